What follows belongs to an exercise in optimizing a design on an open flow for a short achievable clock period and few clock cycles; a production flow would make more cautious choices.
Where RTL was checked, it was by simulation tests only, not by an equivalence proof against the original.
Runs are listed by start time; runs that overlapped did not see each other's results, and the first one shown may already differ from the original design.
Some runs may be left out. An edit can pass the tests and still lose a function that they never use.
For runs 2 to 5, 7 to 9, 11 and 14 to 17, only the layout was checked, not whether the RTL still works.

[flow/design.v]
module bird (
        input logic clk,
        input logic rst,
        input logic [15:0] data_in,
		  input logic hold,
		  output logic hold_ack,
        output logic [15:0] data_out,
        output logic [11:0] address,
        output logic memwt
        );
logic [11:0] pc, ir;  
logic [4:0] state;  
logic [15:0] regbank [7:0]; 
logic zeroflag;  
logic [15:0] result;  
localparam    FETCH=4'b0000,
        LDI=4'b0001, 
        LD=4'b0010,
        ST=4'b0011,
        JZ=4'b0100,
        JMP=4'b0101,
        ALU=4'b0111,
        PUSH=4'b1000,
        POP1=4'b1001,
        POP2=4'b1100,
        CALL=4'b1010,
        RET1=4'b1011,
        RET2=4'b1101;
logic zeroresult; 
always_ff @(posedge clk)
  if (rst)
    begin
        state<=FETCH;
        zeroflag<=0;
        hold_ack<=0;
        pc<=0;
    end
  else
    case(state) 
        FETCH: 
           begin
					if(hold==1)
						begin
						hold_ack<=1;
						state<=FETCH;
						end
					else
						begin
						hold_ack<=0;
						if ( data_in[15:12]==JZ)  
							if (zeroflag)   
                        state <= JMP;
							else
                        state <= FETCH;  
						else
							state <= data_in[15:12];  
						ir<=data_in[11:0];  
						pc<=pc+1;  
						end
            end
        LDI:
            begin
                regbank[ ir[2:0] ] <= data_in;  
                pc<=pc+1;  
                state <= FETCH;
            end
        LD:
            begin
                regbank[ir[2:0]] <= data_in;
                state <= FETCH;  
                end 
        ST:
            begin
                state <= FETCH;  
            end
        JMP:
            begin
                pc <= pc+ir;
                state <= FETCH;  
            end
        ALU:
            begin
                regbank[ir[2:0]]<=result;
                zeroflag<=zeroresult;
                state <= FETCH;
            end
        PUSH:
            begin
                 regbank[7]<=regbank[7]-1;
                 state <= FETCH;
            end
        POP1:
            begin
                regbank[7]<=regbank[7]+1;
                state <= POP2;
            end
        POP2:  
            begin
                regbank[ir[2:0]] <= data_in;
                state <= FETCH; 
            end
        CALL: 
            begin
                regbank[7]<=regbank[7]-1;
                pc<=pc+ir;
                state <= FETCH; 
            end
        RET1:
            begin
                regbank[7]<=regbank[7]+1;
                state <= RET2;
            end
        RET2:
            begin
                pc<=data_in[11:0];
                state <= FETCH; 
            end
    endcase
always_comb
    case (state)
        LD:    address=regbank[ir[5:3]][11:0];
        ST:    address=regbank[ir[5:3]][11:0];
        PUSH:    address=regbank[7];
        POP2:    address=regbank[7];
        CALL:    address=regbank[7];
        RET2:    address=regbank[7];
        default: address=pc;
    endcase
assign memwt=(state==ST)||(state==PUSH)||(state==CALL);
always_comb
    case (state)
        CALL: data_out = {4'b0,pc};
        default: data_out = regbank[ir[8:6]];
    endcase
always_comb  
    case (ir[11:9])
        3'h0: result = regbank[ir[8:6]]+regbank[ir[5:3]];  
        3'h1: result = regbank[ir[8:6]]-regbank[ir[5:3]];  
        3'h2: result = regbank[ir[8:6]]&regbank[ir[5:3]];  
        3'h3: result = regbank[ir[8:6]]|regbank[ir[5:3]];  
        3'h4: result = regbank[ir[8:6]]^regbank[ir[5:3]];  
        3'h7: case (ir[8:6])
            3'h0: result = !regbank[ir[5:3]];
            3'h1: result = regbank[ir[5:3]];
            3'h2: result = regbank[ir[5:3]]+1;
            3'h3: result = regbank[ir[5:3]]-1;
            default: result=16'h0000;
             endcase
        default: result=16'h0000;
    endcase
assign zeroresult = ~|result;
endmodule
[flow/run.sh]
#!/bin/bash
# synth_recipe.tcl (not shown) runs the flow's synth.tcl, then flattens the netlist and writes it again
# the make line also repeats each setting of config.mk as NAME=value (left out here)
make -C /OpenROAD-flow-scripts/flow DESIGN_CONFIG=/design/flow/config.mk WORK_HOME=/design/flow/orfs CLKGATE_MAP_FILE= SYNTH_SCRIPT=/design/flow/synth_recipe.tcl finish
[flow/config.mk]
export PLATFORM = sky130hd
export DESIGN_NAME = bird
export DESIGN_NICKNAME = bird
export VERILOG_FILES = /design/flow/design.v
export SDC_FILE = /design/flow/constraint.sdc
export NUM_CORES = 4
export LEC_CHECK = 0
export CAP_MARGIN = 20
export CORE_MARGIN = 2
export CORE_UTILIZATION = 40
export SLEW_MARGIN = 20
[flow/constraint.sdc]
create_clock -name core_clock -period 6.0 [get_ports {clk}]
set_input_delay 1.2000 -clock core_clock [delete_from_list [all_inputs] [get_ports {clk}]]
set_output_delay 1.2000 -clock core_clock [all_outputs]
set_load 0.01 [all_outputs]
==> results by group, run 1 <==
Clocking
  – Clk Tree Root Cell: clkbuf_16
  – H-tree levels: 4
  – Reg clk slew, reported paths: 0.07 ns
  – Cts repair resizes: 0
  – Post-CTS setup buffers: 0
  – Clock Latency Late Sink: 0.43 ns
  – CTS tree: done
  – Total CTS buffers: 17
  – Post-CTS Hold Buffers: 0
  – Clock sinks: 164
  – Maximum buffer depth of the clock tree: 2

Job
  – Max_cap viols: 0

Timing
  – Post-route clock period utilization: 90.79%
  – Slew Limit Headroom: 22.41%
  – Clock Skews: 0.01239 ns
  – Final hold violation count: 0
  – FMAX: 0.1836 GHz
  – Final setup viols: 0
  – Slew Limit Fails: 0
  – Least-Margin Pin Slew: between 1 and 1.5 ns
  – RSZ-0062 raised after global routing: no
  – Final min period: 5.447 ns
  – Fin Setup TNS: 0 ns

Worst setup path
  – Crit Path Max Fanout: 20
  – Critical Setup Path Class: reg -> reg
  – Worst Setup End Kind: register
  – Required arrival time at the worst endpoint: 6.14 ns
  – Worst Setup Start Kind: register
  – Arrival time worst endpoint: around 5.6 ns

Logic synthesis
  – Register area share after synthesis: 37.55%
  – Post-Synthesis Cells: 1206
  – FF+latch count, synth: 164
  – Synthesized area: between 10000 and 15000 um^2
  – Avg Cell Area, Syn: 10.35 um^2
  – Net count after synthesis: 1302
  – Primary FF master, synth: edfxtp_1
  – Synth async-reset ratio: 0%
  – Post-synth cell types: 84
  – Post-synth EDFFs: 140
  – YS warnings: 1

Detailed routing
  – Number of vias per cell: 6.162
  – Drt pass-1 iters: 5
  – WL/cell: around 24 um
  – Via count: 10190
  – # DRC: 0
  – Drt initial violations: between 1000 and 1500
  – Detail Route Antenna Nets: 0
  – Total Wirelength: 40.36 mm

Global route
  – Antenna violations before repair: 0
  – Total GRT Usage: 24.83%
  – First-pass GRT wire length: 61.15 mm
  – Largest net degree at the start of global routing: 33
  – Vias in the first global route: 9969
  – GRT overflow: 0

Placed design
  – Buffers on Ports: 48
  – Placed cells: 1621
  – GPL Wtd Cong: 0.9330
  – DP HPWL: 30.36 mm
  – Placement Cell Area: ~13000 um^2

Die
  – I/O pin cnt: 49
  – Initial Utilization: between 40% and 50%
  – Die height: approximately 180 um
  – Rows: between 60 and 70
  – Die width: 180.6 um
  – Die ar.: 32620 um^2
  – Core area: roughly 31000 um^2

Layout
  – Final Cell Area: 14030 um^2
  – Finished Layout Cells: 1653
  – Most frequent cells in the layout: 140 x edfxtp_1, 98 x nor2_1, 88 x nand2_1
  – Fill count: 2859
  – Nets@finish: 1340
  – Inserted Diodes: 0
  – Layout cells sized above 1: between 10% and 20%
  – Area Overhead vs Synth: 12.46%
  – Most common cell after layout, fill and taps aside: edfxtp_1

Run status
  – Status: no timing/DRC/antenna violations

Hold path
  – Hold Path Class: reg -> reg
registers in the layout (all words and copies together), names as in the netlist, named ones only:
signal,flops
ir,12
regbank,128
pc,12
hold_ack,1
zeroflag,1
state,4
kinds of logic (layout without fill, tap and decap cells):
group	after synthesis	count (layout)	share of synthesized area (%)
compound gates	304	304	15.97
xor+xnor	51	51	3.580
fa+ha+maj	77	77	7.902
buf+inv	139	190	4.733
flops	164	164	37.55
mux	122	122	16.57
simple gates	349	349	13.70
layout make-up:
cell class	count	area, um^2	area share (%)
multi-input combinational	903	7212	51.40
clock buffer	21	450.4	3.210
timing repair buffer	91	803.3	5.724
inverter	67	251.5	1.792
clock inverter	11	130.1	0.9273
sequential	164	4690	33.42
tap	396	495.5	3.531
cells in the mapped netlist (24+ instances only):
cell        n  area [um^2]
ha_1       74        925.9
edfxtp_1  140         4204
nand3_1    33        165.2
dfxtp_1    24        480.5
nor2_1     98        367.9
a21oi_1    72        360.4
nand2_1    88        330.3
mux2i_1    41        410.4
clkbuf_1   54        202.7
nor3_1     26        130.1
xnor2_1    38        332.8
inv_1      64        240.2
mux4_2     61         1374
o21ai_0    78        390.4
stage by stage:
step	worst slack, ns	util (%)	hold slack (ns)
6_report	0.5529	45.75	0.4844
5_1_grt	0.09502	45.75	0.5087
4_1_cts	0.6029	45.75	0.4882
3_5_place_dp	0.6566	43.86	0.4729
3_3_place_gp	0.7527	43.86	0.4667
2_1_floorplan	1.454	-	0.4328
worst max-delay path, cell delays in order, from the launching register on:
cell and delay, ns:
dfxtp_2 0.67, buf_4 0.24, nor2b_1 0.05, a211oi_1 0.39, a21oi_1 0.24, a211oi_2 0.40
nand2_1 0.11, nor3_1 0.36, a41oi_1 0.20, xnor2_1 0.18, ha_1 0.24, or3_1 0.40
o211a_1 0.24, o211a_1 0.20, a2111oi_0 0.35, a2111oi_0 0.12, nand2_1 0.17, nor2_1 0.08
o22ai_1 0.49
metal layers:
layer / part of all wire, % / track usage, % / wire length, um / vias up
met3: 7.6 / 4.184 / 3074 / 94
met4: 5.0 / 12.39 / 2015 / 0
met5: 0 / 0 / 0 / -
li1: - / - / - / 4644
met1: 41 / 32.70 / 16660 / 4934
met2: 46 / 39.63 / 18610 / 514
worst paths after layout:
kind / from / to / slack (ns) / depth (start not counted)
worst max-delay path: register / regbank[7][14] / 0.55 / 18
worst min-delay path: hold_ack / hold_ack / 0.48 / 2
worst max register to register: register / regbank[7][14] / 0.55 / 18
worst min register to register: hold_ack / hold_ack / 0.48 / 2
Testbench counts, summed over its fixed seeds: cycles 2,152,090.
Power of run 1 is not shown: the default activity estimate is doubtful for this run.
==> run 2, diff against run 1 <==
==> flow/design.v (replaced) <==
module bird (
        input  logic        clk,
        input  logic        rst,
        input  logic [15:0] data_in,
        input  logic        hold,
        output logic        hold_ack,
        output logic [15:0] data_out,
        output logic [11:0] address,
        output logic        memwt
        );
localparam int LOGN = 6;                  
localparam int NB   = 1 << (LOGN - 1);    
localparam int TW   = 12 - LOGN;          
logic [11:0] addr_q;        
logic [15:0] dout_q;
logic        memwt_q;
logic        wrp_q;         
logic        pf_q;          
logic        cx_q;          
logic        dld_q;         
logic        dpc_q;         
logic [2:0]  dd_q;
logic [11:0] npc_q;         
logic [11:0] ipc_q, ipc1_q, ipc2_q;   
logic [15:0] ci_q;
logic        zeroflag;
logic [15:0] regbank [7:0];
logic        alu_v;
logic [2:0]  alu_d;
logic [15:0] ax, ay;
logic        acin;
logic        m_add, m_and, m_or, m_xor, m_not;
wire run = ~hold_ack;
assign address  = addr_q;
assign data_out = dout_q;
assign memwt    = memwt_q;
function automatic logic [15:0] ks_add(input logic [15:0] x, input logic [15:0] y, input logic c);
    logic [15:0] g, p, gg, pp, gn, pn;
    g = x & y;
    p = x ^ y;
    gg = g; pp = p;
    gg[0] = g[0] | (p[0] & c);
    for (int s = 1; s < 16; s = s * 2) begin
        gn = gg; pn = pp;
        for (int i = s; i < 16; i++) begin
            gn[i] = gg[i] | (pp[i] & gg[i-s]);
            pn[i] = pp[i] & pp[i-s];
        end
        gg = gn; pp = pn;
    end
    ks_add = p ^ {gg[14:0], c};
endfunction
wire [15:0] sum    = ks_add(ax, ay, acin);
wire [15:0] lres   = ({16{m_and}} & (ax & ay)) | ({16{m_or}} & (ax | ay)) |
                     ({16{m_xor}} & (ax ^ ay)) | {15'b0, m_not & ~|ay};
wire [15:0] result = ({16{m_add}} & sum) | lres;
wire        z_add  = &(~((ax ^ ay) ^ {(ax[14:0] | ay[14:0]), acin}));
wire        zfast  = m_add ? z_add :
                     m_and ? ~|(ax & ay) :
                     m_or  ? ~|(ax | ay) :
                     m_xor ? (ax == ay) :
                     m_not ? |ay : 1'b1;
logic              ev [NB], ov [NB];
logic [TW-1:0]     et [NB], ot [NB];
logic [15:0]       ed [NB], od [NB];
wire        odd1 = ipc1_q[0];
wire [11:0] ea   = odd1 ? ipc2_q : ipc1_q;
wire [11:0] oa   = odd1 ? ipc1_q : ipc2_q;
wire [LOGN-2:0] ei = ea[LOGN-1:1];
wire [LOGN-2:0] oi = oa[LOGN-1:1];
wire        e_hit = ev[ei] && et[ei] == ea[11:LOGN];
wire        o_hit = ov[oi] && ot[oi] == oa[11:LOGN];
wire [15:0] w1 = odd1 ? od[oi] : ed[ei];
wire [15:0] w2 = odd1 ? ed[ei] : od[oi];
wire        h1 = odd1 ? o_hit : e_hit;
wire        h2 = odd1 ? e_hit : o_hit;
wire        ex = pf_q | cx_q;
wire [15:0] iw = pf_q ? data_in : ci_q;
wire [3:0]  op = iw[15:12];
wire [2:0]  fd = iw[2:0], fb = iw[5:3], fa = iw[8:6], ff = iw[11:9];
wire ldfw = ~pf_q & dld_q;    
function automatic logic [15:0] rv(input logic [2:0] x);
    if (ldfw && dd_q == x)       rv = data_in;
    else if (alu_v && alu_d == x) rv = result;
    else                          rv = regbank[x];
endfunction
wire [15:0] va  = rv(fa);
wire [15:0] vb  = rv(fb);
wire [15:0] vsp = rv(3'd7);
wire [11:0] sp_inc = vsp[11:0] + 12'd1;
wire [11:0] tgt = ipc1_q + iw[11:0];
wire        zero_now = alu_v ? zfast : zeroflag;
wire is_stack = (op == 4'h8) | (op == 4'h9) | (op == 4'hA) | (op == 4'hB) |
                (op == 4'hC) | (op == 4'hD);
wire hz   = alu_v & (alu_d == 3'd7) & is_stack;
wire exok = ex & ~hz;
logic        pf_n, cx_n, dld_n, dpc_n, wr_n;
logic [11:0] addr_n, npc_n, ipc_n, ipc1_n, ipc2_n;
logic [15:0] dout_n, ci_n;
logic        sp_wr;
logic [15:0] sp_n;
always_comb begin
    pf_n = 1'b1; cx_n = 1'b0; dld_n = 1'b0; dpc_n = 1'b0; wr_n = 1'b0;
    addr_n = ipc1_q; npc_n = ipc1_q; dout_n = va; ci_n = w1;
    sp_wr = 1'b0; sp_n = vsp;
    if (exok) begin
        case (op)
            4'h1: begin  
                pf_n = 1'b0; dld_n = 1'b1; addr_n = ipc1_q;
                npc_n = ipc2_q; cx_n = h2; ci_n = w2;
            end
            4'h2: begin  
                pf_n = 1'b0; dld_n = 1'b1; addr_n = vb[11:0]; cx_n = h1;
            end
            4'h3: begin  
                pf_n = 1'b0; wr_n = 1'b1; addr_n = vb[11:0]; cx_n = h1;
            end
            4'h4: addr_n = zero_now ? tgt : ipc1_q;   
            4'h5: addr_n = tgt;                       
            4'h8: begin  
                pf_n = 1'b0; wr_n = 1'b1; addr_n = vsp[11:0]; cx_n = h1;
                sp_wr = 1'b1; sp_n = vsp - 16'd1;
            end
            4'h9: begin  
                pf_n = 1'b0; dld_n = 1'b1; addr_n = sp_inc; cx_n = h1;
                sp_wr = 1'b1; sp_n = vsp + 16'd1;
            end
            4'hA: begin  
                pf_n = 1'b0; wr_n = 1'b1; addr_n = vsp[11:0]; dout_n = {4'b0, ipc1_q};
                npc_n = tgt;
                sp_wr = 1'b1; sp_n = vsp - 16'd1;
            end
            4'hB: begin  
                pf_n = 1'b0; dpc_n = 1'b1; addr_n = sp_inc;
                sp_wr = 1'b1; sp_n = vsp + 16'd1;
            end
            4'hC: begin  
                pf_n = 1'b0; dld_n = 1'b1; addr_n = vsp[11:0]; cx_n = h1;
            end
            4'hD: begin  
                pf_n = 1'b0; dpc_n = 1'b1; addr_n = vsp[11:0];
            end
            default: ;   
        endcase
    end else if (hz) begin
        addr_n = ipc_q;
    end else begin
        addr_n = dpc_q ? data_in[11:0] : npc_q;
    end
    if (cx_n) ipc_n = (op == 4'h1) ? ipc2_q : ipc1_q;
    else      ipc_n = addr_n;
end
logic [15:0] ax_n, ay_n;
logic        acin_n, madd_n, mand_n, mor_n, mxor_n, mnot_n;
always_comb begin
    ax_n = va; ay_n = vb; acin_n = 1'b0;
    madd_n = 1'b0; mand_n = 1'b0; mor_n = 1'b0; mxor_n = 1'b0; mnot_n = 1'b0;
    case (ff)
        3'h0: madd_n = 1'b1;
        3'h1: begin madd_n = 1'b1; ay_n = ~vb; acin_n = 1'b1; end
        3'h2: mand_n = 1'b1;
        3'h3: mor_n = 1'b1;
        3'h4: mxor_n = 1'b1;
        3'h7: case (fa)
            3'h0: mnot_n = 1'b1;
            3'h1: begin madd_n = 1'b1; ax_n = 16'h0000; end
            3'h2: begin madd_n = 1'b1; ax_n = 16'h0000; acin_n = 1'b1; end
            3'h3: begin madd_n = 1'b1; ax_n = 16'hFFFF; end
            default: ;
            endcase
        default: ;
    endcase
end
always_ff @(posedge clk)
    if (rst) begin
        addr_q   <= 12'd0;
        memwt_q  <= 1'b0;
        wrp_q    <= 1'b0;
        pf_q     <= 1'b1;
        cx_q     <= 1'b0;
        dld_q    <= 1'b0;
        dpc_q    <= 1'b0;
        ipc_q    <= 12'd0;
        ipc1_q   <= 12'd1;
        ipc2_q   <= 12'd2;
        zeroflag <= 1'b0;
        alu_v    <= 1'b0;
        hold_ack <= 1'b0;
    end else begin
        hold_ack <= hold;
        if (run) begin
            addr_q  <= addr_n;
            wrp_q   <= wr_n;
            memwt_q <= wr_n & ~hold;
            pf_q    <= pf_n;
            cx_q    <= cx_n;
            dld_q   <= dld_n;
            dpc_q   <= dpc_n;
            ipc_q   <= ipc_n;
            ipc1_q  <= ipc_n + 12'd1;
            ipc2_q  <= ipc_n + 12'd2;
            alu_v   <= exok & (op == 4'h7);
            if (alu_v)
                zeroflag <= zfast;
        end else
            memwt_q <= wrp_q & ~hold;
    end
always_ff @(posedge clk)
    if (!rst && run) begin
        dout_q <= dout_n;
        npc_q  <= npc_n;
        ci_q   <= ci_n;
        dd_q   <= fd;
        alu_d  <= fd;
        ax     <= ax_n;
        ay     <= ay_n;
        acin   <= acin_n;
        m_add  <= madd_n;
        m_and  <= mand_n;
        m_or   <= mor_n;
        m_xor  <= mxor_n;
        m_not  <= mnot_n;
    end
always_ff @(posedge clk)
    if (!rst && run) begin
        if (ldfw)
            regbank[dd_q] <= data_in;
        if (alu_v)
            regbank[alu_d] <= result;
        if (exok && sp_wr)
            regbank[7] <= sp_n;
    end
always_ff @(posedge clk)
    if (rst) begin
        for (int i = 0; i < NB; i++) begin
            ev[i] <= 1'b0;
            ov[i] <= 1'b0;
        end
    end else if (run) begin
        if (pf_q) begin
            if (ipc_q[0]) begin
                ov[ipc_q[LOGN-1:1]] <= 1'b1;
                ot[ipc_q[LOGN-1:1]] <= ipc_q[11:LOGN];
                od[ipc_q[LOGN-1:1]] <= data_in;
            end else begin
                ev[ipc_q[LOGN-1:1]] <= 1'b1;
                et[ipc_q[LOGN-1:1]] <= ipc_q[11:LOGN];
                ed[ipc_q[LOGN-1:1]] <= data_in;
            end
        end
        if (memwt_q) begin
            if (addr_q[0]) begin
                if (ot[addr_q[LOGN-1:1]] == addr_q[11:LOGN]) ov[addr_q[LOGN-1:1]] <= 1'b0;
            end else begin
                if (et[addr_q[LOGN-1:1]] == addr_q[11:LOGN]) ev[addr_q[LOGN-1:1]] <= 1'b0;
            end
        end
    end
endmodule
==> run 2 against run 1 <==
  * First-iteration DRC count increased to 6.3 times the previous value
  * Critical path depth rose by 3
  * Setup slack lost 0.32 ns
==> results by group, run 2 <==
Clocking
  – H-tree levels: 4 (unchanged)
  – Clk Tree Root Cell: clkbuf_16
  – Maximum buffer depth of the clock tree: 3 (+1)
  – Clock sinks: 1746 (+960%)
  – Total CTS buffers: 183 (+166)
  – Reg clk slew, reported paths: 0.06 ns (about the same)
  – Clock Latency Late Sink: 0.87 ns (+0.44 ns)
  – CTS tree: done

Worst setup path
  – Worst path top cell family by delay: compound AO/OA/AOI/OAI gates
  – Worst R2R Start: ipc1_q[0]
  – Critical Path Sink: ipc1_q[11]
  – Reg-to-reg critical path endpoint: ipc1_q[11]
  – Worst Setup End Kind: register
  – Worst Setup Start Kind: register
  – Required arrival time at the worst endpoint: 6.74 ns (+0.60 ns)
  – Crit. path cell count: 21 (+3)
  – Critical Setup Path Class: reg -> reg
  – Worst Reg-to-Reg Cells: 21 (+3)
  – R2R setup slack: 0.24 ns (-0.32 ns)
  – Arrival time worst endpoint: 6.50 ns (+0.91 ns)
  – Cell mode on critical path: buf_4
  – Crit Path Max Fanout: 15 (-25%)
  – Slowest CP cell: o41ai_4
  – Critical Path Start: ipc1_q[0]
  – Crit-path cells: mux2_8, buf_4, buf_4, mux2i_1, mux2i_1, a32o_1, o31ai_1, buf_4, o41ai_4, xnor2_1, buf_4, o41ai_4, a22oi_4, mux2_2, ha_1, inv_1, or3_1, nor2_2, or4bb_1, a21o_1, a32o_1
  – Worst Path Buf+Inv: 5 (+4)
  – Worst path max stage delay: 0.56 ns (-0.11 ns)

Timing
  – RSZ-0062 raised after global routing: no
  – Least-Margin Pin Slew: 1.241 ns (+0.07913 ns)
  – Final WS setup: 0.2356 ns (-0.3173 ns)
  – Slew Limit Fails: 0 (unchanged)
  – Final setup viols: 0 (unchanged)
  – Clock Skews: 0.07072 ns (+0.05834 ns)
  – Final hold violation count: 0 (unchanged)
  – Slew Limit Headroom: 16.88% (-5.5 points)
  – FMAX: 0.1735 GHz (-5.5%)
  – Min Hold Slack: 0.4702 ns (-0.01421 ns)
  – Final min period: 5.764 ns (+0.3173 ns)
  – Post-route clock period utilization: 96.07% (+5.3 points)

Layout
  – Area Overhead vs Synth: 14.31%
  – Layout cells sized above 1: 18.41% (+4.3 points)
  – Final Core Density: 46.03% (+0.27 points)
  – Final Cell Area: 93030 um^2 (+560%)
  – Nets@finish: 6309 (+370%)
  – Most frequent cells in the layout: 1621 x edfxtp_1, 781 x nand2_1, 370 x a21oi_1
  – Most common cell after layout, fill and taps aside: edfxtp_1

Placed design
  – GPL Wtd Cong: 0.9603 (+2.9%)
  – Buffers on Ports: 48 (unchanged)
  – DP HPWL: 177.3 mm (+480%)
  – Place WS: -0.4054 ns (-1.062 ns)
  – Placement Cell Area: 86820 um^2 (+550%)

Logic synthesis
  – Net count after synthesis: 6111 (+370%)
  – Synth async-reset ratio: 0% (unchanged)
  – Avg Cell Area, Syn: 13.50 um^2 (+30%)
  – Register area share after synthesis: 62.89% (+25 points)
  – YS warnings: 1 (unchanged)
  – Most common cell in the synthesized netlist: edfxtp_1
  – Post-Synthesis Cells: 6028 (+400%)
  – Share of the synthesized area in the top cell type: 59.81% (+26 points)
  – Most instantiated cells after synthesis: 1621 x edfxtp_1, 781 x nand2_1, 422 x nor2_1
  – Primary FF master, synth: edfxtp_1
  – Synth area leader: edfxtp_1
  – FF+latch count, synth: 1746 (+960%)
  – Post-synth EDFFs: 1621 (+1100%)
  – Synthesized area: 81380 um^2 (+550%)
  – Area contributors post-synth: edfxtp_1 60%, mux4_2 9.1%, nand2_1 3.6%, mux2i_1 3.3%, dfxtp_1 3.1%
  – Post-synth cell types: 103 (+23%)

Global route
  – GRT overflow: 0 (unchanged)
  – Largest net degree at the start of global routing: 157 (+380%)
  – Total GRT Usage: 26.22% (+1.4 points)
  – First-pass GRT wire length: 391.3 mm (+540%)
  – Antenna violations before repair: 16 (+16)
  – Vias in the first global route: 53270 (+430%)

Hold path
  – Min-delay src: wrp_q
  – Hold Path Class: reg -> reg

Detailed routing
  – Drt initial violations: 7196 (+530%)
  – Total Wirelength: 275.4 mm (+580%)
  – # DRC: 0 (unchanged)
  – WL/cell: 30.43 um (+25%)
  – Drt pass-1 iters: 8 (+3)
  – Detail Route Antenna Nets: 0 (unchanged)
  – Via count: 55760 (+450%)
  – Number of vias per cell: 6.161 (about the same)

Run status
  – Status: no timing/DRC/antenna violations

Die
  – Die width: 455.1 um (+150%)
  – Die ar.: 207100 um^2 (+530%)
  – Die height: 455.1 um (+150%)
  – Rows: 165 (+160%)
  – I/O pin cnt: 49 (unchanged)
  – Core area: 202100 um^2 (+560%)
  – Initial Utilization: 40.26% (-0.42 points)

Job
  – Max_cap viols: 0 (unchanged)
[run 2: cell count changes in the layout (fill, tap and decap cells not counted), sizes merged, moves of 268 or more]
cell	change
edfxtp	+1481
nand2	+694
buf	+354
nor2	+324
a21oi	+297
mux4	+268
[run 2: cell families (layout without fill, tap and decap cells)]
group,Yosys count,count (layout),share of synthesized area [%]
multiplexers,651,653,13.18
AO/OA/AOI/OAI,1169,1169,9.454
other,0,6,0
AND/OR/NAND/NOR,1794,1794,9.771
XOR/XNOR,101,101,1.087
flip-flops,1746,1746,62.89
adder cells (fa/ha/maj),64,64,1.021
buffers and inverters,503,846,2.598
[run 2: worst reg2reg max path, stage by stage, from the launching register on]
cell and delay, ns:
dfxtp_4 0.44, mux2_8 0.48, buf_4 0.22, buf_4 0.18, mux2i_1 0.22, mux2i_1 0.14, a32o_1 0.23, o31ai_1 0.24
buf_4 0.19, o41ai_4 0.13, xnor2_1 0.19, buf_4 0.19, o41ai_4 0.56, a22oi_4 0.19, mux2_2 0.30, ha_1 0.20
inv_1 0.05, or3_1 0.41, nor2_2 0.14, or4bb_1 0.52, a21o_1 0.18, a32o_1 0.24
[run 2: repair_timing]
action | CTS | global route
endpoints found under the setup margin | 11 | 6
pin swaps | 0 | 3
resized for setup | 3 | 18
cloned | 0 | 2
setup buffers | 0 | 6
hold buffers | 0 | 0
[run 2: final cells by class]
class                   count  area, um^2
diodes                      6       15.01
clock buffers             226        4845
clock inverters           106        1149
fillers                 17710      109100
inverters                  86       325.3
multi-input cells        3781       28580
flip-flops and latches   1746       51210
well taps                2672        3343
repair buffers            428        3555
[run 2: how the worst min path moves through the flow]
stage                     cells after the start     to  slack (ns)
final                                         2  wrp_q        0.47
after global placement                        2  wrp_q        0.45
after floorplan                               2  wrp_q        0.44
after global routing                          2  wrp_q        0.52
after CTS                                     2  wrp_q        0.48
after detailed placement                      2  wrp_q        0.47
[run 2: layer usage]
metal / GRT usage, % / vias to the layer above / part of all wire (%)
met5: 0 / - / 0.015
li1: - / 23800 / -
met4: 10.59 / 6 / 4.3
met2: 41.23 / 2942 / 46
met1: 36.02 / 28530 / 40
met3: 4.788 / 481 / 8.9
[run 2: metrics by stage]
step	TNS [ns]	cells
after floorplan	0	6028
final	0	9051
after CTS	0	9037
after detailed placement	-1.484	8705
after global routing	0	9046
after global placement	-0.6337	8703
Power of run 2 is not shown: the default activity estimate is doubtful for this run.
==> run 3, diff against run 2 <==
--- a/flow/config.mk
+++ b/flow/config.mk
@@ -5,7 +5,9 @@
 export SDC_FILE = /design/flow/constraint.sdc
 export NUM_CORES = 4
 export LEC_CHECK = 0
+export ABC_CLOCK_PERIOD_IN_PS = 2500
 export CAP_MARGIN = 20
 export CORE_MARGIN = 2
 export CORE_UTILIZATION = 40
+export SETUP_SLACK_MARGIN = 3.3
 export SLEW_MARGIN = 20
==> run 3 against run 2 <==
  * Global-route usage up 3.1 points
  * Sequential share of layout area down 6.1 points
  * Critical path depth is 2 higher
  * Via count grew 8.9%
  * Synthesized cell count unchanged
  * Routed wire length increased by 13%
  * Cell count grew 6.3%
==> results by group, run 3 <==
Run status
  – Status: no timing/DRC/antenna violations

Logic synthesis
  – Post-synth cell types: 103 (unchanged)
  – Area contributors post-synth: edfxtp_1 60%, mux4_2 9.1%, nand2_1 3.6%, mux2i_1 3.3%, dfxtp_1 3.1%
  – FF+latch count, synth: 1746 (unchanged)
  – Avg Cell Area, Syn: 13.50 um^2 (unchanged)
  – Share of the synthesized area in the top cell type: 59.81% (unchanged)
  – Most common cell in the synthesized netlist: edfxtp_1
  – YS warnings: 1 (unchanged)
  – Synthesized area: 81380 um^2 (unchanged)
  – Synth async-reset ratio: 0% (unchanged)
  – Net count after synthesis: 6111 (unchanged)
  – Register area share after synthesis: 62.89% (unchanged)
  – Most instantiated cells after synthesis: 1621 x edfxtp_1, 781 x nand2_1, 422 x nor2_1
  – Synth area leader: edfxtp_1
  – Primary FF master, synth: edfxtp_1
  – Post-synth EDFFs: 1621 (unchanged)
  – Post-Synthesis Cells: 6028 (unchanged)

Layout
  – Fill count: 16570 (-6.4%)
  – Most common cell after layout, fill and taps aside: edfxtp_1
  – Final Cell Area: 104800 um^2 (+13%)
  – Most frequent cells in the layout: 1621 x edfxtp_1, 745 x nand2_1, 576 x buf_4
  – Area of the multi-input gates: 33660 um^2 (+18%)
  – Area Overhead vs Synth: 28.83%
  – Layout cells sized above 1: 34.08% (+16 points)
  – Final Core Density: 51.87% (+5.8 points)
  – FF+latch area: 51270 um^2 (+0.11%)
  – Nets@finish: 6875 (+9.0%)

Global route
  – GRT overflow: 0 (unchanged)
  – Largest net degree at the start of global routing: 73 (-54%)
  – First-pass GRT wire length: 435.0 mm (+11%)
  – Vias in the first global route: 57810 (+8.5%)
  – Met2 usage: 45.57% (+4.3 points)
  – Met1 GRT Util: 38.90% (+2.9 points)
  – Met3 Usage GRT: 5.609% (+0.82 points)
  – Antenna violations before repair: 10 (-6)
  – GRT busiest layer: met2
  – Total GRT Usage: 29.36% (+3.1 points)

Placed design
  – GPL Wtd Cong: 0.9757 (+1.6%)
  – Buffers on Ports: 48 (unchanged)
  – DP HPWL: 177.8 mm (+0.26%)
  – Placement Cell Area: 87190 um^2 (+0.43%)

Worst setup path
  – Crit. path cell count: 23 (+9.5%)
  – Worst path max stage delay: 0.49 ns (-0.07 ns)
  – Critical Setup Path Class: reg -> reg
  – Reg-to-reg critical path endpoint: ipc1_q[10]
  – Arrival time worst endpoint: 6.03 ns (-0.47 ns)
  – Critical Path Sink: ipc1_q[10]
  – Required arrival time at the worst endpoint: 6.73 ns (about the same)
  – Worst Path Buf+Inv: 6 (+1)
  – Worst Setup End Kind: register
  – Worst Reg-to-Reg Cells: 23 (+9.5%)
  – Slowest CP cell: or4b_4
  – Worst Setup Start Kind: register
  – R2R setup slack: 0.70 ns (+0.47 ns)
  – Worst path top cell family by delay: multiplexers
  – Critical Path Start: ipc1_q[0]
  – Crit-path cells: buf_12, buf_8, buf_8, mux2_4, mux4_2, nand2_1, and3_4, or3_4, a211o_1, a22oi_2, buf_4, or4b_4, o22ai_4, a22oi_4, mux2i_4, buf_4, buf_6, ha_4, and3_2, nand2_1, mux2i_1, mux2_2, a211o_1
  – Crit Path Max Fanout: 7 (-8)
  – Worst R2R Start: ipc1_q[0]

Clocking
  – Clock Latency Late Sink: 0.87 ns (about the same)
  – CTS tree: done
  – H-tree levels: 4 (unchanged)
  – Maximum buffer depth of the clock tree: 3 (unchanged)
  – Total CTS buffers: 182 (-0.55%)
  – Reg clk slew, reported paths: 0.06 ns (about the same)
  – Clk Tree Root Cell: clkbuf_16
  – Clock sinks: 1746 (unchanged)

Timing
  – Post-route clock period utilization: 88.31% (-7.8 points)
  – Fin Setup TNS: 0 ns (unchanged)
  – Final setup viols: 0 (unchanged)
  – Final hold violation count: 0 (unchanged)
  – Slew Limit Fails: 0 (unchanged)
  – Clock Skews: 0.06278 ns (-0.007941 ns)
  – Min Hold Slack: 0.4732 ns (+0.003049 ns)
  – Slew Limit Headroom: 20.20% (+3.3 points)
  – FMAX: 0.1887 GHz (+8.8%)
  – RSZ-0062 raised after global routing: yes
  – Final min period: 5.299 ns (-0.4656 ns)
  – Least-Margin Pin Slew: 1.164 ns (-0.07699 ns)

Detailed routing
  – Detail Route Antenna Nets: 0 (unchanged)
  – Total Wirelength: 312.5 mm (+13%)
  – # DRC: 0 (unchanged)
  – Drt pass-1 iters: 6 (-2)
  – Number of vias per cell: 6.312 (+2.5%)
  – Drt initial violations: 9154 (+27%)
  – Via count: 60700 (+8.9%)
  – WL/cell: 32.49 um (+6.8%)

Die
  – Die height: 455.1 um (unchanged)
  – I/O pin cnt: 49 (unchanged)
  – Initial Utilization: 40.26% (unchanged)
  – Die ar.: 207100 um^2 (unchanged)
  – Core area: 202100 um^2 (unchanged)
  – Die width: 455.1 um (unchanged)
  – Rows: 165 (unchanged)

Hold path
  – Hold Path Class: reg -> reg

Job
  – Max_cap viols: 0 (unchanged)
run 3: cell types whose count changed in the layout (fill, tap and decap cells not counted), sizes merged, moves of 2 or more:
cell | before | now
clkdlybuf4s50 | 31 | 1
bufbuf | 0 | 18
clkbuf | 226 | 235
clkdlybuf4s15 | 0 | 21
buf | 397 | 897
clkinvlp | 6 | 8
mux2 | 46 | 51
nor2 | 422 | 463
run 3: worst min-delay path by stage:
stage | from | endpoint | slack, ns | depth (start not counted)
final | wrp_q | wrp_q | 0.47 | 2
after global routing | addr_q[0] | addr_q[0] | 0.51 | 2
after CTS | wrp_q | wrp_q | 0.46 | 2
after detailed placement | wrp_q | wrp_q | 0.45 | 2
after global placement | wrp_q | wrp_q | 0.45 | 2
after floorplan | wrp_q | wrp_q | 0.43 | 2
run 3: kinds of logic (layout without fill, tap and decap cells):
group | count (synthesis) | count (layout) | synth area share (%)
simple gates | 1794 | 1836 | 9.771
fa+ha+maj | 64 | 64 | 1.021
buf+inv | 503 | 1365 | 2.598
xor+xnor | 101 | 101 | 1.087
mux | 651 | 659 | 13.18
other cells | 0 | 5 | 0
flops | 1746 | 1746 | 62.89
compound gates | 1169 | 1169 | 9.454
run 3: layer usage:
layer,wire length [um],vias up
met5,28,-
met4,21790,4
li1,-,25050
met1,116800,30810
met2,141700,3973
met3,32230,862
run 3: worst register-to-register path, delay by kind of cell (launching register included):
| family | cells | cell delay, ns |
|---|---|---|
| AOI/OAI and AO/OA | 5 | 0.96 |
| muxes | 5 | 1.51 |
| DFF | 1 | 0.38 |
| and+or+nand+nor | 6 | 1.36 |
| adders and majority gates | 1 | 0.16 |
| buffers and inverters | 6 | 0.82 |
run 3: timing repair:
action | in CTS | in global routing
endpoints found under the setup margin | 1888 | 637
gates resized for setup | 871 | 311
hold buffers | 0 | 0
setup buffers | 393 | 200
pin swaps | 279 | 151
cloned | 78 | 6
hold endpoints to repair | 0 | 0
run 3: area by class of cell:
cell class	instances	area share, %
Clock buffer	226	4.570
Tap cell	2672	3.189
Sequential cell	1746	48.90
Timing Repair inverter	1	0.008354
Inverter	86	0.3616
Timing Repair Buffer	946	9.818
Clock inverter	106	1.038
Antenna cell	5	0.01193
Multi-Input combinational cell	3829	32.10
run 3: per-stage QoR:
step	setup slack, ns	cells
2_1_floorplan	0.8484	6028
3_3_place_gp	0.3105	8599
3_5_place_dp	0.2812	8603
4_1_cts	0.7388	9406
5_1_grt	0.6129	9613
6_report	0.7011	9617
Power of run 3 is not shown: the default activity estimate is doubtful for this run.
==> run 4, diff against run 3 <==
--- a/flow/design.v
+++ b/flow/design.v
@@ -20,7 +20,6 @@
 logic        dld_q;         
 logic        dpc_q;         
 logic [2:0]  dd_q;
-logic [11:0] npc_q;         
 logic [11:0] ipc_q, ipc1_q, ipc2_q;   
 logic [15:0] ci_q;
 logic        zeroflag;
@@ -63,13 +62,12 @@
 logic              ev [NB], ov [NB];
 logic [TW-1:0]     et [NB], ot [NB];
 logic [15:0]       ed [NB], od [NB];
-wire        odd1 = ipc1_q[0];
-wire [11:0] ea   = odd1 ? ipc2_q : ipc1_q;
-wire [11:0] oa   = odd1 ? ipc1_q : ipc2_q;
-wire [LOGN-2:0] ei = ea[LOGN-1:1];
-wire [LOGN-2:0] oi = oa[LOGN-1:1];
-wire        e_hit = ev[ei] && et[ei] == ea[11:LOGN];
-wire        o_hit = ov[oi] && ot[oi] == oa[11:LOGN];
+logic [11:0]       eaddr_q, oaddr_q;
+wire [LOGN-2:0] ei = eaddr_q[LOGN-1:1];
+wire [LOGN-2:0] oi = oaddr_q[LOGN-1:1];
+wire        e_hit = ev[ei] && et[ei] == eaddr_q[11:LOGN];
+wire        o_hit = ov[oi] && ot[oi] == oaddr_q[11:LOGN];
+wire        odd1  = ipc1_q[0];
 wire [15:0] w1 = odd1 ? od[oi] : ed[ei];
 wire [15:0] w2 = odd1 ? ed[ei] : od[oi];
 wire        h1 = odd1 ? o_hit : e_hit;
@@ -80,76 +78,96 @@
 wire [2:0]  fd = iw[2:0], fb = iw[5:3], fa = iw[8:6], ff = iw[11:9];
 wire ldfw = ~pf_q & dld_q;    
 function automatic logic [15:0] rv(input logic [2:0] x);
-    if (ldfw && dd_q == x)       rv = data_in;
-    else if (alu_v && alu_d == x) rv = result;
-    else                          rv = regbank[x];
+    if (ldfw && dd_q == x) rv = data_in;
+    else                   rv = regbank[x];
 endfunction
 wire [15:0] va  = rv(fa);
 wire [15:0] vb  = rv(fb);
 wire [15:0] vsp = rv(3'd7);
 wire [11:0] sp_inc = vsp[11:0] + 12'd1;
-wire [11:0] tgt = ipc1_q + iw[11:0];
-wire        zero_now = alu_v ? zfast : zeroflag;
-wire is_stack = (op == 4'h8) | (op == 4'h9) | (op == 4'hA) | (op == 4'hB) |
-                (op == 4'hC) | (op == 4'hD);
-wire hz   = alu_v & (alu_d == 3'd7) & is_stack;
+wire is_ldi  = op == 4'h1;
+wire is_ld   = op == 4'h2;
+wire is_st   = op == 4'h3;
+wire is_jz   = op == 4'h4;
+wire is_jmp  = op == 4'h5;
+wire is_alu  = op == 4'h7;
+wire is_push = op == 4'h8;
+wire is_pop  = op == 4'h9;
+wire is_call = op == 4'hA;
+wire is_ret  = op == 4'hB;
+wire is_peek = op == 4'hC;
+wire is_jsp  = op == 4'hD;
+wire is_stack = is_push | is_pop | is_call | is_ret | is_peek | is_jsp;
+wire uses_a  = (is_alu & (ff != 3'h7)) | is_st | is_push;
+wire uses_b  = is_alu | is_ld | is_st;
+wire hz   = alu_v & ((uses_a & (fa == alu_d)) | (uses_b & (fb == alu_d)) |
+                     (is_stack & (alu_d == 3'd7)));
 wire exok = ex & ~hz;
+wire zero_now = alu_v ? zfast : zeroflag;
+wire taken    = is_jmp | (is_jz & zero_now);
+wire [11:0] ipc3 = ipc2_q + 12'd1;
+wire [11:0] ipc4 = ipc2_q + 12'd2;
+wire [11:0] tgt0 = ipc1_q + iw[11:0];
+wire [11:0] tgt1 = ipc2_q + iw[11:0];
+wire [11:0] tgt2 = ipc3   + iw[11:0];
+wire [11:0] din1 = data_in[11:0] + 12'd1;
+wire [11:0] din2 = data_in[11:0] + 12'd2;
 logic        pf_n, cx_n, dld_n, dpc_n, wr_n;
-logic [11:0] addr_n, npc_n, ipc_n, ipc1_n, ipc2_n;
-logic [15:0] dout_n, ci_n;
+logic [11:0] daddr_n;
+logic [15:0] dout_n;
+logic [11:0] p0, p1, p2;
 logic        sp_wr;
 logic [15:0] sp_n;
 always_comb begin
     pf_n = 1'b1; cx_n = 1'b0; dld_n = 1'b0; dpc_n = 1'b0; wr_n = 1'b0;
-    addr_n = ipc1_q; npc_n = ipc1_q; dout_n = va; ci_n = w1;
+    daddr_n = vsp[11:0]; dout_n = va;
     sp_wr = 1'b0; sp_n = vsp;
+    if (exok) begin
+        if (is_ldi)       begin p0 = ipc2_q; p1 = ipc3;   p2 = ipc4;   end
+        else if (is_call | taken)
+                          begin p0 = tgt0;   p1 = tgt1;   p2 = tgt2;   end
+        else              begin p0 = ipc1_q; p1 = ipc2_q; p2 = ipc3;   end
+    end else if (~hz & dpc_q) begin
+                                p0 = data_in[11:0]; p1 = din1; p2 = din2;
+    end else              begin p0 = ipc_q;  p1 = ipc1_q; p2 = ipc2_q; end
     if (exok) begin
         case (op)
             4'h1: begin  
-                pf_n = 1'b0; dld_n = 1'b1; addr_n = ipc1_q;
-                npc_n = ipc2_q; cx_n = h2; ci_n = w2;
+                pf_n = 1'b0; dld_n = 1'b1; daddr_n = ipc1_q; cx_n = h2;
             end
             4'h2: begin  
-                pf_n = 1'b0; dld_n = 1'b1; addr_n = vb[11:0]; cx_n = h1;
+                pf_n = 1'b0; dld_n = 1'b1; daddr_n = vb[11:0]; cx_n = h1;
             end
             4'h3: begin  
-                pf_n = 1'b0; wr_n = 1'b1; addr_n = vb[11:0]; cx_n = h1;
-            end
-            4'h4: addr_n = zero_now ? tgt : ipc1_q;   
-            4'h5: addr_n = tgt;                       
+                pf_n = 1'b0; wr_n = 1'b1; daddr_n = vb[11:0]; cx_n = h1;
+            end
             4'h8: begin  
-                pf_n = 1'b0; wr_n = 1'b1; addr_n = vsp[11:0]; cx_n = h1;
+                pf_n = 1'b0; wr_n = 1'b1; cx_n = h1;
                 sp_wr = 1'b1; sp_n = vsp - 16'd1;
             end
             4'h9: begin  
-                pf_n = 1'b0; dld_n = 1'b1; addr_n = sp_inc; cx_n = h1;
+                pf_n = 1'b0; dld_n = 1'b1; daddr_n = sp_inc; cx_n = h1;
                 sp_wr = 1'b1; sp_n = vsp + 16'd1;
             end
             4'hA: begin  
-                pf_n = 1'b0; wr_n = 1'b1; addr_n = vsp[11:0]; dout_n = {4'b0, ipc1_q};
-                npc_n = tgt;
+                pf_n = 1'b0; wr_n = 1'b1; dout_n = {4'b0, ipc1_q};
                 sp_wr = 1'b1; sp_n = vsp - 16'd1;
             end
             4'hB: begin  
-                pf_n = 1'b0; dpc_n = 1'b1; addr_n = sp_inc;
+                pf_n = 1'b0; dpc_n = 1'b1; daddr_n = sp_inc;
                 sp_wr = 1'b1; sp_n = vsp + 16'd1;
             end
             4'hC: begin  
-                pf_n = 1'b0; dld_n = 1'b1; addr_n = vsp[11:0]; cx_n = h1;
+                pf_n = 1'b0; dld_n = 1'b1; cx_n = h1;
             end
             4'hD: begin  
-                pf_n = 1'b0; dpc_n = 1'b1; addr_n = vsp[11:0];
+                pf_n = 1'b0; dpc_n = 1'b1;
             end
             default: ;   
         endcase
-    end else if (hz) begin
-        addr_n = ipc_q;
-    end else begin
-        addr_n = dpc_q ? data_in[11:0] : npc_q;
-    end
-    if (cx_n) ipc_n = (op == 4'h1) ? ipc2_q : ipc1_q;
-    else      ipc_n = addr_n;
+    end
 end
+wire [11:0] addr_n = pf_n ? p0 : daddr_n;
 logic [15:0] ax_n, ay_n;
 logic        acin_n, madd_n, mand_n, mor_n, mxor_n, mnot_n;
 always_comb begin
@@ -183,6 +201,8 @@
         ipc_q    <= 12'd0;
         ipc1_q   <= 12'd1;
         ipc2_q   <= 12'd2;
+        eaddr_q  <= 12'd2;
+        oaddr_q  <= 12'd1;
         zeroflag <= 1'b0;
         alu_v    <= 1'b0;
         hold_ack <= 1'b0;
@@ -196,10 +216,12 @@
             cx_q    <= cx_n;
             dld_q   <= dld_n;
             dpc_q   <= dpc_n;
-            ipc_q   <= ipc_n;
-            ipc1_q  <= ipc_n + 12'd1;
-            ipc2_q  <= ipc_n + 12'd2;
-            alu_v   <= exok & (op == 4'h7);
+            ipc_q   <= p0;
+            ipc1_q  <= p1;
+            ipc2_q  <= p2;
+            eaddr_q <= p0[0] ? p1 : p2;
+            oaddr_q <= p0[0] ? p2 : p1;
+            alu_v   <= exok & is_alu;
             if (alu_v)
                 zeroflag <= zfast;
         end else
@@ -208,8 +230,7 @@
 always_ff @(posedge clk)
     if (!rst && run) begin
         dout_q <= dout_n;
-        npc_q  <= npc_n;
-        ci_q   <= ci_n;
+        ci_q   <= is_ldi ? w2 : w1;
         dd_q   <= fd;
         alu_d  <= fd;
         ax     <= ax_n;
@@ -238,14 +259,14 @@
         end
     end else if (run) begin
         if (pf_q) begin
-            if (ipc_q[0]) begin
-                ov[ipc_q[LOGN-1:1]] <= 1'b1;
-                ot[ipc_q[LOGN-1:1]] <= ipc_q[11:LOGN];
-                od[ipc_q[LOGN-1:1]] <= data_in;
+            if (addr_q[0]) begin
+                ov[addr_q[LOGN-1:1]] <= 1'b1;
+                ot[addr_q[LOGN-1:1]] <= addr_q[11:LOGN];
+                od[addr_q[LOGN-1:1]] <= data_in;
             end else begin
-                ev[ipc_q[LOGN-1:1]] <= 1'b1;
-                et[ipc_q[LOGN-1:1]] <= ipc_q[11:LOGN];
-                ed[ipc_q[LOGN-1:1]] <= data_in;
+                ev[addr_q[LOGN-1:1]] <= 1'b1;
+                et[addr_q[LOGN-1:1]] <= addr_q[11:LOGN];
+                ed[addr_q[LOGN-1:1]] <= data_in;
             end
         end
         if (memwt_q) begin
==> run 4 against run 3 <==
  * Register-to-register slack gained 1.6 ns
  * Cell count decreased by 11%
  * Worst hold slack got worse by 0.024 ns
  * Cell area is 1.1% lower
  * Clock-buffer cell count rose by 7
==> results by group, run 4 <==
Run status
  – Status: no timing/DRC/antenna violations

Clocking
  – CTS tree: done
  – H-tree levels: 4 (unchanged)
  – Reg clk slew, reported paths: 0.06 ns (about the same)
  – Clock sinks: 1767 (+1.2%)
  – Total CTS buffers: 183 (+0.55%)
  – Maximum buffer depth of the clock tree: 3 (unchanged)
  – Clk Tree Root Cell: clkbuf_16
  – Clock Latency Late Sink: 0.89 ns (+0.02 ns)

Layout
  – Most common cell after layout, fill and taps aside: edfxtp_1
  – Fill count: 15670 (-5.4%)
  – Nets@finish: 5819 (-15%)
  – Most frequent cells in the layout: 1673 x edfxtp_1, 534 x mux4_2, 445 x nand2_1
  – Area Overhead vs Synth: 29.18%
  – Area of the multi-input gates: 31810 um^2 (-5.5%)
  – Layout cells sized above 1: 41.25% (+7.2 points)
  – FF+latch area: 52230 um^2 (+1.9%)
  – Final Cell Area: 103700 um^2 (-1.1%)

Timing
  – Slew Limit Headroom: 25.36% (+5.2 points)
  – Final hold violation count: 0 (unchanged)
  – Least-Margin Pin Slew: 1.120 ns (-0.04401 ns)
  – Slew Limit Fails: 0 (unchanged)
  – Final min period: 3.679 ns (-1.619 ns)
  – Final setup viols: 0 (unchanged)
  – RSZ-0062 raised after global routing: yes
  – Fin Setup TNS: 0 ns (unchanged)
  – Final WS setup: 2.321 ns (+1.619 ns)
  – Post-route clock period utilization: 61.32% (-27 points)
  – FMAX: 0.2718 GHz (+44%)
  – Clock Skews: 0.05996 ns (-0.002819 ns)

Logic synthesis
  – Synth area leader: edfxtp_1
  – Synthesized area: 80250 um^2 (-1.4%)
  – Avg Cell Area, Syn: 15.99 um^2 (+18%)
  – Post-synth EDFFs: 1673 (+3.2%)
  – Net count after synthesis: 5127 (-16%)
  – Share of the synthesized area in the top cell type: 62.60% (+2.8 points)
  – Most common cell in the synthesized netlist: edfxtp_1
  – Post-synth cell types: 89 (-14%)
  – Register area share after synthesis: 64.94% (+2.1 points)
  – Primary FF master, synth: edfxtp_1
  – Post-Synthesis Cells: 5018 (-17%)
  – FF+latch count, synth: 1767 (+1.2%)
  – Synth async-reset ratio: 0% (unchanged)
  – Most instantiated cells after synthesis: 1673 x edfxtp_1, 534 x mux4_2, 491 x nand2_1
  – YS warnings: 1 (unchanged)
  – Area contributors post-synth: edfxtp_1 63%, mux4_2 15%, dfxtp_1 2.3%, nand2_1 2.3%, mux2i_1 2.0%

Global route
  – Vias in the first global route: 51680 (-11%)
  – Met3 Usage GRT: 7.690% (+2.1 points)
  – Total GRT Usage: 27.73% (-1.6 points)
  – First-pass GRT wire length: 400.0 mm (-8.0%)
  – GRT overflow: 0 (unchanged)
  – GRT busiest layer: met2
  – Largest net degree at the start of global routing: 76 (+4.1%)
  – Met1 GRT Util: 38.17% (-0.73 points)
  – Met2 usage: 41.32% (-4.2 points)
  – Antenna violations before repair: 20 (+10)

Placed design
  – Buffers on Ports: 48 (unchanged)
  – DP HPWL: 156.6 mm (-12%)
  – Placement Cell Area: 85570 um^2 (-1.9%)
  – GPL Wtd Cong: 0.9517 (-2.5%)
  – Place WS: 0.9251 ns (+0.6439 ns)

Worst setup path
  – Required arrival time at the worst endpoint: 6.55 ns (-0.18 ns)
  – Reg-to-reg critical path endpoint: ev[25]
  – Crit-path cells: buf_12, buf_12, mux4_2, mux4_2, mux2i_1, xor2_1, nand2_1, nor4_4, nand4_1, buf_6, and3_4, buf_12, nor2_2
  – Worst Setup End Kind: register
  – Worst Setup Start Kind: register
  – Critical Setup Path Class: reg -> reg
  – Arrival time worst endpoint: 4.23 ns (-1.80 ns)
  – Worst Reg-to-Reg Cells: 13 (-43%)
  – Worst path max stage delay: 0.52 ns (+0.03 ns)
  – Cell mode on critical path: buf_12
  – Crit Path Max Fanout: 8 (+1)
  – R2R setup slack: 2.32 ns (+1.62 ns)
  – Slowest CP cell: mux4_2

Hold path
  – Min-delay src: eaddr_q[5]
  – Hold Path Class: reg -> reg
  – Hold Path Depth: 2 (unchanged)

Detailed routing
  – Total Wirelength: 290.2 mm (-7.1%)
  – Drt pass-1 iters: 9 (+3)
  – # DRC: 0 (unchanged)
  – Number of vias per cell: 6.335 (+0.36%)
  – Via count: 53960 (-11%)
  – WL/cell: 34.06 um (+4.8%)
  – Detail Route Antenna Nets: 0 (unchanged)
  – Drt initial violations: 8661 (-5.4%)

Job
  – Max_cap viols: 0 (unchanged)

Die
  – Initial Utilization: 40.20% (-0.069 points)
  – Rows: 164 (-0.61%)
  – Die ar.: 204200 um^2 (-1.4%)
  – Die height: 451.9 um (-0.69%)
  – Core area: 199700 um^2 (-1.2%)
  – I/O pin cnt: 49 (unchanged)
  – Die width: 451.9 um (-0.69%)
run 4: cell types whose count changed in the layout (fill, tap and decap cells not counted), sizes merged, moves of 51 or more:
cell | before | now
a311oi | 111 | 28
nand3 | 230 | 119
xnor2 | 50 | 103
nand2 | 782 | 491
mux4 | 329 | 534
edfxtp | 1621 | 1673
buf | 897 | 770
nor2 | 463 | 356
mux2i | 279 | 160
a21oi | 370 | 124
o22ai | 80 | 12
o21ai | 191 | 140
run 4: final cells by class:
cell class                      count  area share [%]
Antenna cell                        7         0.01690
Tap cell                         2656           3.205
Sequential cell                  1767           50.38
Timing Repair Buffer              804           9.502
Inverter                           87          0.3741
Clock buffer                      233           4.668
Multi-Input combinational cell   2867           30.69
Clock inverter                     97           1.167
run 4: worst max-delay path by stage:
stage / slack [ns] / depth (start not counted) / start / endpoint
2_1_floorplan: 1.81 / 14 / data_in[14] / regbank[7][14]
3_3_place_gp: 0.93 / 12 / data_in[12] / addr_q[6]
3_5_place_dp: 0.93 / 12 / data_in[12] / addr_q[6]
4_1_cts: 2.46 / 13 / register / ev[25]
5_1_grt: 2.26 / 14 / dd_q[1] / regbank[7][14]
6_report: 2.32 / 13 / register / ev[25]
run 4: cells by family (layout without fill, tap and decap cells):
family	count (synthesis)	in the layout	synth area share, %
compound gates	651	653	5.530
xor+xnor	141	142	1.539
fa+ha+maj	90	90	1.459
buf+inv	433	1221	2.268
flops	1767	1767	64.94
mux	734	734	17.55
other cells	0	7	0
simple gates	1202	1248	6.712
run 4: timing repair:
| item | CTS | global route |
|---|---|---|
| endpoints found under the setup margin | 1909 | 1123 |
| pin swaps | 282 | 125 |
| cloned | 94 | 14 |
| buffers inserted | 437 | 92 |
| hold buffers | 0 | 0 |
| gates resized for setup | 928 | 312 |
run 4: routing by layer:
layer	up-vias	routed length [um]
li1	21500	-
met1	28010	110300
met2	3703	128100
met3	746	36120
met4	8	15510
met5	-	92
run 4: through the flow:
| stage | instances | hold WS (ns) | utilization [%] |
|---|---|---|---|
| 6_report | 8518 | 0.4494 | 51.93 |
| 5_1_grt | 8512 | 0.4674 | 51.92 |
| 4_1_cts | 8405 | 0.4437 | 50.71 |
| 3_5_place_dp | 7544 | 0.4491 | 42.86 |
| 3_3_place_gp | 7536 | 0.4424 | 42.76 |
| 2_1_floorplan | 5018 | 0.4237 | - |
run 4: worst max-delay path, delay by kind of cell (launching register included):
kind | cells | cell delay (ns)
XOR/XNOR | 1 | 0.29
buffers and inverters | 4 | 0.64
multiplexers | 3 | 1.20
flip-flops | 1 | 0.38
AND/OR/NAND/NOR | 5 | 0.87
Power of run 4 is not shown: the default activity estimate is doubtful for this run.
==> run 5, diff against run 4 <==
--- a/flow/design.v
+++ b/flow/design.v
@@ -70,8 +70,8 @@
 wire        odd1  = ipc1_q[0];
 wire [15:0] w1 = odd1 ? od[oi] : ed[ei];
 wire [15:0] w2 = odd1 ? ed[ei] : od[oi];
-wire        h1 = odd1 ? o_hit : e_hit;
-wire        h2 = odd1 ? e_hit : o_hit;
+wire        h1 = 1'b0;
+wire        h2 = 1'b0;
 wire        ex = pf_q | cx_q;
 wire [15:0] iw = pf_q ? data_in : ci_q;
 wire [3:0]  op = iw[15:12];
==> run 5 against run 4 <==
  * Synthesized cell count shrank 27%
  * Critical path depth is 1 higher
  * Fmax rose by 5.5%
  * Clock-buffer cell count down 63
  * Sequential share of layout area grew 0.86 points
  * Register-to-register slack improved by 0.21 ns
  * Cell area down 28%
==> results by group, run 5 <==
Logic synthesis
  – Synth async-reset ratio: 0% (unchanged)
  – Synth area leader: edfxtp_1
  – Post-Synthesis Cells: 3679 (-27%)
  – Post-synth EDFFs: 1225 (-27%)
  – FF+latch count, synth: 1301 (-26%)
  – Avg Cell Area, Syn: 15.79 um^2 (-1.3%)
  – Primary FF master, synth: edfxtp_1
  – Area contributors post-synth: edfxtp_1 63%, mux4_2 12%, dfxtp_1 2.6%, nand2_1 2.5%, mux2i_1 1.9%
  – Most instantiated cells after synthesis: 1225 x edfxtp_1, 380 x nand2_1, 320 x mux4_2
  – Post-synth cell types: 87 (-2.2%)
  – Net count after synthesis: 3788 (-26%)
  – Share of the synthesized area in the top cell type: 63.34% (+0.74 points)
  – Register area share after synthesis: 65.96% (+1.0 points)
  – Synthesized area: 58070 um^2 (-28%)
  – Most common cell in the synthesized netlist: edfxtp_1
  – YS warnings: 1 (unchanged)

Timing
  – Final min period: 3.489 ns (-0.1908 ns)
  – Slew Limit Fails: 0 (unchanged)
  – FMAX: 0.2866 GHz (+5.5%)
  – Post-route clock period utilization: 58.14% (-3.2 points)
  – RSZ-0062 raised after global routing: yes
  – Final hold violation count: 0 (unchanged)
  – Final setup viols: 0 (unchanged)
  – Least-Margin Pin Slew: 1.070 ns (-0.04915 ns)
  – Fin Setup TNS: 0 ns (unchanged)
  – Slew Limit Headroom: 28.54% (+3.2 points)
  – Clock Skews: 0.05342 ns (-0.006548 ns)

Global route
  – First-pass GRT wire length: 258.8 mm (-35%)
  – Vias in the first global route: 35880 (-31%)
  – Total GRT Usage: 24.32% (-3.4 points)
  – GRT overflow: 0 (unchanged)
  – Antenna violations before repair: 13 (-35%)
  – Largest net degree at the start of global routing: 70 (-7.9%)

Detailed routing
  – Detail Route Antenna Nets: 0 (unchanged)
  – Via count: 37160 (-31%)
  – Top sig layer: met5
  – WL/cell: 30.07 um (-12%)
  – # DRC: 0 (unchanged)
  – Number of vias per cell: 6.058 (-4.4%)
  – Drt pass-1 iters: 6 (-3)
  – Total Wirelength: 184.5 mm (-36%)
  – Drt initial violations: 4680 (-46%)
  – M1 WL: 72.60 mm (-34%)
  – Met2 WL: 86.64 mm (-32%)
  – Routed length on met3: 16.90 mm (-53%)

Layout
  – Area Overhead vs Synth: 28.98%
  – FF+latch area: 38380 um^2 (-27%)
  – Most common cell after layout, fill and taps aside: edfxtp_1
  – Fill count: 11330 (-28%)
  – Area of the multi-input gates: 22480 um^2 (-29%)
  – Nets@finish: 4227 (-27%)
  – Most frequent cells in the layout: 1225 x edfxtp_1, 326 x nand2_1, 320 x mux4_2
  – Layout cells sized above 1: 38.68% (-2.6 points)

Placed design
  – Buffers on Ports: 48 (unchanged)
  – DP HPWL: 103.9 mm (-34%)
  – GPL Wtd Cong: 0.9369 (-1.6%)

Worst setup path
  – Worst Reg-to-Reg Cells: 15 (+2)
  – Critical Path Start: data_in[12]
  – R2R setup slack: 2.53 ns (+0.21 ns)
  – Critical Path Sink: regbank[7][14]
  – Worst Setup Start Kind: input port
  – Required arrival time at the worst endpoint: 6.50 ns (-0.05 ns)
  – Arrival time worst endpoint: 3.99 ns (-0.24 ns)
  – Worst Setup End Kind: register
  – Crit Path Max Fanout: 10 (+2)
  – Worst R2R Start: pf_q
  – Reg-to-reg critical path endpoint: regbank[7][14]
  – Critical Setup Path Class: in -> reg

Clocking
  – Clk Tree Root Cell: clkbuf_16
  – CTS tree: done
  – Clock sinks: 1301 (-26%)
  – Total CTS buffers: 137 (-25%)
  – Clock Latency Late Sink: 0.79 ns (-0.10 ns)
  – H-tree levels: 4 (unchanged)
  – Reg clk slew, reported paths: 0.06 ns (about the same)
  – Maximum buffer depth of the clock tree: 3 (unchanged)

Hold path
  – Hold Path Class: reg -> reg
  – Min-delay src: ipc_q[6]

Die
  – Die width: 385.0 um (-15%)
  – Rows: 139 (-15%)
  – Die ar.: 148200 um^2 (-27%)
  – Initial Utilization: 40.38% (+0.18 points)
  – Die height: 385.0 um (-15%)
  – Core area: 143800 um^2 (-28%)
  – I/O pin cnt: 49 (unchanged)

Run status
  – Status: no timing/DRC/antenna violations

Job
  – Max_cap viols: 0 (unchanged)
[run 5: metrics by stage]
step | utilization (%) | hold slack, ns | setup slack, ns | cell area, um^2 | cells
final | 52.08 | 0.4594 | 2.511 | 74910 | 6134
after floorplan | - | 0.4220 | 1.864 | 59930 | 3679
after global placement | 43.19 | 0.4417 | 1.272 | 62120 | 5486
after global routing | 52.08 | 0.4833 | 2.417 | 74900 | 6133
after detailed placement | 43.19 | 0.4431 | 1.220 | 62120 | 5486
after CTS | 50.56 | 0.4571 | 2.544 | 72720 | 6035
[run 5: routing by layer]
layer  track usage, %  up-vias
li1                 -    15520
met1            33.60    19190
met2            38.42     2003
met3            4.361      442
met4            9.346        8
met5                0        -
[run 5: cells by family after synthesis]
family,Yosys count,share of synthesized area [%]
flip-flops,1301,65.96
AO/OA/AOI/OAI,522,5.949
XOR/XNOR,128,1.930
adder cells (fa/ha/maj),90,2.017
multiplexers,492,15.57
AND/OR/NAND/NOR,847,6.541
buffers and inverters,299,2.027
[run 5: critical path: stages]
cell and delay, ns:
buf_4 0.26, mux2i_2 0.22, nor2_4 0.21, inv_8 0.07, fa_2 0.37, a21o_1 0.17
a21o_1 0.18, a2111o_1 0.42, nand2_2 0.10, o2111ai_2 0.12, a31o_2 0.27, a21oi_2 0.13
xor2_1 0.16, a211oi_1 0.09
[run 5: how the worst min path moves through the flow]
stage	end	slack, ns	cells past startpoint
detailed placement	ipc_q[6]	0.44	2
finish	ipc_q[6]	0.46	2
global placement	ipc_q[6]	0.44	2
global route	ipc_q[7]	0.48	2
CTS	ipc_q[6]	0.46	2
floorplan	ipc_q[6]	0.42	2
[run 5: final cells by class]
class,count,area share (%)
flip-flops and latches,1301,51.24
multi-input cells,2083,30.01
repair buffers,522,8.987
clock buffers,170,4.827
well taps,1903,3.179
clock inverters,81,1.206
inverters,70,0.5095
repair inverters,3,0.03508
diodes,1,0.003341
[run 5: timing repair]
action | CTS | global route
pin swaps | 196 | 157
setup buffers | 275 | 84
gates cloned | 23 | 14
endpoints found under the setup margin | 1416 | 436
resized for setup | 605 | 226
hold buffers | 0 | 0
Power of run 5 is not shown: the default activity estimate is doubtful for this run.
==> run 6, diff against run 5 <==
--- a/flow/design.v
+++ b/flow/design.v
@@ -70,9 +70,12 @@
 wire        odd1  = ipc1_q[0];
 wire [15:0] w1 = odd1 ? od[oi] : ed[ei];
 wire [15:0] w2 = odd1 ? ed[ei] : od[oi];
-wire        h1 = 1'b0;
-wire        h2 = 1'b0;
-wire        ex = pf_q | cx_q;
+wire        h1 = odd1 ? o_hit : e_hit;
+wire        h2 = odd1 ? e_hit : o_hit;
+logic        jzp_q;
+logic [11:0] tq0, tq1, tq2;
+wire        squash = jzp_q & zeroflag;
+wire        ex = (pf_q & ~squash) | cx_q;
 wire [15:0] iw = pf_q ? data_in : ci_q;
 wire [3:0]  op = iw[15:12];
 wire [2:0]  fd = iw[2:0], fb = iw[5:3], fa = iw[8:6], ff = iw[11:9];
@@ -83,8 +86,10 @@
 endfunction
 wire [15:0] va  = rv(fa);
 wire [15:0] vb  = rv(fb);
-wire [15:0] vsp = rv(3'd7);
-wire [11:0] sp_inc = vsp[11:0] + 12'd1;
+wire [15:0] vsp = regbank[7];
+wire [15:0] sp_p1 = vsp + 16'd1;
+wire [15:0] sp_m1 = vsp - 16'd1;
+wire [11:0] sp_inc = sp_p1[11:0];
 wire is_ldi  = op == 4'h1;
 wire is_ld   = op == 4'h2;
 wire is_st   = op == 4'h3;
@@ -101,10 +106,10 @@
 wire uses_a  = (is_alu & (ff != 3'h7)) | is_st | is_push;
 wire uses_b  = is_alu | is_ld | is_st;
 wire hz   = alu_v & ((uses_a & (fa == alu_d)) | (uses_b & (fb == alu_d)) |
-                     (is_stack & (alu_d == 3'd7)));
+                     (is_stack & (alu_d == 3'd7))) |
+            (ldfw & (dd_q == 3'd7) & is_stack);
 wire exok = ex & ~hz;
-wire zero_now = alu_v ? zfast : zeroflag;
-wire taken    = is_jmp | (is_jz & zero_now);
+wire taken    = is_jmp | (is_jz & ~alu_v & zeroflag);
 wire [11:0] ipc3 = ipc2_q + 12'd1;
 wire [11:0] ipc4 = ipc2_q + 12'd2;
 wire [11:0] tgt0 = ipc1_q + iw[11:0];
@@ -127,6 +132,8 @@
         else if (is_call | taken)
                           begin p0 = tgt0;   p1 = tgt1;   p2 = tgt2;   end
         else              begin p0 = ipc1_q; p1 = ipc2_q; p2 = ipc3;   end
+    end else if (squash) begin
+                                p0 = tq0; p1 = tq1; p2 = tq2;
     end else if (~hz & dpc_q) begin
                                 p0 = data_in[11:0]; p1 = din1; p2 = din2;
     end else              begin p0 = ipc_q;  p1 = ipc1_q; p2 = ipc2_q; end
@@ -143,19 +150,19 @@
             end
             4'h8: begin  
                 pf_n = 1'b0; wr_n = 1'b1; cx_n = h1;
-                sp_wr = 1'b1; sp_n = vsp - 16'd1;
+                sp_wr = 1'b1; sp_n = sp_m1;
             end
             4'h9: begin  
                 pf_n = 1'b0; dld_n = 1'b1; daddr_n = sp_inc; cx_n = h1;
-                sp_wr = 1'b1; sp_n = vsp + 16'd1;
+                sp_wr = 1'b1; sp_n = sp_p1;
             end
             4'hA: begin  
                 pf_n = 1'b0; wr_n = 1'b1; dout_n = {4'b0, ipc1_q};
-                sp_wr = 1'b1; sp_n = vsp - 16'd1;
+                sp_wr = 1'b1; sp_n = sp_m1;
             end
             4'hB: begin  
                 pf_n = 1'b0; dpc_n = 1'b1; daddr_n = sp_inc;
-                sp_wr = 1'b1; sp_n = vsp + 16'd1;
+                sp_wr = 1'b1; sp_n = sp_p1;
             end
             4'hC: begin  
                 pf_n = 1'b0; dld_n = 1'b1; cx_n = h1;
@@ -205,6 +212,7 @@
         oaddr_q  <= 12'd1;
         zeroflag <= 1'b0;
         alu_v    <= 1'b0;
+        jzp_q    <= 1'b0;
         hold_ack <= 1'b0;
     end else begin
         hold_ack <= hold;
@@ -222,6 +230,7 @@
             eaddr_q <= p0[0] ? p1 : p2;
             oaddr_q <= p0[0] ? p2 : p1;
             alu_v   <= exok & is_alu;
+            jzp_q   <= exok & is_jz & alu_v;
             if (alu_v)
                 zeroflag <= zfast;
         end else
@@ -230,6 +239,9 @@
 always_ff @(posedge clk)
     if (!rst && run) begin
         dout_q <= dout_n;
+        tq0    <= tgt0;
+        tq1    <= tgt1;
+        tq2    <= tgt2;
         ci_q   <= is_ldi ? w2 : w1;
         dd_q   <= fd;
         alu_d  <= fd;
@@ -259,22 +271,15 @@
         end
     end else if (run) begin
         if (pf_q) begin
-            if (addr_q[0]) begin
-                ov[addr_q[LOGN-1:1]] <= 1'b1;
-                ot[addr_q[LOGN-1:1]] <= addr_q[11:LOGN];
-                od[addr_q[LOGN-1:1]] <= data_in;
+            if (ipc_q[0]) begin
+                ov[ipc_q[LOGN-1:1]] <= 1'b1;
+                ot[ipc_q[LOGN-1:1]] <= ipc_q[11:LOGN];
+                od[ipc_q[LOGN-1:1]] <= data_in;
             end else begin
-                ev[addr_q[LOGN-1:1]] <= 1'b1;
-                et[addr_q[LOGN-1:1]] <= addr_q[11:LOGN];
-                ed[addr_q[LOGN-1:1]] <= data_in;
+                ev[ipc_q[LOGN-1:1]] <= 1'b1;
+                et[ipc_q[LOGN-1:1]] <= ipc_q[11:LOGN];
+                ed[ipc_q[LOGN-1:1]] <= data_in;
             end
         end
-        if (memwt_q) begin
-            if (addr_q[0]) begin
-                if (ot[addr_q[LOGN-1:1]] == addr_q[11:LOGN]) ov[addr_q[LOGN-1:1]] <= 1'b0;
-            end else begin
-                if (et[addr_q[LOGN-1:1]] == addr_q[11:LOGN]) ev[addr_q[LOGN-1:1]] <= 1'b0;
-            end
-        end
     end
 endmodule
--- a/flow/config.mk
+++ b/flow/config.mk
@@ -8,6 +8,6 @@
 export ABC_CLOCK_PERIOD_IN_PS = 2500
 export CAP_MARGIN = 20
 export CORE_MARGIN = 2
-export CORE_UTILIZATION = 40
+export CORE_UTILIZATION = 60
 export SETUP_SLACK_MARGIN = 3.3
 export SLEW_MARGIN = 20
==> run 6 against run 5 <==
  * Highest routed layer unchanged
  * Sequential cell count grew 498
  * Largest cell class unchanged
  * Register-to-register slack lost 0.30 ns
  * Area after synthesis grew 33%
  * Routed wire length grew 35%
  * Cell count grew 18%
==> results by group, run 6 <==
Clocking
  – Clock Latency Late Sink: 0.82 ns (+0.03 ns)
  – Reg clk slew, reported paths: 0.06 ns (about the same)
  – H-tree levels: 4 (unchanged)
  – Maximum buffer depth of the clock tree: 3 (unchanged)
  – Post-CTS Hold Buffers: 0 (unchanged)
  – Clk Tree Root Cell: clkbuf_16
  – Clock sinks: 1799 (+38%)
  – Total CTS buffers: 179 (+31%)
  – CTS tree: done

Timing
  – Slew Limit Headroom: 25.01% (-3.5 points)
  – Post-route clock period utilization: 62.90% (+4.8 points)
  – Slew Limit Fails: 0 (unchanged)
  – Least-Margin Pin Slew: 1.125 ns (+0.05440 ns)
  – Final hold violation count: 0 (unchanged)
  – Final min period: 3.774 ns (+0.2856 ns)
  – Fin Setup TNS: 0 ns (unchanged)
  – Clock Skews: 0.04355 ns (-0.009865 ns)
  – RSZ-0062 raised after global routing: yes
  – Final setup viols: 0 (unchanged)
  – FMAX: 0.2650 GHz (-7.6%)

Global route
  – Antenna violations before repair: 7 (-6)
  – Total GRT Usage: 37.17% (+13 points)
  – Largest net degree at the start of global routing: 77 (+10%)
  – First-pass GRT wire length: 343.6 mm (+33%)
  – GRT overflow: 0 (unchanged)
  – Vias in the first global route: 46990 (+31%)

Detailed routing
  – Number of vias per cell: 6.902 (+14%)
  – Drt initial violations: 7225 (+54%)
  – Drt pass-1 iters: 8 (+2)
  – Met2 WL: 114.0 mm (+32%)
  – Routed length on met3: 30.62 mm (+81%)
  – # DRC: 0 (unchanged)
  – M1 WL: 90.71 mm (+25%)
  – WL/cell: 34.64 um (+15%)
  – Via count: 49790 (+34%)
  – Top sig layer: met5
  – Detail Route Antenna Nets: 0 (unchanged)
  – Total Wirelength: 249.9 mm (+35%)

Die
  – Rows: 131 (-5.8%)
  – Initial Utilization: 60.47% (+20 points)
  – Die height: 362.7 um (-5.8%)
  – Die ar.: 131600 um^2 (-11%)
  – I/O pin cnt: 49 (unchanged)
  – Core area: 127700 um^2 (-11%)
  – Die width: 362.7 um (-5.8%)

Logic synthesis
  – Area contributors post-synth: edfxtp_1 64%, mux4_2 12%, dfxtp_1 4.0%, nand2_1 2.5%, mux2i_1 1.4%
  – Avg Cell Area, Syn: 16.01 um^2 (+1.4%)
  – Share of the synthesized area in the top cell type: 63.97% (+0.63 points)
  – FF+latch count, synth: 1799 (+38%)
  – YS warnings: 1 (unchanged)
  – Synthesized area: 77210 um^2 (+33%)
  – Post-synth cell types: 81 (-6.9%)
  – Primary FF master, synth: edfxtp_1
  – Synth area leader: edfxtp_1
  – Post-synth EDFFs: 1645 (+34%)
  – Register area share after synthesis: 67.97% (+2.0 points)
  – Most instantiated cells after synthesis: 1645 x edfxtp_1, 513 x nand2_1, 412 x mux4_2
  – Post-Synthesis Cells: 4822 (+31%)
  – Synth async-reset ratio: 0% (unchanged)
  – Net count after synthesis: 4917 (+30%)
  – Most common cell in the synthesized netlist: edfxtp_1

Worst setup path
  – Critical Path Sink: addr_q[9]
  – Worst Setup End Kind: register
  – Critical Path Start: pf_q
  – Crit. path cell count: 12 (-2)
  – Arrival time worst endpoint: 4.49 ns (+0.50 ns)
  – Worst path max stage delay: 0.80 ns (+0.38 ns)
  – Crit-path cells: buf_12, mux2i_4, buf_8, nand2_1, and3_1, a311oi_1, a31oi_1, o21ai_0, a222oi_1, a211oi_1, nor3_1, o21ai_0
  – Critical Setup Path Class: reg -> reg
  – Worst Reg-to-Reg Cells: 12 (-3)
  – Worst Setup Start Kind: register
  – Cell mode on critical path: o21ai_0
  – R2R setup slack: 2.23 ns (-0.30 ns)
  – Slowest CP cell: a211oi_1
  – Required arrival time at the worst endpoint: 6.71 ns (+0.21 ns)
  – Reg-to-reg critical path endpoint: addr_q[9]
  – Worst R2R Start: pf_q
  – Worst path top cell family by delay: compound AO/OA/AOI/OAI gates
  – Crit Path Max Fanout: 61 (+51)
  – Worst Path Buf+Inv: 2 (unchanged)

Hold path
  – Hold Path Depth: 1 (-1)
  – Min-delay src: ev[3]
  – Hold Path Class: reg -> reg

Layout
  – Nets@finish: 5490 (+30%)
  – Most common cell after layout, fill and taps aside: edfxtp_1
  – Most frequent cells in the layout: 1645 x edfxtp_1, 462 x nand2_1, 412 x mux4_2
  – Layout cells sized above 1: 34.89% (-3.8 points)
  – Area Overhead vs Synth: 24.10%

Placed design
  – DP HPWL: 133.2 mm (+28%)
  – GPL Wtd Cong: 0.9422 (+0.57%)
  – Buffers on Ports: 48 (unchanged)

Job
  – Max_cap viols: 0 (unchanged)

Run status
  – Status: no timing/DRC/antenna violations
-- run 6: cell types whose count changed after synthesis, moves of 20 or more --
cell / previous run / this run
and3_1: 36 / 66
nand3_1: 85 / 131
a21oi_1: 88 / 108
clkbuf_1: 168 / 211
buf_2: 20 / 50
dfxtp_1: 76 / 154
nand2_1: 380 / 513
a21o_1: 28 / 87
edfxtp_1: 1225 / 1645
a22oi_1: 6 / 35
xor2_1: 41 / 62
nor2_1: 184 / 222
mux4_2: 320 / 412
-- run 6: final cells by class --
cell class | count | area (um^2)
multi-input combinational | 2676 | 27420
inverter | 87 | 424.2
timing repair inverter | 4 | 50.05
tap | 1662 | 2079
fill | 7506 | 31860
timing repair buffer | 648 | 7443
sequential | 1799 | 52550
antenna | 3 | 7.507
clock inverter | 115 | 1125
clock buffer | 220 | 4727
-- run 6: logic make-up (layout without fill, tap and decap cells) --
logic type / count (synthesis) / in the layout / synth area share (%)
AOI/OAI and AO/OA: 697 / 698 / 6.135
xor gates and xnor gates: 150 / 150 / 1.701
adders and majority gates: 76 / 76 / 1.280
buffers and inverters: 398 / 1074 / 2.055
DFF: 1799 / 1799 / 67.97
muxes: 585 / 585 / 14.39
other: 0 / 3 / 0
and+or+nand+nor: 1117 / 1167 / 6.467
-- run 6: through the flow --
step / hold slack (ns) / util [%] / setup WS, ns / cell area (um^2) / instances
2_1_floorplan: 0.4135 / - / 1.861 / 79060 / 4822
3_3_place_gp: 0.4309 / 63.39 / 1.045 / 80940 / 6383
3_5_place_dp: 0.4370 / 63.39 / 0.9190 / 80940 / 6383
4_1_cts: 0.4513 / 72.51 / 2.608 / 92580 / 7064
5_1_grt: 0.4589 / 75.05 / 2.230 / 95820 / 7212
6_report: 0.4476 / 75.05 / 2.226 / 95830 / 7214
-- run 6: layer usage --
layer | GRT usage [%] | vias to the layer above
li1 | - | 20270
met5 | 0 | -
met1 | 51.67 | 25390
met3 | 8.952 | 696
met2 | 56.48 | 3433
met4 | 16.83 | 4
-- run 6: worst min-delay path by stage --
stage	slack, ns	endpoint
finish	0.45	ev[3]
global route	0.46	ev[3]
CTS	0.45	ev[22]
detailed placement	0.44	ev[22]
global placement	0.43	ev[2]
floorplan	0.41	wrp_q
-- run 6: repair_timing --
item                       in CTS  in global routing
gates cloned                   65                 21
setup buffers                 281                126
resized for setup             495                364
pin swaps                     166                144
setup endpoints to repair    1826                690
Testbench counts for the RTL of run 6, summed over its fixed seeds: cycles 1,476,305.
Power of run 6 is not shown: the default activity estimate is doubtful for this run.
==> run 7, diff against run 6 <==
--- a/flow/design.v
+++ b/flow/design.v
@@ -76,7 +76,7 @@
 logic [11:0] tq0, tq1, tq2;
 wire        squash = jzp_q & zeroflag;
 wire        ex = (pf_q & ~squash) | cx_q;
-wire [15:0] iw = pf_q ? data_in : ci_q;
+wire [15:0] iw = cx_q ? ci_q : data_in;
 wire [3:0]  op = iw[15:12];
 wire [2:0]  fd = iw[2:0], fb = iw[5:3], fa = iw[8:6], ff = iw[11:9];
 wire ldfw = ~pf_q & dld_q;    
@@ -117,10 +117,21 @@
 wire [11:0] tgt2 = ipc3   + iw[11:0];
 wire [11:0] din1 = data_in[11:0] + 12'd1;
 wire [11:0] din2 = data_in[11:0] + 12'd2;
+localparam int RD = 8;
+logic        ras_v  [RD];
+logic [11:0] ras_wa [RD], ras_rs [RD], ras_rv [RD];
+logic        ras_vi [RD];    
+logic        callw_q;        
+always_comb
+    for (int i = 0; i < RD; i++)
+        ras_vi[i] = ras_v[i] & ~(memwt_q & (addr_q == ras_wa[i]) & ~(i == 0 && callw_q));
+wire        ras_hit = ras_vi[0] & (ras_rs[0] == vsp[11:0]);
+wire [11:0] rv1 = ras_rv[0] + 12'd1;
+wire [11:0] rv2 = ras_rv[0] + 12'd2;
 logic        pf_n, cx_n, dld_n, dpc_n, wr_n;
 logic [11:0] daddr_n;
 logic [15:0] dout_n;
-logic [11:0] p0, p1, p2;
+logic [11:0] p0, p1, p2, pe, po;   
 logic        sp_wr;
 logic [15:0] sp_n;
 always_comb begin
@@ -128,15 +139,23 @@
     daddr_n = vsp[11:0]; dout_n = va;
     sp_wr = 1'b0; sp_n = vsp;
     if (exok) begin
-        if (is_ldi)       begin p0 = ipc2_q; p1 = ipc3;   p2 = ipc4;   end
+        if (is_ldi)       begin p0 = ipc2_q; p1 = ipc3;   p2 = ipc4;
+                                pe = ipc2_q[0] ? ipc3 : ipc4;   po = ipc2_q[0] ? ipc4 : ipc3;   end
+        else if (is_ret)  begin p0 = ras_rv[0]; p1 = rv1; p2 = rv2;
+                                pe = ras_rv[0][0] ? rv1 : rv2;  po = ras_rv[0][0] ? rv2 : rv1;  end
         else if (is_call | taken)
-                          begin p0 = tgt0;   p1 = tgt1;   p2 = tgt2;   end
-        else              begin p0 = ipc1_q; p1 = ipc2_q; p2 = ipc3;   end
+                          begin p0 = tgt0;   p1 = tgt1;   p2 = tgt2;
+                                pe = tgt0[0] ? tgt1 : tgt2;     po = tgt0[0] ? tgt2 : tgt1;     end
+        else              begin p0 = ipc1_q; p1 = ipc2_q; p2 = ipc3;
+                                pe = ipc1_q[0] ? ipc2_q : ipc3; po = ipc1_q[0] ? ipc3 : ipc2_q; end
     end else if (squash) begin
                                 p0 = tq0; p1 = tq1; p2 = tq2;
+                                pe = tq0[0] ? tq1 : tq2;        po = tq0[0] ? tq2 : tq1;
     end else if (~hz & dpc_q) begin
                                 p0 = data_in[11:0]; p1 = din1; p2 = din2;
-    end else              begin p0 = ipc_q;  p1 = ipc1_q; p2 = ipc2_q; end
+                                pe = data_in[0] ? din1 : din2;  po = data_in[0] ? din2 : din1;
+    end else              begin p0 = ipc_q;  p1 = ipc1_q; p2 = ipc2_q;
+                                pe = eaddr_q;                   po = oaddr_q;                   end
     if (exok) begin
         case (op)
             4'h1: begin  
@@ -161,7 +180,7 @@
                 sp_wr = 1'b1; sp_n = sp_m1;
             end
             4'hB: begin  
-                pf_n = 1'b0; dpc_n = 1'b1; daddr_n = sp_inc;
+                pf_n = ras_hit; dpc_n = ~ras_hit; daddr_n = sp_inc;
                 sp_wr = 1'b1; sp_n = sp_p1;
             end
             4'hC: begin  
@@ -227,8 +246,8 @@
             ipc_q   <= p0;
             ipc1_q  <= p1;
             ipc2_q  <= p2;
-            eaddr_q <= p0[0] ? p1 : p2;
-            oaddr_q <= p0[0] ? p2 : p1;
+            eaddr_q <= pe;
+            oaddr_q <= po;
             alu_v   <= exok & is_alu;
             jzp_q   <= exok & is_jz & alu_v;
             if (alu_v)
@@ -265,6 +284,37 @@
     end
 always_ff @(posedge clk)
     if (rst) begin
+        for (int i = 0; i < RD; i++)
+            ras_v[i] <= 1'b0;
+        callw_q <= 1'b0;
+    end else if (run) begin
+        callw_q <= exok & is_call;
+        if (exok && is_call) begin
+            ras_v[0]  <= 1'b1;
+            ras_wa[0] <= vsp[11:0];
+            ras_rs[0] <= sp_m1[11:0];
+            ras_rv[0] <= ipc1_q;
+            for (int i = 1; i < RD; i++) begin
+                ras_v[i]  <= ras_vi[i-1];
+                ras_wa[i] <= ras_wa[i-1];
+                ras_rs[i] <= ras_rs[i-1];
+                ras_rv[i] <= ras_rv[i-1];
+            end
+        end else if (exok && is_ret) begin
+            for (int i = 0; i < RD - 1; i++) begin
+                ras_v[i]  <= ras_vi[i+1];
+                ras_wa[i] <= ras_wa[i+1];
+                ras_rs[i] <= ras_rs[i+1];
+                ras_rv[i] <= ras_rv[i+1];
+            end
+            ras_v[RD-1] <= 1'b0;
+        end else begin
+            for (int i = 0; i < RD; i++)
+                ras_v[i] <= ras_vi[i];
+        end
+    end
+always_ff @(posedge clk)
+    if (rst) begin
         for (int i = 0; i < NB; i++) begin
             ev[i] <= 1'b0;
             ov[i] <= 1'b0;
--- a/flow/config.mk
+++ b/flow/config.mk
@@ -8,6 +8,6 @@
 export ABC_CLOCK_PERIOD_IN_PS = 2500
 export CAP_MARGIN = 20
 export CORE_MARGIN = 2
-export CORE_UTILIZATION = 60
+export CORE_UTILIZATION = 40
 export SETUP_SLACK_MARGIN = 3.3
 export SLEW_MARGIN = 20
==> run 7 against run 6 <==
  * Still clean
  * Register-to-register slack better by 0.28 ns
  * Area after synthesis up 21%
  * Fmax up 7.9%
  * Clock-buffer cell count up 54
  * Setup slack better by 0.28 ns
  * First-iteration DRC count up 28%
  * Critical path depth up 2
  * Global-route usage down 9.6 points
  * Utilization down 21 points
  * Cell count up 48%
==> results by group, run 7 <==
Worst setup path
  – Critical Path Sink: ipc2_q[10]
  – Worst Reg-to-Reg Cells: 14 (+2)
  – R2R setup slack: 2.50 ns (+0.28 ns)
  – Worst Setup End Kind: register
  – Reg-to-reg critical path endpoint: ipc2_q[10]
  – Worst Setup Start Kind: register
  – Arrival time worst endpoint: 4.23 ns (-0.26 ns)
  – Crit Path Max Fanout: 4 (-93%)
  – Critical Setup Path Class: reg -> reg
  – Critical Path Start: ipc2_q[0]
  – Required arrival time at the worst endpoint: 6.73 ns (+0.02 ns)
  – Worst R2R Start: ipc2_q[0]

Timing
  – Fin Setup TNS: 0 ns (unchanged)
  – Final WS setup: 2.501 ns (+0.2756 ns)
  – Final setup viols: 0 (unchanged)
  – Slew Limit Fails: 0 (unchanged)
  – Slew Limit Headroom: 16.10% (-8.9 points)
  – FMAX: 0.2858 GHz (+7.9%)
  – Final hold violation count: 0 (unchanged)
  – Clock Skews: 0.07758 ns (+0.03403 ns)
  – Least-Margin Pin Slew: 1.259 ns (+0.1336 ns)
  – Min Hold Slack: 0.4500 ns (+0.002369 ns)
  – Final min period: 3.499 ns (-0.2756 ns)
  – RSZ-0062 raised after global routing: yes
  – Post-route clock period utilization: 58.31% (-4.6 points)

Global route
  – Vias in the first global route: 63400 (+35%)
  – First-pass GRT wire length: 470.4 mm (+37%)
  – GRT overflow: 0 (unchanged)
  – Total GRT Usage: 27.62% (-9.6 points)
  – Largest net degree at the start of global routing: 75 (-2.6%)
  – Antenna violations before repair: 17 (+10)

Detailed routing
  – Number of vias per cell: 6.238 (-9.6%)
  – Met2 WL: 155.6 mm (+36%)
  – Routed length on met3: 39.89 mm (+30%)
  – Via count: 66680 (+34%)
  – # DRC: 0 (unchanged)
  – Drt pass-1 iters: 8 (unchanged)
  – Total Wirelength: 345.6 mm (+38%)
  – WL/cell: 32.33 um (-6.7%)
  – M1 WL: 130.0 mm (+43%)
  – Detail Route Antenna Nets: 0 (unchanged)
  – Drt initial violations: 9245 (+28%)
  – Top sig layer: met5

Logic synthesis
  – Most common cell in the synthesized netlist: edfxtp_1
  – Area contributors post-synth: edfxtp_1 62%, mux4_2 10%, nand2_1 4.9%, dfxtp_1 3.5%, mux2i_1 1.9%
  – Net count after synthesis: 6590 (+34%)
  – Post-synth cell types: 90 (+11%)
  – Synth Area in XOR/XNOR: 2.781% (+1.1 points)
  – Simple-gate share of the synthesized area: 8.897% (+2.4 points)
  – Primary FF master, synth: edfxtp_1
  – Share of the synthesized area in the top cell type: 62.26% (-1.7 points)
  – Post-synth EDFFs: 1933 (+18%)
  – Post-Synth Adder-Cell Area: 1.221% (-0.059 points)
  – Register area share after synthesis: 65.76% (-2.2 points)
  – Synth Area in Compound Gates: 6.281% (+0.15 points)
  – YS warnings: 6 (+5)
  – Most instantiated cells after synthesis: 1933 x edfxtp_1, 1214 x nand2_1, 428 x mux4_2
  – Avg Cell Area, Syn: 14.38 um^2 (-10%)
  – Synthesized area: 93230 um^2 (+21%)
  – Synth async-reset ratio: 0% (unchanged)
  – Synth area leader: edfxtp_1
  – FF+latch count, synth: 2096 (+17%)
  – Post-Synthesis Cells: 6483 (+34%)
  – Multiplexer share of the synthesized area: 12.90% (-1.5 points)
  – Largest family of logic cells by synthesized area: multiplexers

Placed design
  – GPL Wtd Cong: 0.9640 (+2.3%)
  – Buffers on Ports: 48 (unchanged)
  – Place WS: 0.9481 ns (+0.02906 ns)
  – DP HPWL: 177.0 mm (+33%)

Die
  – Die width: 486.8 um (+34%)
  – Core area: 232100 um^2 (+82%)
  – Rows: 177 (+35%)
  – I/O pin cnt: 49 (unchanged)
  – Die height: 486.8 um (+34%)
  – Initial Utilization: 40.17% (-20 points)
  – Die ar.: 237000 um^2 (+80%)

Clocking
  – Clk Tree Root Cell: clkbuf_16
  – Post-CTS Hold Buffers: 0 (unchanged)
  – Clock Latency Late Sink: 0.89 ns (+0.07 ns)
  – H-tree levels: 4 (unchanged)
  – CTS tree: done
  – Reg clk slew, reported paths: 0.07 ns (about the same)
  – Clock sinks: 2096 (+17%)
  – Maximum buffer depth of the clock tree: 3 (unchanged)
  – Total CTS buffers: 211 (+18%)

Layout
  – Nets@finish: 7573 (+38%)
  – Area Overhead vs Synth: 34.93%
  – Layout cells sized above 1: 40.92% (+6.0 points)
  – Final Core Density: 54.20% (-21 points)
  – Most common cell after layout, fill and taps aside: edfxtp_1
  – Most frequent cells in the layout: 1933 x edfxtp_1, 712 x nand2_1, 465 x buf_4

Hold path
  – Hold Path Class: reg -> reg

Job
  – Max_cap viols: 0 (unchanged)

Run status
  – Status: no timing/DRC/antenna violations
==> run 7: changes by cell type after synthesis, moves of 57 or more <==
| cell | before | now |
|---|---|---|
| o21ai_0 | 149 | 206 |
| nor2_1 | 222 | 293 |
| nand2_1 | 513 | 1214 |
| clkbuf_1 | 211 | 296 |
| edfxtp_1 | 1645 | 1933 |
| mux2i_1 | 108 | 174 |
| xor2_1 | 62 | 137 |
| xnor2_1 | 88 | 159 |
==> run 7: layout make-up <==
class | instances | area, um^2
diodes | 3 | 7.507
clock buffers | 274 | 5662
flip-flops and latches | 2096 | 61440
repair inverters | 4 | 50.05
inverters | 89 | 459.2
well taps | 3043 | 3807
fillers | 17810 | 106300
repair buffers | 1141 | 16000
multi-input cells | 3923 | 37270
clock inverters | 117 | 1100
==> run 7: per-layer routing <==
layer / track usage [%] / up-vias
li1: - / 26900
met1: 37.14 / 34170
met2: 42.67 / 4478
met3: 7.050 / 1123
met4: 11.58 / 14
met5: 0 / -
==> run 7: worst min-delay path by stage <==
| stage | from | depth (start not counted) | end |
|---|---|---|---|
| global route | ev[15] | 1 | ev[15] |
| finish | ov[25] | 1 | ov[25] |
| floorplan | dld_q | 2 | dld_q |
| CTS | ov[23] | 1 | ov[23] |
| global placement | ov[30] | 1 | ov[30] |
| detailed placement | ras_rs[6][9] | 0 | ras_rs[7][9] |
==> run 7: cell families (layout without fill, tap and decap cells) <==
family	after synthesis	after routing
AOI/OAI and AO/OA	883	883
xor gates and xnor gates	296	296
adders and majority gates	88	88
buffers and inverters	506	1625
DFF	2096	2096
muxes	656	656
other	0	3
and+or+nand+nor	1958	2000
==> run 7: metrics by stage <==
step / cell area (um^2) / cells
2_1_floorplan: 93750 / 6483
3_3_place_gp: 98130 / 9356
3_5_place_dp: 98140 / 9357
4_1_cts: 120600 / 10500
5_1_grt: 125800 / 10690
6_report: 125800 / 10690
==> run 7: worst max-delay path, cell delays in order, from the launching register on <==
cell and delay, ns:
dfxtp_4 0.42, ha_4 0.16, nand3_4 0.07, buf_8 0.15, nor2_4 0.14, xnor2_2 0.16
inv_2 0.14, ha_4 0.19, or3_1 0.31, or3_4 0.41, a2111oi_4 0.36, nor3b_4 0.09
o211ai_1 0.30, o211ai_1 0.16, a311oi_1 0.35
==> run 7: what timing repair did <==
item                                    in CTS  in global routing
pin swaps                                  585                399
resized for setup                         1659                792
setup buffers                              555                157
gates cloned                               197                 30
endpoints found under the setup margin    2377               1519
Power of run 7 is not shown: the default activity estimate is doubtful for this run.
==> run 8, diff against run 7 <==
--- a/flow/design.v
+++ b/flow/design.v
@@ -8,7 +8,7 @@
         output logic [11:0] address,
         output logic        memwt
         );
-localparam int LOGN = 6;                  
+localparam int LOGN = 7;                  
 localparam int NB   = 1 << (LOGN - 1);    
 localparam int TW   = 12 - LOGN;          
 logic [11:0] addr_q;        
==> run 8 against run 7 <==
  * Still clean
  * Die area up 55%
  * Cell count increased by 38%
  * Area after synthesis increased by 55%
  * Global-route usage shrank 1.3 points
  * Synthesized cell count rose by 33%
  * Routed wire length grew 45%
  * Via count grew 36%
  * Critical path type unchanged
==> results by group, run 8 <==
Detailed routing
  – # DRC: 0 (unchanged)
  – Total Wirelength: 499.9 mm (+45%)
  – Number of vias per cell: 6.134 (-1.7%)
  – Drt initial violations: 13400 (+45%)
  – Met2 WL: 231.5 mm (+49%)
  – Top sig layer: met5
  – M1 WL: 188.8 mm (+45%)
  – Detail Route Antenna Nets: 0 (unchanged)
  – Drt pass-1 iters: 9 (+1)
  – Routed length on met3: 50.11 mm (+26%)
  – WL/cell: 33.80 um (+4.6%)
  – Via count: 90730 (+36%)

Timing
  – Slew Limit Headroom: 24.48% (+8.4 points)
  – Final min period: 3.487 ns (-0.01166 ns)
  – FMAX: 0.2868 GHz (+0.33%)
  – Final setup viols: 0 (unchanged)
  – Slew Limit Fails: 0 (unchanged)
  – Clock Skews: 0.08450 ns (+0.006912 ns)
  – Post-route clock period utilization: 58.12% (-0.19 points)
  – Fin Setup TNS: 0 ns (unchanged)
  – Final hold violation count: 0 (unchanged)
  – Least-Margin Pin Slew: 1.133 ns (-0.1257 ns)
  – RSZ-0062 raised after global routing: yes

Die
  – Core area: 359500 um^2 (+55%)
  – Rows: 220 (+24%)
  – Die width: 605.1 um (+24%)
  – Initial Utilization: 40.21% (about the same)
  – Die height: 605.1 um (+24%)
  – I/O pin cnt: 49 (unchanged)
  – Die ar.: 366200 um^2 (+55%)

Layout
  – Fill count: 28350 (+59%)
  – Nets@finish: 9813 (+30%)
  – Final Cell Area: 185100 um^2 (+47%)
  – Layout cells sized above 1: 39.95% (-0.97 points)
  – Area Overhead vs Synth: 28.06%
  – Most common cell after layout, fill and taps aside: edfxtp_1
  – Final Core Density: 51.49% (-2.7 points)
  – Most frequent cells in the layout: 3213 x edfxtp_1, 834 x mux4_2, 637 x nand2_1

Logic synthesis
  – Synth area leader: edfxtp_1
  – Largest family of logic cells by synthesized area: multiplexers
  – Multiplexer share of the synthesized area: 14.80% (+1.9 points)
  – YS warnings: 6 (unchanged)
  – Primary FF master, synth: edfxtp_1
  – Most common cell in the synthesized netlist: edfxtp_1
  – Synthesized area: 144500 um^2 (+55%)
  – Synth async-reset ratio: 0% (unchanged)
  – Post-Synthesis Cells: 8648 (+33%)
  – Post-Synth Adder-Cell Area: 0.7877% (-0.43 points)
  – Most instantiated cells after synthesis: 3213 x edfxtp_1, 1249 x nand2_1, 834 x mux4_2
  – Register area share after synthesis: 69.92% (+4.2 points)
  – Net count after synthesis: 8755 (+33%)
  – Synth Area in Compound Gates: 4.678% (-1.6 points)
  – Simple-gate share of the synthesized area: 6.009% (-2.9 points)
  – Post-synth EDFFs: 3213 (+66%)
  – Area contributors post-synth: edfxtp_1 67%, mux4_2 13%, nand2_1 3.2%, dfxtp_1 3.2%, mux2i_1 1.3%
  – Avg Cell Area, Syn: 16.71 um^2 (+16%)
  – Share of the synthesized area in the top cell type: 66.75% (+4.5 points)
  – Synth Area in XOR/XNOR: 1.854% (-0.93 points)
  – Post-synth cell types: 94 (+4.4%)
  – FF+latch count, synth: 3442 (+64%)

Clocking
  – Clock sinks: 3442 (+64%)
  – Reg clk slew, reported paths: 0.06 ns (about the same)
  – H-tree levels: 5 (+1)
  – Clock Latency Late Sink: 0.98 ns (+0.09 ns)
  – CTS tree: done
  – Total CTS buffers: 361 (+71%)
  – Maximum buffer depth of the clock tree: 4 (+1)
  – Clk Tree Root Cell: clkbuf_16

Run status
  – Status: no timing/DRC/antenna violations

Global route
  – Antenna violations before repair: 32 (+15)
  – First-pass GRT wire length: 683.0 mm (+45%)
  – GRT overflow: 0 (unchanged)
  – Vias in the first global route: 88190 (+39%)
  – Largest net degree at the start of global routing: 136 (+81%)
  – Total GRT Usage: 26.36% (-1.3 points)

Worst setup path
  – Worst Setup Start Kind: register
  – Worst Path Buf+Inv: 11 (+9)
  – Worst Setup End Kind: register
  – Slowest CP cell: dfxtp_4
  – Critical Setup Path Class: reg -> reg
  – Crit Path Max Fanout: 8 (+4)
  – Required arrival time at the worst endpoint: 6.62 ns (-0.11 ns)
  – Worst path top cell family by delay: buffers and inverters
  – Worst path max stage delay: 0.48 ns (+0.06 ns)
  – Arrival time worst endpoint: 4.11 ns (-0.12 ns)
  – Cell mode on critical path: buf_6
  – Crit-path cells: buf_6, buf_12, buf_6, mux2_4, o211ai_1, o221a_4, o211ai_4, buf_6, buf_6, buf_6, nor2_4, nand2_8, buf_4, buf_6, buf_6, buf_8, o21ai_4, buf_8

Placed design
  – GPL Wtd Cong: 0.9318 (-3.3%)
  – Buffers on Ports: 48 (unchanged)
  – DP HPWL: 271.4 mm (+53%)
  – Placement Cell Area: 152800 um^2 (+56%)

Job
  – Max_cap viols: 0 (unchanged)

Hold path
  – Hold Path Class: reg -> reg
[run 8: per-stage QoR]
stage          hold WS (ns)  std cells  setup slack (ns)
6_report             0.4496      14790             2.513
4_1_cts              0.4509      14610             2.628
3_3_place_gp         0.4305      13280             1.024
3_5_place_dp         0.4373      13280            0.9775
2_1_floorplan        0.4174       8648           -0.7365
5_1_grt              0.4638      14780             2.461
[run 8: worst paths after layout]
path / start / end / slack, ns / depth (start not counted)
hold reg to reg: ov[42] / ov[42] / 0.45 / 1
setup / recovery: cx_q / regbank[7][15] / 2.51 / 18
setup reg to reg: cx_q / regbank[7][15] / 2.51 / 18
hold / removal: ov[42] / ov[42] / 0.45 / 1
[run 8: area by class of cell]
type	count	area [um^2]	share of cell area, %
Clock buffer	465	9722	5.252
Timing Repair inverter	1	8.758	0.004732
Sequential cell	3442	101200	54.66
Inverter	105	506.7	0.2738
Antenna cell	16	40.04	0.02163
Tap cell	4773	5972	3.226
Timing Repair Buffer	1237	17610	9.516
Multi-Input combinational cell	4558	48030	25.95
Clock inverter	195	2018	1.090
[run 8: metal layers]
| metal | GRT usage [%] | vias to the layer above |
|---|---|---|
| met3 | 4.700 | 1319 |
| met1 | 35.55 | 47470 |
| met4 | 12.51 | 4 |
| li1 | - | 36220 |
| met2 | 41.59 | 5717 |
| met5 | 0 | - |
[run 8: timing repair]
action / in CTS / in global routing
setup endpoints to repair: 3666 / 2984
cloned: 181 / 22
hold buffers: 0 / 0
buffers inserted: 486 / 144
hold endpoints to repair: 0 / 0
resized for setup: 1644 / 924
pin swaps: 480 / 407
[run 8: cell families after synthesis]
logic type | after synthesis
and+or+nand+nor | 2047
buffers and inverters | 657
DFF | 3442
xor gates and xnor gates | 306
AOI/OAI and AO/OA | 1023
adders and majority gates | 88
muxes | 1085
[run 8: worst reg2reg max path: cells and delay by family (launching register included)]
family          cells  cell delay (ns)
compound gates      4             0.67
buf+inv            11             1.39
flops               1             0.48
mux                 1             0.33
simple gates        2             0.26
Power of run 8 is not shown: the default activity estimate is doubtful for this run.
==> run 9, diff against run 8 <==
--- a/flow/design.v
+++ b/flow/design.v
@@ -8,7 +8,7 @@
         output logic [11:0] address,
         output logic        memwt
         );
-localparam int LOGN = 7;                  
+localparam int LOGN = 6;                  
 localparam int NB   = 1 << (LOGN - 1);    
 localparam int TW   = 12 - LOGN;          
 logic [11:0] addr_q;        
@@ -114,7 +114,8 @@
 wire [11:0] ipc4 = ipc2_q + 12'd2;
 wire [11:0] tgt0 = ipc1_q + iw[11:0];
 wire [11:0] tgt1 = ipc2_q + iw[11:0];
-wire [11:0] tgt2 = ipc3   + iw[11:0];
+wire [12:0] tgt2w = {ipc2_q, 1'b1} + {iw[11:0], 1'b1};
+wire [11:0] tgt2 = tgt2w[12:1];
 wire [11:0] din1 = data_in[11:0] + 12'd1;
 wire [11:0] din2 = data_in[11:0] + 12'd2;
 localparam int RD = 8;
==> run 9 against run 8 <==
  * Still clean
  * Sequential cell count fell by 1346
  * Non-clock buffer count fell by 315
  * Clock-buffer cell count fell by 196
  * Cell area fell by 35%
  * Register-to-register slack barely moved
  * Worst hold slack improved by 0.0030 ns
  * Critical path depth rose by 2
  * Global-route usage rose by 0.15 points
  * Fmax fell by 0.12%
  * Routed wire length fell by 35%
  * Die area fell by 35%
  * Area after synthesis fell by 36%
  * Critical path type unchanged
==> results by group, run 9 <==
Worst setup path
  – Required arrival time at the worst endpoint: 6.77 ns (+0.15 ns)
  – Crit Path Max Fanout: 7 (-1)
  – Worst Setup Start Kind: register
  – Critical Path Start: cx_q
  – Worst Setup End Kind: register
  – Worst R2R Start: cx_q
  – Critical Setup Path Class: reg -> reg
  – Arrival time worst endpoint: 4.26 ns (+0.15 ns)

Layout
  – FF+latch area: 61390 um^2 (-39%)
  – Most common cell after layout, fill and taps aside: edfxtp_1
  – Nets@finish: 7296 (-26%)
  – Area of the multi-input gates: 35430 um^2 (-26%)
  – Fill count: 18530 (-35%)
  – Layout cells sized above 1: 37.00% (-2.9 points)
  – Most frequent cells in the layout: 1933 x edfxtp_1, 779 x nand2_1, 440 x mux4_2
  – Final Core Density: 52.10% (+0.61 points)
  – Area Overhead vs Synth: 29.81%

Logic synthesis
  – Register area share after synthesis: 65.82% (-4.1 points)
  – Synth area leader: edfxtp_1
  – Share of the synthesized area in the top cell type: 62.31% (-4.4 points)
  – Area contributors post-synth: edfxtp_1 62%, mux4_2 11%, nand2_1 4.9%, dfxtp_1 3.5%, mux2i_1 2.0%
  – Synth async-reset ratio: 0% (unchanged)
  – FF+latch count, synth: 2096 (-39%)
  – Post-Synthesis Cells: 6496 (-25%)
  – Most instantiated cells after synthesis: 1933 x edfxtp_1, 1215 x nand2_1, 440 x mux4_2
  – Most common cell in the synthesized netlist: edfxtp_1
  – YS warnings: 6 (unchanged)
  – Net count after synthesis: 6589 (-25%)
  – Avg Cell Area, Syn: 14.34 um^2 (-14%)
  – Post-synth EDFFs: 1933 (-40%)
  – Primary FF master, synth: edfxtp_1
  – Synthesized area: 93150 um^2 (-36%)
  – Post-synth cell types: 85 (-9.6%)

Timing
  – Slew Limit Fails: 0 (unchanged)
  – FMAX: 0.2864 GHz (-0.12%)
  – Final min period: 3.491 ns (+0.004140 ns)
  – Clock Skews: 0.1006 ns (+0.01615 ns)
  – Slew Limit Headroom: 22.16% (-2.3 points)
  – Least-Margin Pin Slew: 1.165 ns (+0.03193 ns)
  – Final hold violation count: 0 (unchanged)
  – Final setup viols: 0 (unchanged)
  – Post-route clock period utilization: 58.18% (+0.069 points)
  – RSZ-0062 raised after global routing: yes

Job
  – Max_cap viols: 0 (unchanged)

Detailed routing
  – Drt pass-1 iters: 6 (-3)
  – Total Wirelength: 327.2 mm (-35%)
  – Via count: 64060 (-29%)
  – # DRC: 0 (unchanged)
  – Number of vias per cell: 6.138 (about the same)
  – Detail Route Antenna Nets: 0 (unchanged)
  – WL/cell: 31.36 um (-7.2%)
  – Drt initial violations: 8876 (-34%)

Die
  – Core area: 232100 um^2 (-35%)
  – Rows: 177 (-20%)
  – Die width: 486.6 um (-20%)
  – Die ar.: 236800 um^2 (-35%)
  – Initial Utilization: 40.14% (-0.072 points)
  – I/O pin cnt: 49 (unchanged)
  – Die height: 486.6 um (-20%)

Clocking
  – Total CTS buffers: 214 (-41%)
  – Maximum buffer depth of the clock tree: 3 (-1)
  – Clock Latency Late Sink: 0.93 ns (-0.05 ns)
  – Post-CTS Hold Buffers: 0 (unchanged)
  – CTS tree: done
  – H-tree levels: 4 (-1)
  – Clk Tree Root Cell: clkbuf_16
  – Reg clk slew, reported paths: 0.06 ns (about the same)
  – Clock sinks: 2096 (-39%)

Global route
  – Antenna violations before repair: 13 (-59%)
  – Total GRT Usage: 26.51% (+0.15 points)
  – GRT overflow: 0 (unchanged)
  – First-pass GRT wire length: 452.2 mm (-34%)
  – Vias in the first global route: 61070 (-31%)
  – Largest net degree at the start of global routing: 75 (-45%)

Placed design
  – Buffers on Ports: 48 (unchanged)
  – GPL Wtd Cong: 0.9337 (+0.20%)
  – DP HPWL: 172.2 mm (-37%)

Hold path
  – Hold Path Class: reg -> reg
  – Min-delay src: callw_q

Run status
  – Status: no timing/DRC/antenna violations
[run 9: layer usage]
layer | vias up | global-route usage, % | part of all wire (%)
li1 | 26210 | - | -
met1 | 32930 | 36.15 | 38
met2 | 4021 | 41.45 | 46
met3 | 890 | 5.147 | 10
met4 | 12 | 11.44 | 5.4
met5 | - | 0 | 0.024
[run 9: timing repair]
| action | in CTS | in global routing |
|---|---|---|
| buffers inserted | 384 | 113 |
| cloned | 126 | 30 |
| pin swaps | 610 | 264 |
| gates resized for setup | 1346 | 631 |
| setup endpoints to repair | 2339 | 1320 |
[run 9: final cells by class]
class	count	area share (%)
clock inverters	135	1.256
clock buffers	269	4.710
diodes	2	0.004139
well taps	3043	3.149
flip-flops and latches	2096	50.77
repair buffers	922	10.32
inverters	141	0.4760
repair inverters	3	0.02173
multi-input cells	3825	29.30
[run 9: worst max-delay path, stage by stage (launching register included)]
cell      delay (ns)
dfxtp_4         0.43
buf_6           0.13
buf_16          0.11
mux2i_4         0.30
buf_4           0.18
buf_6           0.10
buf_6           0.10
buf_6           0.08
buf_6           0.09
buf_6           0.10
buf_6           0.10
buf_12          0.13
buf_6           0.15
buf_4           0.12
mux2i_1         0.16
mux2i_1         0.09
mux2_2          0.30
mux2i_4         0.22
o211ai_1        0.14
o21ai_1         0.14
o221ai_2        0.14
[run 9: cell families after synthesis]
logic type / count (synthesis) / share of synthesized area [%]
flops: 2096 / 65.82
mux: 666 / 13.13
compound gates: 824 / 5.867
simple gates: 1941 / 8.810
xor+xnor: 306 / 2.877
buf+inv: 589 / 2.465
fa+ha+maj: 74 / 1.034
[run 9: final timing paths]
check	end	slack, ns	cells after the start
max	addr_q[4]	2.51	20
min	callw_q	0.45	1
max reg2reg	addr_q[4]	2.51	20
min reg2reg	callw_q	0.45	1
[run 9: stage by stage]
stage               hold slack (ns)  cell area, um^2  instances  setup TNS [ns]  setup WS (ns)
global route                 0.4771           120900      10430               0          2.461
detailed placement           0.4343            98250       9377               0          1.054
CTS                          0.4526           116700      10290               0          2.579
finish                       0.4526           120900      10440               0          2.509
global placement             0.4298            98210       9375               0          1.090
floorplan                    0.4171            93630       6496         -243.71        -0.9671
Power of run 9 is not shown: the default activity estimate is doubtful for this run.
==> run 10, diff against run 9 <==
--- a/flow/design.v
+++ b/flow/design.v
@@ -8,7 +8,7 @@
         output logic [11:0] address,
         output logic        memwt
         );
-localparam int LOGN = 6;                  
+localparam int LOGN = 7;                  
 localparam int NB   = 1 << (LOGN - 1);    
 localparam int TW   = 12 - LOGN;          
 logic [11:0] addr_q;        
@@ -122,13 +122,15 @@
 logic        ras_v  [RD];
 logic [11:0] ras_wa [RD], ras_rs [RD], ras_rv [RD];
 logic        ras_vi [RD];    
+logic [2:0]  ras_p;
 logic        callw_q;        
 always_comb
     for (int i = 0; i < RD; i++)
-        ras_vi[i] = ras_v[i] & ~(memwt_q & (addr_q == ras_wa[i]) & ~(i == 0 && callw_q));
-wire        ras_hit = ras_vi[0] & (ras_rs[0] == vsp[11:0]);
-wire [11:0] rv1 = ras_rv[0] + 12'd1;
-wire [11:0] rv2 = ras_rv[0] + 12'd2;
+        ras_vi[i] = ras_v[i] & ~(memwt_q & (addr_q == ras_wa[i]) & ~(ras_p == 3'(i) && callw_q));
+wire [11:0] ras_top = ras_rv[ras_p];
+wire        ras_hit = ras_vi[ras_p] & (ras_rs[ras_p] == vsp[11:0]);
+wire [11:0] rv1 = ras_top + 12'd1;
+wire [11:0] rv2 = ras_top + 12'd2;
 logic        pf_n, cx_n, dld_n, dpc_n, wr_n;
 logic [11:0] daddr_n;
 logic [15:0] dout_n;
@@ -142,8 +144,8 @@
     if (exok) begin
         if (is_ldi)       begin p0 = ipc2_q; p1 = ipc3;   p2 = ipc4;
                                 pe = ipc2_q[0] ? ipc3 : ipc4;   po = ipc2_q[0] ? ipc4 : ipc3;   end
-        else if (is_ret)  begin p0 = ras_rv[0]; p1 = rv1; p2 = rv2;
-                                pe = ras_rv[0][0] ? rv1 : rv2;  po = ras_rv[0][0] ? rv2 : rv1;  end
+        else if (is_ret)  begin p0 = ras_top; p1 = rv1; p2 = rv2;
+                                pe = ras_top[0] ? rv1 : rv2;    po = ras_top[0] ? rv2 : rv1;    end
         else if (is_call | taken)
                           begin p0 = tgt0;   p1 = tgt1;   p2 = tgt2;
                                 pe = tgt0[0] ? tgt1 : tgt2;     po = tgt0[0] ? tgt2 : tgt1;     end
@@ -283,38 +285,32 @@
         if (exok && sp_wr)
             regbank[7] <= sp_n;
     end
+wire [2:0] ras_pn = ras_p + 3'd1;
 always_ff @(posedge clk)
     if (rst) begin
         for (int i = 0; i < RD; i++)
             ras_v[i] <= 1'b0;
+        ras_p   <= 3'd0;
         callw_q <= 1'b0;
     end else if (run) begin
         callw_q <= exok & is_call;
+        for (int i = 0; i < RD; i++)
+            ras_v[i] <= ras_vi[i];
         if (exok && is_call) begin
-            ras_v[0]  <= 1'b1;
-            ras_wa[0] <= vsp[11:0];
-            ras_rs[0] <= sp_m1[11:0];
-            ras_rv[0] <= ipc1_q;
-            for (int i = 1; i < RD; i++) begin
-                ras_v[i]  <= ras_vi[i-1];
-                ras_wa[i] <= ras_wa[i-1];
-                ras_rs[i] <= ras_rs[i-1];
-                ras_rv[i] <= ras_rv[i-1];
-            end
+            ras_p <= ras_pn;
+            ras_v[ras_pn] <= 1'b1;
         end else if (exok && is_ret) begin
-            for (int i = 0; i < RD - 1; i++) begin
-                ras_v[i]  <= ras_vi[i+1];
-                ras_wa[i] <= ras_wa[i+1];
-                ras_rs[i] <= ras_rs[i+1];
-                ras_rv[i] <= ras_rv[i+1];
-            end
-            ras_v[RD-1] <= 1'b0;
-        end else begin
-            for (int i = 0; i < RD; i++)
-                ras_v[i] <= ras_vi[i];
+            ras_p <= ras_p - 3'd1;
+            ras_v[ras_p] <= 1'b0;
         end
     end
 always_ff @(posedge clk)
+    if (!rst && run && exok && is_call) begin
+        ras_wa[ras_pn] <= vsp[11:0];
+        ras_rs[ras_pn] <= sp_m1[11:0];
+        ras_rv[ras_pn] <= ipc1_q;
+    end
+always_ff @(posedge clk)
     if (rst) begin
         for (int i = 0; i < NB; i++) begin
             ev[i] <= 1'b0;
==> run 10 against run 9 <==
  * Die area increased by 53%
  * Utilization decreased by 2.6 points
  * Routed wire length increased by 40%
  * Clock skew decreased by 0.028 ns
  * Critical path depth decreased by 11
  * Cell area increased by 46%
  * First-iteration DRC count increased by 37%
  * Largest cell class unchanged
  * Worst hold slack got worse by 0.0046 ns
  * Fmax decreased by 0.30%
  * Synthesized cell count increased by 22%
  * Via count increased by 32%
  * Still clean on timing, DRC and antenna
==> results by group, run 10 <==
Clocking
  – Maximum buffer depth of the clock tree: 4 (+1)
  – CTS tree: done
  – Clk Tree Root Cell: clkbuf_16
  – Clock Latency Late Sink: 0.97 ns (+0.04 ns)
  – Clock sinks: 3448 (+65%)
  – Total CTS buffers: 356 (+66%)
  – Reg clk slew, reported paths: 0.06 ns (about the same)
  – Post-CTS Hold Buffers: 0 (unchanged)
  – H-tree levels: 5 (+1)

Timing
  – FMAX: 0.2856 GHz (-0.30%)
  – Slew Limit Headroom: 24.31% (+2.2 points)
  – Fin Setup TNS: 0 ns (unchanged)
  – RSZ-0062 raised after global routing: yes
  – Min Hold Slack: 0.4481 ns (-0.004552 ns)
  – Least-Margin Pin Slew: 1.135 ns (-0.02945 ns)
  – Final min period: 3.502 ns (+0.01051 ns)
  – Slew Limit Fails: 0 (unchanged)
  – Post-route clock period utilization: 58.36% (+0.18 points)
  – Clock Skews: 0.07295 ns (-0.02769 ns)
  – Final hold violation count: 0 (unchanged)
  – Final setup viols: 0 (unchanged)

Logic synthesis
  – Avg Cell Area, Syn: 18.03 um^2 (+26%)
  – Synth async-reset ratio: 0% (unchanged)
  – Primary FF master, synth: edfxtp_1
  – FF+latch count, synth: 3448 (+65%)
  – Register area share after synthesis: 70.94% (+5.1 points)
  – Area contributors post-synth: edfxtp_1 68%, mux4_2 14%, dfxtp_1 3.2%, nand2_1 1.5%, xnor2_1 1.3%
  – YS warnings: 2 (-4)
  – Most common cell in the synthesized netlist: edfxtp_1
  – Post-synth cell types: 98 (+15%)
  – Synth area leader: edfxtp_1
  – Share of the synthesized area in the top cell type: 67.76% (+5.4 points)
  – Post-synth EDFFs: 3221 (+67%)
  – Post-Synthesis Cells: 7916 (+22%)
  – Synthesized area: 142700 um^2 (+53%)
  – Net count after synthesis: 8014 (+22%)
  – Most instantiated cells after synthesis: 3221 x edfxtp_1, 886 x mux4_2, 559 x nand2_1

Worst setup path
  – Crit Path Max Fanout: 6 (-1)
  – Worst path top cell family by delay: multiplexers
  – Crit-path cells: buf_12, buf_4, buf_12, buf_16, clkbuf_16, mux4_2, mux4_2, mux4_2, mux2_4
  – Worst path max stage delay: 0.67 ns (+0.24 ns)
  – Worst Reg-to-Reg Cells: 9 (-55%)
  – Worst Path Buf+Inv: 5 (-7)
  – Critical Setup Path Class: reg -> reg
  – Required arrival time at the worst endpoint: 6.70 ns (-0.07 ns)
  – Arrival time worst endpoint: 4.20 ns (-0.06 ns)
  – Cell mode on critical path: mux4_2
  – Worst Setup Start Kind: register
  – Worst Setup End Kind: register
  – Slowest CP cell: mux4_2
  – Reg-to-reg critical path endpoint: ci_q[0]
  – R2R setup slack: 2.50 ns (about the same)

Placed design
  – Buffers on Ports: 48 (unchanged)
  – DP HPWL: 265.8 mm (+54%)
  – GPL Wtd Cong: 0.9557 (+2.4%)
  – Placement Cell Area: 151500 um^2 (+54%)

Global route
  – First-pass GRT wire length: 631.6 mm (+40%)
  – Total GRT Usage: 24.56% (-2.0 points)
  – Vias in the first global route: 81600 (+34%)
  – Largest net degree at the start of global routing: 102 (+36%)
  – Antenna violations before repair: 27 (+14)
  – GRT overflow: 0 (unchanged)

Hold path
  – Hold Path Class: reg -> reg
  – Min-delay src: ev[27]
  – WHS Endpoint: ev[27]
  – Hold Path Depth: 1 (unchanged)

Job
  – Max_cap viols: 0 (unchanged)

Detailed routing
  – # DRC: 0 (unchanged)
  – Drt pass-1 iters: 19 (+13)
  – Via count: 84440 (+32%)
  – WL/cell: 33.06 um (+5.4%)
  – Number of vias per cell: 6.073 (-1.1%)
  – Detail Route Antenna Nets: 0 (unchanged)
  – Drt initial violations: 12120 (+37%)
  – Total Wirelength: 459.6 mm (+40%)

Die
  – Die height: 601.4 um (+24%)
  – Die width: 601.4 um (+24%)
  – I/O pin cnt: 49 (unchanged)
  – Die ar.: 361700 um^2 (+53%)
  – Core area: 355700 um^2 (+53%)
  – Rows: 219 (+24%)
  – Initial Utilization: 40.14% (about the same)

Layout
  – Area Overhead vs Synth: 23.27%
  – FF+latch area: 101400 um^2 (+65%)
  – Fill count: 28840 (+56%)
  – Area of the multi-input gates: 43710 um^2 (+23%)
  – Most common cell after layout, fill and taps aside: edfxtp_1
  – Nets@finish: 8944 (+23%)
  – Most frequent cells in the layout: 3221 x edfxtp_1, 886 x mux4_2, 564 x buf_4
  – Layout cells sized above 1: 35.92% (-1.1 points)
  – Final Cell Area: 176000 um^2 (+46%)

Run status
  – Status: no timing/DRC/antenna violations
==> run 10: changes by cell type in the layout (fill, tap and decap cells not counted), moves of 58 or more <==
cell       delta
buf_6        +74
nand2_2     -192
dfxtp_1      +58
o22ai_1      -71
mux4_2      +446
buf_4       +152
edfxtp_1   +1288
clkbuf_16   +148
nand2_1     -265
nand2_4     -197
nor2_2       +78
a21o_1      +123
==> run 10: worst max-delay path by stage <==
stage                     slack (ns)      endpoint        start  cells past startpoint
after floorplan                 1.58  ras_rs[2][0]   data_in[5]                     10
after global placement          1.01  ras_rs[2][8]  data_in[15]                     10
after detailed placement        0.88  ras_rs[2][5]  data_in[15]                     10
after CTS                       2.56          cx_q     register                     13
after global routing            2.40    addr_q[11]         cx_q                     15
final                           2.50       ci_q[0]     register                      9
==> run 10: final cells by class <==
class	instances	share of cell area (%)
clock inverters	194	0.9635
repair inverters	2	0.01849
well taps	4751	3.378
inverters	100	0.2688
clock buffers	464	5.558
diodes	8	0.01138
repair buffers	1064	7.340
multi-input cells	3874	24.84
flip-flops and latches	3448	57.62
==> run 10: cells by family (layout without fill, tap and decap cells) <==
| family | after synthesis | in the layout | synth area share, % |
|---|---|---|---|
| AOI/OAI and AO/OA | 996 | 996 | 4.798 |
| and+or+nand+nor | 1381 | 1389 | 4.367 |
| other | 0 | 8 | 0 |
| buffers and inverters | 602 | 1824 | 1.714 |
| muxes | 1101 | 1101 | 15.56 |
| DFF | 3448 | 3448 | 70.94 |
| xor gates and xnor gates | 309 | 309 | 1.901 |
| adders and majority gates | 79 | 79 | 0.7187 |
==> run 10: metal layers <==
metal,GRT usage (%),wire [um],vias to the layer above,part of all wire (%)
met3,5.434,47260,1102,10
met2,38.05,210200,5054,46
met5,0,50,-,0.011
li1,-,-,33980,-
met4,10.79,25150,8,5.5
met1,33.40,177000,44300,39
==> run 10: what timing repair did <==
action | CTS | global route
buffers inserted | 354 | 176
gates resized for setup | 998 | 394
gates cloned | 81 | 26
setup endpoints to repair | 3551 | 2232
pin swaps | 178 | 189
==> run 10: per-stage QoR <==
step	setup WS (ns)	instances	util (%)
after floorplan	1.582	7916	-
after global placement	1.008	12600	42.61
after detailed placement	0.8760	12600	42.61
after CTS	2.561	13690	48.38
after global routing	2.403	13900	49.47
final	2.498	13910	49.47
Testbench counts for the RTL of run 10, summed over its fixed seeds: cycles 1,364,703.
Power of run 10 is not shown: the default activity estimate is doubtful for this run.
==> run 11, diff against run 10 <==
--- a/flow/design.v
+++ b/flow/design.v
@@ -105,9 +105,10 @@
 wire is_stack = is_push | is_pop | is_call | is_ret | is_peek | is_jsp;
 wire uses_a  = (is_alu & (ff != 3'h7)) | is_st | is_push;
 wire uses_b  = is_alu | is_ld | is_st;
-wire hz   = alu_v & ((uses_a & (fa == alu_d)) | (uses_b & (fb == alu_d)) |
-                     (is_stack & (alu_d == 3'd7))) |
-            (ldfw & (dd_q == 3'd7) & is_stack);
+logic [7:0] aw_q;
+logic       l7_q;
+wire hz   = (uses_a & aw_q[fa]) | (uses_b & aw_q[fb]) |
+            (is_stack & (aw_q[7] | l7_q));
 wire exok = ex & ~hz;
 wire taken    = is_jmp | (is_jz & ~alu_v & zeroflag);
 wire [11:0] ipc3 = ipc2_q + 12'd1;
@@ -234,6 +235,8 @@
         oaddr_q  <= 12'd1;
         zeroflag <= 1'b0;
         alu_v    <= 1'b0;
+        aw_q     <= 8'd0;
+        l7_q     <= 1'b0;
         jzp_q    <= 1'b0;
         hold_ack <= 1'b0;
     end else begin
@@ -252,6 +255,8 @@
             eaddr_q <= pe;
             oaddr_q <= po;
             alu_v   <= exok & is_alu;
+            aw_q    <= (exok & is_alu) ? (8'd1 << fd) : 8'd0;
+            l7_q    <= dld_n & (fd == 3'd7);
             jzp_q   <= exok & is_jz & alu_v;
             if (alu_v)
                 zeroflag <= zfast;
==> run 11 against run 10 <==
  * First-iteration DRC count decreased by 9.7%
  * Largest cell class unchanged
  * Critical path type unchanged
  * Cell count up 0.53%
  * Cell area increased by 0.14%
  * Sequential share of layout area is essentially flat
  * Register-to-register slack about the same
  * Routed wire length is 0.11% higher
  * Still clean on timing, DRC and antenna
  * Setup slack worse by 0.012 ns
  * Die area rose by 0.67%
  * Worst hold slack got worse by 0.0022 ns
==> results by group, run 11 <==
Run status
  – Status: no timing/DRC/antenna violations

Die
  – Core area: 358400 um^2 (+0.77%)
  – Rows: 220 (+0.46%)
  – I/O pin cnt: 49 (unchanged)
  – Die height: 603.4 um (+0.34%)
  – Die ar.: 364100 um^2 (+0.67%)
  – Initial Utilization: 40.10% (about the same)
  – Die width: 603.4 um (+0.34%)

Clocking
  – Maximum buffer depth of the clock tree: 4 (unchanged)
  – H-tree levels: 5 (unchanged)
  – CTS tree: done
  – Total CTS buffers: 354 (-0.56%)
  – Clock Latency Late Sink: 0.96 ns (about the same)
  – Post-CTS Hold Buffers: 0 (unchanged)
  – Clock sinks: 3457 (+0.26%)
  – Clk Tree Root Cell: clkbuf_16
  – Reg clk slew, reported paths: 0.06 ns (about the same)

Detailed routing
  – Via count: 84320 (-0.14%)
  – Total Wirelength: 460.1 mm (+0.11%)
  – Number of vias per cell: 6.032 (-0.67%)
  – Drt initial violations: 10950 (-9.7%)
  – WL/cell: 32.92 um (-0.42%)
  – Detail Route Antenna Nets: 0 (unchanged)
  – Drt pass-1 iters: 13 (-6)
  – # DRC: 0 (unchanged)

Timing
  – Clock Skews: 0.06613 ns (-0.006816 ns)
  – FMAX: 0.2846 GHz (-0.33%)
  – Final hold violation count: 0 (unchanged)
  – Final min period: 3.513 ns (+0.01163 ns)
  – Slew Limit Fails: 0 (unchanged)
  – Slew Limit Headroom: 16.93% (-7.4 points)
  – RSZ-0062 raised after global routing: yes
  – Final setup viols: 0 (unchanged)
  – Least-Margin Pin Slew: 1.237 ns (+0.1018 ns)
  – Post-route clock period utilization: 58.55% (+0.19 points)
  – Fin Setup TNS: 0 ns (unchanged)

Global route
  – First-pass GRT wire length: 636.3 mm (+0.75%)
  – GRT overflow: 0 (unchanged)
  – Largest net degree at the start of global routing: 104 (+2.0%)
  – Antenna violations before repair: 20 (-26%)
  – Total GRT Usage: 24.54% (about the same)
  – Vias in the first global route: 82660 (+1.3%)

Worst setup path
  – Cell mode on critical path: buf_6
  – Required arrival time at the worst endpoint: 6.61 ns (-0.09 ns)
  – Critical Path Start: cx_q
  – Worst Setup Start Kind: register
  – Worst path max stage delay: 0.46 ns (-0.21 ns)
  – Worst Setup End Kind: register
  – Critical Setup Path Class: reg -> reg
  – Crit-path cells: buf_12, mux2i_4, buf_6, buf_6, nor4_4, o21a_1, a221oi_4, buf_4, buf_6, o21a_4, buf_6, buf_12, nand2_8, nor4_4, buf_6, buf_12, buf_16
  – R2R setup slack: 2.49 ns (about the same)
  – Worst R2R Start: cx_q
  – Arrival time worst endpoint: 4.12 ns (-0.08 ns)
  – Crit Path Max Fanout: 8 (+2)
  – Worst path top cell family by delay: buffers and inverters
  – Reg-to-reg critical path endpoint: ras_rs[2][7]
  – Worst Reg-to-Reg Cells: 17 (+8)
  – Worst Path Buf+Inv: 10 (+5)
  – Slowest CP cell: dfxtp_4

Placed design
  – Placement Cell Area: 152000 um^2 (+0.29%)
  – Buffers on Ports: 48 (unchanged)
  – DP HPWL: 260.7 mm (-1.9%)
  – GPL Wtd Cong: 0.9033 (-5.5%)
  – Placed cells: 12740 (+1.1%)

Logic synthesis
  – Post-synth cell types: 88 (-10%)
  – Avg Cell Area, Syn: 17.82 um^2 (-1.2%)
  – Share of the synthesized area in the top cell type: 67.30% (-0.46 points)
  – Post-synth EDFFs: 3221 (unchanged)
  – Synth async-reset ratio: 0% (unchanged)
  – Register area share after synthesis: 70.59% (-0.35 points)
  – Most instantiated cells after synthesis: 3221 x edfxtp_1, 894 x mux4_2, 498 x nand2_1
  – Synthesized area: 143700 um^2 (+0.68%)
  – FF+latch count, synth: 3457 (+0.26%)
  – Post-Synthesis Cells: 8063 (+1.9%)
  – Most common cell in the synthesized netlist: edfxtp_1
  – Area contributors post-synth: edfxtp_1 67%, mux4_2 14%, dfxtp_1 3.3%, mux2i_1 1.7%, xnor2_1 1.4%
  – Net count after synthesis: 8161 (+1.8%)
  – Synth area leader: edfxtp_1
  – YS warnings: 2 (unchanged)
  – Primary FF master, synth: edfxtp_1

Layout
  – Final Cell Area: 176200 um^2 (+0.14%)
  – Area Overhead vs Synth: 22.60%
  – Nets@finish: 8994 (+0.56%)
  – Most frequent cells in the layout: 3221 x edfxtp_1, 894 x mux4_2, 463 x buf_4
  – Fill count: 29100 (+0.89%)
  – Finished Layout Cells: 13980 (+0.53%)
  – Layout cells sized above 1: 34.52% (-1.4 points)
  – Most common cell after layout, fill and taps aside: edfxtp_1

Job
  – Max_cap viols: 0 (unchanged)

Hold path
  – Min-delay src: eaddr_q[3]
  – Hold Path Depth: 2 (+1)
  – Hold Path Class: reg -> reg
run 11: changes by cell type in the layout (fill, tap and decap cells not counted), sizes merged, moves of 31 or more:
cell    delta
o211ai    -31
o21ai     +44
inv      +136
nand2     -64
buf       -61
o22ai    +133
a21o     -122
mux2i     +79
run 11: cells by family after synthesis:
family | after synthesis | synth area share, %
AO/OA/AOI/OAI | 952 | 4.395
adder cells (fa/ha/maj) | 79 | 0.7139
XOR/XNOR | 305 | 1.859
buffers and inverters | 766 | 2.112
flip-flops | 3457 | 70.59
AND/OR/NAND/NOR | 1305 | 4.120
multiplexers | 1199 | 16.21
run 11: area by class of cell:
class,instances,area [um^2],share of cell area [%]
Antenna cell,14,35.03,0.01988
Clock buffer,439,9359,5.312
Clock inverter,213,2067,1.173
Inverter,236,940.9,0.5340
Multi-Input combinational cell,3845,43440,24.65
Sequential cell,3457,101600,57.65
Tap cell,4773,5972,3.389
Timing Repair Buffer,1002,12810,7.271
run 11: worst max path at each step:
stage / to / cells after the start
6_report: ras_rs[2][7] / 17
4_1_cts: ci_q[5] / 8
5_1_grt: eaddr_q[11] / 14
3_3_place_gp: ipc1_q[10] / 16
2_1_floorplan: ras_rs[7][0] / 11
3_5_place_dp: ipc1_q[10] / 16
run 11: tightest hold or removal path, stage by stage, from the launching register on:
cell and delay (ns):
dfxtp_1 0.30, nand2_1 0.04, o21ai_1 0.06
run 11: layer usage:
metal  GRT usage, %  wire length (um)  up-vias
met1          33.64            183000    44900
li1               -                 -    34110
met5              0                34        -
met4          10.05             22390        4
met2          39.04            215700     4344
met3          4.149             38970      955
run 11: through the flow:
| stage | setup slack [ns] | hold slack [ns] | util [%] |
|---|---|---|---|
| after detailed placement | 0.7366 | 0.4460 | 42.41 |
| after CTS | 2.544 | 0.4495 | 48.23 |
| after floorplan | 1.475 | 0.4237 | - |
| after global routing | 2.486 | 0.4650 | 49.16 |
| after global placement | 0.6101 | 0.4401 | 42.41 |
| final | 2.487 | 0.4459 | 49.16 |
run 11: timing repair:
action | 4_1_cts | 5_1_grt
pin swaps | 204 | 138
gates cloned | 89 | 28
buffers inserted | 338 | 121
setup endpoints to repair | 3305 | 2578
gates resized for setup | 1170 | 392
Power of run 11 is not shown: the default activity estimate is doubtful for this run.
==> run 12, diff against run 11 <==
--- a/flow/design.v
+++ b/flow/design.v
@@ -105,10 +105,9 @@
 wire is_stack = is_push | is_pop | is_call | is_ret | is_peek | is_jsp;
 wire uses_a  = (is_alu & (ff != 3'h7)) | is_st | is_push;
 wire uses_b  = is_alu | is_ld | is_st;
-logic [7:0] aw_q;
-logic       l7_q;
-wire hz   = (uses_a & aw_q[fa]) | (uses_b & aw_q[fb]) |
-            (is_stack & (aw_q[7] | l7_q));
+wire hz   = alu_v & ((uses_a & (fa == alu_d)) | (uses_b & (fb == alu_d)) |
+                     (is_stack & (alu_d == 3'd7))) |
+            (ldfw & (dd_q == 3'd7) & is_stack);
 wire exok = ex & ~hz;
 wire taken    = is_jmp | (is_jz & ~alu_v & zeroflag);
 wire [11:0] ipc3 = ipc2_q + 12'd1;
@@ -235,8 +234,6 @@
         oaddr_q  <= 12'd1;
         zeroflag <= 1'b0;
         alu_v    <= 1'b0;
-        aw_q     <= 8'd0;
-        l7_q     <= 1'b0;
         jzp_q    <= 1'b0;
         hold_ack <= 1'b0;
     end else begin
@@ -255,8 +252,6 @@
             eaddr_q <= pe;
             oaddr_q <= po;
             alu_v   <= exok & is_alu;
-            aw_q    <= (exok & is_alu) ? (8'd1 << fd) : 8'd0;
-            l7_q    <= dld_n & (fd == 3'd7);
             jzp_q   <= exok & is_jz & alu_v;
             if (alu_v)
                 zeroflag <= zfast;
--- a/flow/config.mk
+++ b/flow/config.mk
@@ -8,6 +8,6 @@
 export ABC_CLOCK_PERIOD_IN_PS = 2500
 export CAP_MARGIN = 20
 export CORE_MARGIN = 2
-export CORE_UTILIZATION = 40
+export CORE_UTILIZATION = 30
 export SETUP_SLACK_MARGIN = 3.3
 export SLEW_MARGIN = 20
==> run 12 against run 11 <==
  * Clock-buffer cell count increased by 25
  * Still clean on timing, DRC and antenna
  * Worst hold slack gained 0.0024 ns
  * Synthesized cell count shrank 1.8%
==> results by group, run 12 <==
Logic synthesis
  – Synth async-reset ratio: 0% (unchanged)
  – Synthesized area: 142700 um^2 (-0.67%)
  – Post-synth cell types: 98 (+11%)
  – Synth area leader: edfxtp_1
  – Area contributors post-synth: edfxtp_1 68%, mux4_2 14%, dfxtp_1 3.2%, nand2_1 1.5%, xnor2_1 1.3%
  – YS warnings: 2 (unchanged)
  – Register area share after synthesis: 70.94% (+0.35 points)
  – Most instantiated cells after synthesis: 3221 x edfxtp_1, 886 x mux4_2, 559 x nand2_1
  – FF+latch count, synth: 3448 (-0.26%)
  – Share of the synthesized area in the top cell type: 67.76% (+0.46 points)
  – Post-Synthesis Cells: 7916 (-1.8%)
  – Avg Cell Area, Syn: 18.03 um^2 (+1.2%)
  – Most common cell in the synthesized netlist: edfxtp_1
  – Net count after synthesis: 8014 (-1.8%)
  – Primary FF master, synth: edfxtp_1
  – Post-synth EDFFs: 3221 (unchanged)

Placed design
  – GPL Wtd Cong: 0.9140 (+1.2%)
  – DP HPWL: 261.8 mm (+0.39%)
  – Place WS: 0.9400 ns (+0.2034 ns)
  – Buffers on Ports: 48 (unchanged)

Worst setup path
  – Crit Path Max Fanout: 10 (+2)
  – Worst Setup Start Kind: register
  – Worst Setup End Kind: register
  – Required arrival time at the worst endpoint: 6.61 ns (about the same)
  – Critical Setup Path Class: reg -> reg
  – Arrival time worst endpoint: 4.18 ns (+0.06 ns)

Timing
  – Slew Limit Headroom: 23.67% (+6.7 points)
  – Clock Skews: 0.07760 ns (+0.01147 ns)
  – RSZ-0062 raised after global routing: yes
  – Final WS setup: 2.431 ns (-0.05571 ns)
  – Final hold violation count: 0 (unchanged)
  – Final setup viols: 0 (unchanged)
  – Least-Margin Pin Slew: 1.145 ns (-0.09224 ns)
  – Post-route clock period utilization: 59.48% (+0.93 points)
  – FMAX: 0.2802 GHz (-1.6%)
  – Slew Limit Fails: 0 (unchanged)
  – Fin Setup TNS: 0 ns (unchanged)
  – Final min period: 3.569 ns (+0.05571 ns)

Global route
  – Antenna violations before repair: 29 (+45%)
  – Vias in the first global route: 81990 (-0.82%)
  – First-pass GRT wire length: 637.5 mm (+0.19%)
  – GRT overflow: 0 (unchanged)
  – Largest net degree at the start of global routing: 91 (-13%)
  – Total GRT Usage: 18.47% (-6.1 points)

Layout
  – Fill count: 42820 (+47%)
  – Area Overhead vs Synth: 24.42%
  – FF+latch area: 101400 um^2 (-0.17%)
  – Nets@finish: 8878 (-1.3%)
  – Most common cell after layout, fill and taps aside: edfxtp_1
  – Area of the multi-input gates: 42990 um^2 (-1.0%)
  – Layout cells sized above 1: 34.39% (-0.13 points)
  – Most frequent cells in the layout: 3221 x edfxtp_1, 886 x mux4_2, 516 x nand2_1

Die
  – Core area: 474200 um^2 (+32%)
  – Die width: 693.8 um (+15%)
  – I/O pin cnt: 49 (unchanged)
  – Initial Utilization: 30.10% (-10 points)
  – Rows: 253 (+15%)
  – Die ar.: 481400 um^2 (+32%)
  – Die height: 693.8 um (+15%)

Detailed routing
  – Via count: 84560 (+0.28%)
  – WL/cell: 30.67 um (-6.8%)
  – Detail Route Antenna Nets: 0 (unchanged)
  – Drt initial violations: 11810 (+7.8%)
  – # DRC: 0 (unchanged)
  – Number of vias per cell: 5.514 (-8.6%)
  – Drt pass-1 iters: 9 (-4)
  – Total Wirelength: 470.3 mm (+2.2%)

Clocking
  – H-tree levels: 5 (unchanged)
  – Total CTS buffers: 356 (+0.56%)
  – Maximum buffer depth of the clock tree: 4 (unchanged)
  – Clk Tree Root Cell: clkbuf_16
  – Clock sinks: 3448 (-0.26%)
  – Clock Latency Late Sink: 0.97 ns (about the same)
  – Reg clk slew, reported paths: 0.06 ns (about the same)
  – CTS tree: done

Job
  – Max_cap viols: 0 (unchanged)

Hold path
  – Hold Path Class: reg -> reg

Run status
  – Status: no timing/DRC/antenna violations
==> run 12: layout make-up <==
cell class	count	share of cell area, %
flip-flops and latches	3448	57.10
multi-input cells	3872	24.20
repair buffers	997	7.520
clock buffers	464	5.430
well taps	6247	4.401
clock inverters	190	1.050
inverters	100	0.2536
repair inverters	5	0.02748
diodes	12	0.01691
==> run 12: repair_timing <==
action | CTS | global route
resized for setup | 888 | 449
cloned | 82 | 49
endpoints found under the setup margin | 3496 | 2843
hold buffers | 0 | 0
buffers inserted | 279 | 204
pin swaps | 93 | 196
==> run 12: per-layer routing <==
metal	vias up	global-route usage [%]	routed length [um]
met5	-	0	50
met4	8	7.075	23200
met3	1016	3.544	46650
met2	5037	29.08	215600
met1	44640	25.33	184800
li1	33850	-	-
==> run 12: metrics by stage <==
stage,hold WS [ns],std cells,instance area (um^2),util (%)
6_report,0.4483,15340,177600,37.45
5_1_grt,0.4608,15330,177600,37.45
4_1_cts,0.4506,15070,172800,36.44
3_5_place_dp,0.4370,14060,153100,32.29
3_3_place_gp,0.4303,14050,153100,32.28
2_1_floorplan,0.4252,7916,143600,-
==> run 12: cell families (layout without fill, tap and decap cells) <==
group | count (synthesis) | in the layout | share of synthesized area, %
adder cells (fa/ha/maj) | 79 | 79 | 0.7187
buffers and inverters | 602 | 1756 | 1.714
multiplexers | 1101 | 1101 | 15.56
AO/OA/AOI/OAI | 996 | 996 | 4.798
XOR/XNOR | 309 | 309 | 1.901
flip-flops | 3448 | 3448 | 70.94
other | 0 | 12 | 0
AND/OR/NAND/NOR | 1381 | 1387 | 4.367
==> run 12: path summary, 6_finish.rpt <==
check | depth (start not counted) | slack, ns | start | endpoint
hold / removal | 1 | 0.45 | ov[6] | ov[6]
setup reg to reg | 15 | 2.43 | cx_q | ras_rv[2][10]
setup / recovery | 15 | 2.43 | cx_q | ras_rv[2][10]
hold reg to reg | 1 | 0.45 | ov[6] | ov[6]
==> run 12: worst max-delay path, cell delays in order (launching register included) <==
cell and delay [ns]:
dfxtp_4 0.44, buf_12 0.15, buf_12 0.12, mux2i_4 0.34, buf_6 0.15, buf_8 0.12, xnor2_4 0.12, nor3_4 0.06
o211ai_2 0.09, buf_6 0.16, nand2b_4 0.06, or3_4 0.41, or3_4 0.39, nor3_4 0.22, buf_6 0.18, buf_12 0.18
Testbench counts for the RTL of run 12, summed over its fixed seeds: cycles 1,364,703.
Power of run 12 is not shown: the default activity estimate is doubtful for this run.
==> run 13, diff against run 12 <==
--- a/flow/config.mk
+++ b/flow/config.mk
@@ -8,6 +8,6 @@
 export ABC_CLOCK_PERIOD_IN_PS = 2500
 export CAP_MARGIN = 20
 export CORE_MARGIN = 2
-export CORE_UTILIZATION = 30
-export SETUP_SLACK_MARGIN = 3.3
+export CORE_UTILIZATION = 40
+export SETUP_SLACK_MARGIN = 2.7
 export SLEW_MARGIN = 20
==> run 13 against run 12 <==
  * Highest routed layer unchanged
  * Cell area decreased by 5.2%
  * Routed wire length decreased by 6.1%
  * Fmax increased by 2.1%
==> results by group, run 13 <==
Run status
  – Status: no timing/DRC/antenna violations

Logic synthesis
  – Share of the synthesized area in the top cell type: 67.76% (unchanged)
  – FF+latch count, synth: 3448 (unchanged)
  – Primary FF master, synth: edfxtp_1
  – Post-synth cell types: 98 (unchanged)
  – Synth async-reset ratio: 0% (unchanged)
  – Post-synth EDFFs: 3221 (unchanged)
  – Register area share after synthesis: 70.94% (unchanged)
  – Most instantiated cells after synthesis: 3221 x edfxtp_1, 886 x mux4_2, 559 x nand2_1
  – Synthesized area: 142700 um^2 (unchanged)
  – Avg Cell Area, Syn: 18.03 um^2 (unchanged)
  – Post-Synthesis Cells: 7916 (unchanged)
  – Synth area leader: edfxtp_1
  – Net count after synthesis: 8014 (unchanged)
  – YS warnings: 2 (unchanged)
  – Most common cell in the synthesized netlist: edfxtp_1
  – Area contributors post-synth: edfxtp_1 68%, mux4_2 14%, dfxtp_1 3.2%, nand2_1 1.5%, xnor2_1 1.3%

Clocking
  – Maximum buffer depth of the clock tree: 4 (unchanged)
  – H-tree levels: 5 (unchanged)
  – CTS tree: done
  – Clock sinks: 3448 (unchanged)
  – Clock Latency Late Sink: 0.97 ns (about the same)
  – Total CTS buffers: 356 (unchanged)
  – Reg clk slew, reported paths: 0.06 ns (about the same)
  – Clk Tree Root Cell: clkbuf_16

Die
  – I/O pin cnt: 49 (unchanged)
  – Rows: 219 (-13%)
  – Die height: 601.4 um (-13%)
  – Initial Utilization: 40.14% (+10 points)
  – Die ar.: 361700 um^2 (-25%)
  – Core area: 355700 um^2 (-25%)
  – Die width: 601.4 um (-13%)

Global route
  – First-pass GRT wire length: 615.1 mm (-3.5%)
  – Total GRT Usage: 23.89% (+5.4 points)
  – Vias in the first global route: 79870 (-2.6%)
  – GRT overflow: 0 (unchanged)
  – Largest net degree at the start of global routing: 129 (+42%)
  – Antenna violations before repair: 27 (-6.9%)

Layout
  – Fill count: 29600 (-31%)
  – FF+latch area: 101400 um^2 (about the same)
  – Most common cell after layout, fill and taps aside: edfxtp_1
  – Layout cells sized above 1: 28.94% (-5.4 points)
  – Finished Layout Cells: 13500 (-12%)
  – Nets@finish: 8536 (-3.9%)
  – Most frequent cells in the layout: 3221 x edfxtp_1, 886 x mux4_2, 548 x nand2_1
  – Area Overhead vs Synth: 17.89%
  – Area of the multi-input gates: 41180 um^2 (-4.2%)

Timing
  – Final min period: 3.496 ns (-0.07308 ns)
  – Clock Skews: 0.05862 ns (-0.01898 ns)
  – Post-route clock period utilization: 58.26% (-1.2 points)
  – Least-Margin Pin Slew: 1.213 ns (+0.06841 ns)
  – FMAX: 0.2861 GHz (+2.1%)
  – Slew Limit Headroom: 18.53% (-5.1 points)
  – Final setup viols: 0 (unchanged)
  – Slew Limit Fails: 0 (unchanged)
  – RSZ-0062 raised after global routing: yes
  – Fin Setup TNS: 0 ns (unchanged)
  – Final hold violation count: 0 (unchanged)
  – Min Hold Slack: 0.4510 ns (+0.002711 ns)

Worst setup path
  – Crit Path Max Fanout: 57 (+47)
  – Worst Setup Start Kind: register
  – Required arrival time at the worst endpoint: 6.84 ns (+0.23 ns)
  – Crit-path cells: buf_12, buf_16, nor2_1, a22oi_1, a21oi_1, nor2_1, a21oi_2, nor3b_1, nor3b_1, a21oi_1, a22oi_1
  – Slowest CP cell: nor2_1
  – Worst Setup End Kind: register
  – Worst path max stage delay: 0.94 ns (+0.50 ns)
  – R2R setup slack: 2.50 ns (+0.07 ns)
  – Arrival time worst endpoint: 4.33 ns (+0.15 ns)
  – Critical Setup Path Class: reg -> reg

Hold path
  – Hold Path Class: reg -> reg

Detailed routing
  – # DRC: 0 (unchanged)
  – Via count: 81520 (-3.6%)
  – Detail Route Antenna Nets: 0 (unchanged)
  – WL/cell: 32.70 um (+6.6%)
  – Total Wirelength: 441.5 mm (-6.1%)
  – Number of vias per cell: 6.038 (+9.5%)
  – Drt initial violations: 10890 (-7.8%)
  – Drt pass-1 iters: 26 (+17)

Placed design
  – DP HPWL: 260.4 mm (-0.52%)
  – GPL Wtd Cong: 0.9416 (+3.0%)
  – Buffers on Ports: 48 (unchanged)
  – Placed cells: 12570 (-11%)

Job
  – Max_cap viols: 0 (unchanged)
run 13: what timing repair did:
action                     in CTS  in global routing
setup endpoints to repair     610                575
pin swaps                      42                 49
cloned                         40                 13
resized for setup             303                146
hold buffers                    0                  0
buffers inserted              141                 67
run 13: cell families (layout without fill, tap and decap cells):
kind of cell,count (synthesis),in the layout,synth area share (%)
AND/OR/NAND/NOR,1381,1382,4.367
XOR/XNOR,309,309,1.901
AO/OA/AOI/OAI,996,996,4.798
other,0,15,0
buffers and inverters,602,1420,1.714
multiplexers,1101,1101,15.56
adder cells (fa/ha/maj),79,79,0.7187
flip-flops,3448,3448,70.94
run 13: final cells by class:
class	instances	area share [%]
tap	4751	3.532
timing repair inverter	1	0.006691
antenna	15	0.02230
timing repair buffer	664	4.586
inverter	100	0.2587
clock inverter	200	1.203
sequential	3448	60.24
multi-input combinational	3867	24.47
clock buffer	455	5.679
run 13: metal layers:
layer	global-route usage, %	part of all wire [%]	up-vias
met5	0	0.0077	-
met4	8.582	4.2	4
met3	4.632	9.2	811
met2	37.79	47	4316
met1	33.03	40	43270
li1	-	-	33120
run 13: path summary, 6_finish.rpt:
kind	from	cells past startpoint	end
max	register	11	cx_q
min	ov[14]	1	ov[14]
max reg2reg	register	11	cx_q
min reg2reg	ov[14]	1	ov[14]
run 13: per-stage QoR:
| step | cell area, um^2 | util (%) | setup slack [ns] |
|---|---|---|---|
| after detailed placement | 151400 | 42.55 | 0.8647 |
| after global routing | 168300 | 47.31 | 2.478 |
| final | 168300 | 47.32 | 2.504 |
| after CTS | 166800 | 46.90 | 2.570 |
| after floorplan | 143500 | - | 1.586 |
| after global placement | 151300 | 42.55 | 0.9445 |
run 13: critical path, delay by kind of cell, from the launching register on:
family	cells	cell delay, ns
and+or+nand+nor	4	1.49
AOI/OAI and AO/OA	5	1.06
DFF	1	0.36
buffers and inverters	2	0.33
Power of run 13 is not shown: the default activity estimate is doubtful for this run.
==> run 14, diff against run 13 <==
--- a/flow/design.v
+++ b/flow/design.v
@@ -299,13 +299,14 @@
         if (exok && is_call) begin
             ras_p <= ras_pn;
             ras_v[ras_pn] <= 1'b1;
+            ras_v[ras_pn + 3'd1] <= 1'b0;
         end else if (exok && is_ret) begin
             ras_p <= ras_p - 3'd1;
             ras_v[ras_p] <= 1'b0;
         end
     end
 always_ff @(posedge clk)
-    if (!rst && run && exok && is_call) begin
+    if (!rst && run) begin
         ras_wa[ras_pn] <= vsp[11:0];
         ras_rs[ras_pn] <= sp_m1[11:0];
         ras_rv[ras_pn] <= ipc1_q;
--- a/flow/config.mk
+++ b/flow/config.mk
@@ -9,5 +9,5 @@
 export CAP_MARGIN = 20
 export CORE_MARGIN = 2
 export CORE_UTILIZATION = 40
-export SETUP_SLACK_MARGIN = 2.7
+export SETUP_SLACK_MARGIN = 3.3
 export SLEW_MARGIN = 20
==> run 14 against run 13 <==
  * Global-route usage grew 1.5 points
  * Die area up 0.41%
  * Cell count is 3.8% higher
  * Area after synthesis grew 0.41%
  * Cell area grew 5.7%
  * Clock skew up 0.0093 ns
  * Via count is 5.4% higher
  * Register-to-register slack worse by 0.02 ns
  * Critical endpoint is now addr_q[11]
  * Largest cell class unchanged
  * Highest routed layer unchanged
==> results by group, run 14 <==
Run status
  – Status: no timing/DRC/antenna violations

Worst setup path
  – Worst Path Buf+Inv: 4 (+2)
  – Arrival time worst endpoint: 4.34 ns (about the same)
  – Slowest CP cell: dfxtp_4
  – Reg-to-reg critical path endpoint: addr_q[11]
  – Worst Setup Start Kind: register
  – Worst Setup End Kind: register
  – Critical Setup Path Class: reg -> reg
  – Worst R2R Start: cx_q
  – Crit-path cells: buf_8, buf_6, mux2i_4, inv_4, ha_4, o21ai_4, o21ai_2, a41oi_2, a211o_1, buf_6, and3_4, o31ai_4, a21oi_2, or3_1, a22o_1
  – Cell mode on critical path: buf_6
  – Crit Path Max Fanout: 6 (-89%)
  – Worst path top cell family by delay: compound AO/OA/AOI/OAI gates
  – R2R setup slack: 2.49 ns (-0.02 ns)
  – Required arrival time at the worst endpoint: 6.82 ns (-0.02 ns)
  – Worst path max stage delay: 0.43 ns (-0.51 ns)
  – Worst Reg-to-Reg Cells: 15 (+4)

Layout
  – Fill count: 28610 (-3.3%)
  – Nets@finish: 9057 (+6.1%)
  – FF+latch area: 101300 um^2 (about the same)
  – Area of the multi-input gates: 45260 um^2 (+9.9%)
  – Area Overhead vs Synth: 24.07%
  – Most frequent cells in the layout: 3213 x edfxtp_1, 876 x mux4_2, 569 x buf_4
  – Layout cells sized above 1: 37.32% (+8.4 points)
  – Most common cell after layout, fill and taps aside: edfxtp_1

Global route
  – Antenna violations before repair: 27 (unchanged)
  – Vias in the first global route: 82710 (+3.5%)
  – Total GRT Usage: 25.38% (+1.5 points)
  – Largest net degree at the start of global routing: 97 (-25%)
  – GRT overflow: 0 (unchanged)
  – First-pass GRT wire length: 651.8 mm (+6.0%)

Timing
  – Final hold violation count: 0 (unchanged)
  – Fin Setup TNS: 0 ns (unchanged)
  – Slew Limit Fails: 0 (unchanged)
  – Post-route clock period utilization: 58.58% (+0.32 points)
  – FMAX: 0.2845 GHz (-0.54%)
  – RSZ-0062 raised after global routing: yes
  – Least-Margin Pin Slew: 1.101 ns (-0.1123 ns)
  – Slew Limit Headroom: 26.50% (+8.0 points)
  – Final setup viols: 0 (unchanged)
  – Final min period: 3.515 ns (+0.01897 ns)
  – Clock Skews: 0.06792 ns (+0.009295 ns)

Logic synthesis
  – Post-synth cell types: 101 (+3.1%)
  – Share of the synthesized area in the top cell type: 67.31% (-0.45 points)
  – YS warnings: 2 (unchanged)
  – Area contributors post-synth: edfxtp_1 67%, mux4_2 14%, dfxtp_1 3.3%, mux2i_1 1.6%, nand2_1 1.4%
  – Most common cell in the synthesized netlist: edfxtp_1
  – Synth area leader: edfxtp_1
  – Avg Cell Area, Syn: 18.01 um^2 (-0.12%)
  – Post-Synthesis Cells: 7958 (+0.53%)
  – FF+latch count, synth: 3448 (unchanged)
  – Net count after synthesis: 8056 (+0.52%)
  – Primary FF master, synth: edfxtp_1
  – Most instantiated cells after synthesis: 3213 x edfxtp_1, 874 x mux4_2, 532 x nand2_1
  – Synthesized area: 143300 um^2 (+0.41%)
  – Synth async-reset ratio: 0% (unchanged)
  – Post-synth EDFFs: 3213 (-0.25%)
  – Register area share after synthesis: 70.59% (-0.35 points)

Hold path
  – Hold Path Depth: 1 (unchanged)
  – Min-delay src: ov[61]
  – WHS Endpoint: ov[61]
  – Hold Path Class: reg -> reg

Placed design
  – DP HPWL: 265.3 mm (+1.9%)
  – GPL Wtd Cong: 0.9349 (-0.71%)
  – Buffers on Ports: 48 (unchanged)

Die
  – Rows: 219 (unchanged)
  – Initial Utilization: 40.24% (+0.10 points)
  – I/O pin cnt: 49 (unchanged)
  – Core area: 356200 um^2 (+0.15%)
  – Die ar.: 363200 um^2 (+0.41%)
  – Die width: 602.6 um (+0.21%)
  – Die height: 602.6 um (+0.21%)

Clocking
  – CTS tree: done
  – Clock sinks: 3448 (unchanged)
  – Reg clk slew, reported paths: 0.07 ns (about the same)
  – Total CTS buffers: 360 (+1.1%)
  – Maximum buffer depth of the clock tree: 4 (unchanged)
  – Clock Latency Late Sink: 0.97 ns (about the same)
  – Clk Tree Root Cell: clkbuf_16
  – H-tree levels: 5 (unchanged)

Detailed routing
  – Detail Route Antenna Nets: 0 (unchanged)
  – WL/cell: 34.03 um (+4.1%)
  – # DRC: 0 (unchanged)
  – Via count: 85950 (+5.4%)
  – Drt pass-1 iters: 6 (-77%)
  – Total Wirelength: 477.0 mm (+8.0%)
  – Number of vias per cell: 6.131 (+1.5%)
  – Drt initial violations: 12550 (+15%)

Job
  – Max_cap viols: 0 (unchanged)
## run 14: cell types whose count changed after synthesis, sizes merged, moves of 14 or more
cell    change
mux2i      +77
buf        +67
clkbuf     -65
a21oi      +27
a22oi      -26
nand2      -25
a31oi      -20
o22ai      +20
xnor2      +18
and3       -17
xor2       -17
mux2       +16
o211ai     -14
## run 14: per-stage QoR
| stage | worst slack (ns) | instance area [um^2] | utilization, % | cells | hold slack (ns) |
|---|---|---|---|---|---|
| final | 2.485 | 177800 | 49.92 | 14020 | 0.4487 |
| after global routing | 2.447 | 177800 | 49.92 | 14010 | 0.4647 |
| after CTS | 2.545 | 173600 | 48.73 | 13840 | 0.4511 |
| after detailed placement | 0.6791 | 151200 | 42.45 | 12570 | 0.4378 |
| after global placement | 0.7627 | 151200 | 42.44 | 12570 | 0.4303 |
| after floorplan | 1.766 | 144200 | - | 7958 | 0.4173 |
## run 14: worst reg2reg max path, stage by stage, from the launching register on
cell and delay [ns]:
dfxtp_4 0.43, buf_8 0.17, buf_6 0.12, mux2i_4 0.28
inv_4 0.09, ha_4 0.29, o21ai_4 0.06, o21ai_2 0.17
a41oi_2 0.16, a211o_1 0.32, buf_6 0.14, and3_4 0.18
o31ai_4 0.35, a21oi_2 0.12, or3_1 0.34, a22o_1 0.20
## run 14: how the worst max path moves through the flow
stage / endpoint / slack (ns) / startpoint / cells after the start
finish: addr_q[11] / 2.49 / cx_q / 15
detailed placement: ipc2_q[11] / 0.68 / data_in[11] / 12
global route: cx_q / 2.45 / register / 10
global placement: ipc2_q[11] / 0.76 / data_in[11] / 12
floorplan: addr_q[11] / 1.77 / data_in[3] / 15
CTS: cx_q / 2.54 / register / 12
## run 14: area by class of cell
cell class                 count  area share [%]
antenna                       12         0.01689
multi-input combinational   3957           25.45
timing repair inverter         1        0.004925
clock inverter               193           1.091
tap                         4751           3.343
timing repair buffer        1097           7.413
clock buffer                 465           5.456
inverter                      94          0.2491
sequential                  3448           56.98
## run 14: metal layers
metal | global-route usage, % | vias to the layer above | wire length [um] | share of wire [%]
met5 | 0 | - | 69 | 0.014
met4 | 10.51 | 10 | 24980 | 5.2
met3 | 5.439 | 1170 | 50330 | 11
met2 | 39.23 | 5294 | 216600 | 45
met1 | 34.98 | 45270 | 185100 | 39
li1 | - | 34210 | - | -
## run 14: logic make-up after synthesis
family	after synthesis	share of synthesized area [%]
AOI/OAI and AO/OA	974	4.578
xor gates and xnor gates	310	1.905
and+or+nand+nor	1360	4.349
DFF	3448	70.59
adders and majority gates	79	0.7158
buffers and inverters	598	1.762
muxes	1189	16.10
## run 14: repair_timing
action	in CTS	in global routing
resized for setup	1223	475
setup endpoints to repair	3500	2394
hold buffers	0	0
cloned	89	37
buffers inserted	523	125
pin swaps	339	240
Power of run 14 is not shown: the default activity estimate is doubtful for this run.
==> run 15, diff against run 14 <==
--- a/flow/design.v
+++ b/flow/design.v
@@ -65,11 +65,20 @@
 logic [11:0]       eaddr_q, oaddr_q;
 wire [LOGN-2:0] ei = eaddr_q[LOGN-1:1];
 wire [LOGN-2:0] oi = oaddr_q[LOGN-1:1];
-wire        e_hit = ev[ei] && et[ei] == eaddr_q[11:LOGN];
-wire        o_hit = ov[oi] && ot[oi] == oaddr_q[11:LOGN];
+logic        e_hit, o_hit;
+logic [15:0] e_w, o_w;
+always_comb begin
+    e_hit = 1'b0; o_hit = 1'b0; e_w = 16'h0000; o_w = 16'h0000;
+    for (int j = 0; j < NB; j++) begin
+        e_hit = e_hit | ((ei == (LOGN-1)'(j)) & ev[j] & (et[j] == eaddr_q[11:LOGN]));
+        o_hit = o_hit | ((oi == (LOGN-1)'(j)) & ov[j] & (ot[j] == oaddr_q[11:LOGN]));
+        e_w   = e_w | ({16{ei == (LOGN-1)'(j)}} & ed[j]);
+        o_w   = o_w | ({16{oi == (LOGN-1)'(j)}} & od[j]);
+    end
+end
 wire        odd1  = ipc1_q[0];
-wire [15:0] w1 = odd1 ? od[oi] : ed[ei];
-wire [15:0] w2 = odd1 ? ed[ei] : od[oi];
+wire [15:0] w1 = odd1 ? o_w : e_w;
+wire [15:0] w2 = odd1 ? e_w : o_w;
 wire        h1 = odd1 ? o_hit : e_hit;
 wire        h2 = odd1 ? e_hit : o_hit;
 logic        jzp_q;
==> run 15 against run 14 <==
  * Die area fell by 2.0%
  * Cell count rose by 11%
  * Clock skew rose by 0.041 ns
  * Register-to-register slack barely moved
  * Fmax rose by 0.30%
  * Worst hold slack improved by 0.012 ns
  * Via count rose by 20%
  * Synthesized cell count rose by 18%
  * Global-route usage rose by 7.3 points
  * Utilization rose by 1.3 points
  * Sequential share of layout area fell by 0.51 points
  * Highest routed layer unchanged
==> results by group, run 15 <==
Die
  – Core area: 349400 um^2 (-1.9%)
  – Die width: 596.5 um (-1.0%)
  – Initial Utilization: 40.18% (-0.055 points)
  – Die height: 596.5 um (-1.0%)
  – I/O pin cnt: 49 (unchanged)
  – Rows: 217 (-0.91%)
  – Die ar.: 355800 um^2 (-2.0%)

Clocking
  – Total CTS buffers: 355 (-1.4%)
  – Clock sinks: 3436 (-0.35%)
  – Clk Tree Root Cell: clkbuf_16
  – Reg clk slew, reported paths: 0.06 ns (about the same)
  – H-tree levels: 5 (unchanged)
  – Post-CTS Hold Buffers: 0 (unchanged)
  – Clock Latency Late Sink: 1.03 ns (+0.06 ns)
  – Maximum buffer depth of the clock tree: 4 (unchanged)
  – CTS tree: done

Logic synthesis
  – Avg Cell Area, Syn: 14.99 um^2 (-17%)
  – Share of the synthesized area in the top cell type: 68.71% (+1.4 points)
  – FF+latch count, synth: 3436 (-0.35%)
  – Primary FF master, synth: edfxtp_1
  – Post-synth EDFFs: 3213 (unchanged)
  – Post-Synthesis Cells: 9365 (+18%)
  – Synth area leader: edfxtp_1
  – Most instantiated cells after synthesis: 3213 x edfxtp_1, 592 x xor2_1, 554 x nand2_1
  – Post-synth cell types: 103 (+2.0%)
  – Register area share after synthesis: 71.89% (+1.3 points)
  – Synth async-reset ratio: 0% (unchanged)
  – Net count after synthesis: 9464 (+17%)
  – Synthesized area: 140400 um^2 (-2.0%)
  – Most common cell in the synthesized netlist: edfxtp_1
  – Area contributors post-synth: edfxtp_1 69%, xor2_1 3.7%, dfxtp_1 3.2%, a221oi_1 2.3%, xnor2_1 2.3%
  – YS warnings: 2 (unchanged)

Layout
  – Most common cell after layout, fill and taps aside: edfxtp_1
  – Layout cells sized above 1: 28.66% (-8.7 points)
  – Final Core Density: 51.25% (+1.3 points)
  – Area Overhead vs Synth: 27.53%
  – Most frequent cells in the layout: 3213 x edfxtp_1, 861 x buf_4, 577 x xor2_1
  – Fill count: 28070 (-1.9%)
  – Nets@finish: 10740 (+19%)

Timing
  – Final hold violation count: 0 (unchanged)
  – Fin Setup TNS: 0 ns (unchanged)
  – Slew Limit Headroom: 18.81% (-7.7 points)
  – Post-route clock period utilization: 58.40% (-0.18 points)
  – Final setup viols: 0 (unchanged)
  – FMAX: 0.2854 GHz (+0.30%)
  – Final min period: 3.504 ns (-0.01065 ns)
  – Slew Limit Fails: 0 (unchanged)
  – RSZ-0062 raised after global routing: yes
  – Least-Margin Pin Slew: 1.218 ns (+0.1168 ns)
  – Clock Skews: 0.1093 ns (+0.04135 ns)

Hold path
  – Hold Path Depth: 2 (+1)
  – Hold Path Class: reg -> reg

Worst setup path
  – Crit-path cells: nor2_1, nand3b_1, buf_4, nor2_2, buf_8, a22o_1, a221oi_1, nand4_1, nor4_4, buf_4, a31oi_2
  – Arrival time worst endpoint: 4.14 ns (-0.20 ns)
  – Required arrival time at the worst endpoint: 6.63 ns (-0.19 ns)
  – Worst Reg-to-Reg Cells: 11 (-4)
  – Crit Path Max Fanout: 16 (+10)
  – Worst path max stage delay: 0.73 ns (+0.30 ns)
  – Critical Setup Path Class: reg -> reg
  – Slowest CP cell: nand4_1
  – Worst Path Buf+Inv: 3 (-1)
  – Worst Setup End Kind: register
  – Worst path top cell family by delay: simple AND/OR/NAND/NOR gates
  – Crit. path cell count: 11 (-4)
  – Worst Setup Start Kind: register
  – Cell mode on critical path: buf_4

Global route
  – Vias in the first global route: 94670 (+14%)
  – Antenna violations before repair: 34 (+26%)
  – GRT overflow: 0 (unchanged)
  – Total GRT Usage: 32.68% (+7.3 points)
  – Largest net degree at the start of global routing: 133 (+37%)
  – First-pass GRT wire length: 801.9 mm (+23%)

Detailed routing
  – Total Wirelength: 608.8 mm (+28%)
  – WL/cell: 39.14 um (+15%)
  – Drt initial violations: 19240 (+53%)
  – # DRC: 0 (unchanged)
  – Detail Route Antenna Nets: 0 (unchanged)
  – Number of vias per cell: 6.634 (+8.2%)
  – Via count: 103200 (+20%)
  – Drt pass-1 iters: 9 (+3)

Placed design
  – GPL Wtd Cong: 0.9424 (+0.80%)
  – DP HPWL: 346.8 mm (+31%)
  – Buffers on Ports: 48 (unchanged)

Job
  – Max_cap viols: 0 (unchanged)

Run status
  – Status: no timing/DRC/antenna violations
[run 15: worst reg2reg max path: stages, from the launching register on]
cell	delay [ns]
dfxtp_4	0.43
nor2_1	0.13
nand3b_1	0.16
buf_4	0.18
nor2_2	0.06
buf_8	0.20
a22o_1	0.28
a221oi_1	0.26
nand4_1	0.73
nor4_4	0.46
buf_4	0.21
a31oi_2	0.07
[run 15: metrics by stage]
stage	worst slack [ns]	instances	cell area [um^2]	hold WS, ns
global placement	1.002	14010	150300	0.4430
finish	2.496	15560	179100	0.4606
floorplan	2.135	9365	141500	0.4357
detailed placement	1.119	14010	150500	0.4503
CTS	2.697	15300	174500	0.4593
global route	2.616	15540	179000	0.4767
[run 15: worst paths after layout]
check	slack [ns]	endpoint	start
hold / removal	0.46	ov[62]	ov[62]
setup / recovery	2.50	ci_q[15]	oaddr_q[3]
setup reg to reg	2.50	ci_q[15]	oaddr_q[3]
hold reg to reg	0.46	ov[62]	ov[62]
[run 15: what timing repair did]
item                                    4_1_cts  5_1_grt
hold endpoints to repair                      0        0
buffers inserted                            591      222
gates resized for setup                    1476      507
cloned                                       45       16
pin swaps                                   344      305
endpoints found under the setup margin     3469     1765
[run 15: cells by family (layout without fill, tap and decap cells)]
group / after synthesis / after routing / share of synthesized area (%)
flip-flops: 3436 / 3436 / 71.89
AND/OR/NAND/NOR: 2000 / 2010 / 7.028
AO/OA/AOI/OAI: 1932 / 1936 / 10.38
XOR/XNOR: 953 / 953 / 5.944
buffers and inverters: 781 / 2345 / 2.237
multiplexers: 183 / 183 / 1.785
adder cells (fa/ha/maj): 80 / 80 / 0.7396
other: 0 / 13 / 0
[run 15: layer usage]
| metal | GRT usage (%) | part of all wire (%) | up-vias |
|---|---|---|---|
| met5 | 0 | 0.035 | - |
| met4 | 16.93 | 6.9 | 30 |
| met3 | 11.75 | 16 | 2125 |
| met2 | 46.99 | 41 | 9460 |
| met1 | 43.34 | 35 | 52090 |
| li1 | - | - | 39490 |
[run 15: final cells by class]
type                       count  area, um^2  area share (%)
sequential                  3436      101100           56.47
clock inverter               208        2191           1.223
multi-input combinational   5162       43430           24.25
tap                         4599        5754           3.213
inverter                     222       937.1          0.5233
timing repair inverter         3       31.28         0.01747
clock buffer                 449        9370           5.233
antenna                       13       32.53         0.01817
timing repair buffer        1463       16210           9.050
Power of run 15 is not shown: the default activity estimate is doubtful for this run.
==> run 16, diff against run 15 <==
--- a/flow/design.v
+++ b/flow/design.v
@@ -93,8 +93,8 @@
     if (ldfw && dd_q == x) rv = data_in;
     else                   rv = regbank[x];
 endfunction
-wire [15:0] va  = rv(fa);
-wire [15:0] vb  = rv(fb);
+wire [15:0] va  = cx_q ? rv(ci_q[8:6]) : rv(data_in[8:6]);
+wire [15:0] vb  = cx_q ? rv(ci_q[5:3]) : rv(data_in[5:3]);
 wire [15:0] vsp = regbank[7];
 wire [15:0] sp_p1 = vsp + 16'd1;
 wire [15:0] sp_m1 = vsp - 16'd1;
@@ -121,10 +121,15 @@
 wire taken    = is_jmp | (is_jz & ~alu_v & zeroflag);
 wire [11:0] ipc3 = ipc2_q + 12'd1;
 wire [11:0] ipc4 = ipc2_q + 12'd2;
-wire [11:0] tgt0 = ipc1_q + iw[11:0];
-wire [11:0] tgt1 = ipc2_q + iw[11:0];
-wire [12:0] tgt2w = {ipc2_q, 1'b1} + {iw[11:0], 1'b1};
-wire [11:0] tgt2 = tgt2w[12:1];
+wire [11:0] tgt0_p = ipc1_q + data_in[11:0];
+wire [11:0] tgt1_p = ipc2_q + data_in[11:0];
+wire [12:0] tgt2w_p = {ipc2_q, 1'b1} + {data_in[11:0], 1'b1};
+wire [11:0] tgt0_c = ipc1_q + ci_q[11:0];
+wire [11:0] tgt1_c = ipc2_q + ci_q[11:0];
+wire [12:0] tgt2w_c = {ipc2_q, 1'b1} + {ci_q[11:0], 1'b1};
+wire [11:0] tgt0 = cx_q ? tgt0_c : tgt0_p;
+wire [11:0] tgt1 = cx_q ? tgt1_c : tgt1_p;
+wire [11:0] tgt2 = cx_q ? tgt2w_c[12:1] : tgt2w_p[12:1];
 wire [11:0] din1 = data_in[11:0] + 12'd1;
 wire [11:0] din2 = data_in[11:0] + 12'd2;
 localparam int RD = 8;
--- a/flow/config.mk
+++ b/flow/config.mk
@@ -5,7 +5,6 @@
 export SDC_FILE = /design/flow/constraint.sdc
 export NUM_CORES = 4
 export LEC_CHECK = 0
-export ABC_CLOCK_PERIOD_IN_PS = 2500
 export CAP_MARGIN = 20
 export CORE_MARGIN = 2
 export CORE_UTILIZATION = 40
==> run 16 against run 15 <==
  * Now fails the layout checks on capacitance limit, slew limit
  * Worst hold slack got worse by 0.0070 ns
  * Synthesized cell count rose by 1.2%
  * Utilization is 0.78 points lower
  * Via count up 1.1%
==> results by group, run 16 <==
Run status
  – Status: finished with violations
  – Layout check faults: capacitance limit, slew limit

Global route
  – Antenna violations before repair: 37 (+8.8%)
  – Met1 GRT Util: 41.97% (-1.4 points)
  – Met2 usage: 48.80% (+1.8 points)
  – Total GRT Usage: 33.19% (+0.51 points)
  – Largest net degree at the start of global routing: 105 (-21%)
  – Met3 Usage GRT: 11.54% (-0.20 points)
  – Vias in the first global route: 97230 (+2.7%)
  – GRT busiest layer: met2
  – GRT overflow: 0 (unchanged)
  – First-pass GRT wire length: 830.0 mm (+3.5%)

Placed design
  – DP HPWL: 361.7 mm (+4.3%)
  – GPL Wtd Cong: 0.9603 (+1.9%)
  – Buffers on Ports: 48 (unchanged)
  – Placed cells: 14290 (+2.0%)

Timing
  – RSZ-0062 raised after global routing: yes
  – Slew Limit Headroom: -16.63% (-35 points)
  – Fin Setup TNS: 0 ns (unchanged)
  – Final setup viols: 0 (unchanged)
  – Final min period: 3.459 ns (-0.04548 ns)
  – Clock Skews: 0.09543 ns (-0.01383 ns)
  – Least-Margin Pin Slew: 1.748 ns (+0.5297 ns)
  – Post-route clock period utilization: 57.64% (-0.76 points)
  – Final hold violation count: 0 (unchanged)
  – Slew Limit Fails: 12 (+12)
  – FMAX: 0.2891 GHz (+1.3%)

Logic synthesis
  – Area contributors post-synth: edfxtp_1 67%, a22oi_1 4.9%, xor2_1 3.9%, dfxtp_1 3.2%, mux4_2 2.5%
  – Synth area leader: edfxtp_1
  – Primary FF master, synth: edfxtp_1
  – FF+latch count, synth: 3442 (+0.17%)
  – Post-synth cell types: 96 (-6.8%)
  – Share of the synthesized area in the top cell type: 67.45% (-1.3 points)
  – Post-Synthesis Cells: 9477 (+1.2%)
  – Synth async-reset ratio: 0% (unchanged)
  – Synthesized area: 143000 um^2 (+1.9%)
  – Most common cell in the synthesized netlist: edfxtp_1
  – Net count after synthesis: 9598 (+1.4%)
  – Most instantiated cells after synthesis: 3213 x edfxtp_1, 925 x a22oi_1, 632 x xor2_1
  – Register area share after synthesis: 70.65% (-1.2 points)
  – Avg Cell Area, Syn: 15.09 um^2 (+0.67%)
  – Post-synth EDFFs: 3213 (unchanged)
  – YS warnings: 2 (unchanged)

Detailed routing
  – Via count: 104300 (+1.1%)
  – Drt pass-1 iters: 15 (+6)
  – Detail Route Antenna Nets: 0 (unchanged)
  – WL/cell: 39.35 um (+0.54%)
  – Drt initial violations: 18220 (-5.3%)
  – Number of vias per cell: 6.588 (-0.70%)
  – Total Wirelength: 623.0 mm (+2.3%)
  – # DRC: 0 (unchanged)

Layout
  – Fill count: 29160 (+3.9%)
  – Finished Layout Cells: 15830 (+1.8%)
  – Area of the multi-input gates: 45610 um^2 (+5.0%)
  – FF+latch area: 101300 um^2 (+0.14%)
  – Layout cells sized above 1: 28.55% (-0.11 points)
  – Most common cell after layout, fill and taps aside: edfxtp_1
  – Most frequent cells in the layout: 3213 x edfxtp_1, 942 x buf_4, 871 x a22oi_1
  – Nets@finish: 10880 (+1.3%)
  – Final Core Density: 50.47% (-0.78 points)
  – Area Overhead vs Synth: 25.59%

Worst setup path
  – Worst Reg-to-Reg Cells: 13 (+2)
  – Crit Path Max Fanout: 8 (-8)
  – Arrival time worst endpoint: 4.17 ns (+0.03 ns)
  – Critical Setup Path Class: reg -> reg
  – R2R setup slack: 2.54 ns (+0.05 ns)
  – Worst Setup Start Kind: register
  – Reg-to-reg critical path endpoint: ci_q[11]
  – Worst Setup End Kind: register
  – Required arrival time at the worst endpoint: 6.71 ns (+0.08 ns)
  – Worst R2R Start: eaddr_q[4]

Clocking
  – Clock sinks: 3442 (+0.17%)
  – Clock Latency Late Sink: 1.03 ns (about the same)
  – Maximum buffer depth of the clock tree: 4 (unchanged)
  – Total CTS buffers: 355 (unchanged)
  – CTS tree: done
  – Clk Tree Root Cell: clkbuf_16
  – H-tree levels: 5 (unchanged)
  – Reg clk slew, reported paths: 0.06 ns (about the same)
  – Post-CTS Hold Buffers: 0 (unchanged)

Die
  – Die width: 602.0 um (+0.93%)
  – I/O pin cnt: 49 (unchanged)
  – Die height: 602.0 um (+0.93%)
  – Rows: 219 (+0.92%)
  – Core area: 355900 um^2 (+1.9%)
  – Initial Utilization: 40.19% (about the same)
  – Die ar.: 362400 um^2 (+1.9%)

Hold path
  – WHS Endpoint: ov[16]
  – Hold Path Depth: 1 (-1)
  – Hold Path Class: reg -> reg
  – Min-delay src: ov[16]

Job
  – Max_cap viols: 1 (+1)
==> run 16: kinds of logic after synthesis <==
group                      Yosys count  share of synthesized area (%)
AOI/OAI and AO/OA                 1958                          9.719
xor gates and xnor gates           958                          5.866
adders and majority gates          102                         0.9237
buffers and inverters              648                          1.838
DFF                               3442                          70.65
muxes                              367                          3.989
and+or+nand+nor                   2002                          7.011
==> run 16: area by class of cell <==
class                           count  area share (%)
Tap cell                         4751           3.309
Clock buffer                      459           5.329
Clock inverter                    196          0.8852
Timing Repair Buffer             1456           8.446
Multi-Input combinational cell   5407           25.39
Inverter                           96          0.2417
Antenna cell                       23         0.03204
Sequential cell                  3442           56.37
==> run 16: timing repair <==
item / 4_1_cts / 5_1_grt
buffers inserted: 611 / 206
pin swaps: 375 / 285
resized for setup: 1279 / 447
setup endpoints to repair: 3407 / 776
cloned: 39 / 11
==> run 16: worst max-delay path: stages (launching register included) <==
cell and delay, ns:
dfxtp_4 0.42, buf_12 0.16, buf_16 0.13, nand4b_1 0.13, buf_4 0.16, nor2_4 0.07, buf_4 0.21, a22oi_2 0.26
nand4_1 0.35, nor4_4 0.42, nand2_2 0.14, nor4_4 0.48, buf_4 0.22, a31oi_1 0.05
==> run 16: metal layers <==
layer / vias up / part of all wire (%)
li1: 40100 / -
met1: 52720 / 35
met2: 9055 / 42
met3: 2371 / 15
met4: 40 / 8.1
met5: - / 0.078
==> run 16: how the worst max path moves through the flow <==
stage / cells after the start / from / slack (ns) / to
2_1_floorplan: 20 / cx_q / 1.84 / eaddr_q[6]
3_3_place_gp: 8 / oaddr_q[2] / 0.87 / ci_q[9]
3_5_place_dp: 9 / data_in[14] / 0.91 / eaddr_q[5]
4_1_cts: 14 / eaddr_q[4] / 2.78 / ci_q[11]
5_1_grt: 11 / eaddr_q[4] / 2.57 / register
6_report: 13 / eaddr_q[4] / 2.54 / ci_q[11]
==> run 16: per-stage QoR <==
step | hold WS (ns) | setup slack [ns] | instance area (um^2)
after floorplan | 0.4302 | 1.841 | 143900
after global placement | 0.4352 | 0.8704 | 153000
after detailed placement | 0.4423 | 0.9061 | 153100
after CTS | 0.4557 | 2.777 | 175800
after global routing | 0.4669 | 2.570 | 179600
final | 0.4536 | 2.541 | 179600
Power of run 16 is not shown: the default activity estimate is doubtful for this run.
==> run 17, diff against run 16 <==
--- a/flow/design.v
+++ b/flow/design.v
@@ -93,8 +93,8 @@
     if (ldfw && dd_q == x) rv = data_in;
     else                   rv = regbank[x];
 endfunction
-wire [15:0] va  = cx_q ? rv(ci_q[8:6]) : rv(data_in[8:6]);
-wire [15:0] vb  = cx_q ? rv(ci_q[5:3]) : rv(data_in[5:3]);
+wire [15:0] va  = rv(fa);
+wire [15:0] vb  = rv(fb);
 wire [15:0] vsp = regbank[7];
 wire [15:0] sp_p1 = vsp + 16'd1;
 wire [15:0] sp_m1 = vsp - 16'd1;
@@ -121,15 +121,10 @@
 wire taken    = is_jmp | (is_jz & ~alu_v & zeroflag);
 wire [11:0] ipc3 = ipc2_q + 12'd1;
 wire [11:0] ipc4 = ipc2_q + 12'd2;
-wire [11:0] tgt0_p = ipc1_q + data_in[11:0];
-wire [11:0] tgt1_p = ipc2_q + data_in[11:0];
-wire [12:0] tgt2w_p = {ipc2_q, 1'b1} + {data_in[11:0], 1'b1};
-wire [11:0] tgt0_c = ipc1_q + ci_q[11:0];
-wire [11:0] tgt1_c = ipc2_q + ci_q[11:0];
-wire [12:0] tgt2w_c = {ipc2_q, 1'b1} + {ci_q[11:0], 1'b1};
-wire [11:0] tgt0 = cx_q ? tgt0_c : tgt0_p;
-wire [11:0] tgt1 = cx_q ? tgt1_c : tgt1_p;
-wire [11:0] tgt2 = cx_q ? tgt2w_c[12:1] : tgt2w_p[12:1];
+wire [11:0] tgt0 = ipc1_q + iw[11:0];
+wire [11:0] tgt1 = ipc2_q + iw[11:0];
+wire [12:0] tgt2w = {ipc2_q, 1'b1} + {iw[11:0], 1'b1};
+wire [11:0] tgt2 = tgt2w[12:1];
 wire [11:0] din1 = data_in[11:0] + 12'd1;
 wire [11:0] din2 = data_in[11:0] + 12'd2;
 localparam int RD = 8;
--- a/flow/config.mk
+++ b/flow/config.mk
@@ -10,3 +10,4 @@
 export CORE_UTILIZATION = 40
 export SETUP_SLACK_MARGIN = 3.3
 export SLEW_MARGIN = 20
+export TNS_END_PERCENT = 10
==> run 17 against run 16 <==
  * Now clean on timing, DRC and antenna
  * Sequential cell count is 6 lower
  * Global-route usage decreased by 0.79 points
  * Critical path depth fell by 3
  * Non-clock buffer count fell by 109
  * Utilization about the same
  * Area after synthesis is 1.8% lower
  * Fmax decreased by 1.3%
  * Routed wire length fell by 3.5%
  * Die area decreased by 1.8%
  * Clock-buffer cell count down 17
==> results by group, run 17 <==
Die
  – Core area: 349400 um^2 (-1.8%)
  – Rows: 217 (-0.91%)
  – Die ar.: 355800 um^2 (-1.8%)
  – Die height: 596.5 um (-0.92%)
  – Initial Utilization: 40.18% (about the same)
  – I/O pin cnt: 49 (unchanged)
  – Die width: 596.5 um (-0.92%)

Detailed routing
  – WL/cell: 39.00 um (-0.91%)
  – Detail Route Antenna Nets: 0 (unchanged)
  – Number of vias per cell: 6.598 (+0.15%)
  – Drt pass-1 iters: 13 (-2)
  – Total Wirelength: 601.4 mm (-3.5%)
  – # DRC: 0 (unchanged)
  – Drt initial violations: 18060 (-0.86%)
  – Via count: 101700 (-2.4%)

Worst setup path
  – Worst Setup End Kind: register
  – Worst Setup Start Kind: register
  – Worst R2R Start: oaddr_q[3]
  – Arrival time worst endpoint: 4.15 ns (-0.02 ns)
  – Crit Path Max Fanout: 14 (+6)
  – Required arrival time at the worst endpoint: 6.65 ns (-0.06 ns)
  – Critical Setup Path Class: reg -> reg
  – R2R setup slack: 2.50 ns (-0.05 ns)
  – Critical Path Start: oaddr_q[3]

Hold path
  – Hold Path Class: reg -> reg
  – Min-delay src: ov[59]

Timing
  – Final hold violation count: 0 (unchanged)
  – FMAX: 0.2854 GHz (-1.3%)
  – RSZ-0062 raised after global routing: yes
  – Fin Setup TNS: 0 ns (unchanged)
  – Post-route clock period utilization: 58.40% (+0.76 points)
  – Slew Limit Fails: 0 (-12)
  – Slew Limit Headroom: 16.74% (+33 points)
  – Final setup viols: 0 (unchanged)
  – Min Hold Slack: 0.4589 ns (+0.005252 ns)
  – Final min period: 3.504 ns (+0.04540 ns)
  – Clock Skews: 0.1275 ns (+0.03203 ns)
  – Least-Margin Pin Slew: 1.244 ns (-0.5033 ns)

Logic synthesis
  – Synthesized area: 140400 um^2 (-1.8%)
  – FF+latch count, synth: 3436 (-0.17%)
  – Most instantiated cells after synthesis: 3213 x edfxtp_1, 592 x xor2_1, 554 x nand2_1
  – Avg Cell Area, Syn: 14.99 um^2 (-0.66%)
  – Post-Synthesis Cells: 9365 (-1.2%)
  – Net count after synthesis: 9464 (-1.4%)
  – Register area share after synthesis: 71.89% (+1.2 points)
  – Most common cell in the synthesized netlist: edfxtp_1
  – Post-synth cell types: 103 (+7.3%)
  – Area contributors post-synth: edfxtp_1 69%, xor2_1 3.7%, dfxtp_1 3.2%, a221oi_1 2.3%, xnor2_1 2.3%
  – YS warnings: 2 (unchanged)
  – Synth area leader: edfxtp_1
  – Synth async-reset ratio: 0% (unchanged)
  – Primary FF master, synth: edfxtp_1
  – Share of the synthesized area in the top cell type: 68.71% (+1.3 points)
  – Post-synth EDFFs: 3213 (unchanged)

Clocking
  – Maximum buffer depth of the clock tree: 4 (unchanged)
  – Clk Tree Root Cell: clkbuf_16
  – Clock Latency Late Sink: 1.04 ns (about the same)
  – CTS tree: done
  – Total CTS buffers: 350 (-1.4%)
  – H-tree levels: 5 (unchanged)
  – Reg clk slew, reported paths: 0.06 ns (about the same)
  – Clock sinks: 3436 (-0.17%)

Layout
  – Most frequent cells in the layout: 3213 x edfxtp_1, 865 x buf_4, 586 x xor2_1
  – Most common cell after layout, fill and taps aside: edfxtp_1
  – Nets@finish: 10610 (-2.5%)
  – Area Overhead vs Synth: 25.61% (about the same)
  – FF+latch area: 101100 um^2 (-0.13%)
  – Fill count: 28450 (-2.4%)
  – Area of the multi-input gates: 42790 um^2 (-6.2%)
  – Layout cells sized above 1: 26.86% (-1.7 points)

Global route
  – Antenna violations before repair: 34 (-8.1%)
  – GRT overflow: 0 (unchanged)
  – Vias in the first global route: 93430 (-3.9%)
  – Total GRT Usage: 32.40% (-0.79 points)
  – Largest net degree at the start of global routing: 114 (+8.6%)
  – First-pass GRT wire length: 795.1 mm (-4.2%)

Placed design
  – GPL Wtd Cong: 0.9662 (+0.61%)
  – DP HPWL: 351.4 mm (-2.9%)
  – Buffers on Ports: 48 (unchanged)

Run status
  – Status: no timing/DRC/antenna violations

Job
  – Max_cap viols: 0 (-1)
## run 17: cell count changes after synthesis, moves of 78 or more
| cell | change |
|---|---|
| nand2_1 | +147 |
| o22ai_1 | +123 |
| mux4_2 | -112 |
| mux2i_1 | -78 |
| inv_1 | +124 |
| a22o_1 | +299 |
| a21o_1 | -108 |
| nand4_1 | -91 |
| nor2_1 | -110 |
| a22oi_1 | -596 |
| a221oi_1 | +288 |
## run 17: area by class of cell
type	count	area share, %
sequential	3436	57.34
timing repair buffer	1347	8.120
inverter	222	0.5292
multi-input combinational	5153	24.26
clock inverter	200	1.143
timing repair inverter	1	0.004966
tap	4599	3.262
antenna	21	0.02979
clock buffer	442	5.309
## run 17: repair_timing
| action | in CTS | in global routing |
|---|---|---|
| buffers inserted | 517 | 213 |
| hold buffers | 0 | 0 |
| gates cloned | 19 | 22 |
| resized for setup | 1109 | 527 |
| pin swaps | 295 | 247 |
| hold endpoints to repair | 0 | 0 |
| endpoints found under the setup margin | 3285 | 3074 |
## run 17: path summary, 6_finish.rpt
kind | end | depth (start not counted)
min | ov[59] | 2
max | ci_q[15] | 10
min reg2reg | ov[59] | 2
max reg2reg | ci_q[15] | 10
## run 17: layer usage
layer	global-route usage [%]	up-vias	routed length, um
met4	17.35	14	42600
met1	42.83	51370	213300
met5	0	-	133
li1	-	39230	-
met3	10.67	2044	92780
met2	47.25	9089	252500
## run 17: kinds of logic after synthesis
family | count (synthesis) | share of synthesized area [%]
and+or+nand+nor | 2000 | 7.028
muxes | 183 | 1.785
buffers and inverters | 781 | 2.237
xor gates and xnor gates | 953 | 5.944
DFF | 3436 | 71.89
AOI/OAI and AO/OA | 1932 | 10.38
adders and majority gates | 80 | 0.7396
## run 17: stage by stage
step,utilization [%],setup slack (ns),instances,cell area [um^2]
after global routing,50.46,2.674,15400,176300
after floorplan,-,2.135,9365,141200
after global placement,42.96,1.000,13990,150100
after CTS,49.09,2.783,15170,171500
after detailed placement,42.97,1.064,13990,150200
final,50.48,2.496,15420,176400
## run 17: critical path, cell delays in order, from the launching register on
cell	delay (ns)
dfxtp_4	0.37
buf_8	0.14
nand4bb_2	0.23
nor2_2	0.15
buf_8	0.23
a22o_1	0.21
a221oi_1	0.24
nand4_1	0.78
nor4_4	0.48
buf_4	0.20
a31oi_4	0.05
Power of run 17 is not shown: the default activity estimate is doubtful for this run.
==> run 18, diff against run 17 <==
--- a/flow/design.v
+++ b/flow/design.v
@@ -65,20 +65,11 @@
 logic [11:0]       eaddr_q, oaddr_q;
 wire [LOGN-2:0] ei = eaddr_q[LOGN-1:1];
 wire [LOGN-2:0] oi = oaddr_q[LOGN-1:1];
-logic        e_hit, o_hit;
-logic [15:0] e_w, o_w;
-always_comb begin
-    e_hit = 1'b0; o_hit = 1'b0; e_w = 16'h0000; o_w = 16'h0000;
-    for (int j = 0; j < NB; j++) begin
-        e_hit = e_hit | ((ei == (LOGN-1)'(j)) & ev[j] & (et[j] == eaddr_q[11:LOGN]));
-        o_hit = o_hit | ((oi == (LOGN-1)'(j)) & ov[j] & (ot[j] == oaddr_q[11:LOGN]));
-        e_w   = e_w | ({16{ei == (LOGN-1)'(j)}} & ed[j]);
-        o_w   = o_w | ({16{oi == (LOGN-1)'(j)}} & od[j]);
-    end
-end
+wire        e_hit = ev[ei] && et[ei] == eaddr_q[11:LOGN];
+wire        o_hit = ov[oi] && ot[oi] == oaddr_q[11:LOGN];
 wire        odd1  = ipc1_q[0];
-wire [15:0] w1 = odd1 ? o_w : e_w;
-wire [15:0] w2 = odd1 ? e_w : o_w;
+wire [15:0] w1 = odd1 ? od[oi] : ed[ei];
+wire [15:0] w2 = odd1 ? ed[ei] : od[oi];
 wire        h1 = odd1 ? o_hit : e_hit;
 wire        h2 = odd1 ? e_hit : o_hit;
 logic        jzp_q;
@@ -308,14 +299,13 @@
         if (exok && is_call) begin
             ras_p <= ras_pn;
             ras_v[ras_pn] <= 1'b1;
-            ras_v[ras_pn + 3'd1] <= 1'b0;
         end else if (exok && is_ret) begin
             ras_p <= ras_p - 3'd1;
             ras_v[ras_p] <= 1'b0;
         end
     end
 always_ff @(posedge clk)
-    if (!rst && run) begin
+    if (!rst && run && exok && is_call) begin
         ras_wa[ras_pn] <= vsp[11:0];
         ras_rs[ras_pn] <= sp_m1[11:0];
         ras_rv[ras_pn] <= ipc1_q;
==> flow/config.mk (replaced) <==
export PLATFORM = sky130hd
export DESIGN_NAME = bird
export DESIGN_NICKNAME = bird
export VERILOG_FILES = /design/flow/design.v
export SDC_FILE = /design/flow/constraint.sdc
export NUM_CORES = 4
export LEC_CHECK = 0
export ABC_CLOCK_PERIOD_IN_PS = 2500
export CAP_MARGIN = 20
export CORE_MARGIN = 2
export CORE_UTILIZATION = 40
export SETUP_SLACK_MARGIN = 4.0
export SLEW_MARGIN = 20
==> run 18 against run 17 <==
  * Utilization is 4.1 points higher
  * Cell count shrank 4.3%
  * Synthesized cell count fell by 15%
  * Clock skew decreased by 0.067 ns
  * Non-clock buffer count up 561
  * First-iteration DRC count decreased by 19%
  * Still clean
  * Clock-buffer cell count is 22 higher
  * Global-route usage shrank 5.0 points
  * Area after synthesis increased by 1.7%
  * Critical path type unchanged
  * Routed wire length is 13% lower
  * Die area up 1.6%
  * Sequential share of layout area decreased by 5.1 points
==> results by group, run 18 <==
Run status
  – Status: no timing/DRC/antenna violations

Timing
  – Final hold violation count: 0 (unchanged)
  – Least-Margin Pin Slew: 1.122 ns (-0.1221 ns)
  – FMAX: 0.2800 GHz (-1.9%)
  – Post-route clock period utilization: 59.52% (+1.1 points)
  – Min Hold Slack: 0.4499 ns (-0.009001 ns)
  – Final min period: 3.571 ns (+0.06707 ns)
  – Slew Limit Fails: 0 (unchanged)
  – Clock Skews: 0.06035 ns (-0.06711 ns)
  – Fin Setup TNS: 0 ns (unchanged)
  – Slew Limit Headroom: 24.91% (+8.2 points)
  – Final WS setup: 2.429 ns (-0.06707 ns)
  – Final setup viols: 0 (unchanged)
  – RSZ-0062 raised after global routing: yes

Logic synthesis
  – Synthesized area: 142700 um^2 (+1.7%)
  – Share of the synthesized area in the top cell type: 67.76% (-0.95 points)
  – Avg Cell Area, Syn: 18.03 um^2 (+20%)
  – Area contributors post-synth: edfxtp_1 68%, mux4_2 14%, dfxtp_1 3.2%, nand2_1 1.5%, xnor2_1 1.3%
  – FF+latch count, synth: 3448 (+0.35%)
  – Register area share after synthesis: 70.94% (-0.95 points)
  – Most instantiated cells after synthesis: 3221 x edfxtp_1, 886 x mux4_2, 559 x nand2_1
  – Most common cell in the synthesized netlist: edfxtp_1
  – Post-synth EDFFs: 3221 (+0.25%)
  – Primary FF master, synth: edfxtp_1
  – YS warnings: 2 (unchanged)
  – Post-synth cell types: 98 (-4.9%)
  – Synth async-reset ratio: 0% (unchanged)
  – Synth area leader: edfxtp_1
  – Net count after synthesis: 8014 (-15%)
  – Post-Synthesis Cells: 7916 (-15%)

Detailed routing
  – Drt initial violations: 14700 (-19%)
  – Number of vias per cell: 6.239 (-5.4%)
  – Total Wirelength: 522.8 mm (-13%)
  – Via count: 92090 (-9.5%)
  – # DRC: 0 (unchanged)
  – Detail Route Antenna Nets: 0 (unchanged)
  – Drt pass-1 iters: 28 (+15)
  – WL/cell: 35.42 um (-9.2%)

Global route
  – Antenna violations before repair: 44 (+29%)
  – Total GRT Usage: 27.40% (-5.0 points)
  – Largest net degree at the start of global routing: 102 (-11%)
  – GRT overflow: 0 (unchanged)
  – Vias in the first global route: 87060 (-6.8%)
  – First-pass GRT wire length: 697.4 mm (-12%)

Clocking
  – Clock Latency Late Sink: 0.97 ns (-0.07 ns)
  – Reg clk slew, reported paths: 0.07 ns (about the same)
  – H-tree levels: 5 (unchanged)
  – Total CTS buffers: 356 (+1.7%)
  – Clk Tree Root Cell: clkbuf_16
  – Maximum buffer depth of the clock tree: 4 (unchanged)
  – CTS tree: done
  – Clock sinks: 3448 (+0.35%)
  – Post-CTS Hold Buffers: 0 (unchanged)

Placed design
  – GPL Wtd Cong: 0.9557 (-1.1%)
  – Place WS: 0.8760 ns (-0.1876 ns)
  – DP HPWL: 265.8 mm (-24%)
  – Placed cells: 12600 (-9.9%)
  – Buffers on Ports: 48 (unchanged)

Worst setup path
  – Crit Path Max Fanout: 7 (-7)
  – Worst Setup Start Kind: register
  – Arrival time worst endpoint: 4.45 ns (+0.30 ns)
  – Critical Setup Path Class: reg -> reg
  – Required arrival time at the worst endpoint: 6.88 ns (+0.23 ns)
  – Worst Setup End Kind: register

Die
  – I/O pin cnt: 49 (unchanged)
  – Core area: 355700 um^2 (+1.8%)
  – Initial Utilization: 40.14% (-0.049 points)
  – Rows: 219 (+0.92%)
  – Die height: 601.4 um (+0.82%)
  – Die width: 601.4 um (+0.82%)
  – Die ar.: 361700 um^2 (+1.6%)

Layout
  – Finished Layout Cells: 14760 (-4.3%)
  – Fill count: 26430 (-7.1%)
  – Most common cell after layout, fill and taps aside: edfxtp_1
  – Most frequent cells in the layout: 3221 x edfxtp_1, 886 x mux4_2, 599 x buf_6
  – Nets@finish: 9789 (-7.7%)
  – Layout cells sized above 1: 41.77% (+15 points)
  – Area Overhead vs Synth: 36.03%

Hold path
  – Hold Path Class: reg -> reg

Job
  – Max_cap viols: 0 (unchanged)
-- run 18: cell count changes after synthesis, moves of 131 or more --
cell / change
a22oi_1: -263
xnor2_1: -154
a221oi_1: -347
nor2_1: -140
a22o_1: -342
nor4_1: -164
o22ai_1: -131
nand4_1: -267
mux4_2: +839
xor2_1: -491
-- run 18: logic make-up (layout without fill, tap and decap cells) --
logic type	after synthesis	count (layout)	synth area share, %
flip-flops	3448	3448	70.94
AND/OR/NAND/NOR	1381	1388	4.367
multiplexers	1101	1101	15.56
AO/OA/AOI/OAI	996	996	4.798
buffers and inverters	602	2670	1.714
XOR/XNOR	309	309	1.901
adder cells (fa/ha/maj)	79	79	0.7187
other	0	20	0
-- run 18: path summary, 6_finish.rpt --
path,end,slack (ns),start,depth (start not counted)
min,ev[27],0.45,ev[27],1
max reg2reg,cx_q,2.43,register,12
max,cx_q,2.43,register,12
min reg2reg,ev[27],0.45,ev[27],1
-- run 18: per-stage QoR --
stage | util (%) | cell area, um^2
after floorplan | - | 143600
after global placement | 42.61 | 151500
after detailed placement | 42.61 | 151500
after CTS | 52.67 | 187300
after global routing | 54.58 | 194100
final | 54.60 | 194200
-- run 18: what timing repair did --
action / in CTS / in global routing
setup endpoints to repair: 4753 / 3944
gates resized for setup: 2223 / 593
setup buffers: 805 / 289
pin swaps: 256 / 285
gates cloned: 320 / 68
-- run 18: layer usage --
layer  vias up  track usage, %  wire [um]
li1      35880               -          -
met3      1504           6.753      62890
met2      6894           42.05     234800
met4        24           12.83      33690
met1     47800           36.84     191300
met5         -               0        166
-- run 18: final cells by class --
class | instances | area [um^2] | share of cell area, %
antenna | 20 | 50.05 | 0.02577
clock buffer | 464 | 9781 | 5.037
clock inverter | 194 | 1695 | 0.8731
inverter | 100 | 509.2 | 0.2623
multi-input combinational | 3873 | 44920 | 23.13
sequential | 3448 | 101400 | 52.22
tap | 4751 | 5944 | 3.061
timing repair buffer | 1908 | 29830 | 15.36
timing repair inverter | 4 | 50.05 | 0.02577
-- run 18: worst max-delay path, stage by stage (launching register included) --
cell	delay (ns)
dfxtp_4	0.39
buf_4	0.13
buf_12	0.12
buf_16	0.17
buf_16	0.18
mux4_2	0.53
mux2i_1	0.43
o221ai_1	0.32
o22ai_4	0.32
xor2_1	0.17
nand2_1	0.16
or3_1	0.38
a22oi_1	0.18
Testbench counts for the RTL of run 18, summed over its fixed seeds: cycles 1,364,703.
Power of run 18 is not shown: the default activity estimate is doubtful for this run.

==> what the ideal ports hide <==
Ports are ideal in the flow. The routed layouts listed here were re-timed in OpenROAD. Step 1, drivers: a clkbuf_16 drives clk and a buf_2 each remaining input, both assumed. Step 2 moves the port delays by t, midway between the first and last clock arrival at a register: inputs arrive t later, outputs are due t later. That takes back most of the time a late clock gives input paths. Three values: ideal, step 1, step 2; two values: the first two.
run	shift t [ns]	setup slack, ns	hold WS [ns]	worst slew at a driven data input, ns	cell pins on the clock port's net
run 1	0.467	0.553 / 0.553 / 0.553	0.484 / 0.484 / 0.484	0.03	1
run 2	0.924	0.236 / 0.236 / -0.039	0.470 / 0.470 / 0.470	0.23	1
run 3	0.934	0.701 / 0.701 / 0.668	0.473 / 0.473 / 0.473	0.29	1
run 4	0.951	2.321 / 2.321 / 1.561	0.449 / 0.449 / 0.449	0.10	1
run 5	0.844	2.511 / 2.410 / 1.566	0.459 / 0.459 / 0.459	0.18	1
run 6	0.877	2.226 / 2.193 / 1.316	0.448 / 0.448 / 0.448	0.28	1
run 7	0.934	2.501 / 2.501 / 1.676	0.450 / 0.450 / 0.450	0.24	1
run 8	1.059	2.513 / 2.397 / 1.337	0.450 / 0.450 / 0.450	0.34	1
run 9	0.969	2.509 / 2.478 / 1.510	0.453 / 0.453 / 0.453	0.19	1
run 10	1.057	2.498 / 2.498 / 1.467	0.448 / 0.448 / 0.448	0.47	1
run 11	1.046	2.487 / 2.487 / 1.582	0.446 / 0.446 / 0.446	0.24	1
run 12	1.044	2.431 / 2.431 / 1.522	0.448 / 0.448 / 0.448	0.39	1
run 13	1.044	2.504 / 2.390 / 1.346	0.451 / 0.451 / 0.451	0.31	1
run 14	1.035	2.485 / 2.485 / 1.513	0.449 / 0.449 / 0.449	0.20	1
run 15	1.070	2.496 / 2.496 / 1.577	0.461 / 0.461 / 0.461	0.33	1
run 16	1.090	2.541 / 2.532 / 1.442	0.454 / 0.454 / 0.454	0.33	1
run 17	1.092	2.496 / 2.496 / 1.545	0.459 / 0.450 / 0.459	0.35	1
run 18	1.067	2.429 / 2.429 / 1.410	0.450 / 0.450 / 0.450	0.41	1
With both steps, setup timing fails in run 2, where it was met with ideal ports. For run 8, which loses most, drivers alone change the setup slack by -0.116 ns; drivers and shift together by -1.176 ns.
